What follows belongs to an exercise in optimizing a design on an open flow for small area and a short achievable clock period; a production flow would make more cautious choices.
RTL that was checked went through simulation tests only; none was proved equivalent to the original.
Order is by start time. A run may have started before the one above it ended, and the first run may already hold edits.
The series may have gaps, and a smaller design here may also do less where the tests do not look.
Only the layout flow was run in run 3; the RTL was not checked for function there.

==> design/flow/design.v <==
module Full_Adder_1b(input  logic A, B, Cin,
						output logic S, Cout);
always_comb begin
	S = A ^ B ^ Cin;
	Cout = A & B | (A^B) & Cin;
end
endmodule 
module Full_Adder #(parameter N = 4)
						 (input  logic [N-1:0] A, B,
						  input  logic  		  Cin,
						  output logic [N-1:0] S,
						  output logic 		  Cout);
	logic [N-1:0] w;
	assign w[0] = Cin;
	genvar i;
	generate
		for(i = 0; i < N-1; i++)
			begin : generate_adder
				Full_Adder_1b adder(A[i], B[i], w[i], S[i], w[i+1]);
			end	
	endgenerate
	Full_Adder_1b adder(A[N-1], B[N-1], w[N-1], S[N-1], Cout);
endmodule 
module Register #(parameter N=2) (input  logic CLK, RST, EN,
						   	input  logic [N-1:0] Data_In,
							   output logic [N-1:0] Data_Out);
	logic [N-1:0] OUT;
	always_ff @(posedge CLK) begin
		if      (RST) OUT <= 0;
		else if (EN) OUT <= Data_In;
	end
	assign Data_Out = OUT;
endmodule 
module Addition #(parameter N = 4)
					  (input  logic [N-1:0] A, B,
						output logic [N-1:0] S);
logic Cout, Overflow;
logic [N-1:0] OverflowResult;
logic [N-1:0] Result;
logic neg;
Full_Adder #(N) adder(.A(A), 
							 .B(B), 
							 .Cin(1'b0), 
							 .S(Result), 
							 .Cout(Cout));
assign Overflow = (A[N-1] === B[N-1]) && (A[N-1] !== Result[N-1]);
assign neg = A[N-1] && B[N-1] && (Result[N-1] === 1'b0);
assign OverflowResult = neg ? ({1'b1, {N-2{1'b0}}, 1'b1}) : ({1'b0, {N-1{1'b1}}});
assign S = Overflow ? OverflowResult : Result;
endmodule 
module Multiplication #(parameter N = 16)
							  (input logic  [N-1:0] A, B,
							   output logic [N-1:0] Result);
logic neg, overflow, overflow_result;					
logic [N-1:0] Am, Bm;
logic [(N*2)-1:0] mult;		
logic [N-1:0] high, mid, low;					
logic [(N/2)-1:0] a, b, c, d;
assign Am = A[N-1] ? (~A)+1 : A;  
assign Bm = B[N-1] ? (~B)+1 : B;  
assign a = Am[N-1:(N/2)];
assign b = Am[(N/2)-1:0];
assign c = Bm[N-1:(N/2)];
assign d = Bm[(N/2)-1:0];
assign high = (a * c);
assign mid  = (a * d) + (b * c);
assign low  = (b * d); 
assign mult = ((high << (N/2)) + mid + (low >> (N/2)));
assign neg = (A[N-1] || B[N-1]) && (A[N-1] !== B[N-1]); 
always_comb begin
	if(mult[(N*2)-1:N-1] === {{N{1'b0}}}) begin
		Result <= neg ? (~mult[N-1:0])+1 : mult[N-1:0];
	end else begin
		Result <= neg ? ({1'b1, {N-2{1'b0}}, 1'b1}) : {1'b0, {N-1{1'b1}}};
	end
	if(A === 0 || B === 0) Result <= {N{1'b0}};
end
endmodule 
module DigitalFilter(input  logic clk, rst, 
							input  logic [31:0] data_in, a1, b0, b1,
							output logic [31:0] yn);
logic [31:0] xn, wn, wn1, wn1_a1, wn1_b1, wn_b0;
Addition #(32) adder1(.A(data_in), 
							 .B(32'hFFC00001), 
							 .S(xn));
Addition #(32) adder2(.A(xn), 
							 .B(wn1_a1), 
							 .S(wn));
Register #(32) reg1(.CLK(clk),
						  .RST(rst),
						  .EN(1'b1),
						  .Data_In(wn),
						  .Data_Out(wn1));
Multiplication #(32) mult1(.A(wn1),
								   .B(a1),
								   .Result(wn1_a1));
Multiplication #(32) mult2(.A(wn1),
								   .B(b1),
								   .Result(wn1_b1));
Multiplication #(32) mult3(.A(wn),
								   .B(b0),
								   .Result(wn_b0));
Addition #(32) adder3(.A(wn_b0), 
							 .B(wn1_b1), 
							 .S(yn));			  
endmodule 
==> design/flow/run.sh <==
#!/bin/bash
# synth_recipe.tcl (not shown) runs the flow's synth.tcl, then flattens the netlist and writes it again
# the make line also repeats each setting of config.mk as NAME=value (left out here)
make -C /OpenROAD-flow-scripts/flow DESIGN_CONFIG=/design/flow/config.mk WORK_HOME=/design/flow/orfs CLKGATE_MAP_FILE= SYNTH_SCRIPT=/design/flow/synth_recipe.tcl finish
==> design/flow/config.mk <==
export PLATFORM = sky130hd
export DESIGN_NAME = DigitalFilter
export DESIGN_NICKNAME = DigitalFilter
export VERILOG_FILES = /design/flow/design.v
export SDC_FILE = /design/flow/constraint.sdc
export NUM_CORES = 4
export LEC_CHECK = 0
export CAP_MARGIN = 20
export CORE_MARGIN = 2
export CORE_UTILIZATION = 40
export PLACE_DENSITY = 0.6
export SLEW_MARGIN = 20
==> design/flow/constraint.sdc <==
create_clock -name core_clock -period 110.0 [get_ports {clk}]
set_input_delay 22.0000 -clock core_clock [delete_from_list [all_inputs] [get_ports {clk}]]
set_output_delay 22.0000 -clock core_clock [all_outputs]
set_load 0.01 [all_outputs]
==> out/results.tsv, run 1 <==
stage	metric	value	unit
outcome	status	complete, no violations	
routing	DRT antenna net count	0	
critical_path	flop2flop setup slack	77750	ps
routing	Residual DRC	0	
sta	post-route setup TNS	0	ps
placement	count of input and output buffers	161	
critical_path	crit path kind	primary input to output port	
clock_network	clock sink count	32	
clock_network	# hold bufs at CTS	0	
die	Horiz. Die Dim	544	µm
critical_path	CP required	88000	ps
placement	Final GP Congestion	0.969	
clock_network	Max clock buf depth	2	
yosys	yosys warns	3	
yosys	post-synth cell types	108	
sta	Max-Slew Margin vs Limit	20.5	%
sta	Fin. Hold Viols	0	
die	die area	0.296	mm²
critical_path	most frequent CP cell	fa_1	
layout	Reg with most FFs	reg1.OUT	
die	Core ar.	0.291	mm²
critical_path	slowest stage delay, CP	830	ps
sta	final setup fails	0	
yosys	Post-synth EDFFs	0	
clock_network	number of buffers created by CTS	5	
routing	drt pass-1 iters	6	
critical_path	Crit-path slowest cell	a2111oi_0	
yosys	Mapped Area	0.117	mm²
die	# IOs	162	
critical_path	critical path arrival	81440	ps
clock_network	# Post-CTS Setup Buffers	0	
layout	Sequential Area	642	µm²
critical_path	Worst Setup End Kind	output port	
flow_run	# Max-Cap Violations	0	
clock_network	CTS root buffer	clkbuf_16	
layout	Finished Core Util	43.2	%
layout	Filler cells	29100	
yosys	syn avg cell area	8.22	µm²
die	Die H	544	µm
grt	number of global-route vias before repair	99100	
sta	Post-Route Skew	6.44	ps
clock_network	H-tree levels	2	
routing	total number of vias	97500	
yosys	ys async rst share	0	%
layout	P&R area growth vs syn	7.46	%
sta	crit share post-route	94.0	%
die	Cell Rows	198	
layout	max reg flops	32	
clock_network	insertion delay to the later sink of the worst-skew pair	280	ps
sta	worst setup margin	6560	ps
die	Initial Utilization	40.2	%
yosys	post-synthesis cell count	14200	
critical_path	CP max FO	60	
grt	GRT Residual Overflow	0	
critical_path	Worst Setup Start Kind	primary input	
layout	most frequent cells in the layout	inv_1 (3067), fa_1 (2566), nand2_1 (1881)	
clock_network	clock slew at reported path FFs	60	ps
grt	global-route usage over all layers	27.2	%
routing	drt total wl	397000	µm
routing	Avg WL per Cell	22.0	µm
layout	biggest regs	reg1.OUT (32)	
sta	Worst-Margin Slew	1190	ps
placement	pre-CTS setup slack	6870	ps
placement	Post-DP HPWL	317000	µm
sta	achievable clock frequency	0.00967	GHz
grt	largest net degree at the start of global routing	61	
worst_hold_path	hold crit path type	register to register	
grt	initial antenna violation count	24	
yosys	synthesized flop and latch total	32	
routing	DR vias/cell	5.41	
yosys	sequential share of the synthesized area	0.549	%
grt	global-route wire length before repair	609000	µm
layout	# nets final	18100	
routing	1st-iter DRT viols	8481	
yosys	Primary FF master, synth	dfxtp_1	
sta	Final Slew Violations	0	
sta	minimum clock period	103440	ps
clock_network	CTS tree	built	
layout	layout cells sized above 1	4.60	%
layout	multi-input logic area	0.104	mm²
sta	RSZ-0062 raised after global routing	no	
layout	leading cell type in the layout, fill and taps excluded	inv_1	
clock_network	post_cts resized	0	
sta	minimum hold slack	1840	ps
-- layout make-up --
cell class / instances / area share [%]
flip-flops and latches: 32 / 0.512
inverters: 3070 / 9.19
clock inverters: 3 / 0.0369
well taps: 3900 / 3.89
multi-input cells: 10500 / 83.0
clock buffers: 5 / 0.0997
repair buffers: 495 / 3.28
diodes: 15 / 0.0299
-- per-stage QoR --
step / cells / cell area [µm²]
after floorplan: 14200 / 117000
after global placement: 18000 / 125000
after detailed placement: 18000 / 125000
after CTS: 18000 / 125000
after global routing: 18000 / 125000
final: 18000 / 125000
-- path summary, 6_finish.rpt --
kind           startpoint  cells past startpoint      endpoint
max                 a1[6]                    173        yn[28]
max reg2reg   reg1.OUT[0]                     88   reg1.OUT[0]
min          reg1.OUT[30]                      8  reg1.OUT[10]
min reg2reg  reg1.OUT[30]                      8  reg1.OUT[10]
-- kinds of logic after synthesis --
group                      count (synthesis)  share of synthesized area (%)
and+or+nand+nor                         4543                           16.3
adders and majority gates               3896                           58.3
buffers and inverters                   3678                           11.8
AOI/OAI and AO/OA                       1371                           7.83
xor gates and xnor gates                 636                           4.80
muxes                                     42                          0.371
DFF                                       32                          0.549
-- per-layer routing --
layer | part of all wire [%] | vias to the layer above | GRT usage [%]
met5 | 0.022 | - | 0
met4 | 5.4 | 14 | 12.0
met3 | 10 | 923 | 5.56
met2 | 45 | 4378 | 42.8
met1 | 40 | 49100 | 36.0
li1 | - | 43000 | -
-- synth_stat cells (16+ instances only) --
library cell | count | area (µm²)
a211o_1 | 18 | 158
a211oi_1 | 53 | 398
a21boi_0 | 21 | 158
a21o_1 | 93 | 698
a21oi_1 | 303 | 1520
a311oi_1 | 16 | 140
a31o_2 | 17 | 149
a31oi_1 | 66 | 413
and2_1 | 75 | 469
and3_1 | 51 | 319
buf_1 | 25 | 93.8
clkbuf_1 | 569 | 2140
dfxtp_1 | 32 | 641
fa_1 | 2567 | 51400
ha_1 | 1329 | 16600
inv_1 | 3067 | 11500
mux2i_1 | 35 | 350
nand2_1 | 1881 | 7060
nand2b_1 | 57 | 357
nand3_1 | 117 | 586
nand3b_1 | 16 | 120
nand4_1 | 45 | 282
nor2_1 | 1826 | 6850
nor2b_1 | 54 | 338
nor3_1 | 153 | 766
nor3b_1 | 22 | 165
nor4_1 | 51 | 319
o211ai_1 | 48 | 360
o21a_1 | 84 | 631
o21ai_0 | 280 | 1400
o21ai_1 | 42 | 210
o21bai_1 | 41 | 308
o31a_1 | 24 | 210
o31ai_1 | 79 | 593
o41ai_1 | 23 | 201
or2_2 | 47 | 294
or3_1 | 68 | 425
or4_1 | 30 | 225
xnor2_1 | 393 | 3440
xor2_1 | 240 | 2100
-- critical path: cells and delay by family --
family / cells / cell delay (ps)
AOI/OAI and AO/OA: 30 / 8240
xor gates and xnor gates: 6 / 1080
muxes: 1 / 300
buffers and inverters: 17 / 2970
and+or+nand+nor: 36 / 10220
adders and majority gates: 83 / 36520
Power of run 1 is left out: the tool's default activity adds up to more than one toggle a clock period on the data nets, which glitch-free logic cannot reach.
==> inputs of run 2 (changes only) <==
==> design/flow/design.v (replaced) <==
module Full_Adder_1b(input  logic A, B, Cin,
						output logic S, Cout);
always_comb begin
	S = A ^ B ^ Cin;
	Cout = A & B | (A^B) & Cin;
end
endmodule 
module Half_Adder_1b(input  logic A, B,
						output logic S, Cout);
always_comb begin
	S = A ^ B;
	Cout = A & B;
end
endmodule
module Full_Adder #(parameter N = 4)
						 (input  logic [N-1:0] A, B,
						  input  logic  		  Cin,
						  output logic [N-1:0] S,
						  output logic 		  Cout);
	logic [N-1:0] w;
	assign w[0] = Cin;
	genvar i;
	generate
		for(i = 0; i < N-1; i++)
			begin : generate_adder
				Full_Adder_1b adder(A[i], B[i], w[i], S[i], w[i+1]);
			end	
	endgenerate
	Full_Adder_1b adder(A[N-1], B[N-1], w[N-1], S[N-1], Cout);
endmodule 
module Register #(parameter N=2) (input  logic CLK, RST, EN,
						   	input  logic [N-1:0] Data_In,
							   output logic [N-1:0] Data_Out);
	logic [N-1:0] OUT;
	always_ff @(posedge CLK) begin
		if      (RST) OUT <= 0;
		else if (EN) OUT <= Data_In;
	end
	assign Data_Out = OUT;
endmodule 
module Addition #(parameter N = 4)
					  (input  logic [N-1:0] A, B,
						output logic [N-1:0] S);
logic [N-1:0] Result;
logic Overflow;
assign Result = A + B;
assign Overflow = (A[N-1] == B[N-1]) && (A[N-1] != Result[N-1]);
assign S = Overflow ? (A[N-1] ? {1'b1, {N-2{1'b0}}, 1'b1} : {1'b0, {N-1{1'b1}}}) : Result;
endmodule
module Multiplication #(parameter N = 32)
  (input  logic [N-1:0] A, B,
   output logic [N-1:0] Result);
wire [31:0] X = A;
wire [31:0] Y = B;
wire p1;
wire p2;
wire p3;
wire p4;
wire p5;
wire p6;
wire p7;
wire p8;
wire p9;
wire p10;
wire p11;
wire p12;
wire p13;
wire p14;
wire p15;
wire p16;
wire p17;
wire p18;
wire p19;
wire p20;
wire p21;
wire p22;
wire p23;
wire p24;
wire p25;
wire p26;
wire p27;
wire p28;
wire p29;
wire p30;
wire p31;
wire p32;
wire p33;
wire p34;
wire p35;
wire p36;
wire p37;
wire p38;
wire p39;
wire p40;
wire p41;
wire p42;
wire p43;
wire p44;
wire p45;
wire p46;
wire p47;
wire p48;
wire p49;
wire p50;
wire p51;
wire p52;
wire p53;
wire p54;
wire p55;
wire p56;
wire p57;
wire p58;
wire p59;
wire p60;
wire p61;
wire p62;
wire p63;
wire p64;
wire p65;
wire p66;
wire p67;
wire p68;
wire p69;
wire p70;
wire p71;
wire p72;
wire p73;
wire p74;
wire p75;
wire p76;
wire p77;
wire p78;
wire p79;
wire p80;
wire p81;
wire p82;
wire p83;
wire p84;
wire p85;
wire p86;
wire p87;
wire p88;
wire p89;
wire p90;
wire p91;
wire p92;
wire p93;
wire p94;
wire p95;
wire p96;
wire p97;
wire p98;
wire p99;
wire p100;
wire p101;
wire p102;
wire p103;
wire p104;
wire p105;
wire p106;
wire p107;
wire p108;
wire p109;
wire p110;
wire p111;
wire p112;
wire p113;
wire p114;
wire p115;
wire p116;
wire p117;
wire p118;
wire p119;
wire p120;
wire p121;
wire p122;
wire p123;
wire p124;
wire p125;
wire p126;
wire p127;
wire p128;
wire p129;
wire p130;
wire p131;
wire p132;
wire p133;
wire p134;
wire p135;
wire p136;
wire p137;
wire p138;
wire p139;
wire p140;
wire p141;
wire p142;
wire p143;
wire p144;
wire p145;
wire p146;
wire p147;
wire p148;
wire p149;
wire p150;
wire p151;
wire p152;
wire p153;
wire p154;
wire p155;
wire p156;
wire p157;
wire p158;
wire p159;
wire p160;
wire p161;
wire p162;
wire p163;
wire p164;
wire p165;
wire p166;
wire p167;
wire p168;
wire p169;
wire p170;
wire p171;
wire p172;
wire p173;
wire p174;
wire p175;
wire p176;
wire p177;
wire p178;
wire p179;
wire p180;
wire p181;
wire p182;
wire p183;
wire p184;
wire p185;
wire p186;
wire p187;
wire p188;
wire p189;
wire p190;
wire p191;
wire p192;
wire p193;
wire p194;
wire p195;
wire p196;
wire p197;
wire p198;
wire p199;
wire p200;
wire p201;
wire p202;
wire p203;
wire p204;
wire p205;
wire p206;
wire p207;
wire p208;
wire p209;
wire p210;
wire p211;
wire p212;
wire p213;
wire p214;
wire p215;
wire p216;
wire p217;
wire p218;
wire p219;
wire p220;
wire p221;
wire p222;
wire p223;
wire p224;
wire p225;
wire p226;
wire p227;
wire p228;
wire p229;
wire p230;
wire p231;
wire p232;
wire p233;
wire p234;
wire p235;
wire p236;
wire p237;
wire p238;
wire p239;
wire p240;
wire p241;
wire p242;
wire p243;
wire p244;
wire p245;
wire p246;
wire p247;
wire p248;
wire p249;
wire p250;
wire p251;
wire p252;
wire p253;
wire p254;
wire p255;
wire p256;
wire p257;
wire p258;
wire p259;
wire p260;
wire p261;
wire p262;
wire p263;
wire p264;
wire p265;
wire p266;
wire p267;
wire p268;
wire p269;
wire p270;
wire p271;
wire p272;
wire p273;
wire p274;
wire p275;
wire p276;
wire p277;
wire p278;
wire p279;
wire p280;
wire p281;
wire p282;
wire p283;
wire p284;
wire p285;
wire p286;
wire p287;
wire p288;
wire p289;
wire p290;
wire p291;
wire p292;
wire p293;
wire p294;
wire p295;
wire p296;
wire p297;
wire p298;
wire p299;
wire p300;
wire p301;
wire p302;
wire p303;
wire p304;
wire p305;
wire p306;
wire p307;
wire p308;
wire p309;
wire p310;
wire p311;
wire p312;
wire p313;
wire p314;
wire p315;
wire p316;
wire p317;
wire p318;
wire p319;
wire p320;
wire p321;
wire p322;
wire p323;
wire p324;
wire p325;
wire p326;
wire p327;
wire p328;
wire p329;
wire p330;
wire p331;
wire p332;
wire p333;
wire p334;
wire p335;
wire p336;
wire p337;
wire p338;
wire p339;
wire p340;
wire p341;
wire p342;
wire p343;
wire p344;
wire p345;
wire p346;
wire p347;
wire p348;
wire p349;
wire p350;
wire p351;
wire p352;
wire p353;
wire p354;
wire p355;
wire p356;
wire p357;
wire p358;
wire p359;
wire p360;
wire p361;
wire p362;
wire p363;
wire p364;
wire p365;
wire p366;
wire p367;
wire p368;
wire p369;
wire p370;
wire p371;
wire p372;
wire p373;
wire p374;
wire p375;
wire p376;
wire p377;
wire p378;
wire p379;
wire p380;
wire p381;
wire p382;
wire p383;
wire p384;
wire p385;
wire p386;
wire p387;
wire p388;
wire p389;
wire p390;
wire p391;
wire p392;
wire p393;
wire p394;
wire p395;
wire p396;
wire p397;
wire p398;
wire p399;
wire p400;
wire p401;
wire p402;
wire p403;
wire p404;
wire p405;
wire p406;
wire p407;
wire p408;
wire p409;
wire p410;
wire p411;
wire p412;
wire p413;
wire p414;
wire p415;
wire p416;
wire p417;
wire p418;
wire p419;
wire p420;
wire p421;
wire p422;
wire p423;
wire p424;
wire p425;
wire p426;
wire p427;
wire p428;
wire p429;
wire p430;
wire p431;
wire p432;
wire p433;
wire p434;
wire p435;
wire p436;
wire p437;
wire p438;
wire p439;
wire p440;
wire p441;
wire p442;
wire p443;
wire p444;
wire p445;
wire p446;
wire p447;
wire p448;
wire p449;
wire p450;
wire p451;
wire p452;
wire p453;
wire p454;
wire p455;
wire p456;
wire p457;
wire p458;
wire p459;
wire p460;
wire p461;
wire p462;
wire p463;
wire p464;
wire p465;
wire p466;
wire p467;
wire p468;
wire p469;
wire p470;
wire p471;
wire p472;
wire p473;
wire p474;
wire p475;
wire p476;
wire p477;
wire p478;
wire p479;
wire s480;
wire c481;
wire s482;
wire c483;
wire s484;
wire c485;
wire s486;
wire c487;
wire s488;
wire c489;
wire s490;
wire c491;
wire s492;
wire c493;
wire s494;
wire c495;
wire s496;
wire c497;
wire s498;
wire c499;
wire s500;
wire c501;
wire s502;
wire c503;
wire s504;
wire c505;
wire s506;
wire c507;
wire s508;
wire c509;
wire s510;
wire c511;
wire s512;
wire c513;
wire s514;
wire c515;
wire s516;
wire c517;
wire s518;
wire c519;
wire s520;
wire c521;
wire s522;
wire c523;
wire s524;
wire c525;
wire s526;
wire c527;
wire s528;
wire c529;
wire s530;
wire c531;
wire s532;
wire c533;
wire s534;
wire c535;
wire s536;
wire c537;
wire s538;
wire c539;
wire s540;
wire c541;
wire s542;
wire c543;
wire s544;
wire c545;
wire s546;
wire c547;
wire s548;
wire c549;
wire s550;
wire c551;
wire s552;
wire c553;
wire s554;
wire c555;
wire s556;
wire c557;
wire s558;
wire c559;
wire s560;
wire c561;
wire s562;
wire c563;
wire s564;
wire c565;
wire s566;
wire c567;
wire s568;
wire c569;
wire s570;
wire c571;
wire s572;
wire c573;
wire s574;
wire c575;
wire s576;
wire c577;
wire s578;
wire c579;
wire s580;
wire c581;
wire s582;
wire c583;
wire s584;
wire c585;
wire s586;
wire c587;
wire s588;
wire c589;
wire s590;
wire c591;
wire s592;
wire c593;
wire s594;
wire c595;
wire s596;
wire c597;
wire s598;
wire c599;
wire s600;
wire c601;
wire s602;
wire c603;
wire s604;
wire c605;
wire s606;
wire c607;
wire s608;
wire c609;
wire s610;
wire c611;
wire s612;
wire c613;
wire s614;
wire c615;
wire s616;
wire c617;
wire s618;
wire c619;
wire s620;
wire c621;
wire s622;
wire c623;
wire s624;
wire c625;
wire s626;
wire c627;
wire s628;
wire c629;
wire s630;
wire c631;
wire s632;
wire c633;
wire s634;
wire c635;
wire s636;
wire c637;
wire s638;
wire c639;
wire s640;
wire c641;
wire s642;
wire c643;
wire s644;
wire c645;
wire s646;
wire c647;
wire s648;
wire c649;
wire s650;
wire c651;
wire s652;
wire c653;
wire s654;
wire c655;
wire s656;
wire c657;
wire s658;
wire c659;
wire s660;
wire c661;
wire s662;
wire c663;
wire s664;
wire c665;
wire s666;
wire c667;
wire s668;
wire c669;
wire s670;
wire c671;
wire s672;
wire c673;
wire s674;
wire c675;
wire s676;
wire c677;
wire s678;
wire c679;
wire s680;
wire c681;
wire s682;
wire c683;
wire s684;
wire c685;
wire s686;
wire c687;
wire s688;
wire c689;
wire s690;
wire c691;
wire s692;
wire c693;
wire s694;
wire c695;
wire s696;
wire c697;
wire s698;
wire c699;
wire s700;
wire c701;
wire s702;
wire c703;
wire s704;
wire c705;
wire s706;
wire c707;
wire s708;
wire c709;
wire s710;
wire c711;
wire s712;
wire c713;
wire s714;
wire c715;
wire s716;
wire c717;
wire s718;
wire c719;
wire s720;
wire c721;
wire s722;
wire c723;
wire s724;
wire c725;
wire s726;
wire c727;
wire s728;
wire c729;
wire s730;
wire c731;
wire s732;
wire c733;
wire s734;
wire c735;
wire s736;
wire c737;
wire s738;
wire c739;
wire s740;
wire c741;
wire s742;
wire c743;
wire s744;
wire c745;
wire s746;
wire c747;
wire s748;
wire c749;
wire s750;
wire c751;
wire s752;
wire c753;
wire s754;
wire c755;
wire s756;
wire c757;
wire s758;
wire c759;
wire s760;
wire c761;
wire s762;
wire c763;
wire s764;
wire c765;
wire s766;
wire c767;
wire s768;
wire c769;
wire s770;
wire c771;
wire s772;
wire c773;
wire s774;
wire c775;
wire s776;
wire c777;
wire s778;
wire c779;
wire s780;
wire c781;
wire s782;
wire c783;
wire s784;
wire c785;
wire s786;
wire c787;
wire s788;
wire c789;
wire s790;
wire c791;
wire s792;
wire c793;
wire s794;
wire c795;
wire s796;
wire c797;
wire s798;
wire c799;
wire s800;
wire c801;
wire s802;
wire c803;
wire s804;
wire c805;
wire s806;
wire c807;
wire s808;
wire c809;
wire s810;
wire c811;
wire s812;
wire c813;
wire s814;
wire c815;
wire s816;
wire c817;
wire s818;
wire c819;
wire s820;
wire c821;
wire s822;
wire c823;
wire s824;
wire c825;
wire s826;
wire c827;
wire s828;
wire c829;
wire s830;
wire c831;
wire s832;
wire c833;
wire s834;
wire c835;
wire s836;
wire c837;
wire s838;
wire c839;
wire s840;
wire c841;
wire s842;
wire c843;
wire s844;
wire c845;
wire s846;
wire c847;
wire s848;
wire c849;
wire s850;
wire c851;
wire s852;
wire c853;
wire s854;
wire c855;
wire s856;
wire c857;
wire s858;
wire c859;
wire s860;
wire c861;
wire s862;
wire c863;
wire s864;
wire c865;
wire s866;
wire c867;
wire s868;
wire c869;
wire s870;
wire c871;
wire s872;
wire c873;
wire s874;
wire c875;
wire s876;
wire c877;
wire s878;
wire c879;
wire s880;
wire c881;
wire s882;
wire c883;
wire s884;
wire c885;
wire s886;
wire c887;
wire s888;
wire c889;
wire s890;
wire c891;
wire s892;
wire c893;
wire s894;
wire c895;
wire s896;
wire c897;
wire s898;
wire c899;
wire s900;
wire c901;
wire s902;
wire c903;
wire s904;
wire c905;
wire s906;
wire c907;
wire s908;
wire c909;
wire s910;
wire c911;
wire s912;
wire c913;
wire s914;
wire c915;
wire s916;
wire c917;
wire s918;
wire c919;
wire s920;
wire c921;
wire s922;
wire c923;
wire s924;
wire c925;
wire s926;
wire c927;
wire s928;
wire c929;
wire s930;
wire c931;
wire s932;
wire c933;
wire s934;
wire c935;
wire s936;
wire c937;
wire s938;
wire c939;
wire s940;
wire c941;
wire s942;
wire c943;
wire s944;
wire c945;
wire s946;
wire c947;
wire s948;
wire c949;
wire s950;
wire c951;
wire s952;
wire c953;
wire s954;
wire c955;
wire s956;
wire c957;
wire s958;
wire c959;
wire s960;
wire c961;
wire s962;
wire c963;
wire s964;
wire c965;
wire s966;
wire c967;
wire s968;
wire c969;
wire s970;
wire c971;
wire s972;
wire c973;
wire s974;
wire c975;
wire s976;
wire c977;
wire s978;
wire c979;
wire s980;
wire c981;
wire s982;
wire c983;
wire s984;
wire c985;
wire s986;
wire c987;
wire s988;
wire c989;
wire s990;
wire c991;
wire s992;
wire c993;
wire s994;
wire c995;
wire s996;
wire c997;
wire s998;
wire c999;
wire s1000;
wire c1001;
wire s1002;
wire c1003;
wire s1004;
wire c1005;
wire s1006;
wire c1007;
wire s1008;
wire c1009;
wire s1010;
wire c1011;
wire s1012;
wire c1013;
wire s1014;
wire c1015;
wire s1016;
wire c1017;
wire s1018;
wire c1019;
wire s1020;
wire c1021;
wire s1022;
wire c1023;
wire s1024;
wire c1025;
wire s1026;
wire c1027;
wire s1028;
wire c1029;
wire s1030;
wire c1031;
wire s1032;
wire c1033;
wire s1034;
wire c1035;
wire s1036;
wire c1037;
wire s1038;
wire c1039;
wire s1040;
wire c1041;
wire s1042;
wire c1043;
wire s1044;
wire c1045;
wire s1046;
wire c1047;
wire s1048;
wire c1049;
wire s1050;
wire c1051;
wire s1052;
wire c1053;
wire s1054;
wire c1055;
wire s1056;
wire c1057;
wire s1058;
wire c1059;
wire s1060;
wire c1061;
wire s1062;
wire c1063;
wire s1064;
wire c1065;
wire s1066;
wire c1067;
wire s1068;
wire c1069;
wire s1070;
wire c1071;
wire s1072;
wire c1073;
wire s1074;
wire c1075;
wire s1076;
wire c1077;
wire s1078;
wire c1079;
wire s1080;
wire c1081;
wire s1082;
wire c1083;
wire s1084;
wire c1085;
wire s1086;
wire c1087;
wire s1088;
wire c1089;
wire s1090;
wire c1091;
wire s1092;
wire c1093;
wire s1094;
wire c1095;
wire s1096;
wire c1097;
wire s1098;
wire c1099;
wire s1100;
wire c1101;
wire s1102;
wire c1103;
wire s1104;
wire c1105;
wire s1106;
wire c1107;
wire s1108;
wire c1109;
wire s1110;
wire c1111;
wire s1112;
wire c1113;
wire s1114;
wire c1115;
wire s1116;
wire c1117;
wire s1118;
wire c1119;
wire s1120;
wire c1121;
wire s1122;
wire c1123;
wire s1124;
wire c1125;
wire s1126;
wire c1127;
wire s1128;
wire c1129;
wire s1130;
wire c1131;
wire s1132;
wire c1133;
wire s1134;
wire c1135;
wire s1136;
wire c1137;
wire s1138;
wire c1139;
wire s1140;
wire c1141;
wire s1142;
wire c1143;
wire s1144;
wire c1145;
wire s1146;
wire c1147;
wire s1148;
wire c1149;
wire s1150;
wire c1151;
wire s1152;
wire c1153;
wire s1154;
wire c1155;
wire s1156;
wire c1157;
wire s1158;
wire c1159;
wire s1160;
wire c1161;
wire s1162;
wire c1163;
wire s1164;
wire c1165;
wire s1166;
wire c1167;
wire s1168;
wire c1169;
wire s1170;
wire c1171;
wire s1172;
wire c1173;
wire s1174;
wire c1175;
wire s1176;
wire c1177;
wire s1178;
wire c1179;
wire s1180;
wire c1181;
wire s1182;
wire c1183;
wire s1184;
wire c1185;
wire s1186;
wire c1187;
wire s1188;
wire c1189;
wire s1190;
wire c1191;
wire s1192;
wire c1193;
wire s1194;
wire c1195;
wire s1196;
wire c1197;
wire s1198;
wire c1199;
wire s1200;
wire c1201;
wire s1202;
wire c1203;
wire s1204;
wire c1205;
wire s1206;
wire c1207;
wire s1208;
wire c1209;
wire s1210;
wire c1211;
wire s1212;
wire c1213;
wire s1214;
wire c1215;
wire s1216;
wire c1217;
wire s1218;
wire c1219;
wire s1220;
wire c1221;
wire s1222;
wire c1223;
wire s1224;
wire c1225;
wire s1226;
wire c1227;
wire s1228;
wire c1229;
wire s1230;
wire c1231;
wire s1232;
wire c1233;
wire s1234;
wire c1235;
wire s1236;
wire c1237;
wire s1238;
wire c1239;
wire s1240;
wire c1241;
wire s1242;
wire c1243;
wire s1244;
wire c1245;
wire s1246;
wire c1247;
wire s1248;
wire c1249;
wire s1250;
wire c1251;
wire s1252;
wire c1253;
wire s1254;
wire c1255;
wire s1256;
wire c1257;
wire s1258;
wire c1259;
wire s1260;
wire c1261;
wire s1262;
wire c1263;
wire s1264;
wire c1265;
wire s1266;
wire c1267;
wire s1268;
wire c1269;
wire s1270;
wire c1271;
wire s1272;
wire c1273;
wire s1274;
wire c1275;
wire s1276;
wire c1277;
wire s1278;
wire c1279;
wire s1280;
wire c1281;
wire s1282;
wire c1283;
wire s1284;
wire c1285;
wire s1286;
wire c1287;
wire s1288;
wire c1289;
wire s1290;
wire c1291;
wire s1292;
wire c1293;
wire s1294;
wire c1295;
wire s1296;
wire c1297;
wire s1298;
wire c1299;
wire s1300;
wire c1301;
wire s1302;
wire c1303;
wire s1304;
wire c1305;
wire s1306;
wire c1307;
wire s1308;
wire c1309;
wire s1310;
wire c1311;
wire s1312;
wire c1313;
wire s1314;
wire c1315;
wire s1316;
wire c1317;
wire s1318;
wire c1319;
wire s1320;
wire c1321;
wire s1322;
wire c1323;
wire s1324;
wire c1325;
wire s1326;
wire c1327;
wire s1328;
wire c1329;
wire s1330;
wire c1331;
wire s1332;
wire c1333;
wire s1334;
wire c1335;
wire s1336;
wire c1337;
wire s1338;
wire c1339;
wire s1340;
wire c1341;
wire s1342;
wire c1343;
wire s1344;
wire c1345;
wire s1346;
wire c1347;
wire s1348;
wire c1349;
wire s1350;
wire c1351;
wire s1352;
wire c1353;
wire s1354;
wire c1355;
wire s1356;
wire c1357;
wire s1358;
wire c1359;
wire s1360;
wire c1361;
wire s1362;
wire c1363;
wire s1364;
wire c1365;
wire s1366;
wire c1367;
wire s1368;
wire c1369;
wire s1370;
wire c1371;
wire s1372;
wire c1373;
wire s1374;
wire c1375;
wire s1376;
wire c1377;
wire s1378;
wire c1379;
wire s1380;
wire c1381;
wire s1382;
wire c1383;
wire s1384;
wire c1385;
wire s1386;
wire c1387;
wire one0 = Y[0] ^ 1'b0;
wire two0 = (Y[1] & ~Y[0] & ~1'b0) | (~Y[1] & Y[0] & 1'b0);
assign p1 = (((X[0] & one0)) ^ Y[1]);
assign p2 = (((X[1] & one0) | (X[0] & two0)) ^ Y[1]);
assign p3 = (((X[2] & one0) | (X[1] & two0)) ^ Y[1]);
assign p4 = (((X[3] & one0) | (X[2] & two0)) ^ Y[1]);
assign p5 = (((X[4] & one0) | (X[3] & two0)) ^ Y[1]);
assign p6 = (((X[5] & one0) | (X[4] & two0)) ^ Y[1]);
assign p7 = (((X[6] & one0) | (X[5] & two0)) ^ Y[1]);
assign p8 = (((X[7] & one0) | (X[6] & two0)) ^ Y[1]);
assign p9 = (((X[8] & one0) | (X[7] & two0)) ^ Y[1]);
assign p10 = (((X[9] & one0) | (X[8] & two0)) ^ Y[1]);
assign p11 = (((X[10] & one0) | (X[9] & two0)) ^ Y[1]);
assign p12 = (((X[11] & one0) | (X[10] & two0)) ^ Y[1]);
assign p13 = (((X[12] & one0) | (X[11] & two0)) ^ Y[1]);
assign p14 = (((X[13] & one0) | (X[12] & two0)) ^ Y[1]);
assign p15 = (((X[14] & one0) | (X[13] & two0)) ^ Y[1]);
assign p16 = (((X[15] & one0) | (X[14] & two0)) ^ Y[1]);
assign p17 = (((X[16] & one0) | (X[15] & two0)) ^ Y[1]);
assign p18 = (((X[17] & one0) | (X[16] & two0)) ^ Y[1]);
assign p19 = (((X[18] & one0) | (X[17] & two0)) ^ Y[1]);
assign p20 = (((X[19] & one0) | (X[18] & two0)) ^ Y[1]);
assign p21 = (((X[20] & one0) | (X[19] & two0)) ^ Y[1]);
assign p22 = (((X[21] & one0) | (X[20] & two0)) ^ Y[1]);
assign p23 = (((X[22] & one0) | (X[21] & two0)) ^ Y[1]);
assign p24 = (((X[23] & one0) | (X[22] & two0)) ^ Y[1]);
assign p25 = (((X[24] & one0) | (X[23] & two0)) ^ Y[1]);
assign p26 = (((X[25] & one0) | (X[24] & two0)) ^ Y[1]);
assign p27 = (((X[26] & one0) | (X[25] & two0)) ^ Y[1]);
assign p28 = (((X[27] & one0) | (X[26] & two0)) ^ Y[1]);
assign p29 = (((X[28] & one0) | (X[27] & two0)) ^ Y[1]);
assign p30 = (((X[29] & one0) | (X[28] & two0)) ^ Y[1]);
assign p31 = (((X[30] & one0) | (X[29] & two0)) ^ Y[1]);
assign p32 = (((X[31] & one0) | (X[30] & two0)) ^ Y[1]);
assign p33 = ~(((X[31] & one0) | (X[31] & two0)) ^ Y[1]);
wire one1 = Y[2] ^ Y[1];
wire two1 = (Y[3] & ~Y[2] & ~Y[1]) | (~Y[3] & Y[2] & Y[1]);
assign p34 = (((X[0] & one1)) ^ Y[3]);
assign p35 = (((X[1] & one1) | (X[0] & two1)) ^ Y[3]);
assign p36 = (((X[2] & one1) | (X[1] & two1)) ^ Y[3]);
assign p37 = (((X[3] & one1) | (X[2] & two1)) ^ Y[3]);
assign p38 = (((X[4] & one1) | (X[3] & two1)) ^ Y[3]);
assign p39 = (((X[5] & one1) | (X[4] & two1)) ^ Y[3]);
assign p40 = (((X[6] & one1) | (X[5] & two1)) ^ Y[3]);
assign p41 = (((X[7] & one1) | (X[6] & two1)) ^ Y[3]);
assign p42 = (((X[8] & one1) | (X[7] & two1)) ^ Y[3]);
assign p43 = (((X[9] & one1) | (X[8] & two1)) ^ Y[3]);
assign p44 = (((X[10] & one1) | (X[9] & two1)) ^ Y[3]);
assign p45 = (((X[11] & one1) | (X[10] & two1)) ^ Y[3]);
assign p46 = (((X[12] & one1) | (X[11] & two1)) ^ Y[3]);
assign p47 = (((X[13] & one1) | (X[12] & two1)) ^ Y[3]);
assign p48 = (((X[14] & one1) | (X[13] & two1)) ^ Y[3]);
assign p49 = (((X[15] & one1) | (X[14] & two1)) ^ Y[3]);
assign p50 = (((X[16] & one1) | (X[15] & two1)) ^ Y[3]);
assign p51 = (((X[17] & one1) | (X[16] & two1)) ^ Y[3]);
assign p52 = (((X[18] & one1) | (X[17] & two1)) ^ Y[3]);
assign p53 = (((X[19] & one1) | (X[18] & two1)) ^ Y[3]);
assign p54 = (((X[20] & one1) | (X[19] & two1)) ^ Y[3]);
assign p55 = (((X[21] & one1) | (X[20] & two1)) ^ Y[3]);
assign p56 = (((X[22] & one1) | (X[21] & two1)) ^ Y[3]);
assign p57 = (((X[23] & one1) | (X[22] & two1)) ^ Y[3]);
assign p58 = (((X[24] & one1) | (X[23] & two1)) ^ Y[3]);
assign p59 = (((X[25] & one1) | (X[24] & two1)) ^ Y[3]);
assign p60 = (((X[26] & one1) | (X[25] & two1)) ^ Y[3]);
assign p61 = (((X[27] & one1) | (X[26] & two1)) ^ Y[3]);
assign p62 = (((X[28] & one1) | (X[27] & two1)) ^ Y[3]);
assign p63 = (((X[29] & one1) | (X[28] & two1)) ^ Y[3]);
assign p64 = (((X[30] & one1) | (X[29] & two1)) ^ Y[3]);
assign p65 = (((X[31] & one1) | (X[30] & two1)) ^ Y[3]);
assign p66 = ~(((X[31] & one1) | (X[31] & two1)) ^ Y[3]);
wire one2 = Y[4] ^ Y[3];
wire two2 = (Y[5] & ~Y[4] & ~Y[3]) | (~Y[5] & Y[4] & Y[3]);
assign p67 = (((X[0] & one2)) ^ Y[5]);
assign p68 = (((X[1] & one2) | (X[0] & two2)) ^ Y[5]);
assign p69 = (((X[2] & one2) | (X[1] & two2)) ^ Y[5]);
assign p70 = (((X[3] & one2) | (X[2] & two2)) ^ Y[5]);
assign p71 = (((X[4] & one2) | (X[3] & two2)) ^ Y[5]);
assign p72 = (((X[5] & one2) | (X[4] & two2)) ^ Y[5]);
assign p73 = (((X[6] & one2) | (X[5] & two2)) ^ Y[5]);
assign p74 = (((X[7] & one2) | (X[6] & two2)) ^ Y[5]);
assign p75 = (((X[8] & one2) | (X[7] & two2)) ^ Y[5]);
assign p76 = (((X[9] & one2) | (X[8] & two2)) ^ Y[5]);
assign p77 = (((X[10] & one2) | (X[9] & two2)) ^ Y[5]);
assign p78 = (((X[11] & one2) | (X[10] & two2)) ^ Y[5]);
assign p79 = (((X[12] & one2) | (X[11] & two2)) ^ Y[5]);
assign p80 = (((X[13] & one2) | (X[12] & two2)) ^ Y[5]);
assign p81 = (((X[14] & one2) | (X[13] & two2)) ^ Y[5]);
assign p82 = (((X[15] & one2) | (X[14] & two2)) ^ Y[5]);
assign p83 = (((X[16] & one2) | (X[15] & two2)) ^ Y[5]);
assign p84 = (((X[17] & one2) | (X[16] & two2)) ^ Y[5]);
assign p85 = (((X[18] & one2) | (X[17] & two2)) ^ Y[5]);
assign p86 = (((X[19] & one2) | (X[18] & two2)) ^ Y[5]);
assign p87 = (((X[20] & one2) | (X[19] & two2)) ^ Y[5]);
assign p88 = (((X[21] & one2) | (X[20] & two2)) ^ Y[5]);
assign p89 = (((X[22] & one2) | (X[21] & two2)) ^ Y[5]);
assign p90 = (((X[23] & one2) | (X[22] & two2)) ^ Y[5]);
assign p91 = (((X[24] & one2) | (X[23] & two2)) ^ Y[5]);
assign p92 = (((X[25] & one2) | (X[24] & two2)) ^ Y[5]);
assign p93 = (((X[26] & one2) | (X[25] & two2)) ^ Y[5]);
assign p94 = (((X[27] & one2) | (X[26] & two2)) ^ Y[5]);
assign p95 = (((X[28] & one2) | (X[27] & two2)) ^ Y[5]);
assign p96 = (((X[29] & one2) | (X[28] & two2)) ^ Y[5]);
assign p97 = (((X[30] & one2) | (X[29] & two2)) ^ Y[5]);
assign p98 = (((X[31] & one2) | (X[30] & two2)) ^ Y[5]);
assign p99 = ~(((X[31] & one2) | (X[31] & two2)) ^ Y[5]);
wire one3 = Y[6] ^ Y[5];
wire two3 = (Y[7] & ~Y[6] & ~Y[5]) | (~Y[7] & Y[6] & Y[5]);
assign p100 = (((X[0] & one3)) ^ Y[7]);
assign p101 = (((X[1] & one3) | (X[0] & two3)) ^ Y[7]);
assign p102 = (((X[2] & one3) | (X[1] & two3)) ^ Y[7]);
assign p103 = (((X[3] & one3) | (X[2] & two3)) ^ Y[7]);
assign p104 = (((X[4] & one3) | (X[3] & two3)) ^ Y[7]);
assign p105 = (((X[5] & one3) | (X[4] & two3)) ^ Y[7]);
assign p106 = (((X[6] & one3) | (X[5] & two3)) ^ Y[7]);
assign p107 = (((X[7] & one3) | (X[6] & two3)) ^ Y[7]);
assign p108 = (((X[8] & one3) | (X[7] & two3)) ^ Y[7]);
assign p109 = (((X[9] & one3) | (X[8] & two3)) ^ Y[7]);
assign p110 = (((X[10] & one3) | (X[9] & two3)) ^ Y[7]);
assign p111 = (((X[11] & one3) | (X[10] & two3)) ^ Y[7]);
assign p112 = (((X[12] & one3) | (X[11] & two3)) ^ Y[7]);
assign p113 = (((X[13] & one3) | (X[12] & two3)) ^ Y[7]);
assign p114 = (((X[14] & one3) | (X[13] & two3)) ^ Y[7]);
assign p115 = (((X[15] & one3) | (X[14] & two3)) ^ Y[7]);
assign p116 = (((X[16] & one3) | (X[15] & two3)) ^ Y[7]);
assign p117 = (((X[17] & one3) | (X[16] & two3)) ^ Y[7]);
assign p118 = (((X[18] & one3) | (X[17] & two3)) ^ Y[7]);
assign p119 = (((X[19] & one3) | (X[18] & two3)) ^ Y[7]);
assign p120 = (((X[20] & one3) | (X[19] & two3)) ^ Y[7]);
assign p121 = (((X[21] & one3) | (X[20] & two3)) ^ Y[7]);
assign p122 = (((X[22] & one3) | (X[21] & two3)) ^ Y[7]);
assign p123 = (((X[23] & one3) | (X[22] & two3)) ^ Y[7]);
assign p124 = (((X[24] & one3) | (X[23] & two3)) ^ Y[7]);
assign p125 = (((X[25] & one3) | (X[24] & two3)) ^ Y[7]);
assign p126 = (((X[26] & one3) | (X[25] & two3)) ^ Y[7]);
assign p127 = (((X[27] & one3) | (X[26] & two3)) ^ Y[7]);
assign p128 = (((X[28] & one3) | (X[27] & two3)) ^ Y[7]);
assign p129 = (((X[29] & one3) | (X[28] & two3)) ^ Y[7]);
assign p130 = (((X[30] & one3) | (X[29] & two3)) ^ Y[7]);
assign p131 = (((X[31] & one3) | (X[30] & two3)) ^ Y[7]);
assign p132 = ~(((X[31] & one3) | (X[31] & two3)) ^ Y[7]);
wire one4 = Y[8] ^ Y[7];
wire two4 = (Y[9] & ~Y[8] & ~Y[7]) | (~Y[9] & Y[8] & Y[7]);
assign p133 = (((X[0] & one4)) ^ Y[9]);
assign p134 = (((X[1] & one4) | (X[0] & two4)) ^ Y[9]);
assign p135 = (((X[2] & one4) | (X[1] & two4)) ^ Y[9]);
assign p136 = (((X[3] & one4) | (X[2] & two4)) ^ Y[9]);
assign p137 = (((X[4] & one4) | (X[3] & two4)) ^ Y[9]);
assign p138 = (((X[5] & one4) | (X[4] & two4)) ^ Y[9]);
assign p139 = (((X[6] & one4) | (X[5] & two4)) ^ Y[9]);
assign p140 = (((X[7] & one4) | (X[6] & two4)) ^ Y[9]);
assign p141 = (((X[8] & one4) | (X[7] & two4)) ^ Y[9]);
assign p142 = (((X[9] & one4) | (X[8] & two4)) ^ Y[9]);
assign p143 = (((X[10] & one4) | (X[9] & two4)) ^ Y[9]);
assign p144 = (((X[11] & one4) | (X[10] & two4)) ^ Y[9]);
assign p145 = (((X[12] & one4) | (X[11] & two4)) ^ Y[9]);
assign p146 = (((X[13] & one4) | (X[12] & two4)) ^ Y[9]);
assign p147 = (((X[14] & one4) | (X[13] & two4)) ^ Y[9]);
assign p148 = (((X[15] & one4) | (X[14] & two4)) ^ Y[9]);
assign p149 = (((X[16] & one4) | (X[15] & two4)) ^ Y[9]);
assign p150 = (((X[17] & one4) | (X[16] & two4)) ^ Y[9]);
assign p151 = (((X[18] & one4) | (X[17] & two4)) ^ Y[9]);
assign p152 = (((X[19] & one4) | (X[18] & two4)) ^ Y[9]);
assign p153 = (((X[20] & one4) | (X[19] & two4)) ^ Y[9]);
assign p154 = (((X[21] & one4) | (X[20] & two4)) ^ Y[9]);
assign p155 = (((X[22] & one4) | (X[21] & two4)) ^ Y[9]);
assign p156 = (((X[23] & one4) | (X[22] & two4)) ^ Y[9]);
assign p157 = (((X[24] & one4) | (X[23] & two4)) ^ Y[9]);
assign p158 = (((X[25] & one4) | (X[24] & two4)) ^ Y[9]);
assign p159 = (((X[26] & one4) | (X[25] & two4)) ^ Y[9]);
assign p160 = (((X[27] & one4) | (X[26] & two4)) ^ Y[9]);
assign p161 = (((X[28] & one4) | (X[27] & two4)) ^ Y[9]);
assign p162 = (((X[29] & one4) | (X[28] & two4)) ^ Y[9]);
assign p163 = (((X[30] & one4) | (X[29] & two4)) ^ Y[9]);
assign p164 = (((X[31] & one4) | (X[30] & two4)) ^ Y[9]);
assign p165 = ~(((X[31] & one4) | (X[31] & two4)) ^ Y[9]);
wire one5 = Y[10] ^ Y[9];
wire two5 = (Y[11] & ~Y[10] & ~Y[9]) | (~Y[11] & Y[10] & Y[9]);
assign p166 = (((X[0] & one5)) ^ Y[11]);
assign p167 = (((X[1] & one5) | (X[0] & two5)) ^ Y[11]);
assign p168 = (((X[2] & one5) | (X[1] & two5)) ^ Y[11]);
assign p169 = (((X[3] & one5) | (X[2] & two5)) ^ Y[11]);
assign p170 = (((X[4] & one5) | (X[3] & two5)) ^ Y[11]);
assign p171 = (((X[5] & one5) | (X[4] & two5)) ^ Y[11]);
assign p172 = (((X[6] & one5) | (X[5] & two5)) ^ Y[11]);
assign p173 = (((X[7] & one5) | (X[6] & two5)) ^ Y[11]);
assign p174 = (((X[8] & one5) | (X[7] & two5)) ^ Y[11]);
assign p175 = (((X[9] & one5) | (X[8] & two5)) ^ Y[11]);
assign p176 = (((X[10] & one5) | (X[9] & two5)) ^ Y[11]);
assign p177 = (((X[11] & one5) | (X[10] & two5)) ^ Y[11]);
assign p178 = (((X[12] & one5) | (X[11] & two5)) ^ Y[11]);
assign p179 = (((X[13] & one5) | (X[12] & two5)) ^ Y[11]);
assign p180 = (((X[14] & one5) | (X[13] & two5)) ^ Y[11]);
assign p181 = (((X[15] & one5) | (X[14] & two5)) ^ Y[11]);
assign p182 = (((X[16] & one5) | (X[15] & two5)) ^ Y[11]);
assign p183 = (((X[17] & one5) | (X[16] & two5)) ^ Y[11]);
assign p184 = (((X[18] & one5) | (X[17] & two5)) ^ Y[11]);
assign p185 = (((X[19] & one5) | (X[18] & two5)) ^ Y[11]);
assign p186 = (((X[20] & one5) | (X[19] & two5)) ^ Y[11]);
assign p187 = (((X[21] & one5) | (X[20] & two5)) ^ Y[11]);
assign p188 = (((X[22] & one5) | (X[21] & two5)) ^ Y[11]);
assign p189 = (((X[23] & one5) | (X[22] & two5)) ^ Y[11]);
assign p190 = (((X[24] & one5) | (X[23] & two5)) ^ Y[11]);
assign p191 = (((X[25] & one5) | (X[24] & two5)) ^ Y[11]);
assign p192 = (((X[26] & one5) | (X[25] & two5)) ^ Y[11]);
assign p193 = (((X[27] & one5) | (X[26] & two5)) ^ Y[11]);
assign p194 = (((X[28] & one5) | (X[27] & two5)) ^ Y[11]);
assign p195 = (((X[29] & one5) | (X[28] & two5)) ^ Y[11]);
assign p196 = (((X[30] & one5) | (X[29] & two5)) ^ Y[11]);
assign p197 = (((X[31] & one5) | (X[30] & two5)) ^ Y[11]);
assign p198 = ~(((X[31] & one5) | (X[31] & two5)) ^ Y[11]);
wire one6 = Y[12] ^ Y[11];
wire two6 = (Y[13] & ~Y[12] & ~Y[11]) | (~Y[13] & Y[12] & Y[11]);
assign p199 = (((X[0] & one6)) ^ Y[13]);
assign p200 = (((X[1] & one6) | (X[0] & two6)) ^ Y[13]);
assign p201 = (((X[2] & one6) | (X[1] & two6)) ^ Y[13]);
assign p202 = (((X[3] & one6) | (X[2] & two6)) ^ Y[13]);
assign p203 = (((X[4] & one6) | (X[3] & two6)) ^ Y[13]);
assign p204 = (((X[5] & one6) | (X[4] & two6)) ^ Y[13]);
assign p205 = (((X[6] & one6) | (X[5] & two6)) ^ Y[13]);
assign p206 = (((X[7] & one6) | (X[6] & two6)) ^ Y[13]);
assign p207 = (((X[8] & one6) | (X[7] & two6)) ^ Y[13]);
assign p208 = (((X[9] & one6) | (X[8] & two6)) ^ Y[13]);
assign p209 = (((X[10] & one6) | (X[9] & two6)) ^ Y[13]);
assign p210 = (((X[11] & one6) | (X[10] & two6)) ^ Y[13]);
assign p211 = (((X[12] & one6) | (X[11] & two6)) ^ Y[13]);
assign p212 = (((X[13] & one6) | (X[12] & two6)) ^ Y[13]);
assign p213 = (((X[14] & one6) | (X[13] & two6)) ^ Y[13]);
assign p214 = (((X[15] & one6) | (X[14] & two6)) ^ Y[13]);
assign p215 = (((X[16] & one6) | (X[15] & two6)) ^ Y[13]);
assign p216 = (((X[17] & one6) | (X[16] & two6)) ^ Y[13]);
assign p217 = (((X[18] & one6) | (X[17] & two6)) ^ Y[13]);
assign p218 = (((X[19] & one6) | (X[18] & two6)) ^ Y[13]);
assign p219 = (((X[20] & one6) | (X[19] & two6)) ^ Y[13]);
assign p220 = (((X[21] & one6) | (X[20] & two6)) ^ Y[13]);
assign p221 = (((X[22] & one6) | (X[21] & two6)) ^ Y[13]);
assign p222 = (((X[23] & one6) | (X[22] & two6)) ^ Y[13]);
assign p223 = (((X[24] & one6) | (X[23] & two6)) ^ Y[13]);
assign p224 = (((X[25] & one6) | (X[24] & two6)) ^ Y[13]);
assign p225 = (((X[26] & one6) | (X[25] & two6)) ^ Y[13]);
assign p226 = (((X[27] & one6) | (X[26] & two6)) ^ Y[13]);
assign p227 = (((X[28] & one6) | (X[27] & two6)) ^ Y[13]);
assign p228 = (((X[29] & one6) | (X[28] & two6)) ^ Y[13]);
assign p229 = (((X[30] & one6) | (X[29] & two6)) ^ Y[13]);
assign p230 = (((X[31] & one6) | (X[30] & two6)) ^ Y[13]);
assign p231 = ~(((X[31] & one6) | (X[31] & two6)) ^ Y[13]);
wire one7 = Y[14] ^ Y[13];
wire two7 = (Y[15] & ~Y[14] & ~Y[13]) | (~Y[15] & Y[14] & Y[13]);
assign p232 = (((X[0] & one7)) ^ Y[15]);
assign p233 = (((X[1] & one7) | (X[0] & two7)) ^ Y[15]);
assign p234 = (((X[2] & one7) | (X[1] & two7)) ^ Y[15]);
assign p235 = (((X[3] & one7) | (X[2] & two7)) ^ Y[15]);
assign p236 = (((X[4] & one7) | (X[3] & two7)) ^ Y[15]);
assign p237 = (((X[5] & one7) | (X[4] & two7)) ^ Y[15]);
assign p238 = (((X[6] & one7) | (X[5] & two7)) ^ Y[15]);
assign p239 = (((X[7] & one7) | (X[6] & two7)) ^ Y[15]);
assign p240 = (((X[8] & one7) | (X[7] & two7)) ^ Y[15]);
assign p241 = (((X[9] & one7) | (X[8] & two7)) ^ Y[15]);
assign p242 = (((X[10] & one7) | (X[9] & two7)) ^ Y[15]);
assign p243 = (((X[11] & one7) | (X[10] & two7)) ^ Y[15]);
assign p244 = (((X[12] & one7) | (X[11] & two7)) ^ Y[15]);
assign p245 = (((X[13] & one7) | (X[12] & two7)) ^ Y[15]);
assign p246 = (((X[14] & one7) | (X[13] & two7)) ^ Y[15]);
assign p247 = (((X[15] & one7) | (X[14] & two7)) ^ Y[15]);
assign p248 = (((X[16] & one7) | (X[15] & two7)) ^ Y[15]);
assign p249 = (((X[17] & one7) | (X[16] & two7)) ^ Y[15]);
assign p250 = (((X[18] & one7) | (X[17] & two7)) ^ Y[15]);
assign p251 = (((X[19] & one7) | (X[18] & two7)) ^ Y[15]);
assign p252 = (((X[20] & one7) | (X[19] & two7)) ^ Y[15]);
assign p253 = (((X[21] & one7) | (X[20] & two7)) ^ Y[15]);
assign p254 = (((X[22] & one7) | (X[21] & two7)) ^ Y[15]);
assign p255 = (((X[23] & one7) | (X[22] & two7)) ^ Y[15]);
assign p256 = (((X[24] & one7) | (X[23] & two7)) ^ Y[15]);
assign p257 = (((X[25] & one7) | (X[24] & two7)) ^ Y[15]);
assign p258 = (((X[26] & one7) | (X[25] & two7)) ^ Y[15]);
assign p259 = (((X[27] & one7) | (X[26] & two7)) ^ Y[15]);
assign p260 = (((X[28] & one7) | (X[27] & two7)) ^ Y[15]);
assign p261 = (((X[29] & one7) | (X[28] & two7)) ^ Y[15]);
assign p262 = (((X[30] & one7) | (X[29] & two7)) ^ Y[15]);
assign p263 = (((X[31] & one7) | (X[30] & two7)) ^ Y[15]);
assign p264 = ~(((X[31] & one7) | (X[31] & two7)) ^ Y[15]);
wire one8 = Y[16] ^ Y[15];
wire two8 = (Y[17] & ~Y[16] & ~Y[15]) | (~Y[17] & Y[16] & Y[15]);
assign p265 = (((X[0] & one8)) ^ Y[17]);
assign p266 = (((X[1] & one8) | (X[0] & two8)) ^ Y[17]);
assign p267 = (((X[2] & one8) | (X[1] & two8)) ^ Y[17]);
assign p268 = (((X[3] & one8) | (X[2] & two8)) ^ Y[17]);
assign p269 = (((X[4] & one8) | (X[3] & two8)) ^ Y[17]);
assign p270 = (((X[5] & one8) | (X[4] & two8)) ^ Y[17]);
assign p271 = (((X[6] & one8) | (X[5] & two8)) ^ Y[17]);
assign p272 = (((X[7] & one8) | (X[6] & two8)) ^ Y[17]);
assign p273 = (((X[8] & one8) | (X[7] & two8)) ^ Y[17]);
assign p274 = (((X[9] & one8) | (X[8] & two8)) ^ Y[17]);
assign p275 = (((X[10] & one8) | (X[9] & two8)) ^ Y[17]);
assign p276 = (((X[11] & one8) | (X[10] & two8)) ^ Y[17]);
assign p277 = (((X[12] & one8) | (X[11] & two8)) ^ Y[17]);
assign p278 = (((X[13] & one8) | (X[12] & two8)) ^ Y[17]);
assign p279 = (((X[14] & one8) | (X[13] & two8)) ^ Y[17]);
assign p280 = (((X[15] & one8) | (X[14] & two8)) ^ Y[17]);
assign p281 = (((X[16] & one8) | (X[15] & two8)) ^ Y[17]);
assign p282 = (((X[17] & one8) | (X[16] & two8)) ^ Y[17]);
assign p283 = (((X[18] & one8) | (X[17] & two8)) ^ Y[17]);
assign p284 = (((X[19] & one8) | (X[18] & two8)) ^ Y[17]);
assign p285 = (((X[20] & one8) | (X[19] & two8)) ^ Y[17]);
assign p286 = (((X[21] & one8) | (X[20] & two8)) ^ Y[17]);
assign p287 = (((X[22] & one8) | (X[21] & two8)) ^ Y[17]);
assign p288 = (((X[23] & one8) | (X[22] & two8)) ^ Y[17]);
assign p289 = (((X[24] & one8) | (X[23] & two8)) ^ Y[17]);
assign p290 = (((X[25] & one8) | (X[24] & two8)) ^ Y[17]);
assign p291 = (((X[26] & one8) | (X[25] & two8)) ^ Y[17]);
assign p292 = (((X[27] & one8) | (X[26] & two8)) ^ Y[17]);
assign p293 = (((X[28] & one8) | (X[27] & two8)) ^ Y[17]);
assign p294 = (((X[29] & one8) | (X[28] & two8)) ^ Y[17]);
assign p295 = (((X[30] & one8) | (X[29] & two8)) ^ Y[17]);
assign p296 = (((X[31] & one8) | (X[30] & two8)) ^ Y[17]);
assign p297 = ~(((X[31] & one8) | (X[31] & two8)) ^ Y[17]);
wire one9 = Y[18] ^ Y[17];
wire two9 = (Y[19] & ~Y[18] & ~Y[17]) | (~Y[19] & Y[18] & Y[17]);
assign p298 = (((X[0] & one9)) ^ Y[19]);
assign p299 = (((X[1] & one9) | (X[0] & two9)) ^ Y[19]);
assign p300 = (((X[2] & one9) | (X[1] & two9)) ^ Y[19]);
assign p301 = (((X[3] & one9) | (X[2] & two9)) ^ Y[19]);
assign p302 = (((X[4] & one9) | (X[3] & two9)) ^ Y[19]);
assign p303 = (((X[5] & one9) | (X[4] & two9)) ^ Y[19]);
assign p304 = (((X[6] & one9) | (X[5] & two9)) ^ Y[19]);
assign p305 = (((X[7] & one9) | (X[6] & two9)) ^ Y[19]);
assign p306 = (((X[8] & one9) | (X[7] & two9)) ^ Y[19]);
assign p307 = (((X[9] & one9) | (X[8] & two9)) ^ Y[19]);
assign p308 = (((X[10] & one9) | (X[9] & two9)) ^ Y[19]);
assign p309 = (((X[11] & one9) | (X[10] & two9)) ^ Y[19]);
assign p310 = (((X[12] & one9) | (X[11] & two9)) ^ Y[19]);
assign p311 = (((X[13] & one9) | (X[12] & two9)) ^ Y[19]);
assign p312 = (((X[14] & one9) | (X[13] & two9)) ^ Y[19]);
assign p313 = (((X[15] & one9) | (X[14] & two9)) ^ Y[19]);
assign p314 = (((X[16] & one9) | (X[15] & two9)) ^ Y[19]);
assign p315 = (((X[17] & one9) | (X[16] & two9)) ^ Y[19]);
assign p316 = (((X[18] & one9) | (X[17] & two9)) ^ Y[19]);
assign p317 = (((X[19] & one9) | (X[18] & two9)) ^ Y[19]);
assign p318 = (((X[20] & one9) | (X[19] & two9)) ^ Y[19]);
assign p319 = (((X[21] & one9) | (X[20] & two9)) ^ Y[19]);
assign p320 = (((X[22] & one9) | (X[21] & two9)) ^ Y[19]);
assign p321 = (((X[23] & one9) | (X[22] & two9)) ^ Y[19]);
assign p322 = (((X[24] & one9) | (X[23] & two9)) ^ Y[19]);
assign p323 = (((X[25] & one9) | (X[24] & two9)) ^ Y[19]);
assign p324 = (((X[26] & one9) | (X[25] & two9)) ^ Y[19]);
assign p325 = (((X[27] & one9) | (X[26] & two9)) ^ Y[19]);
assign p326 = (((X[28] & one9) | (X[27] & two9)) ^ Y[19]);
assign p327 = (((X[29] & one9) | (X[28] & two9)) ^ Y[19]);
assign p328 = (((X[30] & one9) | (X[29] & two9)) ^ Y[19]);
assign p329 = (((X[31] & one9) | (X[30] & two9)) ^ Y[19]);
wire one10 = Y[20] ^ Y[19];
wire two10 = (Y[21] & ~Y[20] & ~Y[19]) | (~Y[21] & Y[20] & Y[19]);
assign p330 = (((X[0] & one10)) ^ Y[21]);
assign p331 = (((X[1] & one10) | (X[0] & two10)) ^ Y[21]);
assign p332 = (((X[2] & one10) | (X[1] & two10)) ^ Y[21]);
assign p333 = (((X[3] & one10) | (X[2] & two10)) ^ Y[21]);
assign p334 = (((X[4] & one10) | (X[3] & two10)) ^ Y[21]);
assign p335 = (((X[5] & one10) | (X[4] & two10)) ^ Y[21]);
assign p336 = (((X[6] & one10) | (X[5] & two10)) ^ Y[21]);
assign p337 = (((X[7] & one10) | (X[6] & two10)) ^ Y[21]);
assign p338 = (((X[8] & one10) | (X[7] & two10)) ^ Y[21]);
assign p339 = (((X[9] & one10) | (X[8] & two10)) ^ Y[21]);
assign p340 = (((X[10] & one10) | (X[9] & two10)) ^ Y[21]);
assign p341 = (((X[11] & one10) | (X[10] & two10)) ^ Y[21]);
assign p342 = (((X[12] & one10) | (X[11] & two10)) ^ Y[21]);
assign p343 = (((X[13] & one10) | (X[12] & two10)) ^ Y[21]);
assign p344 = (((X[14] & one10) | (X[13] & two10)) ^ Y[21]);
assign p345 = (((X[15] & one10) | (X[14] & two10)) ^ Y[21]);
assign p346 = (((X[16] & one10) | (X[15] & two10)) ^ Y[21]);
assign p347 = (((X[17] & one10) | (X[16] & two10)) ^ Y[21]);
assign p348 = (((X[18] & one10) | (X[17] & two10)) ^ Y[21]);
assign p349 = (((X[19] & one10) | (X[18] & two10)) ^ Y[21]);
assign p350 = (((X[20] & one10) | (X[19] & two10)) ^ Y[21]);
assign p351 = (((X[21] & one10) | (X[20] & two10)) ^ Y[21]);
assign p352 = (((X[22] & one10) | (X[21] & two10)) ^ Y[21]);
assign p353 = (((X[23] & one10) | (X[22] & two10)) ^ Y[21]);
assign p354 = (((X[24] & one10) | (X[23] & two10)) ^ Y[21]);
assign p355 = (((X[25] & one10) | (X[24] & two10)) ^ Y[21]);
assign p356 = (((X[26] & one10) | (X[25] & two10)) ^ Y[21]);
assign p357 = (((X[27] & one10) | (X[26] & two10)) ^ Y[21]);
assign p358 = (((X[28] & one10) | (X[27] & two10)) ^ Y[21]);
assign p359 = (((X[29] & one10) | (X[28] & two10)) ^ Y[21]);
wire one11 = Y[22] ^ Y[21];
wire two11 = (Y[23] & ~Y[22] & ~Y[21]) | (~Y[23] & Y[22] & Y[21]);
assign p360 = (((X[0] & one11)) ^ Y[23]);
assign p361 = (((X[1] & one11) | (X[0] & two11)) ^ Y[23]);
assign p362 = (((X[2] & one11) | (X[1] & two11)) ^ Y[23]);
assign p363 = (((X[3] & one11) | (X[2] & two11)) ^ Y[23]);
assign p364 = (((X[4] & one11) | (X[3] & two11)) ^ Y[23]);
assign p365 = (((X[5] & one11) | (X[4] & two11)) ^ Y[23]);
assign p366 = (((X[6] & one11) | (X[5] & two11)) ^ Y[23]);
assign p367 = (((X[7] & one11) | (X[6] & two11)) ^ Y[23]);
assign p368 = (((X[8] & one11) | (X[7] & two11)) ^ Y[23]);
assign p369 = (((X[9] & one11) | (X[8] & two11)) ^ Y[23]);
assign p370 = (((X[10] & one11) | (X[9] & two11)) ^ Y[23]);
assign p371 = (((X[11] & one11) | (X[10] & two11)) ^ Y[23]);
assign p372 = (((X[12] & one11) | (X[11] & two11)) ^ Y[23]);
assign p373 = (((X[13] & one11) | (X[12] & two11)) ^ Y[23]);
assign p374 = (((X[14] & one11) | (X[13] & two11)) ^ Y[23]);
assign p375 = (((X[15] & one11) | (X[14] & two11)) ^ Y[23]);
assign p376 = (((X[16] & one11) | (X[15] & two11)) ^ Y[23]);
assign p377 = (((X[17] & one11) | (X[16] & two11)) ^ Y[23]);
assign p378 = (((X[18] & one11) | (X[17] & two11)) ^ Y[23]);
assign p379 = (((X[19] & one11) | (X[18] & two11)) ^ Y[23]);
assign p380 = (((X[20] & one11) | (X[19] & two11)) ^ Y[23]);
assign p381 = (((X[21] & one11) | (X[20] & two11)) ^ Y[23]);
assign p382 = (((X[22] & one11) | (X[21] & two11)) ^ Y[23]);
assign p383 = (((X[23] & one11) | (X[22] & two11)) ^ Y[23]);
assign p384 = (((X[24] & one11) | (X[23] & two11)) ^ Y[23]);
assign p385 = (((X[25] & one11) | (X[24] & two11)) ^ Y[23]);
assign p386 = (((X[26] & one11) | (X[25] & two11)) ^ Y[23]);
assign p387 = (((X[27] & one11) | (X[26] & two11)) ^ Y[23]);
wire one12 = Y[24] ^ Y[23];
wire two12 = (Y[25] & ~Y[24] & ~Y[23]) | (~Y[25] & Y[24] & Y[23]);
assign p388 = (((X[0] & one12)) ^ Y[25]);
assign p389 = (((X[1] & one12) | (X[0] & two12)) ^ Y[25]);
assign p390 = (((X[2] & one12) | (X[1] & two12)) ^ Y[25]);
assign p391 = (((X[3] & one12) | (X[2] & two12)) ^ Y[25]);
assign p392 = (((X[4] & one12) | (X[3] & two12)) ^ Y[25]);
assign p393 = (((X[5] & one12) | (X[4] & two12)) ^ Y[25]);
assign p394 = (((X[6] & one12) | (X[5] & two12)) ^ Y[25]);
assign p395 = (((X[7] & one12) | (X[6] & two12)) ^ Y[25]);
assign p396 = (((X[8] & one12) | (X[7] & two12)) ^ Y[25]);
assign p397 = (((X[9] & one12) | (X[8] & two12)) ^ Y[25]);
assign p398 = (((X[10] & one12) | (X[9] & two12)) ^ Y[25]);
assign p399 = (((X[11] & one12) | (X[10] & two12)) ^ Y[25]);
assign p400 = (((X[12] & one12) | (X[11] & two12)) ^ Y[25]);
assign p401 = (((X[13] & one12) | (X[12] & two12)) ^ Y[25]);
assign p402 = (((X[14] & one12) | (X[13] & two12)) ^ Y[25]);
assign p403 = (((X[15] & one12) | (X[14] & two12)) ^ Y[25]);
assign p404 = (((X[16] & one12) | (X[15] & two12)) ^ Y[25]);
assign p405 = (((X[17] & one12) | (X[16] & two12)) ^ Y[25]);
assign p406 = (((X[18] & one12) | (X[17] & two12)) ^ Y[25]);
assign p407 = (((X[19] & one12) | (X[18] & two12)) ^ Y[25]);
assign p408 = (((X[20] & one12) | (X[19] & two12)) ^ Y[25]);
assign p409 = (((X[21] & one12) | (X[20] & two12)) ^ Y[25]);
assign p410 = (((X[22] & one12) | (X[21] & two12)) ^ Y[25]);
assign p411 = (((X[23] & one12) | (X[22] & two12)) ^ Y[25]);
assign p412 = (((X[24] & one12) | (X[23] & two12)) ^ Y[25]);
assign p413 = (((X[25] & one12) | (X[24] & two12)) ^ Y[25]);
wire one13 = Y[26] ^ Y[25];
wire two13 = (Y[27] & ~Y[26] & ~Y[25]) | (~Y[27] & Y[26] & Y[25]);
assign p414 = (((X[0] & one13)) ^ Y[27]);
assign p415 = (((X[1] & one13) | (X[0] & two13)) ^ Y[27]);
assign p416 = (((X[2] & one13) | (X[1] & two13)) ^ Y[27]);
assign p417 = (((X[3] & one13) | (X[2] & two13)) ^ Y[27]);
assign p418 = (((X[4] & one13) | (X[3] & two13)) ^ Y[27]);
assign p419 = (((X[5] & one13) | (X[4] & two13)) ^ Y[27]);
assign p420 = (((X[6] & one13) | (X[5] & two13)) ^ Y[27]);
assign p421 = (((X[7] & one13) | (X[6] & two13)) ^ Y[27]);
assign p422 = (((X[8] & one13) | (X[7] & two13)) ^ Y[27]);
assign p423 = (((X[9] & one13) | (X[8] & two13)) ^ Y[27]);
assign p424 = (((X[10] & one13) | (X[9] & two13)) ^ Y[27]);
assign p425 = (((X[11] & one13) | (X[10] & two13)) ^ Y[27]);
assign p426 = (((X[12] & one13) | (X[11] & two13)) ^ Y[27]);
assign p427 = (((X[13] & one13) | (X[12] & two13)) ^ Y[27]);
assign p428 = (((X[14] & one13) | (X[13] & two13)) ^ Y[27]);
assign p429 = (((X[15] & one13) | (X[14] & two13)) ^ Y[27]);
assign p430 = (((X[16] & one13) | (X[15] & two13)) ^ Y[27]);
assign p431 = (((X[17] & one13) | (X[16] & two13)) ^ Y[27]);
assign p432 = (((X[18] & one13) | (X[17] & two13)) ^ Y[27]);
assign p433 = (((X[19] & one13) | (X[18] & two13)) ^ Y[27]);
assign p434 = (((X[20] & one13) | (X[19] & two13)) ^ Y[27]);
assign p435 = (((X[21] & one13) | (X[20] & two13)) ^ Y[27]);
assign p436 = (((X[22] & one13) | (X[21] & two13)) ^ Y[27]);
assign p437 = (((X[23] & one13) | (X[22] & two13)) ^ Y[27]);
wire one14 = Y[28] ^ Y[27];
wire two14 = (Y[29] & ~Y[28] & ~Y[27]) | (~Y[29] & Y[28] & Y[27]);
assign p438 = (((X[0] & one14)) ^ Y[29]);
assign p439 = (((X[1] & one14) | (X[0] & two14)) ^ Y[29]);
assign p440 = (((X[2] & one14) | (X[1] & two14)) ^ Y[29]);
assign p441 = (((X[3] & one14) | (X[2] & two14)) ^ Y[29]);
assign p442 = (((X[4] & one14) | (X[3] & two14)) ^ Y[29]);
assign p443 = (((X[5] & one14) | (X[4] & two14)) ^ Y[29]);
assign p444 = (((X[6] & one14) | (X[5] & two14)) ^ Y[29]);
assign p445 = (((X[7] & one14) | (X[6] & two14)) ^ Y[29]);
assign p446 = (((X[8] & one14) | (X[7] & two14)) ^ Y[29]);
assign p447 = (((X[9] & one14) | (X[8] & two14)) ^ Y[29]);
assign p448 = (((X[10] & one14) | (X[9] & two14)) ^ Y[29]);
assign p449 = (((X[11] & one14) | (X[10] & two14)) ^ Y[29]);
assign p450 = (((X[12] & one14) | (X[11] & two14)) ^ Y[29]);
assign p451 = (((X[13] & one14) | (X[12] & two14)) ^ Y[29]);
assign p452 = (((X[14] & one14) | (X[13] & two14)) ^ Y[29]);
assign p453 = (((X[15] & one14) | (X[14] & two14)) ^ Y[29]);
assign p454 = (((X[16] & one14) | (X[15] & two14)) ^ Y[29]);
assign p455 = (((X[17] & one14) | (X[16] & two14)) ^ Y[29]);
assign p456 = (((X[18] & one14) | (X[17] & two14)) ^ Y[29]);
assign p457 = (((X[19] & one14) | (X[18] & two14)) ^ Y[29]);
assign p458 = (((X[20] & one14) | (X[19] & two14)) ^ Y[29]);
assign p459 = (((X[21] & one14) | (X[20] & two14)) ^ Y[29]);
wire one15 = Y[30] ^ Y[29];
wire two15 = (Y[31] & ~Y[30] & ~Y[29]) | (~Y[31] & Y[30] & Y[29]);
assign p460 = (((X[0] & one15)) ^ Y[31]);
assign p461 = (((X[1] & one15) | (X[0] & two15)) ^ Y[31]);
assign p462 = (((X[2] & one15) | (X[1] & two15)) ^ Y[31]);
assign p463 = (((X[3] & one15) | (X[2] & two15)) ^ Y[31]);
assign p464 = (((X[4] & one15) | (X[3] & two15)) ^ Y[31]);
assign p465 = (((X[5] & one15) | (X[4] & two15)) ^ Y[31]);
assign p466 = (((X[6] & one15) | (X[5] & two15)) ^ Y[31]);
assign p467 = (((X[7] & one15) | (X[6] & two15)) ^ Y[31]);
assign p468 = (((X[8] & one15) | (X[7] & two15)) ^ Y[31]);
assign p469 = (((X[9] & one15) | (X[8] & two15)) ^ Y[31]);
assign p470 = (((X[10] & one15) | (X[9] & two15)) ^ Y[31]);
assign p471 = (((X[11] & one15) | (X[10] & two15)) ^ Y[31]);
assign p472 = (((X[12] & one15) | (X[11] & two15)) ^ Y[31]);
assign p473 = (((X[13] & one15) | (X[12] & two15)) ^ Y[31]);
assign p474 = (((X[14] & one15) | (X[13] & two15)) ^ Y[31]);
assign p475 = (((X[15] & one15) | (X[14] & two15)) ^ Y[31]);
assign p476 = (((X[16] & one15) | (X[15] & two15)) ^ Y[31]);
assign p477 = (((X[17] & one15) | (X[16] & two15)) ^ Y[31]);
assign p478 = (((X[18] & one15) | (X[17] & two15)) ^ Y[31]);
assign p479 = (((X[19] & one15) | (X[18] & two15)) ^ Y[31]);
wire s = X[31] ^ Y[31];
Half_Adder_1b ha0 (p25, p56, s480, c481);
Half_Adder_1b ha1 (p26, p57, s482, c483);
Full_Adder_1b fa0 (p27, p58, p89, s484, c485);
Half_Adder_1b ha2 (p120, p151, s486, c487);
Full_Adder_1b fa1 (p28, p59, p90, s488, c489);
Half_Adder_1b ha3 (p121, p152, s490, c491);
Full_Adder_1b fa2 (p29, p60, p91, s492, c493);
Full_Adder_1b fa3 (p122, p153, p184, s494, c495);
Half_Adder_1b ha4 (p215, p246, s496, c497);
Full_Adder_1b fa4 (p30, p61, p92, s498, c499);
Full_Adder_1b fa5 (p123, p154, p185, s500, c501);
Half_Adder_1b ha5 (p216, p247, s502, c503);
Full_Adder_1b fa6 (p31, p62, p93, s504, c505);
Full_Adder_1b fa7 (p124, p155, p186, s506, c507);
Full_Adder_1b fa8 (p217, p248, p279, s508, c509);
Half_Adder_1b ha6 (p310, p340, s510, c511);
Full_Adder_1b fa9 (p32, p63, p94, s512, c513);
Full_Adder_1b fa10 (p125, p156, p187, s514, c515);
Full_Adder_1b fa11 (p218, p249, p280, s516, c517);
Half_Adder_1b ha7 (p311, p341, s518, c519);
Full_Adder_1b fa12 (p33, p64, p95, s520, c521);
Full_Adder_1b fa13 (p126, p157, p188, s522, c523);
Full_Adder_1b fa14 (p219, p250, p281, s524, c525);
Full_Adder_1b fa15 (p312, p342, p370, s526, c527);
Full_Adder_1b fa16 (p65, p96, p127, s528, c529);
Full_Adder_1b fa17 (p158, p189, p220, s530, c531);
Full_Adder_1b fa18 (p251, p282, p313, s532, c533);
Half_Adder_1b ha8 (p343, p371, s534, c535);
Full_Adder_1b fa19 (p66, p97, p128, s536, c537);
Full_Adder_1b fa20 (p159, p190, p221, s538, c539);
Full_Adder_1b fa21 (p252, p283, p314, s540, c541);
Full_Adder_1b fa22 (p98, p129, p160, s542, c543);
Full_Adder_1b fa23 (p191, p222, p253, s544, c545);
Half_Adder_1b ha9 (p284, p315, s546, c547);
Full_Adder_1b fa24 (p99, p130, p161, s548, c549);
Full_Adder_1b fa25 (p192, p223, p254, s550, c551);
Full_Adder_1b fa26 (p131, p162, p193, s552, c553);
Half_Adder_1b ha10 (p224, p255, s554, c555);
Full_Adder_1b fa27 (p132, p163, p194, s556, c557);
Half_Adder_1b ha11 (p164, p195, s558, c559);
Half_Adder_1b ha12 (p15, p46, s560, c561);
Half_Adder_1b ha13 (p16, p47, s562, c563);
Full_Adder_1b fa28 (p17, p48, p79, s564, c565);
Half_Adder_1b ha14 (p18, p49, s566, c567);
Full_Adder_1b fa29 (p19, p50, p81, s568, c569);
Half_Adder_1b ha15 (p112, p143, s570, c571);
Full_Adder_1b fa30 (p20, p51, p82, s572, c573);
Half_Adder_1b ha16 (p113, p144, s574, c575);
Full_Adder_1b fa31 (p21, p52, p83, s576, c577);
Full_Adder_1b fa32 (p114, p145, p176, s578, c579);
Half_Adder_1b ha17 (p207, p238, s580, c581);
Full_Adder_1b fa33 (p22, p53, p84, s582, c583);
Full_Adder_1b fa34 (p115, p146, p177, s584, c585);
Half_Adder_1b ha18 (p208, p239, s586, c587);
Full_Adder_1b fa35 (p23, p54, p85, s588, c589);
Full_Adder_1b fa36 (p116, p147, p178, s590, c591);
Full_Adder_1b fa37 (p209, p240, p271, s592, c593);
Half_Adder_1b ha19 (p302, p332, s594, c595);
Full_Adder_1b fa38 (p24, p55, p86, s596, c597);
Full_Adder_1b fa39 (p117, p148, p179, s598, c599);
Full_Adder_1b fa40 (p210, p241, p272, s600, c601);
Half_Adder_1b ha20 (p303, p333, s602, c603);
Full_Adder_1b fa41 (p87, p118, p149, s604, c605);
Full_Adder_1b fa42 (p180, p211, p242, s606, c607);
Full_Adder_1b fa43 (p273, p304, p334, s608, c609);
Full_Adder_1b fa44 (p362, p388, Y[25], s610, c611);
Full_Adder_1b fa45 (p88, p119, p150, s612, c613);
Full_Adder_1b fa46 (p181, p212, p243, s614, c615);
Full_Adder_1b fa47 (p274, p305, p335, s616, c617);
Full_Adder_1b fa48 (p363, p389, c481, s618, c619);
Full_Adder_1b fa49 (p182, p213, p244, s620, c621);
Full_Adder_1b fa50 (p275, p306, p336, s622, c623);
Full_Adder_1b fa51 (p364, p390, p414, s624, c625);
Full_Adder_1b fa52 (Y[27], c483, s486, s626, c627);
Full_Adder_1b fa53 (p183, p214, p245, s628, c629);
Full_Adder_1b fa54 (p276, p307, p337, s630, c631);
Full_Adder_1b fa55 (p365, p391, p415, s632, c633);
Full_Adder_1b fa56 (c487, s490, c485, s634, c635);
Full_Adder_1b fa57 (p277, p308, p338, s636, c637);
Full_Adder_1b fa58 (p366, p392, p416, s638, c639);
Full_Adder_1b fa59 (p438, Y[29], c491, s640, c641);
Full_Adder_1b fa60 (s496, c489, s492, s642, c643);
Full_Adder_1b fa61 (p278, p309, p339, s644, c645);
Full_Adder_1b fa62 (p367, p393, p417, s646, c647);
Full_Adder_1b fa63 (p439, c497, s502, s648, c649);
Full_Adder_1b fa64 (c493, c495, s498, s650, c651);
Full_Adder_1b fa65 (p368, p394, p418, s652, c653);
Full_Adder_1b fa66 (p440, p460, Y[31], s654, c655);
Full_Adder_1b fa67 (c503, s510, c499, s656, c657);
Full_Adder_1b fa68 (c501, s504, s506, s658, c659);
Full_Adder_1b fa69 (p369, p395, p419, s660, c661);
Full_Adder_1b fa70 (p441, p461, c511, s662, c663);
Full_Adder_1b fa71 (s518, c505, c507, s664, c665);
Full_Adder_1b fa72 (c509, s512, s514, s666, c667);
Full_Adder_1b fa73 (p396, p420, p442, s668, c669);
Full_Adder_1b fa74 (p462, 1'b1, c519, s670, c671);
Full_Adder_1b fa75 (c513, c515, c517, s672, c673);
Full_Adder_1b fa76 (s520, s522, s524, s674, c675);
Full_Adder_1b fa77 (p397, p421, p443, s676, c677);
Full_Adder_1b fa78 (p463, 1'b1, s534, s678, c679);
Full_Adder_1b fa79 (c521, c523, c525, s680, c681);
Full_Adder_1b fa80 (c527, s528, s530, s682, c683);
Full_Adder_1b fa81 (p344, p372, p398, s684, c685);
Full_Adder_1b fa82 (p422, p444, p464, s686, c687);
Full_Adder_1b fa83 (c535, c529, c531, s688, c689);
Full_Adder_1b fa84 (c533, s536, s538, s690, c691);
Full_Adder_1b fa85 (p345, p373, p399, s692, c693);
Full_Adder_1b fa86 (p423, p445, p465, s694, c695);
Full_Adder_1b fa87 (1'b1, s546, c537, s696, c697);
Full_Adder_1b fa88 (c539, c541, s542, s698, c699);
Full_Adder_1b fa89 (p285, p316, p346, s700, c701);
Full_Adder_1b fa90 (p374, p400, p424, s702, c703);
Full_Adder_1b fa91 (p446, p466, c547, s704, c705);
Full_Adder_1b fa92 (c543, c545, s548, s706, c707);
Full_Adder_1b fa93 (p286, p317, p347, s708, c709);
Full_Adder_1b fa94 (p375, p401, p425, s710, c711);
Full_Adder_1b fa95 (p447, p467, 1'b1, s712, c713);
Full_Adder_1b fa96 (s554, c549, c551, s714, c715);
Full_Adder_1b fa97 (p225, p256, p287, s716, c717);
Full_Adder_1b fa98 (p318, p348, p376, s718, c719);
Full_Adder_1b fa99 (p402, p426, p448, s720, c721);
Full_Adder_1b fa100 (p468, c555, c553, s722, c723);
Full_Adder_1b fa101 (p226, p257, p288, s724, c725);
Full_Adder_1b fa102 (p319, p349, p377, s726, c727);
Full_Adder_1b fa103 (p403, p427, p449, s728, c729);
Full_Adder_1b fa104 (p469, 1'b1, s558, s730, c731);
Full_Adder_1b fa105 (p165, p196, p227, s732, c733);
Full_Adder_1b fa106 (p258, p289, p320, s734, c735);
Full_Adder_1b fa107 (p350, p378, p404, s736, c737);
Full_Adder_1b fa108 (p428, p450, p470, s738, c739);
Full_Adder_1b fa109 (p197, p228, p259, s740, c741);
Full_Adder_1b fa110 (p290, p321, p351, s742, c743);
Full_Adder_1b fa111 (p379, p405, p429, s744, c745);
Half_Adder_1b ha21 (p451, p471, s746, c747);
Full_Adder_1b fa112 (p198, p229, p260, s748, c749);
Full_Adder_1b fa113 (p291, p322, p352, s750, c751);
Full_Adder_1b fa114 (p380, p406, p430, s752, c753);
Full_Adder_1b fa115 (p230, p261, p292, s754, c755);
Full_Adder_1b fa116 (p323, p353, p381, s756, c757);
Half_Adder_1b ha22 (p407, p431, s758, c759);
Full_Adder_1b fa117 (p231, p262, p293, s760, c761);
Full_Adder_1b fa118 (p324, p354, p382, s762, c763);
Full_Adder_1b fa119 (p263, p294, p325, s764, c765);
Half_Adder_1b ha23 (p355, p383, s766, c767);
Full_Adder_1b fa120 (p264, p295, p326, s768, c769);
Half_Adder_1b ha24 (p296, p327, s770, c771);
Half_Adder_1b ha25 (p9, p40, s772, c773);
Half_Adder_1b ha26 (p10, p41, s774, c775);
Full_Adder_1b fa121 (p11, p42, p73, s776, c777);
Half_Adder_1b ha27 (p104, p135, s778, c779);
Full_Adder_1b fa122 (p12, p43, p74, s780, c781);
Half_Adder_1b ha28 (p105, p136, s782, c783);
Full_Adder_1b fa123 (p13, p44, p75, s784, c785);
Full_Adder_1b fa124 (p106, p137, p168, s786, c787);
Half_Adder_1b ha29 (p199, Y[13], s788, c789);
Full_Adder_1b fa125 (p14, p45, p76, s790, c791);
Full_Adder_1b fa126 (p107, p138, p169, s792, c793);
Half_Adder_1b ha30 (p200, s, s794, c795);
Full_Adder_1b fa127 (p77, p108, p139, s796, c797);
Full_Adder_1b fa128 (p170, p201, p232, s798, c799);
Full_Adder_1b fa129 (Y[15], s, s560, s800, c801);
Full_Adder_1b fa130 (p78, p109, p140, s802, c803);
Full_Adder_1b fa131 (p171, p202, p233, s804, c805);
Full_Adder_1b fa132 (s, c561, s562, s806, c807);
Full_Adder_1b fa133 (p110, p141, p172, s808, c809);
Full_Adder_1b fa134 (p203, p234, p265, s810, c811);
Full_Adder_1b fa135 (Y[17], c563, s564, s812, c813);
Full_Adder_1b fa136 (p80, p111, p142, s814, c815);
Full_Adder_1b fa137 (p173, p204, p235, s816, c817);
Full_Adder_1b fa138 (p266, s566, c565, s818, c819);
Full_Adder_1b fa139 (p174, p205, p236, s820, c821);
Full_Adder_1b fa140 (p267, p298, Y[19], s822, c823);
Full_Adder_1b fa141 (c567, s570, s568, s824, c825);
Full_Adder_1b fa142 (p175, p206, p237, s826, c827);
Full_Adder_1b fa143 (p268, p299, c571, s828, c829);
Full_Adder_1b fa144 (s574, c569, s572, s830, c831);
Full_Adder_1b fa145 (p269, p300, p330, s832, c833);
Full_Adder_1b fa146 (Y[21], c575, s580, s834, c835);
Full_Adder_1b fa147 (c573, s576, s578, s836, c837);
Full_Adder_1b fa148 (p270, p301, p331, s838, c839);
Full_Adder_1b fa149 (c581, s586, c577, s840, c841);
Full_Adder_1b fa150 (c579, s582, s584, s842, c843);
Full_Adder_1b fa151 (p360, Y[23], c587, s844, c845);
Full_Adder_1b fa152 (s594, c583, c585, s846, c847);
Full_Adder_1b fa153 (s588, s590, s592, s848, c849);
Full_Adder_1b fa154 (p361, c595, s602, s850, c851);
Full_Adder_1b fa155 (c589, c591, c593, s852, c853);
Full_Adder_1b fa156 (s596, s598, s600, s854, c855);
Full_Adder_1b fa157 (c603, s480, c597, s856, c857);
Full_Adder_1b fa158 (c599, c601, s604, s858, c859);
Full_Adder_1b fa159 (s606, s608, s610, s860, c861);
Full_Adder_1b fa160 (s482, c605, c607, s862, c863);
Full_Adder_1b fa161 (c609, c611, s612, s864, c865);
Full_Adder_1b fa162 (s614, s616, s618, s866, c867);
Full_Adder_1b fa163 (c613, c615, c617, s868, c869);
Full_Adder_1b fa164 (s620, s622, s624, s870, c871);
Full_Adder_1b fa165 (s484, c619, s626, s872, c873);
Full_Adder_1b fa166 (c621, c623, c625, s874, c875);
Full_Adder_1b fa167 (s628, s630, s632, s876, c877);
Full_Adder_1b fa168 (s488, c627, s634, s878, c879);
Full_Adder_1b fa169 (c629, c631, c633, s880, c881);
Full_Adder_1b fa170 (s636, s638, s494, s882, c883);
Full_Adder_1b fa171 (s640, c635, s642, s884, c885);
Full_Adder_1b fa172 (c637, c639, s644, s886, c887);
Full_Adder_1b fa173 (s646, s500, c641, s888, c889);
Full_Adder_1b fa174 (s648, c643, s650, s890, c891);
Full_Adder_1b fa175 (c645, c647, s652, s892, c893);
Full_Adder_1b fa176 (s654, s508, c649, s894, c895);
Full_Adder_1b fa177 (c651, s656, s658, s896, c897);
Full_Adder_1b fa178 (c653, c655, s660, s898, c899);
Full_Adder_1b fa179 (s516, s662, c657, s900, c901);
Full_Adder_1b fa180 (c659, s664, s666, s902, c903);
Full_Adder_1b fa181 (c661, s668, s526, s904, c905);
Full_Adder_1b fa182 (c663, s670, c665, s906, c907);
Full_Adder_1b fa183 (c667, s672, s674, s908, c909);
Full_Adder_1b fa184 (c669, s676, s532, s910, c911);
Full_Adder_1b fa185 (c671, c673, s678, s912, c913);
Full_Adder_1b fa186 (c675, s680, s682, s914, c915);
Full_Adder_1b fa187 (c677, s684, s686, s916, c917);
Full_Adder_1b fa188 (s540, c679, c681, s918, c919);
Full_Adder_1b fa189 (c683, s688, s690, s920, c921);
Full_Adder_1b fa190 (c685, c687, s692, s922, c923);
Full_Adder_1b fa191 (s694, s544, c689, s924, c925);
Full_Adder_1b fa192 (c691, s696, s698, s926, c927);
Full_Adder_1b fa193 (c693, c695, s700, s928, c929);
Full_Adder_1b fa194 (s702, s550, s704, s930, c931);
Full_Adder_1b fa195 (c697, c699, s706, s932, c933);
Full_Adder_1b fa196 (c701, c703, s708, s934, c935);
Full_Adder_1b fa197 (s710, s712, s552, s936, c937);
Full_Adder_1b fa198 (c705, c707, s714, s938, c939);
Full_Adder_1b fa199 (c709, c711, c713, s940, c941);
Full_Adder_1b fa200 (s716, s718, s720, s942, c943);
Full_Adder_1b fa201 (s556, c715, s722, s944, c945);
Full_Adder_1b fa202 (c717, c719, c721, s946, c947);
Full_Adder_1b fa203 (c557, s724, s726, s948, c949);
Full_Adder_1b fa204 (s728, c723, s730, s950, c951);
Full_Adder_1b fa205 (c559, c725, c727, s952, c953);
Full_Adder_1b fa206 (c729, s732, s734, s954, c955);
Full_Adder_1b fa207 (s736, s738, c731, s956, c957);
Full_Adder_1b fa208 (1'b1, s746, c733, s958, c959);
Full_Adder_1b fa209 (c735, c737, c739, s960, c961);
Full_Adder_1b fa210 (s740, s742, s744, s962, c963);
Full_Adder_1b fa211 (p452, p472, c747, s964, c965);
Full_Adder_1b fa212 (c741, c743, c745, s966, c967);
Full_Adder_1b fa213 (s748, s750, s752, s968, c969);
Full_Adder_1b fa214 (p453, p473, 1'b1, s970, c971);
Full_Adder_1b fa215 (s758, c749, c751, s972, c973);
Full_Adder_1b fa216 (c753, s754, s756, s974, c975);
Full_Adder_1b fa217 (p408, p432, p454, s976, c977);
Full_Adder_1b fa218 (p474, c759, c755, s978, c979);
Full_Adder_1b fa219 (c757, s760, s762, s980, c981);
Full_Adder_1b fa220 (p409, p433, p455, s982, c983);
Full_Adder_1b fa221 (p475, 1'b1, s766, s984, c985);
Full_Adder_1b fa222 (c761, c763, s764, s986, c987);
Full_Adder_1b fa223 (p356, p384, p410, s988, c989);
Full_Adder_1b fa224 (p434, p456, p476, s990, c991);
Full_Adder_1b fa225 (c767, c765, s768, s992, c993);
Full_Adder_1b fa226 (p357, p385, p411, s994, c995);
Full_Adder_1b fa227 (p435, p457, p477, s996, c997);
Full_Adder_1b fa228 (1'b1, s770, c769, s998, c999);
Full_Adder_1b fa229 (p297, p328, p358, s1000, c1001);
Full_Adder_1b fa230 (p386, p412, p436, s1002, c1003);
Full_Adder_1b fa231 (p458, p478, c771, s1004, c1005);
Full_Adder_1b fa232 (p329, p359, p387, s1006, c1007);
Full_Adder_1b fa233 (p413, p437, p459, s1008, c1009);
Half_Adder_1b ha31 (p479, 1'b1, s1010, c1011);
Half_Adder_1b ha32 (p5, p36, s1012, c1013);
Half_Adder_1b ha33 (p6, p37, s1014, c1015);
Full_Adder_1b fa234 (p7, p38, p69, s1016, c1017);
Half_Adder_1b ha34 (p100, Y[7], s1018, c1019);
Full_Adder_1b fa235 (p8, p39, p70, s1020, c1021);
Half_Adder_1b ha35 (p101, s, s1022, c1023);
Full_Adder_1b fa236 (p71, p102, p133, s1024, c1025);
Full_Adder_1b fa237 (Y[9], s, s772, s1026, c1027);
Full_Adder_1b fa238 (p72, p103, p134, s1028, c1029);
Full_Adder_1b fa239 (s, c773, s774, s1030, c1031);
Full_Adder_1b fa240 (p166, Y[11], s, s1032, c1033);
Full_Adder_1b fa241 (c775, s778, s776, s1034, c1035);
Full_Adder_1b fa242 (p167, s, c779, s1036, c1037);
Full_Adder_1b fa243 (s782, c777, s780, s1038, c1039);
Full_Adder_1b fa244 (s, c783, s788, s1040, c1041);
Full_Adder_1b fa245 (c781, s784, s786, s1042, c1043);
Full_Adder_1b fa246 (c789, s794, c785, s1044, c1045);
Full_Adder_1b fa247 (c787, s790, s792, s1046, c1047);
Full_Adder_1b fa248 (c795, c791, c793, s1048, c1049);
Full_Adder_1b fa249 (s796, s798, s800, s1050, c1051);
Full_Adder_1b fa250 (c797, c799, s802, s1052, c1053);
Full_Adder_1b fa251 (s804, c801, s806, s1054, c1055);
Full_Adder_1b fa252 (c803, c805, s808, s1056, c1057);
Full_Adder_1b fa253 (s810, c807, s812, s1058, c1059);
Full_Adder_1b fa254 (c809, c811, s814, s1060, c1061);
Full_Adder_1b fa255 (s816, c813, s818, s1062, c1063);
Full_Adder_1b fa256 (c815, c817, s820, s1064, c1065);
Full_Adder_1b fa257 (s822, c819, s824, s1066, c1067);
Full_Adder_1b fa258 (c821, c823, s826, s1068, c1069);
Full_Adder_1b fa259 (s828, c825, s830, s1070, c1071);
Full_Adder_1b fa260 (c827, s832, c829, s1072, c1073);
Full_Adder_1b fa261 (s834, c831, s836, s1074, c1075);
Full_Adder_1b fa262 (c833, s838, c835, s1076, c1077);
Full_Adder_1b fa263 (c837, s840, s842, s1078, c1079);
Full_Adder_1b fa264 (c839, s844, c841, s1080, c1081);
Full_Adder_1b fa265 (c843, s846, s848, s1082, c1083);
Full_Adder_1b fa266 (c845, c847, s850, s1084, c1085);
Full_Adder_1b fa267 (c849, s852, s854, s1086, c1087);
Full_Adder_1b fa268 (c851, c853, c855, s1088, c1089);
Full_Adder_1b fa269 (s856, s858, s860, s1090, c1091);
Full_Adder_1b fa270 (c857, c859, c861, s1092, c1093);
Full_Adder_1b fa271 (s862, s864, s866, s1094, c1095);
Full_Adder_1b fa272 (c863, c865, s868, s1096, c1097);
Full_Adder_1b fa273 (s870, c867, s872, s1098, c1099);
Full_Adder_1b fa274 (c869, c871, s874, s1100, c1101);
Full_Adder_1b fa275 (s876, c873, s878, s1102, c1103);
Full_Adder_1b fa276 (c875, c877, s880, s1104, c1105);
Full_Adder_1b fa277 (s882, c879, s884, s1106, c1107);
Full_Adder_1b fa278 (c881, c883, s886, s1108, c1109);
Full_Adder_1b fa279 (s888, c885, s890, s1110, c1111);
Full_Adder_1b fa280 (c887, s892, c889, s1112, c1113);
Full_Adder_1b fa281 (s894, c891, s896, s1114, c1115);
Full_Adder_1b fa282 (c893, s898, c895, s1116, c1117);
Full_Adder_1b fa283 (s900, c897, s902, s1118, c1119);
Full_Adder_1b fa284 (c899, s904, c901, s1120, c1121);
Full_Adder_1b fa285 (s906, c903, s908, s1122, c1123);
Full_Adder_1b fa286 (c905, s910, c907, s1124, c1125);
Full_Adder_1b fa287 (s912, c909, s914, s1126, c1127);
Full_Adder_1b fa288 (c911, s916, c913, s1128, c1129);
Full_Adder_1b fa289 (s918, c915, s920, s1130, c1131);
Full_Adder_1b fa290 (c917, s922, c919, s1132, c1133);
Full_Adder_1b fa291 (s924, c921, s926, s1134, c1135);
Full_Adder_1b fa292 (c923, s928, c925, s1136, c1137);
Full_Adder_1b fa293 (s930, c927, s932, s1138, c1139);
Full_Adder_1b fa294 (c929, s934, s936, s1140, c1141);
Full_Adder_1b fa295 (c931, c933, s938, s1142, c1143);
Full_Adder_1b fa296 (c935, c937, s940, s1144, c1145);
Full_Adder_1b fa297 (s942, c939, s944, s1146, c1147);
Full_Adder_1b fa298 (c941, c943, s946, s1148, c1149);
Full_Adder_1b fa299 (s948, c945, s950, s1150, c1151);
Full_Adder_1b fa300 (c947, c949, s952, s1152, c1153);
Full_Adder_1b fa301 (s954, c951, s956, s1154, c1155);
Full_Adder_1b fa302 (c953, c955, s958, s1156, c1157);
Full_Adder_1b fa303 (s960, s962, c957, s1158, c1159);
Full_Adder_1b fa304 (s964, c959, c961, s1160, c1161);
Full_Adder_1b fa305 (c963, s966, s968, s1162, c1163);
Full_Adder_1b fa306 (s970, c965, c967, s1164, c1165);
Full_Adder_1b fa307 (c969, s972, s974, s1166, c1167);
Full_Adder_1b fa308 (c971, s976, c973, s1168, c1169);
Full_Adder_1b fa309 (c975, s978, s980, s1170, c1171);
Full_Adder_1b fa310 (c977, s982, c979, s1172, c1173);
Full_Adder_1b fa311 (s984, c981, s986, s1174, c1175);
Full_Adder_1b fa312 (c983, s988, s990, s1176, c1177);
Full_Adder_1b fa313 (c985, c987, s992, s1178, c1179);
Full_Adder_1b fa314 (c989, c991, s994, s1180, c1181);
Full_Adder_1b fa315 (s996, c993, s998, s1182, c1183);
Full_Adder_1b fa316 (c995, c997, s1000, s1184, c1185);
Full_Adder_1b fa317 (s1002, s1004, c999, s1186, c1187);
Full_Adder_1b fa318 (s1010, c1001, c1003, s1188, c1189);
Full_Adder_1b fa319 (s1006, s1008, c1005, s1190, c1191);
Half_Adder_1b ha36 (p3, p34, s1192, c1193);
Half_Adder_1b ha37 (p4, p35, s1194, c1195);
Full_Adder_1b fa320 (p67, Y[5], s, s1196, c1197);
Full_Adder_1b fa321 (p68, s, c1013, s1198, c1199);
Full_Adder_1b fa322 (s, c1015, s1018, s1200, c1201);
Full_Adder_1b fa323 (c1019, s1022, c1017, s1202, c1203);
Full_Adder_1b fa324 (c1023, c1021, s1024, s1204, c1205);
Full_Adder_1b fa325 (c1025, s1028, c1027, s1206, c1207);
Full_Adder_1b fa326 (c1029, s1032, c1031, s1208, c1209);
Full_Adder_1b fa327 (c1033, s1036, c1035, s1210, c1211);
Full_Adder_1b fa328 (c1037, s1040, c1039, s1212, c1213);
Full_Adder_1b fa329 (c1041, c1043, s1044, s1214, c1215);
Full_Adder_1b fa330 (c1045, c1047, s1048, s1216, c1217);
Full_Adder_1b fa331 (c1049, s1052, c1051, s1218, c1219);
Full_Adder_1b fa332 (c1053, s1056, c1055, s1220, c1221);
Full_Adder_1b fa333 (c1057, s1060, c1059, s1222, c1223);
Full_Adder_1b fa334 (c1061, s1064, c1063, s1224, c1225);
Full_Adder_1b fa335 (c1065, s1068, c1067, s1226, c1227);
Full_Adder_1b fa336 (c1069, s1072, c1071, s1228, c1229);
Full_Adder_1b fa337 (c1073, s1076, c1075, s1230, c1231);
Full_Adder_1b fa338 (c1077, s1080, c1079, s1232, c1233);
Full_Adder_1b fa339 (c1081, s1084, c1083, s1234, c1235);
Full_Adder_1b fa340 (c1085, c1087, s1088, s1236, c1237);
Full_Adder_1b fa341 (c1089, c1091, s1092, s1238, c1239);
Full_Adder_1b fa342 (c1093, s1096, c1095, s1240, c1241);
Full_Adder_1b fa343 (c1097, s1100, c1099, s1242, c1243);
Full_Adder_1b fa344 (c1101, s1104, c1103, s1244, c1245);
Full_Adder_1b fa345 (c1105, s1108, c1107, s1246, c1247);
Full_Adder_1b fa346 (c1109, s1112, c1111, s1248, c1249);
Full_Adder_1b fa347 (c1113, s1116, c1115, s1250, c1251);
Full_Adder_1b fa348 (c1117, s1120, c1119, s1252, c1253);
Full_Adder_1b fa349 (c1121, s1124, c1123, s1254, c1255);
Full_Adder_1b fa350 (c1125, s1128, c1127, s1256, c1257);
Full_Adder_1b fa351 (c1129, s1132, c1131, s1258, c1259);
Full_Adder_1b fa352 (c1133, s1136, c1135, s1260, c1261);
Full_Adder_1b fa353 (s1140, c1137, c1139, s1262, c1263);
Full_Adder_1b fa354 (c1141, s1144, c1143, s1264, c1265);
Full_Adder_1b fa355 (c1145, s1148, c1147, s1266, c1267);
Full_Adder_1b fa356 (c1149, s1152, c1151, s1268, c1269);
Full_Adder_1b fa357 (c1153, s1156, c1155, s1270, c1271);
Full_Adder_1b fa358 (c1157, s1160, s1162, s1272, c1273);
Full_Adder_1b fa359 (c1161, s1164, c1163, s1274, c1275);
Full_Adder_1b fa360 (c1165, s1168, c1167, s1276, c1277);
Full_Adder_1b fa361 (c1169, s1172, c1171, s1278, c1279);
Full_Adder_1b fa362 (s1176, c1173, c1175, s1280, c1281);
Full_Adder_1b fa363 (c1177, s1180, c1179, s1282, c1283);
Full_Adder_1b fa364 (c1181, s1184, c1183, s1284, c1285);
Full_Adder_1b fa365 (c1185, s1188, s1190, s1286, c1287);
Half_Adder_1b ha38 (p1, Y[1], s1288, c1289);
Half_Adder_1b ha39 (p2, s, s1290, c1291);
Full_Adder_1b fa366 (Y[3], s, s1192, s1292, c1293);
Full_Adder_1b fa367 (s, c1193, s1194, s1294, c1295);
Full_Adder_1b fa368 (c1195, s1012, s1196, s1296, c1297);
Full_Adder_1b fa369 (s1014, c1197, s1198, s1298, c1299);
Full_Adder_1b fa370 (s1016, c1199, s1200, s1300, c1301);
Full_Adder_1b fa371 (s1020, c1201, s1202, s1302, c1303);
Full_Adder_1b fa372 (c1203, s1026, s1204, s1304, c1305);
Full_Adder_1b fa373 (s1030, c1205, s1206, s1306, c1307);
Full_Adder_1b fa374 (s1034, c1207, s1208, s1308, c1309);
Full_Adder_1b fa375 (s1038, c1209, s1210, s1310, c1311);
Full_Adder_1b fa376 (s1042, c1211, s1212, s1312, c1313);
Full_Adder_1b fa377 (s1046, c1213, s1214, s1314, c1315);
Full_Adder_1b fa378 (c1215, s1050, s1216, s1316, c1317);
Full_Adder_1b fa379 (c1217, s1054, s1218, s1318, c1319);
Full_Adder_1b fa380 (s1058, c1219, s1220, s1320, c1321);
Full_Adder_1b fa381 (s1062, c1221, s1222, s1322, c1323);
Full_Adder_1b fa382 (s1066, c1223, s1224, s1324, c1325);
Full_Adder_1b fa383 (s1070, c1225, s1226, s1326, c1327);
Full_Adder_1b fa384 (s1074, c1227, s1228, s1328, c1329);
Full_Adder_1b fa385 (s1078, c1229, s1230, s1330, c1331);
Full_Adder_1b fa386 (s1082, c1231, s1232, s1332, c1333);
Full_Adder_1b fa387 (s1086, c1233, s1234, s1334, c1335);
Full_Adder_1b fa388 (s1090, c1235, s1236, s1336, c1337);
Full_Adder_1b fa389 (s1094, c1237, s1238, s1338, c1339);
Full_Adder_1b fa390 (c1239, s1098, s1240, s1340, c1341);
Full_Adder_1b fa391 (s1102, c1241, s1242, s1342, c1343);
Full_Adder_1b fa392 (s1106, c1243, s1244, s1344, c1345);
Full_Adder_1b fa393 (s1110, c1245, s1246, s1346, c1347);
Full_Adder_1b fa394 (s1114, c1247, s1248, s1348, c1349);
Full_Adder_1b fa395 (s1118, c1249, s1250, s1350, c1351);
Full_Adder_1b fa396 (s1122, c1251, s1252, s1352, c1353);
Full_Adder_1b fa397 (s1126, c1253, s1254, s1354, c1355);
Full_Adder_1b fa398 (s1130, c1255, s1256, s1356, c1357);
Full_Adder_1b fa399 (s1134, c1257, s1258, s1358, c1359);
Full_Adder_1b fa400 (s1138, c1259, s1260, s1360, c1361);
Full_Adder_1b fa401 (s1142, c1261, s1262, s1362, c1363);
Full_Adder_1b fa402 (s1146, c1263, s1264, s1364, c1365);
Full_Adder_1b fa403 (s1150, c1265, s1266, s1366, c1367);
Full_Adder_1b fa404 (s1154, c1267, s1268, s1368, c1369);
Full_Adder_1b fa405 (s1158, c1269, s1270, s1370, c1371);
Full_Adder_1b fa406 (c1159, s1272, c1271, s1372, c1373);
Full_Adder_1b fa407 (s1166, c1273, s1274, s1374, c1375);
Full_Adder_1b fa408 (s1170, c1275, s1276, s1376, c1377);
Full_Adder_1b fa409 (s1174, c1277, s1278, s1378, c1379);
Full_Adder_1b fa410 (s1178, c1279, s1280, s1380, c1381);
Full_Adder_1b fa411 (s1182, c1281, s1282, s1382, c1383);
Full_Adder_1b fa412 (s1186, c1283, s1284, s1384, c1385);
Full_Adder_1b fa413 (c1187, s1286, c1285, s1386, c1387);
wire [15:0] rlo_a = {c1317, c1315, c1313, c1311, c1309, c1307, c1305, c1303, c1301, c1299, c1297, c1295, c1293, c1291, c1289, s1288};
wire [15:0] rlo_b = {s1318, s1316, s1314, s1312, s1310, s1308, s1306, s1304, s1302, s1300, s1298, s1296, s1294, s1292, s1290, s};
wire [33:0] rhi_a = {c1385, c1383, c1381, c1379, c1377, c1375, c1373, c1371, c1369, c1367, c1365, c1363, c1361, c1359, c1357, c1355, c1353, c1351, c1349, c1347, c1345, c1343, c1341, c1339, c1337, c1335, c1333, c1331, c1329, c1327, c1325, c1323, c1321, c1319};
wire [33:0] rhi_b = {s1386, s1384, s1382, s1380, s1378, s1376, s1374, s1372, s1370, s1368, s1366, s1364, s1362, s1360, s1358, s1356, s1354, s1352, s1350, s1348, s1346, s1344, s1342, s1340, s1338, s1336, s1334, s1332, s1330, s1328, s1326, s1324, s1322, s1320};
wire [16:0] lo = {1'b0, rlo_a} + {1'b0, rlo_b};
wire [33:0] hi = rhi_a + rhi_b + {33'b0, lo[16]};
wire [30:0] ta = A[30:0] ^ {31{A[31]}};
wire [30:0] ub = B[30:0] ^ {31{B[31]}};
logic big;
always_comb begin
  big = 1'b0;
  for (int i = 17; i <= 30; i++)
    big = big | (ta[i] & (|(ub[30:0] >> (47 - i))));
end
wire in_range = (hi[33:31] == 3'b000) | ((hi[33:31] == 3'b111) & (|hi[30:0]));
wire ovf = big | ~in_range;
assign Result = ovf ? (s ? 32'h80000001 : 32'h7FFFFFFF) : hi[31:0];
endmodule
module DigitalFilter(input  logic clk, rst, 
							input  logic [31:0] data_in, a1, b0, b1,
							output logic [31:0] yn);
logic [31:0] xn, xr, wn, wn1, wn1_a1, wn1_b1, wn_b0;
assign xr = data_in + 32'hFFC00001;
assign xn = (data_in[31] & ~xr[31]) ? 32'h80000001 : xr;
Addition #(32) adder2(.A(xn), 
							 .B(wn1_a1), 
							 .S(wn));
always_ff @(posedge clk) begin
	if (rst) wn1 <= 32'd0;
	else     wn1 <= wn;
end
Multiplication #(32) mult1(.A(wn1),
								   .B(a1),
								   .Result(wn1_a1));
Multiplication #(32) mult2(.A(wn1),
								   .B(b1),
								   .Result(wn1_b1));
Multiplication #(32) mult3(.A(b0),
								   .B(wn),
								   .Result(wn_b0));
Addition #(32) adder3(.A(wn_b0), 
							 .B(wn1_b1), 
							 .S(yn));			  
endmodule
--- a/design/flow/config.mk
+++ b/design/flow/config.mk
@@ -7,2 +7,3 @@
 export LEC_CHECK = 0
+export ABC_AREA = 1
 export CAP_MARGIN = 20
@@ -12 +13,3 @@
 export SLEW_MARGIN = 20
+export SYNTH_HIERARCHICAL = 1
+export SYNTH_MINIMUM_KEEP_SIZE = 0
==> run 2 against run 1 <==
Still clean on timing, DRC and antenna. Wire length fell by 31%. Via count fell by 31%. Clock-buffer cell count rose by 1. Global-route usage rose by 2.8 points. Core utilization fell by 0.91 points. Critical path depth fell by 90. Synthesized cell count fell by 35%. Largest cell class unchanged.
==> out/results.tsv, run 2 <==
stage	metric	value	unit	change
yosys	Compound-Gate Fraction of Synth Area	14.7	%	+6.8 points
routing	drt pass-1 iters	9		+3
routing	1st-iter DRT viols	7520		-11%
yosys	Post-synth EDFFs	0		unchanged
layout	layout cells sized above 1	4.95	%	+0.35 points
routing	DR vias/cell	6.00		+11%
critical_path	CP max FO	33		-45%
yosys	syn avg cell area	7.73	µm²	-5.9%
yosys	Synth Area in Adders	41.0	%	-17 points
yosys	Synth area leaders	fa_1 (35%), xor2_1 (18%), o22ai_1 (12%), nand2_1 (8.9%), ha_1 (5.8%)		
critical_path	most frequent CP cell	nand2_1		
grt	GRT Residual Overflow	0		unchanged
yosys	synthesized flop and latch total	32		unchanged
critical_path	CP required	88000	ps	about the same
critical_path	critical path arrival	43510	ps	-37930 ps
yosys	ys async rst share	0	%	unchanged
sta	final setup fails	0		unchanged
routing	drt total wl	275000	µm	-31%
sta	crit share post-route	59.6	%	-34 points
sta	Worst-Margin Slew	1270	ps	+84.9 ps
yosys	main combinational cell family by area after synthesis	adder cells		
die	Horiz. Die Dim	426	µm	-22%
placement	Final GP Congestion	0.954		-1.6%
layout	P&R area growth vs syn	4.86	%	
outcome	status	complete, no violations		
flow_run	# Max-Cap Violations	0		unchanged
clock_network	# hold bufs at CTS	0		unchanged
critical_path	Worst Setup Start Kind	primary input		
yosys	share of the synthesized area in the top cell type	35.2	%	-8.8 points
placement	count of input and output buffers	161		unchanged
layout	leading cell type in the layout, fill and taps excluded	nand2_1		
sta	achievable clock frequency	0.0153	GHz	+58%
die	# IOs	162		unchanged
yosys	mux share of post-synthesis cell area	0.0422	%	-0.33 points
clock_network	H-tree levels	2		unchanged
yosys	Synth area leader	fa_1		
clock_network	# Post-CTS Setup Buffers	0		unchanged
critical_path	Crit-path slowest cell	nand2_1		
layout	Filler cells	18100		-38%
placement	Post-DP HPWL	197000	µm	-38%
routing	Avg WL per Cell	24.5	µm	+11%
routing	DRT antenna net count	0		unchanged
die	Die H	426	µm	-22%
die	Cell Rows	154		-22%
sta	minimum clock period	65510	ps	-37920 ps
layout	max reg flops	32		unchanged
yosys	post-synth cell types	50		-54%
clock_network	clock slew at reported path FFs	50	ps	about the same
layout	most frequent cells in the layout	nand2_1 (1672), xor2_1 (1479), o22ai_1 (1362)		
sta	Max-Slew Margin vs Limit	15.3	%	-5.3 points
sta	RSZ-0062 raised after global routing	no		
die	die area	0.181	mm²	-39%
critical_path	Worst Setup End Kind	output port		
yosys	Mapped Area	0.0711	mm²	-39%
yosys	yosys warns	10		+7
grt	largest net degree at the start of global routing	41		-33%
clock_network	clock sink count	32		unchanged
yosys	post-synthesis cell count	9198		-35%
grt	initial antenna violation count	11		-54%
clock_network	CTS tree	built		
yosys	count leader, synth	nand2_1		
sta	Fin. Hold Viols	0		unchanged
grt	global-route usage over all layers	29.9	%	+2.8 points
yosys	sequential share of the synthesized area	0.901	%	+0.35 points
clock_network	insertion delay to the later sink of the worst-skew pair	270	ps	about the same
sta	Post-Route Skew	5.42	ps	-1.02 ps
yosys	Primary FF master, synth	dfxtp_1		
clock_network	number of buffers created by CTS	5		unchanged
die	Initial Utilization	40.3	%	+0.13 points
routing	total number of vias	67200		-31%
yosys	Simple-Gate Fraction of Synth Area	15.2	%	-1.1 points
critical_path	slowest stage delay, CP	820	ps	about the same
grt	global-route wire length before repair	422000	µm	-31%
clock_network	post_cts resized	0		unchanged
yosys	Post-synth top cells	nand2_1 (1696), xor2_1 (1479), o22ai_1 (1362)		
sta	post-route setup TNS	0	ps	unchanged
clock_network	CTS root buffer	clkbuf_16		
routing	Residual DRC	0		unchanged
layout	Reg with most FFs	wn1		
die	Core ar.	0.176	mm²	-39%
layout	Finished Core Util	42.3	%	-0.91 points
layout	biggest regs	wn1 (32)		
layout	# nets final	10600		-42%
critical_path	crit path kind	primary input to output port		
clock_network	Max clock buf depth	2		unchanged
sta	Final Slew Violations	0		unchanged
worst_hold_path	hold crit path type	register to register		
yosys	Post-Synth XOR/XNOR Area	18.9	%	+14 points
grt	number of global-route vias before repair	69400		-30%
-- run 2: modules after synthesis (local to each module, per instance), a selection --
module,cell area (µm²),times used
DigitalFilter,2110,1
Full_Adder_1b,20.0,1242
Half_Adder_1b,12.5,120
-- run 2: worst paths after layout --
| path | startpoint | to | slack (ps) | cells past startpoint |
|---|---|---|---|---|
| setup reg to reg | wn1[31] | wn1[1] | 99210 | 40 |
| hold reg to reg | wn1[28] | wn1[0] | 1720 | 9 |
| hold / removal | wn1[28] | wn1[0] | 1720 | 9 |
| setup / recovery | a1[0] | yn[0] | 44490 | 83 |
-- run 2: routing by layer --
metal	track usage (%)	part of all wire [%]	wire length, µm
met1	39.6	40	110000
met5	0	0	0
met2	46.2	44	120000
met4	12.6	4.8	13200
met3	7.78	11	31600
-- run 2: layout make-up --
cell class,instances,area [µm²],share of cell area [%]
clock inverters,1,5.00,0.00671
well taps,2340,2930,3.93
multi-input cells,7492,64200,86.1
repair buffers,382,3110,4.16
clock buffers,6,129,0.173
flip-flops and latches,32,642,0.861
diodes,6,15.0,0.0201
inverters,952,3570,4.79
-- run 2: critical path, delay by kind of cell --
family,cells,cell delay [ps]
AO/OA/AOI/OAI,16,3030
XOR/XNOR,4,720
adder cells (fa/ha/maj),18,7090
buffers and inverters,10,3020
AND/OR/NAND/NOR,35,7500
-- run 2: stage by stage --
| stage | setup slack [ps] | area [µm²] | hold WS [ps] | std cells |
|---|---|---|---|---|
| 2_1_floorplan | 51290 | 71200 | 1160 | 9225 |
| 3_3_place_gp | 45410 | 74400 | 1620 | 11200 |
| 3_5_place_dp | 44830 | 74400 | 1650 | 11200 |
| 4_1_cts | 44790 | 74600 | 1660 | 11200 |
| 5_1_grt | 42660 | 74600 | 1850 | 11200 |
| 6_report | 44490 | 74600 | 1720 | 11200 |
-- run 2: kinds of logic after synthesis --
| kind of cell | after synthesis |
|---|---|
| buffers and inverters | 1701 |
| adder cells (fa/ha/maj) | 1580 |
| other | 3 |
| AO/OA/AOI/OAI | 1700 |
| AND/OR/NAND/NOR | 2648 |
| multiplexers | 3 |
| XOR/XNOR | 1531 |
| flip-flops | 32 |
Power of run 2 is left out for the same reason.
==> run 3: too many edits to list; what changed since run 2 <==
design/flow/design.v: 2451 -> 6708 lines; modules unchanged: 5
  Booth_Encoder: new, 12 lines
  Mul_Big: new, 12 lines
  Add_Sat_Const: new, 12 lines
  Booth_PP: new, 4 lines
  Booth_PP0: new, 4 lines
  Booth_PPN: new, 4 lines
  Mul_Core_V: new, 2432 lines, shown in part
  Mul_Core_P: new, 2335 lines, not shown
  Sat_Stage: new, 1147 lines, not shown
  Sat_Plain: new, 666 lines
  DigitalFilter: edited, 26 -> 31 lines
  removed: Multiplication
==> module Booth_Encoder as of run 3 <==
module Booth_Encoder(input  logic [31:0] Y,
                     output logic [15:0] one, two, neg);
  logic [32:0] y;
  assign y = {Y, 1'b0};
  always_comb begin
    for (int k = 0; k < 16; k++) begin
      one[k] = y[2*k+1] ^ y[2*k];
      two[k] = (y[2*k+2] & ~y[2*k+1] & ~y[2*k]) | (~y[2*k+2] & y[2*k+1] & y[2*k]);
      neg[k] = y[2*k+2];
    end
  end
endmodule
==> module Mul_Big as of run 3 <==
module Mul_Big(input  logic [31:0] X, Y,
               output logic big);
  logic [30:0] tx, uy, su;
  assign tx = X[30:0] ^ {31{X[31]}};
  assign uy = Y[30:0] ^ {31{Y[31]}};
  always_comb begin
    su[30] = uy[30];
    for (int j = 29; j >= 0; j--) su[j] = su[j+1] | uy[j];
    big = 1'b0;
    for (int i = 17; i <= 30; i++) big = big | (tx[i] & su[47-i]);
  end
endmodule
==> module Add_Sat_Const as of run 3 <==
module Add_Sat_Const(input  logic [31:0] V,
                     input  logic s,
                     output logic [31:0] D);
  logic [31:0] flip;
  always_comb begin
    flip[0] = 1'b1;
    for (int i = 1; i < 32; i++) flip[i] = flip[i-1] & (V[i-1] ~^ s);
    if (V[31] != s) D = (V ^ flip) ^ 32'h80000000;
    else if (s)     D = {1'b1, 30'b0, ~flip[31]};
    else            D = 32'h7FFFFFFF;
  end
endmodule
==> module Booth_PP as of run 3 <==
module Booth_PP(input  logic x, x_m1, one, two, neg,
                output logic p);
  assign p = ((x & one) | (x_m1 & two)) ^ neg;
endmodule
==> module Booth_PP0 as of run 3 <==
module Booth_PP0(input  logic x, one, neg,
                 output logic p);
  assign p = (x & one) ^ neg;
endmodule
==> module Booth_PPN as of run 3 <==
module Booth_PPN(input  logic x, x_m1, one, two, neg,
                 output logic p);
  assign p = ~(((x & one) | (x_m1 & two)) ^ neg);
endmodule
==> module Mul_Core_V as of run 3, first 166 of 2432 lines <==
module Mul_Core_V(
  input  logic [31:0] X,
  input  logic [15:0] one, two, neg,
  input  logic s,
  input  logic [31:0] V,
  output logic [49:0] RA, RB
);
wire p1;
wire p2;
wire p3;
wire p4;
wire p5;
wire p6;
wire p7;
wire p8;
wire p9;
wire p10;
wire p11;
wire p12;
wire p13;
wire p14;
wire p15;
wire p16;
wire p17;
wire p18;
wire p19;
wire p20;
wire p21;
wire p22;
wire p23;
wire p24;
wire p25;
wire p26;
wire p27;
wire p28;
wire p29;
wire p30;
wire p31;
wire p32;
wire p33;
wire p34;
wire p35;
wire p36;
wire p37;
wire p38;
wire p39;
wire p40;
wire p41;
wire p42;
wire p43;
wire p44;
wire p45;
wire p46;
wire p47;
wire p48;
wire p49;
wire p50;
wire p51;
wire p52;
wire p53;
wire p54;
wire p55;
wire p56;
wire p57;
wire p58;
wire p59;
wire p60;
wire p61;
wire p62;
wire p63;
wire p64;
wire p65;
wire p66;
wire p67;
wire p68;
wire p69;
wire p70;
wire p71;
wire p72;
wire p73;
wire p74;
wire p75;
wire p76;
wire p77;
wire p78;
wire p79;
wire p80;
wire p81;
wire p82;
wire p83;
wire p84;
wire p85;
wire p86;
wire p87;
wire p88;
wire p89;
wire p90;
wire p91;
wire p92;
wire p93;
wire p94;
wire p95;
wire p96;
wire p97;
wire p98;
wire p99;
wire p100;
wire p101;
wire p102;
wire p103;
wire p104;
wire p105;
wire p106;
wire p107;
wire p108;
wire p109;
wire p110;
wire p111;
wire p112;
wire p113;
wire p114;
wire p115;
wire p116;
wire p117;
wire p118;
wire p119;
wire p120;
wire p121;
wire p122;
wire p123;
wire p124;
wire p125;
wire p126;
wire p127;
wire p128;
wire p129;
wire p130;
wire p131;
wire p132;
wire p133;
wire p134;
wire p135;
wire p136;
wire p137;
wire p138;
wire p139;
wire p140;
wire p141;
wire p142;
wire p143;
wire p144;
wire p145;
wire p146;
wire p147;
wire p148;
wire p149;
wire p150;
wire p151;
wire p152;
wire p153;
wire p154;
wire p155;
wire p156;
wire p157;
wire p158;
wire p159;
==> module Sat_Plain as of run 3 <==
module Sat_Plain(
  input  logic [49:0] RA, RB,
  input  logic big, s,
  output logic [31:0] R
);
wire g1;
wire g2;
wire g3;
wire g4;
wire g5;
wire g6;
wire g7;
wire g8;
wire g9;
wire g10;
wire g11;
wire g12;
wire g13;
wire g14;
wire g15;
wire g16;
wire q17;
wire q18;
wire q19;
wire q20;
wire q21;
wire q22;
wire q23;
wire q24;
wire q25;
wire q26;
wire q27;
wire q28;
wire q29;
wire q30;
wire q31;
wire q32;
wire g33;
wire g34;
wire g35;
wire q36;
wire g37;
wire q38;
wire g39;
wire q40;
wire g41;
wire q42;
wire g43;
wire q44;
wire g45;
wire q46;
wire g47;
wire q48;
wire g49;
wire g50;
wire q51;
wire g52;
wire q53;
wire g54;
wire q55;
wire g56;
wire g57;
wire q58;
wire g59;
wire g60;
wire g61;
wire g62;
wire g63;
wire g64;
wire g65;
wire g66;
wire g67;
wire g68;
wire g69;
wire g70;
wire g71;
wire g72;
wire g73;
wire g74;
wire g75;
wire g76;
wire g77;
wire g78;
wire g79;
wire g80;
wire g81;
wire g82;
wire g83;
wire g84;
wire g85;
wire g86;
wire g87;
wire g88;
wire g89;
wire g90;
wire g91;
wire g92;
wire g93;
wire x94;
wire x95;
wire x96;
wire x97;
wire x98;
wire x99;
wire x100;
wire x101;
wire x102;
wire x103;
wire x104;
wire x105;
wire x106;
wire x107;
wire x108;
wire x109;
wire x110;
wire x111;
wire x112;
wire x113;
wire x114;
wire x115;
wire x116;
wire x117;
wire x118;
wire x119;
wire x120;
wire x121;
wire x122;
wire x123;
wire x124;
wire x125;
wire x126;
wire x127;
wire g128;
wire g129;
wire q130;
wire g131;
wire q132;
wire g133;
wire q134;
wire g135;
wire q136;
wire g137;
wire q138;
wire g139;
wire q140;
wire g141;
wire q142;
wire g143;
wire q144;
wire g145;
wire q146;
wire g147;
wire q148;
wire g149;
wire q150;
wire g151;
wire q152;
wire g153;
wire q154;
wire g155;
wire q156;
wire g157;
wire q158;
wire g159;
wire q160;
wire g161;
wire q162;
wire g163;
wire q164;
wire g165;
wire q166;
wire g167;
wire q168;
wire g169;
wire q170;
wire g171;
wire q172;
wire g173;
wire q174;
wire g175;
wire q176;
wire g177;
wire q178;
wire g179;
wire q180;
wire g181;
wire q182;
wire g183;
wire q184;
wire g185;
wire q186;
wire g187;
wire q188;
wire g189;
wire q190;
wire g191;
wire q192;
wire g193;
wire q194;
wire g195;
wire q196;
wire g197;
wire q198;
wire g199;
wire q200;
wire g201;
wire q202;
wire g203;
wire q204;
wire g205;
wire q206;
wire g207;
wire q208;
wire g209;
wire q210;
wire g211;
wire q212;
wire g213;
wire q214;
wire g215;
wire q216;
wire g217;
wire q218;
wire g219;
wire q220;
wire g221;
wire q222;
wire g223;
wire q224;
wire g225;
wire q226;
wire g227;
wire q228;
wire g229;
wire q230;
wire g231;
wire q232;
wire g233;
wire q234;
wire g235;
wire q236;
wire g237;
wire q238;
wire g239;
wire q240;
wire g241;
wire q242;
wire g243;
wire q244;
wire g245;
wire q246;
wire g247;
wire q248;
wire g249;
wire q250;
wire g251;
wire q252;
wire g253;
wire q254;
wire g255;
wire q256;
wire g257;
wire q258;
wire g259;
wire q260;
wire g261;
wire q262;
wire g263;
wire q264;
wire g265;
wire q266;
wire g267;
wire q268;
wire g269;
wire q270;
wire g271;
wire q272;
wire g273;
wire q274;
wire g275;
wire q276;
wire g277;
wire q278;
wire g279;
wire q280;
wire g281;
wire q282;
wire g283;
wire q284;
wire g285;
wire q286;
wire g287;
wire q288;
wire g289;
wire q290;
wire g291;
wire q292;
wire g293;
wire q294;
wire r295;
wire r296;
wire r297;
wire r298;
wire r299;
wire r300;
wire r301;
wire r302;
wire r303;
wire r304;
wire r305;
wire r306;
wire r307;
wire r308;
wire r309;
wire r310;
wire r311;
wire r312;
wire r313;
wire r314;
wire r315;
wire r316;
wire r317;
wire r318;
wire r319;
wire r320;
wire r321;
wire r322;
wire r323;
wire r324;
wire r325;
wire r326;
wire r327;
wire r328;
assign g1 = RA[0] & RB[0];
assign g2 = RA[1] & RB[1];
assign g3 = RA[2] & RB[2];
assign g4 = RA[3] & RB[3];
assign g5 = RA[4] & RB[4];
assign g6 = RA[5] & RB[5];
assign g7 = RA[6] & RB[6];
assign g8 = RA[7] & RB[7];
assign g9 = RA[8] & RB[8];
assign g10 = RA[9] & RB[9];
assign g11 = RA[10] & RB[10];
assign g12 = RA[11] & RB[11];
assign g13 = RA[12] & RB[12];
assign g14 = RA[13] & RB[13];
assign g15 = RA[14] & RB[14];
assign g16 = RA[15] & RB[15];
assign q17 = RA[0] | RB[0];
assign q18 = RA[1] | RB[1];
assign q19 = RA[2] | RB[2];
assign q20 = RA[3] | RB[3];
assign q21 = RA[4] | RB[4];
assign q22 = RA[5] | RB[5];
assign q23 = RA[6] | RB[6];
assign q24 = RA[7] | RB[7];
assign q25 = RA[8] | RB[8];
assign q26 = RA[9] | RB[9];
assign q27 = RA[10] | RB[10];
assign q28 = RA[11] | RB[11];
assign q29 = RA[12] | RB[12];
assign q30 = RA[13] | RB[13];
assign q31 = RA[14] | RB[14];
assign q32 = RA[15] | RB[15];
assign g33 = g1 | (q17 & 1'b0);
assign g34 = g2 | (q18 & g33);
assign g35 = g4 | (q20 & g3);
assign q36 = q20 & q19;
assign g37 = g6 | (q22 & g5);
assign q38 = q22 & q21;
assign g39 = g8 | (q24 & g7);
assign q40 = q24 & q23;
assign g41 = g10 | (q26 & g9);
assign q42 = q26 & q25;
assign g43 = g12 | (q28 & g11);
assign q44 = q28 & q27;
assign g45 = g14 | (q30 & g13);
assign q46 = q30 & q29;
assign g47 = g16 | (q32 & g15);
assign q48 = q32 & q31;
assign g49 = g35 | (q36 & g34);
assign g50 = g39 | (q40 & g37);
assign q51 = q40 & q38;
assign g52 = g43 | (q44 & g41);
assign q53 = q44 & q42;
assign g54 = g47 | (q48 & g45);
assign q55 = q48 & q46;
assign g56 = g50 | (q51 & g49);
assign g57 = g54 | (q55 & g52);
assign q58 = q55 & q53;
assign g59 = g57 | (q58 & g56);
assign g60 = RA[16] & RB[16];
assign g61 = RA[17] & RB[17];
assign g62 = RA[18] & RB[18];
assign g63 = RA[19] & RB[19];
assign g64 = RA[20] & RB[20];
assign g65 = RA[21] & RB[21];
assign g66 = RA[22] & RB[22];
assign g67 = RA[23] & RB[23];
assign g68 = RA[24] & RB[24];
assign g69 = RA[25] & RB[25];
assign g70 = RA[26] & RB[26];
assign g71 = RA[27] & RB[27];
assign g72 = RA[28] & RB[28];
assign g73 = RA[29] & RB[29];
assign g74 = RA[30] & RB[30];
assign g75 = RA[31] & RB[31];
assign g76 = RA[32] & RB[32];
assign g77 = RA[33] & RB[33];
assign g78 = RA[34] & RB[34];
assign g79 = RA[35] & RB[35];
assign g80 = RA[36] & RB[36];
assign g81 = RA[37] & RB[37];
assign g82 = RA[38] & RB[38];
assign g83 = RA[39] & RB[39];
assign g84 = RA[40] & RB[40];
assign g85 = RA[41] & RB[41];
assign g86 = RA[42] & RB[42];
assign g87 = RA[43] & RB[43];
assign g88 = RA[44] & RB[44];
assign g89 = RA[45] & RB[45];
assign g90 = RA[46] & RB[46];
assign g91 = RA[47] & RB[47];
assign g92 = RA[48] & RB[48];
assign g93 = RA[49] & RB[49];
assign x94 = RA[16] ^ RB[16];
assign x95 = RA[17] ^ RB[17];
assign x96 = RA[18] ^ RB[18];
assign x97 = RA[19] ^ RB[19];
assign x98 = RA[20] ^ RB[20];
assign x99 = RA[21] ^ RB[21];
assign x100 = RA[22] ^ RB[22];
assign x101 = RA[23] ^ RB[23];
assign x102 = RA[24] ^ RB[24];
assign x103 = RA[25] ^ RB[25];
assign x104 = RA[26] ^ RB[26];
assign x105 = RA[27] ^ RB[27];
assign x106 = RA[28] ^ RB[28];
assign x107 = RA[29] ^ RB[29];
assign x108 = RA[30] ^ RB[30];
assign x109 = RA[31] ^ RB[31];
assign x110 = RA[32] ^ RB[32];
assign x111 = RA[33] ^ RB[33];
assign x112 = RA[34] ^ RB[34];
assign x113 = RA[35] ^ RB[35];
assign x114 = RA[36] ^ RB[36];
assign x115 = RA[37] ^ RB[37];
assign x116 = RA[38] ^ RB[38];
assign x117 = RA[39] ^ RB[39];
assign x118 = RA[40] ^ RB[40];
assign x119 = RA[41] ^ RB[41];
assign x120 = RA[42] ^ RB[42];
assign x121 = RA[43] ^ RB[43];
assign x122 = RA[44] ^ RB[44];
assign x123 = RA[45] ^ RB[45];
assign x124 = RA[46] ^ RB[46];
assign x125 = RA[47] ^ RB[47];
assign x126 = RA[48] ^ RB[48];
assign x127 = RA[49] ^ RB[49];
assign g128 = g60 | (x94 & g59);
assign g129 = g61 | (x95 & g128);
assign q130 = x95 & x94;
assign g131 = g63 | (x97 & g62);
assign q132 = x97 & x96;
assign g133 = g65 | (x99 & g64);
assign q134 = x99 & x98;
assign g135 = g67 | (x101 & g66);
assign q136 = x101 & x100;
assign g137 = g69 | (x103 & g68);
assign q138 = x103 & x102;
assign g139 = g71 | (x105 & g70);
assign q140 = x105 & x104;
assign g141 = g73 | (x107 & g72);
assign q142 = x107 & x106;
assign g143 = g75 | (x109 & g74);
assign q144 = x109 & x108;
assign g145 = g77 | (x111 & g76);
assign q146 = x111 & x110;
assign g147 = g79 | (x113 & g78);
assign q148 = x113 & x112;
assign g149 = g81 | (x115 & g80);
assign q150 = x115 & x114;
assign g151 = g83 | (x117 & g82);
assign q152 = x117 & x116;
assign g153 = g85 | (x119 & g84);
assign q154 = x119 & x118;
assign g155 = g87 | (x121 & g86);
assign q156 = x121 & x120;
assign g157 = g89 | (x123 & g88);
assign q158 = x123 & x122;
assign g159 = g91 | (x125 & g90);
assign q160 = x125 & x124;
assign g161 = g93 | (x127 & g92);
assign q162 = x127 & x126;
assign g163 = g62 | (x96 & g129);
assign q164 = x96 & q130;
assign g165 = g131 | (q132 & g129);
assign q166 = q132 & q130;
assign g167 = g66 | (x100 & g133);
assign q168 = x100 & q134;
assign g169 = g135 | (q136 & g133);
assign q170 = q136 & q134;
assign g171 = g70 | (x104 & g137);
assign q172 = x104 & q138;
assign g173 = g139 | (q140 & g137);
assign q174 = q140 & q138;
assign g175 = g74 | (x108 & g141);
assign q176 = x108 & q142;
assign g177 = g143 | (q144 & g141);
assign q178 = q144 & q142;
assign g179 = g78 | (x112 & g145);
assign q180 = x112 & q146;
assign g181 = g147 | (q148 & g145);
assign q182 = q148 & q146;
assign g183 = g82 | (x116 & g149);
assign q184 = x116 & q150;
assign g185 = g151 | (q152 & g149);
assign q186 = q152 & q150;
assign g187 = g86 | (x120 & g153);
assign q188 = x120 & q154;
assign g189 = g155 | (q156 & g153);
assign q190 = q156 & q154;
assign g191 = g90 | (x124 & g157);
assign q192 = x124 & q158;
assign g193 = g159 | (q160 & g157);
assign q194 = q160 & q158;
assign g195 = g64 | (x98 & g165);
assign q196 = x98 & q166;
assign g197 = g133 | (q134 & g165);
assign q198 = q134 & q166;
assign g199 = g167 | (q168 & g165);
assign q200 = q168 & q166;
assign g201 = g169 | (q170 & g165);
assign q202 = q170 & q166;
assign g203 = g72 | (x106 & g173);
assign q204 = x106 & q174;
assign g205 = g141 | (q142 & g173);
assign q206 = q142 & q174;
assign g207 = g175 | (q176 & g173);
assign q208 = q176 & q174;
assign g209 = g177 | (q178 & g173);
assign q210 = q178 & q174;
assign g211 = g80 | (x114 & g181);
assign q212 = x114 & q182;
assign g213 = g149 | (q150 & g181);
assign q214 = q150 & q182;
assign g215 = g183 | (q184 & g181);
assign q216 = q184 & q182;
assign g217 = g185 | (q186 & g181);
assign q218 = q186 & q182;
assign g219 = g88 | (x122 & g189);
assign q220 = x122 & q190;
assign g221 = g157 | (q158 & g189);
assign q222 = q158 & q190;
assign g223 = g191 | (q192 & g189);
assign q224 = q192 & q190;
assign g225 = g193 | (q194 & g189);
assign q226 = q194 & q190;
assign g227 = g68 | (x102 & g201);
assign q228 = x102 & q202;
assign g229 = g137 | (q138 & g201);
assign q230 = q138 & q202;
assign g231 = g171 | (q172 & g201);
assign q232 = q172 & q202;
assign g233 = g173 | (q174 & g201);
assign q234 = q174 & q202;
assign g235 = g203 | (q204 & g201);
assign q236 = q204 & q202;
assign g237 = g205 | (q206 & g201);
assign q238 = q206 & q202;
assign g239 = g207 | (q208 & g201);
assign q240 = q208 & q202;
assign g241 = g209 | (q210 & g201);
assign q242 = q210 & q202;
assign g243 = g84 | (x118 & g217);
assign q244 = x118 & q218;
assign g245 = g153 | (q154 & g217);
assign q246 = q154 & q218;
assign g247 = g187 | (q188 & g217);
assign q248 = q188 & q218;
assign g249 = g189 | (q190 & g217);
assign q250 = q190 & q218;
assign g251 = g219 | (q220 & g217);
assign q252 = q220 & q218;
assign g253 = g221 | (q222 & g217);
assign q254 = q222 & q218;
assign g255 = g223 | (q224 & g217);
assign q256 = q224 & q218;
assign g257 = g225 | (q226 & g217);
assign q258 = q226 & q218;
assign g259 = g76 | (x110 & g241);
assign q260 = x110 & q242;
assign g261 = g145 | (q146 & g241);
assign q262 = q146 & q242;
assign g263 = g179 | (q180 & g241);
assign q264 = q180 & q242;
assign g265 = g181 | (q182 & g241);
assign q266 = q182 & q242;
assign g267 = g211 | (q212 & g241);
assign q268 = q212 & q242;
assign g269 = g213 | (q214 & g241);
assign q270 = q214 & q242;
assign g271 = g215 | (q216 & g241);
assign q272 = q216 & q242;
assign g273 = g217 | (q218 & g241);
assign q274 = q218 & q242;
assign g275 = g243 | (q244 & g241);
assign q276 = q244 & q242;
assign g277 = g245 | (q246 & g241);
assign q278 = q246 & q242;
assign g279 = g247 | (q248 & g241);
assign q280 = q248 & q242;
assign g281 = g249 | (q250 & g241);
assign q282 = q250 & q242;
assign g283 = g251 | (q252 & g241);
assign q284 = q252 & q242;
assign g285 = g253 | (q254 & g241);
assign q286 = q254 & q242;
assign g287 = g255 | (q256 & g241);
assign q288 = q256 & q242;
assign g289 = g257 | (q258 & g241);
assign q290 = q258 & q242;
assign g291 = g92 | (x126 & g289);
assign q292 = x126 & q290;
assign g293 = g161 | (q162 & g289);
assign q294 = q162 & q290;
assign r295 = x94 ^ g59;
assign r296 = x95 ^ g128;
assign r297 = x96 ^ g129;
assign r298 = x97 ^ g163;
assign r299 = x98 ^ g165;
assign r300 = x99 ^ g195;
assign r301 = x100 ^ g197;
assign r302 = x101 ^ g199;
assign r303 = x102 ^ g201;
assign r304 = x103 ^ g227;
assign r305 = x104 ^ g229;
assign r306 = x105 ^ g231;
assign r307 = x106 ^ g233;
assign r308 = x107 ^ g235;
assign r309 = x108 ^ g237;
assign r310 = x109 ^ g239;
assign r311 = x110 ^ g241;
assign r312 = x111 ^ g259;
assign r313 = x112 ^ g261;
assign r314 = x113 ^ g263;
assign r315 = x114 ^ g265;
assign r316 = x115 ^ g267;
assign r317 = x116 ^ g269;
assign r318 = x117 ^ g271;
assign r319 = x118 ^ g273;
assign r320 = x119 ^ g275;
assign r321 = x120 ^ g277;
assign r322 = x121 ^ g279;
assign r323 = x122 ^ g281;
assign r324 = x123 ^ g283;
assign r325 = x124 ^ g285;
assign r326 = x125 ^ g287;
assign r327 = x126 ^ g289;
assign r328 = x127 ^ g291;
wire [33:0] hi = {r328, r327, r326, r325, r324, r323, r322, r321, r320, r319, r318, r317, r316, r315, r314, r313, r312, r311, r310, r309, r308, r307, r306, r305, r304, r303, r302, r301, r300, r299, r298, r297, r296, r295};
wire in_range = (hi[33:31] == 3'b000) | ((hi[33:31] == 3'b111) & (|hi[30:0]));
wire sat = big | ~in_range;
assign R = sat ? (s ? 32'h80000001 : 32'h7FFFFFFF) : hi[31:0];
endmodule
==> module DigitalFilter as of run 3 <==
module DigitalFilter(input  logic clk, rst,
                     input  logic [31:0] data_in, a1, b0, b1,
                     output logic [31:0] yn);
logic [31:0] xr, xn, wn, wn1, m2;
logic [15:0] one_w, two_w, neg_w, one_b, two_b, neg_b;
logic [49:0] ra1, rb1, ra2, rb2, ra3, rb3;
logic big1, big2, big3, s1, s2, s3;
logic [31:0] d1, d3;
assign xr = data_in + 32'hFFC00001;
assign xn = (data_in[31] & ~xr[31]) ? 32'h80000001 : xr;
always_ff @(posedge clk) begin
  if (rst) wn1 <= 32'd0;
  else     wn1 <= wn;
end
Booth_Encoder enc_w(.Y(wn1), .one(one_w), .two(two_w), .neg(neg_w));
Booth_Encoder enc_b(.Y(b0), .one(one_b), .two(two_b), .neg(neg_b));
assign s1 = a1[31] ^ wn1[31];
assign s2 = b1[31] ^ wn1[31];
assign s3 = wn[31] ^ b0[31];
Mul_Big big_1(.X(a1), .Y(wn1), .big(big1));
Mul_Big big_2(.X(b1), .Y(wn1), .big(big2));
Mul_Big big_3(.X(wn), .Y(b0), .big(big3));
Mul_Core_V core1(.X(a1), .one(one_w), .two(two_w), .neg(neg_w), .s(s1), .V(xn), .RA(ra1), .RB(rb1));
Add_Sat_Const dc1(.V(xn), .s(s1), .D(d1));
Sat_Stage st1(.RA(ra1), .RB(rb1), .V(xn), .D(d1), .big(big1), .s(s1), .R(wn));
Mul_Core_P core2(.X(b1), .one(one_w), .two(two_w), .neg(neg_w), .s(s2), .RA(ra2), .RB(rb2));
Sat_Plain st2(.RA(ra2), .RB(rb2), .big(big2), .s(s2), .R(m2));
Mul_Core_V core3(.X(wn), .one(one_b), .two(two_b), .neg(neg_b), .s(s3), .V(m2), .RA(ra3), .RB(rb3));
Add_Sat_Const dc3(.V(m2), .s(s3), .D(d3));
Sat_Stage st3(.RA(ra3), .RB(rb3), .V(m2), .D(d3), .big(big3), .s(s3), .R(yn));
endmodule
--- a/design/flow/config.mk
+++ b/design/flow/config.mk
@@ -7,3 +7,3 @@
 export LEC_CHECK = 0
-export ABC_AREA = 1
+export ABC_AREA = 0
 export CAP_MARGIN = 20
==> run 3 against run 2 <==
Still clean. Highest routed layer is now met5. Critical endpoint is now yn[30]. Largest cell class unchanged. Critical path depth down 22. Final cell count decreased by 11%. Sequential cell count unchanged. Setup slack gained 1600 ps.
==> out/results.tsv, run 3 <==
stage	metric	value	unit	change
yosys	ys async rst share	0	%	unchanged
die	Cell Rows	163		+5.8%
sta	Final Slew Violations	0		unchanged
clock_network	clock sink count	32		unchanged
die	Horiz. Die Dim	449	µm	+5.5%
placement	Final GP Congestion	0.981		+2.9%
critical_path	crit path kind	primary input to output port		
die	Die H	449	µm	+5.5%
clock_network	# hold bufs at CTS	0		unchanged
yosys	Synth area leader	fa_1		
routing	drt total wl	312000	µm	+13%
layout	multi-input logic area	0.0756	mm²	+18%
die	# IOs	162		unchanged
layout	layout cells sized above 1	26.8	%	+22 points
yosys	Compound-Gate Fraction of Synth Area	27.4	%	+13 points
grt	busiest grt layer	met2		
routing	total number of vias	64100		-4.6%
layout	Finished Core Util	42.9	%	+0.66 points
layout	most frequent cells in the layout	xnor2_1 (1510), a22oi_2 (1390), fa_1 (1373)		
layout	max reg flops	32		unchanged
sta	minimum clock period	63960	ps	-1550 ps
critical_path	Worst Setup End Kind	output port		
yosys	mux share of post-synthesis cell area	0.909	%	+0.87 points
die	Core ar.	0.197	mm²	+12%
yosys	Post-synth EDFFs	0		unchanged
layout	Sequential Area	704	µm²	+9.7%
routing	DRT antenna net count	0		unchanged
yosys	share of the synthesized area in the top cell type	34.7	%	-0.52 points
clock_network	Max clock buf depth	2		unchanged
grt	GRT Residual Overflow	0		unchanged
placement	Post-DP HPWL	213000	µm	+7.9%
clock_network	# Post-CTS Setup Buffers	0		unchanged
layout	# nets final	9198		-13%
flow_run	# Max-Cap Violations	0		unchanged
critical_path	Worst Setup Start Kind	primary input		
yosys	Post-synth top cells	xnor2_1 (1510), a22oi_2 (1389), fa_1 (1373)		
sta	achievable clock frequency	0.0156	GHz	+2.4%
placement	count of input and output buffers	161		unchanged
sta	Fin. Hold Viols	0		unchanged
clock_network	number of buffers created by CTS	5		unchanged
yosys	syn avg cell area	10.8	µm²	+40%
sta	crit share post-route	58.1	%	-1.4 points
grt	number of global-route vias before repair	69200		-0.30%
clock_network	insertion delay to the later sink of the worst-skew pair	300	ps	+30 ps
yosys	sequential share of the synthesized area	0.808	%	-0.093 points
routing	1st-iter DRT viols	6604		-12%
yosys	Synth area leaders	fa_1 (35%), a22oi_2 (22%), xnor2_1 (17%), ha_1 (5.5%), buf_4 (3.3%)		
sta	RSZ-0062 raised after global routing	no		
layout	Filler cells	18700		+3.2%
grt	global-route usage over all layers	30.4	%	+0.49 points
sta	Worst-Margin Slew	1170	ps	-98.2 ps
grt	initial antenna violation count	10		-1
layout	Reg with most FFs	wn1		
outcome	status	complete, no violations		
worst_hold_path	hold crit path type	register to register		
critical_path	most frequent CP cell	fa_1		
sta	Post-Route Skew	14.0	ps	+8.60 ps
grt	met2 GRT Util	48.4	%	+2.2 points
yosys	post-synthesis cell count	7315		-20%
grt	largest net degree at the start of global routing	69		+68%
yosys	post-synth cell types	101		+100%
yosys	yosys warns	12		+2
routing	DR vias/cell	6.42		+7.0%
yosys	Simple-Gate Fraction of Synth Area	6.29	%	-8.9 points
yosys	Mapped Area	0.0793	mm²	+11%
layout	biggest regs	wn1 (32)		
yosys	main combinational cell family by area after synthesis	adder cells		
layout	leading cell type in the layout, fill and taps excluded	xnor2_1		
critical_path	critical path arrival	41960	ps	-1550 ps
routing	Residual DRC	0		unchanged
grt	M3 GR Usage	7.36	%	-0.43 points
layout	P&R area growth vs syn	6.73	%	
sta	Max-Slew Margin vs Limit	21.5	%	+6.3 points
clock_network	clock slew at reported path FFs	70	ps	+20 ps
critical_path	slowest stage delay, CP	910	ps	+90 ps
die	die area	0.202	mm²	+11%
die	Initial Utilization	40.2	%	-0.090 points
sta	final setup fails	0		unchanged
sta	post-route setup TNS	0	ps	unchanged
grt	global-route wire length before repair	464000	µm	+9.9%
routing	drt pass-1 iters	5		-4
critical_path	CP max FO	35		+6.1%
clock_network	CTS root buffer	clkbuf_16		
critical_path	Crit-path slowest cell	nor4bb_1		
yosys	count leader, synth	xnor2_1		
grt	met1 usage	38.5	%	-1.1 points
yosys	Synth Area in Adders	40.7	%	-0.28 points
yosys	Post-Synth XOR/XNOR Area	18.4	%	-0.47 points
clock_network	post_cts resized	0		unchanged
routing	Avg WL per Cell	31.2	µm	+27%
clock_network	H-tree levels	2		unchanged
yosys	synthesized flop and latch total	32		unchanged
critical_path	CP required	88000	ps	about the same
clock_network	CTS tree	built		
yosys	Primary FF master, synth	dfxtp_1		
[run 3: worst max-delay path, delay by kind of cell]
| family | cells | cell delay (ps) |
|---|---|---|
| AO/OA/AOI/OAI | 21 | 4360 |
| AND/OR/NAND/NOR | 10 | 5290 |
| XOR/XNOR | 4 | 570 |
| buffers and inverters | 9 | 3010 |
| adder cells (fa/ha/maj) | 17 | 6640 |
[run 3: layout make-up]
class / instances / area share, %
Multi-Input combinational cell: 6476 / 89.3
Clock buffer: 6 / 0.152
Timing Repair Buffer: 449 / 4.08
Inverter: 381 / 1.69
Tap cell: 2640 / 3.90
Sequential cell: 32 / 0.832
Antenna cell: 2 / 0.00591
Clock inverter: 2 / 0.0133
[run 3: Yosys stat by module, one instance, submodules excluded, a selection]
module         flip-flops and latches  times used
Mul_Core_V                          0           2
Add_Sat_Const                       0           2
Booth_PP0                           0          48
Mul_Big                             0           3
DigitalFilter                      32           1
Mul_Core_P                          0           1
Booth_PP                            0        1362
Sat_Stage                           0           2
Full_Adder_1b                       0        1348
Sat_Plain                           0           1
Half_Adder_1b                       0         116
Booth_PPN                           0          27
[run 3: metal layers]
metal / vias to the layer above / wire length (µm)
li1: 25900 / -
met1: 33300 / 121000
met2: 3926 / 142000
met3: 981 / 31500
met4: 10 / 18000
met5: - / 63
[run 3: kinds of logic after synthesis]
| group | count (synthesis) |
|---|---|
| AO/OA/AOI/OAI | 2048 |
| XOR/XNOR | 1664 |
| adder cells (fa/ha/maj) | 1763 |
| buffers and inverters | 807 |
| flip-flops | 32 |
| multiplexers | 63 |
| AND/OR/NAND/NOR | 938 |
[run 3: worst paths after layout]
path                    from      end  slack, ps  cells after the start
setup / recovery  data_in[0]   yn[30]      46040                     61
hold reg to reg      wn1[23]   wn1[7]       2470                     10
hold / removal       wn1[23]   wn1[7]       2470                     10
setup reg to reg      wn1[1]  wn1[20]      97590                     37
[run 3: through the flow]
step	worst slack, ps	hold WS (ps)	area [µm²]	cells
2_1_floorplan	48430	1630	79300	7315
3_3_place_gp	46660	2420	84500	9977
3_5_place_dp	46190	2400	84500	9977
4_1_cts	46160	2420	84600	9985
5_1_grt	45150	2550	84600	9988
6_report	46040	2470	84600	9988
Power of run 3 is left out for the same reason.

## afterwards: timing with drivers on the ports
The results above use ideal ports. As a check the final layouts listed here were re-extracted and re-timed, cells and wires unchanged. Step 1, drivers: a clkbuf_16 drives clk and a buf_2 each remaining input, both assumed. Step 2 adds t to the input delays and takes it off the output delays; t is the mean of the earliest and latest rising clock arrival at the registers after step 1. Input paths then give back, and output paths get back, about the clock's delay inside the block. a / b / c = ideal / step 1 / step 2; a / b = the first two.
| run | t, ns | setup slack, ns | hold WS [ns] |
|---|---|---|---|
| run 1 | 0.343 | 6.564 / 6.485 / 6.485 | 1.841 / 1.841 / 1.841 |
| run 2 | 0.322 | 44.485 / 44.462 / 44.463 | 1.721 / 1.721 / 1.721 |
| run 3 | 0.365 | 46.037 / 46.015 / 46.015 | 2.470 / 2.470 / 2.470 |
After both steps every run listed still meets setup and hold. The setup slack of run 1, which loses most, moves by -0.079 ns with the drivers and by -0.079 ns with both steps.
